Background: an optimization exercise with open tools, aiming at small area. Do not read the settings as production practice.
Where RTL was checked, it was by simulation tests only, not by an equivalence proof against the original.
Runs are listed by start time; runs that overlapped did not see each other's results, and the first one shown may already differ from the original design.
Not every run is shown, and edits may drop behaviour that the tests do not exercise.
Function not checked in run 2: the RTL went through the layout flow alone.
The clock port is modelled as an ideal driver, which makes a skipped or thinned clock tree look cheaper than it is; a real chip needs a root buffer or a tree.

[constraint.sdc]
create_clock -name core_clock -period 14.0 [get_ports {clk_100MHz}]
set_input_delay 2.8000 -clock core_clock [delete_from_list [all_inputs] [get_ports {clk_100MHz}]]
set_output_delay 2.8000 -clock core_clock [all_outputs]
set_load 0.01 [all_outputs]
[design.v]
`timescale 1ns / 1ps
module vga_controller(
    input clk_100MHz,    
    input reset,         
    output video_on,     
    output hsync,        
    output vsync,        
    output p_tick,       
    output [9:0] x,      
    output [9:0] y       
    );
    parameter HD = 640;              
    parameter HF = 48;               
    parameter HB = 16;               
    parameter HR = 96;               
    parameter HMAX = HD+HF+HB+HR-1;  
    parameter VD = 480;              
    parameter VF = 10;               
    parameter VB = 33;               
    parameter VR = 2;                
    parameter VMAX = VD+VF+VB+VR-1;  
	reg  [1:0] r_25MHz;
	wire w_25MHz;
	always @(posedge clk_100MHz or posedge reset)
		if(reset)
		  r_25MHz <= 0;
		else
		  r_25MHz <= r_25MHz + 1;
	assign w_25MHz = (r_25MHz == 0) ? 1 : 0;  
    reg [9:0] h_count_reg, h_count_next;
    reg [9:0] v_count_reg, v_count_next;
    reg v_sync_reg, h_sync_reg;
    wire v_sync_next, h_sync_next;
    always @(posedge clk_100MHz or posedge reset)
        if(reset) begin
            v_count_reg <= 0;
            h_count_reg <= 0;
            v_sync_reg  <= 1'b0;
            h_sync_reg  <= 1'b0;
        end
        else begin
            v_count_reg <= v_count_next;
            h_count_reg <= h_count_next;
            v_sync_reg  <= v_sync_next;
            h_sync_reg  <= h_sync_next;
        end
    wire w_tick_edge = (r_25MHz == 2'd3);
    always @(posedge clk_100MHz or posedge reset)       
        if(reset)
            h_count_next <= 0;
        else if(w_tick_edge)
            if(h_count_next == HMAX)                 
                h_count_next <= 0;
            else
                h_count_next <= h_count_next + 1;         
    always @(posedge clk_100MHz or posedge reset)
        if(reset)
            v_count_next <= 0;
        else if(w_tick_edge)
            if(h_count_next == HMAX)                 
                if((v_count_next == VMAX))           
                    v_count_next <= 0;
                else
                    v_count_next <= v_count_next + 1;
    assign h_sync_next = (h_count_reg >= (HD+HB) && h_count_reg <= (HD+HB+HR-1));
    assign v_sync_next = (v_count_reg >= (VD+VB) && v_count_reg <= (VD+VB+VR-1));
    assign video_on = (h_count_reg < HD) && (v_count_reg < VD);  
    assign hsync  = h_sync_reg;
    assign vsync  = v_sync_reg;
    assign x      = h_count_reg;
    assign y      = v_count_reg;
    assign p_tick = w_25MHz;
endmodule
`timescale 1ns / 1ps
module simple_nuclear_display(
    input clk_100MHz,       
    input reset,
    input [11:0] sw,        
    output hsync, 
    output vsync,
    output [11:0] rgb       
);
    wire video_on;          
    wire p_tick;            
    wire [9:0] x, y;        
    reg [11:0] rgb_reg;     
    localparam BLACK       = 12'h000;
    localparam WHITE       = 12'hFFF;
    localparam YELLOW      = 12'hFF0;
    localparam GREEN       = 12'h0F0;
    localparam DARK_GREEN  = 12'h080;
    localparam RED         = 12'hF00;
    localparam DISPLAY_X = 120;        
    localparam DISPLAY_Y = 110;        
    localparam DISPLAY_WIDTH = 400;    
    localparam DISPLAY_HEIGHT = 260;   
    vga_controller vga_c(
        .clk_100MHz(clk_100MHz), 
        .reset(reset), 
        .video_on(video_on), 
        .hsync(hsync), 
        .vsync(vsync), 
        .p_tick(p_tick), 
        .x(x), 
        .y(y)
    );
    always @(posedge clk_100MHz or posedge reset)
    begin
        if (reset)
            rgb_reg <= BLACK;
        else if (p_tick) begin
            rgb_reg <= BLACK;
            if (video_on) begin
                if (x >= DISPLAY_X && x < DISPLAY_X + DISPLAY_WIDTH && 
                    y >= DISPLAY_Y && y < DISPLAY_Y + DISPLAY_HEIGHT) begin
                    if (x < DISPLAY_X + 3 || x >= DISPLAY_X + DISPLAY_WIDTH - 3 ||
                        y < DISPLAY_Y + 3 || y >= DISPLAY_Y + DISPLAY_HEIGHT - 3) begin
                        rgb_reg <= GREEN;
                    end
                    else if (y >= DISPLAY_Y + 60 && y < DISPLAY_Y + 63) begin
                        rgb_reg <= GREEN;
                    end
                    else if (y >= DISPLAY_Y + 210 && y < DISPLAY_Y + 213) begin
                        rgb_reg <= GREEN;
                    end
                    else if (x >= DISPLAY_X + DISPLAY_WIDTH/2 - 1 && 
                             x < DISPLAY_X + DISPLAY_WIDTH/2 + 2 &&
                             y >= DISPLAY_Y + 63 && y < DISPLAY_Y + 210) begin
                        rgb_reg <= GREEN;
                    end
                    else if ((x-DISPLAY_X-340)*(x-DISPLAY_X-340) + (y-DISPLAY_Y-30)*(y-DISPLAY_Y-30) <= 225 &&
                             (x-DISPLAY_X-340)*(x-DISPLAY_X-340) + (y-DISPLAY_Y-30)*(y-DISPLAY_Y-30) >= 100) begin
                        rgb_reg <= BLACK;
                    end
                    else if (x >= DISPLAY_X + 50 && x < DISPLAY_X + 150 &&
                             y >= DISPLAY_Y + 100 && y < DISPLAY_Y + 150) begin
                        rgb_reg <= BLACK;
                    end
                    else if (x >= DISPLAY_X + 250 && x < DISPLAY_X + 350 &&
                             y >= DISPLAY_Y + 100 && y < DISPLAY_Y + 150) begin
                        rgb_reg <= BLACK;
                    end
                    else if (y >= DISPLAY_Y + 225 && y < DISPLAY_Y + 240) begin
                        if (x >= DISPLAY_X + 50 && x < DISPLAY_X + 80) begin
                            rgb_reg <= RED;
                        end
                        else if ((x >= DISPLAY_X + 90 && x < DISPLAY_X + 120) ||
                                 (x >= DISPLAY_X + 130 && x < DISPLAY_X + 160) ||
                                 (x >= DISPLAY_X + 170 && x < DISPLAY_X + 200) ||
                                 (x >= DISPLAY_X + 210 && x < DISPLAY_X + 240) ||
                                 (x >= DISPLAY_X + 250 && x < DISPLAY_X + 280) ||
                                 (x >= DISPLAY_X + 290 && x < DISPLAY_X + 320) ||
                                 (x >= DISPLAY_X + 330 && x < DISPLAY_X + 360)) begin
                            rgb_reg <= DARK_GREEN;
                        end
                        else begin
                            rgb_reg <= YELLOW;
                        end
                    end
                    else if (y >= DISPLAY_Y + 20 && y < DISPLAY_Y + 40 &&
                             x >= DISPLAY_X + 50 && x < DISPLAY_X + 250) begin
                        rgb_reg <= BLACK;
                    end
                    else if (y >= DISPLAY_Y + 15 && y < DISPLAY_Y + 45 &&
                             x >= DISPLAY_X + 360 && x < DISPLAY_X + 390) begin
                        rgb_reg <= BLACK;
                    end
                    else begin
                        rgb_reg <= YELLOW;
                    end
                end
                else if (x >= DISPLAY_X + DISPLAY_WIDTH + 10 &&
                         x < DISPLAY_X + DISPLAY_WIDTH + 20 &&
                         y >= DISPLAY_Y + 200 &&
                         y < DISPLAY_Y + 210) begin
                    rgb_reg <= GREEN;
                end
            end
        end
    end
    assign rgb = (video_on) ? rgb_reg : 12'b0;
endmodule
`timescale 1ns / 1ps
module nuclear_top(
    input clk_100MHz,
    input reset,
    input [11:0] sw,
    output hsync,
    output vsync,
    output [11:0] rgb
);
    simple_nuclear_display display(
        .clk_100MHz(clk_100MHz),
        .reset(reset),
        .sw(sw),
        .hsync(hsync),
        .vsync(vsync),
        .rgb(rgb)
    );
endmodule
[run.sh]
#!/bin/bash
# synth_recipe.tcl (not shown) runs the flow's synth.tcl, then flattens the netlist and writes it again
# the make line also repeats each setting of config.mk as NAME=value (left out here)
make -C /OpenROAD-flow-scripts/flow DESIGN_CONFIG=/design/flow/config.mk WORK_HOME=/design/flow/orfs CLKGATE_MAP_FILE= SYNTH_SCRIPT=/design/flow/synth_recipe.tcl finish
[config.mk]
export PLATFORM = sky130hd
export DESIGN_NAME = nuclear_top
export DESIGN_NICKNAME = nuclear_top
export VERILOG_FILES = /design/flow/design.v
export SDC_FILE = /design/flow/constraint.sdc
export NUM_CORES = 4
export LEC_CHECK = 0
export CAP_MARGIN = 20
export CORE_MARGIN = 2
export CORE_UTILIZATION = 40
export SLEW_MARGIN = 20
==> results.txt, run 1 <==
Met2 Routed Length=39750 microns; largest net degree at the start of global routing=48; mean routed wirelength per cell=18.95 microns; Hold Crit Start=display.vga_c.h_count_next[1]$_DFFE_PP0N_; clk_skew=3.670 ps; Pre-antenna DRT Iters=5; Die Ht=280.8 microns; row cnt=101; Critical path origin=display.vga_c.h_count_reg[3]$_DFF_PP0_; vias in the first global route=22970; area delta synth->final=4.859%; Max stage delay on crit path=910 ps; post_cts resized=0; max-slew violations=0; total track usage=0.2180; post-layout net count=4338; maximum net fanout on the critical path=19; starting density of the core=0.4035; post-CTS setup buffer count=0; hpwl dp=70610 microns; Critical Path RT=14130 ps; register area share after synthesis=0.03838; diode count=0; maxcap violations=0; layout cells sized above 1=0.02744; Tmin final=13060 ps; Final Hold Fails=0; final setup violation count=0; crit end category=flop; worst-margin pin slew=1083 ps; vias after detailed routing=20950; M1 WL=33910 microns; initial antenna violation count=1; first-pass GRT wire length=130400 microns; area share of the largest cell type after synthesis=0.5180; core area=0.07595 sq mm; number of synthesized flops with an enable pin=0; HP Class=flop to flop; clock sinks=47; Syn. warnings=2; PortBufs=11; Most common cell on crit path=fa_1; routed length on met3=5026 microns; FFs w/ async S/R, synth=1.000; clock latency on the worst-skew pair=290 ps; cells after synthesis=3279; Syn Std Cell Area=0.03065 sq mm; CTS H-Tree Depth=2; top routing layer in use=met4; path type of the worst setup path=flop to flop; die area=0.07884 sq mm; Worst-path clk slew=60 ps; CP max-delay cell=ha_1; run status=complete, no violations; CTS root buffer=clkbuf_16; GPL Wtd Cong=0.9713; CP arrival=13180 ps; Layout fillers=7466; CTS Hold Bufs=0; CTS tree=yes; Initial DRC Count=1415; fmax=76.59 MHz; Tcrit/Tclk final=0.9326; RSZ-0062 raised after global routing=no; Setup crit start kind=flop; relative slew slack=0.2746; Num CTS Buffers=5; drt via density=4.901; Primary FF master, synth=dfrtp_1; Die Wd=280.8 microns; syn_area_per_cell=9.346 sq um; Antenna Violating Nets Remaining=0; # DRC=0; Fin Setup TNS=0 ps; hold_ws=424.8 ps; Reg-to-Reg Start=display.vga_c.h_count_reg[3]$_DFF_PP0_; Synth area leaders=fa_1 52%, inv_1 13%, ha_1 12%, dfrtp_1 3.8%, nand2_1 3.4%; Yosys cell types=85; number of synthesized register bits=47; Clock Tree Buf Depth=2; grt total ovfl=0; top cell type by total area after synthesis=fa_1; IO Pins=28; final wirelength=80980 microns
synthesized netlist by cell type, drive strengths merged (7+ instances only):
cell type  count
nand2        275
nand3         31
or2            8
nand2b        24
nor2b          9
a31oi          9
and2          84
ha           288
dfrtp         47
nor3          19
a21oi         53
xor2          28
inv         1056
a21o          15
nor2         144
a211oi        15
o211ai         7
nand4         10
buf           18
and3          15
fa           793
nor4           8
xnor2         87
o21ai         56
clkbuf        79
worst paths after layout:
| kind | endpoint | slack [ps] | cells after the start |
|---|---|---|---|
| min in group asynchronous | display.vga_c.v_count_reg[5]$_DFF_PP0_ | 2960 | 2 |
| worst min register to register | display.vga_c.h_count_reg[1]$_DFF_PP0_ | 420 | 0 |
| max in group asynchronous | display.vga_c.r_25MHz[1]$_DFF_PP0_ | 10550 | 2 |
| worst min-delay path | display.vga_c.h_count_reg[1]$_DFF_PP0_ | 420 | 0 |
| worst max register to register | display.rgb_reg[7]$_DFFE_PP0N_ | 940 | 35 |
| worst max-delay path | display.rgb_reg[7]$_DFFE_PP0N_ | 940 | 35 |
per-stage QoR:
stage	worst slack, ps	instances	instance area, sq um	utilization
global placement	1184	4266	31980	0.4210
global route	416.3	4274	32130	0.4231
floorplan	2900	3282	30660	-
detailed placement	1117	4266	31980	0.4210
finish	943.0	4274	32130	0.4231
CTS	1106	4274	32130	0.4231
final cells by class:
cell class,instances,area (sq um),area share
Multi-Input combinational cell,2077,25120,0.7816
Clock buffer,8,156.4,0.004867
Inverter,1061,3985,0.1240
Timing Repair Buffer,51,410.4,0.01277
Sequential cell,47,1176,0.03660
Tap cell,1030,1289,0.04010
cells in the final DEF, fill, tap and decap left out, drive strengths merged, types with 19 or more instances in the layout:
cell / n
nand3: 31
inv: 1055
buf: 40
o21ai: 56
ha: 288
and2: 84
dfrtp: 47
nor2: 144
xor2: 28
fa: 793
nand2b: 24
nor3: 19
xnor2: 87
a21oi: 53
nand2: 275
routing by layer:
metal,GRT usage,vias up
met5,0,-
met4,0.05238,0
met3,0.02785,99
met2,0.3731,624
met1,0.2940,10810
li1,-,9417
critical path: cells and delay by family, from the launching register on:
| family | cells | cell delay (ps) |
|---|---|---|
| DFF | 1 | 690 |
| buffers and inverters | 8 | 750 |
| and+or+nand+nor | 4 | 1390 |
| xor gates and xnor gates | 1 | 270 |
| adders and majority gates | 13 | 6780 |
| AOI/OAI and AO/OA | 9 | 3000 |
cell families (layout without fill, tap and decap cells):
family	after synthesis	after routing	synth area share
buffers and inverters	1158	1120	0.1435
and+or+nand+nor	650	650	0.09823
AOI/OAI and AO/OA	221	221	0.04863
xor gates and xnor gates	116	116	0.03385
DFF	47	47	0.03838
adders and majority gates	1081	1081	0.6356
other	1	4	0.0001224
muxes	5	5	0.001715
Power of run 1 is not shown: the default activity estimate is doubtful for this run.
==> run 2: changes to the inputs <==
==> design.v (replaced) <==
`timescale 1ns / 1ps
module vga_controller(
    input clk_100MHz,
    input reset,
    output [1:0] phase,
    output [9:0] x,
    output [9:0] y
    );
    reg [1:0] r;
    reg [9:0] dx, dy;
    always @(posedge clk_100MHz or posedge reset)
        if (reset) begin
            r  <= 2'd0;
            dx <= 10'd798;
            dy <= 10'd524;
        end else begin
            r <= r + 2'd1;
            if (r == 2'd0) begin
                if (dx == 10'd799) begin
                    dx <= 10'd0;
                    dy <= (dy == 10'd524) ? 10'd0 : dy + 10'd1;
                end else
                    dx <= dx + 10'd1;
            end
        end
    assign phase = r;
    assign x = dx;
    assign y = dy;
endmodule
`timescale 1ns / 1ps
module simple_nuclear_display(
    input clk_100MHz,
    input reset,
    input [11:0] sw,
    output hsync,
    output vsync,
    output [11:0] rgb
);
    wire [1:0] r;
    wire [9:0] x, y;
    vga_controller vga_c(.clk_100MHz(clk_100MHz), .reset(reset),
                         .phase(r), .x(x), .y(y));
    wire r1 = (r == 2'd1);
    assign hsync = r1 ? (x >= 656 && x <= 751) : (x >= 655 && x <= 750);
    assign vsync = (r1 || x != 799) ? (y >= 513 && y <= 514)
                                    : (y >= 512 && y <= 513);
    wire panel  = x >= 120 && x < 520 && y >= 110 && y < 370;
    wire border = x < 123 || x >= 517 || y < 113 || y >= 367;
    wire hdiv   = (y >= 170 && y < 173) || (y >= 320 && y < 323);
    wire vdiv   = x >= 319 && x < 322 && y >= 173 && y < 320;
    reg [31:0] ring_row;
    always @* begin
        case (y[4:0])
            5'd0: ring_row = 32'h003ffff8;
            5'd1: ring_row = 32'h007ffffc;
            5'd2: ring_row = 32'h00fffffe;
            5'd3: ring_row = 32'h01fe00ff;
            5'd4: ring_row = 32'h01fc007f;
            5'd5: ring_row = 32'h83f0001f;
            5'd6: ring_row = 32'h83f0001f;
            5'd7: ring_row = 32'hc7e0000f;
            5'd8: ring_row = 32'hc7c00007;
            5'd9: ring_row = 32'hc7c00007;
            5'd10: ring_row = 32'hc7c00007;
            5'd11: ring_row = 32'hc7c00007;
            5'd12: ring_row = 32'hefc00007;
            5'd13: ring_row = 32'hc7c00007;
            5'd14: ring_row = 32'hc7c00007;
            5'd15: ring_row = 32'hc7c00007;
            5'd16: ring_row = 32'hc7c00007;
            5'd17: ring_row = 32'hc7e0000f;
            5'd18: ring_row = 32'h83f0001f;
            5'd19: ring_row = 32'h83f0001f;
            5'd20: ring_row = 32'h01fc007f;
            5'd21: ring_row = 32'h01fe00ff;
            5'd22: ring_row = 32'h00fffffe;
            5'd23: ring_row = 32'h007ffffc;
            5'd24: ring_row = 32'h003ffff8;
            5'd25: ring_row = 32'h000fffe0;
            5'd26: ring_row = 32'h0003ff80;
            5'd27: ring_row = 32'h00001000;
            5'd28: ring_row = 32'h00000000;
            5'd29: ring_row = 32'h00001000;
            5'd30: ring_row = 32'h0003ff80;
            5'd31: ring_row = 32'h000fffe0;
            default: ring_row = 32'h0;
        endcase
    end
    wire ring   = x >= 445 && x <= 475 && y >= 125 && y <= 155 && ring_row[x[4:0]];
    wire boxes  = y >= 210 && y < 260 &&
                  ((x >= 170 && x < 270) || (x >= 370 && x < 470));
    wire lamps  = y >= 335 && y < 350;
    wire red    = x >= 170 && x < 200;
    wire dgreen = (x >= 210 && x < 240) || (x >= 250 && x < 280) ||
                  (x >= 290 && x < 320) || (x >= 330 && x < 360) ||
                  (x >= 370 && x < 400) || (x >= 410 && x < 440) ||
                  (x >= 450 && x < 480);
    wire title  = y >= 130 && y < 150 && x >= 170 && x < 370;
    wire label  = y >= 125 && y < 155 && x >= 480 && x < 510;
    wire status = x >= 530 && x < 540 && y >= 310 && y < 320;
    reg [2:0] c;  
    always @* begin
        if (panel) begin
            if (border || hdiv || vdiv)  c = 3'b011;
            else if (ring || boxes)      c = 3'b000;
            else if (lamps)              c = red ? 3'b100 : dgreen ? 3'b010 : 3'b111;
            else if (title || label)     c = 3'b000;
            else                         c = 3'b111;
        end else if (status)             c = 3'b011;
        else                             c = 3'b000;
    end
    assign rgb = {{4{c[2]}}, c[1], {3{c[0]}}, 4'b0000};
endmodule
`timescale 1ns / 1ps
module nuclear_top(
    input clk_100MHz,
    input reset,
    input [11:0] sw,
    output hsync,
    output vsync,
    output [11:0] rgb
);
    simple_nuclear_display display(
        .clk_100MHz(clk_100MHz),
        .reset(reset),
        .sw(sw),
        .hsync(hsync),
        .vsync(vsync),
        .rgb(rgb)
    );
endmodule
--- a/config.mk
+++ b/config.mk
@@ -7,2 +7,3 @@
 export LEC_CHECK = 0
+export ABC_AREA = 1
 export CAP_MARGIN = 20
==> results.txt, run 2 <==
Critical Path RT=11200 ps (-2930 ps); biggest regs=display.vga_c.dx (10), display.vga_c.dy (10), display.vga_c.r (2); synth cell count leaders=103 x nand2_1, 55 x inv_1, 52 x nand3_1, 48 x nor2_1, 23 x a21oi_1; Primary FF master, synth=dfrtp_1; fmax=168.1 MHz (+120%); Pre-antenna DRT Iters=5 (unchanged); Hold Crit Start=display.vga_c.r[0]$_DFF_PP0_; FFs w/ async S/R, synth=1.000 (unchanged); final wirelength=7867 microns (-90%); crit end category=primary output; worst-margin pin slew=836.1 ps (-246.7 ps); clock latency on the worst-skew pair=260 ps (-30 ps); first-pass GRT wire length=13450 microns (-90%); layout cells sized above 1=0.08072 (+0.05328); Critical path origin=display.vga_c.dx[1]$_DFFE_PP1N_; clk_skew=3.471 ps (-0.1985 ps); largest net degree at the start of global routing=23 (-52%); Fin Setup TNS=0 ps (unchanged); Synth area leaders=nand2_1 14%, dfrtp_1 12%, nand3_1 9.4%, dfstp_2 8.5%, inv_1 7.4%; drt via density=5.627 (+15%); post-layout net count=473 (-89%); CTS H-Tree Depth=1 (-1); post_cts resized=0 (unchanged); RSZ-0062 raised after global routing=no; Num CTS Buffers=3 (-2); Clock Tree Buf Depth=2 (unchanged); grt total ovfl=0 (unchanged); top cell type by total area after synthesis=nand2_1; Yosys cell types=48 (-44%); hold_ws=449.3 ps (+24.45 ps); Syn. warnings=2 (unchanged); max-slew violations=0 (unchanged); commonest non-fill, non-tap cell in the layout=nand2_1; HP Class=flop to flop; Setup crit start kind=flop; relative slew slack=0.4420 (+0.1674); hpwl dp=6328 microns (-91%); die area=0.007623 sq mm (-90%); clock sinks=22 (-53%); final setup violation count=0 (unchanged); Syn Std Cell Area=0.002776 sq mm (-91%); syn_area_per_cell=6.143 sq um (-34%); core area=0.006756 sq mm (-91%); row cnt=30 (-70%); mean routed wirelength per cell=14.96 microns (-21%); PortBufs=11 (unchanged); leading cell types in the layout, fill and taps excluded=103 x nand2_1, 55 x inv_1, 52 x nand3_1, 48 x nor2_1, 23 x a21oi_1; IO Pins=28 (unchanged); Tmin final=5949 ps (-7108 ps); initial antenna violation count=0 (-1); CP arrival=3150 ps (-10030 ps); total track usage=0.2192 (+0.001212); vias after detailed routing=2960 (-86%); Worst-path clk slew=80 ps (+20 ps); area delta synth->final=4.191%; maximum net fanout on the critical path=14 (-5); starting density of the core=0.4109 (+0.007424); most common cell in the netlist=nand2_1; Die Ht=87.31 microns (-69%); post-CTS setup buffer count=0 (unchanged); diode count=0 (unchanged); number of synthesized register bits=22 (-53%); CTS tree=yes; Initial DRC Count=321 (-77%); cells after synthesis=452 (-86%); Antenna Violating Nets Remaining=0 (unchanged); register area share after synthesis=0.2023 (+0.1640); CTS root buffer=clkbuf_8; Die Wd=87.31 microns (-69%); number of synthesized flops with an enable pin=0 (unchanged); Reg-to-Reg Start=display.vga_c.dx[1]$_DFFE_PP1N_; path type of the worst setup path=flop to primary output; CTS Hold Bufs=0 (unchanged); # DRC=0 (unchanged); maxcap violations=0 (unchanged); area share of the largest cell type after synthesis=0.1393 (-0.3788); vias in the first global route=2698 (-88%); run status=complete, no violations; Tcrit/Tclk final=0.4249 (-0.5077); GPL Wtd Cong=1.057 (+8.8%); Final Hold Fails=0 (unchanged)
## run 2: cell types whose count changed in the layout (fill, tap and decap cells not counted), sizes merged, moves of 34 or more
cell | before | now
buf | 40 | 0
nand2 | 275 | 106
and2 | 84 | 0
xnor2 | 87 | 0
nor2 | 144 | 55
ha | 288 | 12
fa | 793 | 0
inv | 1055 | 60
dfrtp | 47 | 13
## run 2: cell type report
type	instances	area, sq um
Clock inverter	1	30.03
Fill cell	737	3864
Timing Repair Buffer	11	110.1
Inverter	62	232.7
Sequential cell	22	561.8
Clock buffer	3	41.29
Tap cell	80	100.1
Multi-Input combinational cell	347	1817
## run 2: worst max-delay path, stage by stage, from the launching register on
cell	delay, ps
dfstp_2	700
inv_1	300
nand2_1	290
nand2_1	70
nand2_1	110
nand2_1	80
a2111oi_0	370
nand4_1	230
nand2_1	170
clkdlybuf4s50_1	550
## run 2: cells by family after synthesis
| family | after synthesis | synth area share |
|---|---|---|
| AOI/OAI and AO/OA | 74 | 0.1600 |
| adders and majority gates | 12 | 0.05408 |
| xor gates and xnor gates | 5 | 0.01577 |
| and+or+nand+nor | 252 | 0.4191 |
| buffers and inverters | 86 | 0.1474 |
| DFF | 22 | 0.2023 |
| other | 1 | 0.001351 |
## run 2: per-stage QoR
step	instances	area, sq um	util	worst slack [ps]
after floorplan	455	2788	-	9139
after global placement	522	2821	0.4176	8420
after detailed placement	522	2821	0.4176	8388
after CTS	526	2893	0.4281	8075
after global routing	526	2893	0.4281	7783
final	526	2893	0.4281	8051
## run 2: worst paths after layout
kind | endpoint | slack, ps | cells after the start
min | display.vga_c.r[0]$_DFF_PP0_ | 450 | 1
max reg2reg | display.vga_c.dy[6]$_DFFE_PP0P_ | 11600 | 9
max | rgb[6] | 8050 | 9
min in group asynchronous | display.vga_c.r[0]$_DFF_PP0_ | 3000 | 2
min reg2reg | display.vga_c.r[0]$_DFF_PP0_ | 450 | 1
max in group asynchronous | display.vga_c.dy[8]$_DFFE_PP0P_ | 10490 | 2
## run 2: layer usage
layer	up-vias	track usage	part of all wire
li1	1485	-	-
met1	1329	0.3297	0.48
met2	136	0.3464	0.44
met3	10	0.009479	0.062
met4	0	0.04615	0.0097
met5	-	0	0
Power of run 2 is not shown: the default activity estimate is doubtful for this run.
==> run 3: changes to the inputs <==
==> design.v (replaced) <==
`timescale 1ns / 1ps
module vga_controller(
    input [1:0] qs,
    input [4:0] XHs,
    input [5:0] XLs,
    input [6:0] YHs,
    input [2:0] YLs,
    output [1:0] qns,
    output [4:0] XHns,
    output [5:0] XLns,
    output [6:0] YHns,
    output [2:0] YLns,
    output hsync,
    output vsync,
    output [2:0] c);
    wire new_n101;
    wire new_n103;
    wire new_n104;
    wire new_n105;
    wire new_n106;
    wire new_n108;
    wire new_n110;
    wire new_n111;
    wire new_n112;
    wire new_n113;
    wire new_n114;
    wire new_n115;
    wire new_n116;
    wire new_n117;
    wire new_n118;
    wire new_n119;
    wire new_n120;
    wire new_n121;
    wire new_n122;
    wire new_n123;
    wire new_n125;
    wire new_n126;
    wire new_n127;
    wire new_n128;
    wire new_n129;
    wire new_n130;
    wire new_n131;
    wire new_n133;
    wire new_n134;
    wire new_n135;
    wire new_n136;
    wire new_n137;
    wire new_n139;
    wire new_n140;
    wire new_n141;
    wire new_n143;
    wire new_n144;
    wire new_n145;
    wire new_n147;
    wire new_n149;
    wire new_n150;
    wire new_n151;
    wire new_n152;
    wire new_n153;
    wire new_n155;
    wire new_n157;
    wire new_n158;
    wire new_n159;
    wire new_n162;
    wire new_n163;
    wire new_n164;
    wire new_n165;
    wire new_n166;
    wire new_n167;
    wire new_n168;
    wire new_n169;
    wire new_n170;
    wire new_n171;
    wire new_n172;
    wire new_n173;
    wire new_n175;
    wire new_n176;
    wire new_n177;
    wire new_n178;
    wire new_n179;
    wire new_n180;
    wire new_n181;
    wire new_n183;
    wire new_n184;
    wire new_n185;
    wire new_n186;
    wire new_n187;
    wire new_n188;
    wire new_n189;
    wire new_n190;
    wire new_n191;
    wire new_n192;
    wire new_n193;
    wire new_n194;
    wire new_n195;
    wire new_n196;
    wire new_n197;
    wire new_n198;
    wire new_n199;
    wire new_n200;
    wire new_n201;
    wire new_n202;
    wire new_n203;
    wire new_n204;
    wire new_n205;
    wire new_n206;
    wire new_n207;
    wire new_n208;
    wire new_n209;
    wire new_n210;
    wire new_n211;
    wire new_n212;
    wire new_n213;
    wire new_n214;
    wire new_n215;
    wire new_n216;
    wire new_n217;
    wire new_n218;
    wire new_n219;
    wire new_n220;
    wire new_n221;
    wire new_n222;
    wire new_n223;
    wire new_n224;
    wire new_n225;
    wire new_n226;
    wire new_n227;
    wire new_n228;
    wire new_n229;
    wire new_n230;
    wire new_n231;
    wire new_n232;
    wire new_n233;
    wire new_n234;
    wire new_n235;
    wire new_n236;
    wire new_n237;
    wire new_n238;
    wire new_n239;
    wire new_n240;
    wire new_n241;
    wire new_n242;
    wire new_n243;
    wire new_n244;
    wire new_n245;
    wire new_n246;
    wire new_n247;
    wire new_n248;
    wire new_n249;
    wire new_n250;
    wire new_n251;
    wire new_n252;
    wire new_n253;
    wire new_n254;
    wire new_n255;
    wire new_n256;
    wire new_n257;
    wire new_n258;
    wire new_n259;
    wire new_n260;
    wire new_n261;
    wire new_n262;
    wire new_n263;
    wire new_n264;
    wire new_n265;
    wire new_n266;
    wire new_n267;
    wire new_n268;
    wire new_n269;
    wire new_n270;
    wire new_n271;
    wire new_n272;
    wire new_n273;
    wire new_n274;
    wire new_n275;
    wire new_n276;
    wire new_n277;
    wire new_n278;
    wire new_n279;
    wire new_n280;
    wire new_n281;
    wire new_n282;
    wire new_n283;
    wire new_n284;
    wire new_n285;
    wire new_n286;
    wire new_n287;
    wire new_n288;
    wire new_n289;
    wire new_n290;
    wire new_n291;
    wire new_n292;
    wire new_n293;
    wire new_n294;
    wire new_n295;
    wire new_n296;
    wire new_n297;
    wire new_n298;
    wire new_n299;
    wire new_n300;
    wire new_n301;
    wire new_n302;
    wire new_n303;
    wire new_n304;
    wire new_n305;
    wire new_n306;
    wire new_n307;
    wire new_n308;
    wire new_n311;
    wire new_n312;
    wire new_n313;
    wire new_n314;
    wire new_n315;
    wire new_n316;
    wire new_n317;
    wire new_n318;
    wire new_n319;
    wire new_n320;
    wire new_n321;
    wire new_n322;
    wire new_n323;
    wire new_n324;
    wire new_n54;
    wire new_n55;
    wire new_n56;
    wire new_n57;
    wire new_n58;
    wire new_n59;
    wire new_n60;
    wire new_n61;
    wire new_n62;
    wire new_n63;
    wire new_n64;
    wire new_n65;
    wire new_n66;
    wire new_n68;
    wire new_n69;
    wire new_n70;
    wire new_n72;
    wire new_n73;
    wire new_n74;
    wire new_n75;
    wire new_n76;
    wire new_n77;
    wire new_n78;
    wire new_n79;
    wire new_n80;
    wire new_n81;
    wire new_n83;
    wire new_n84;
    wire new_n85;
    wire new_n86;
    wire new_n87;
    wire new_n88;
    wire new_n90;
    wire new_n91;
    wire new_n92;
    wire new_n95;
    wire new_n96;
    wire new_n98;
    wire new_n99;
    assign qns[0] = ( ~ qs[1] );
    assign qns[1] = ( qs[0] );
    assign new_n54 = ( ~ XLs[0] );
    assign new_n55 = ( ~ XLs[1] & ~ new_n54 );
    assign new_n56 = ( ~ qs[0] & ~ qs[1] );
    assign new_n57 = ( ~ new_n55 ) | ( ~ new_n56 );
    assign new_n58 = ( ~ XLs[2] & ~ new_n57 );
    assign new_n59 = ( ~ XLs[3] );
    assign new_n60 = ( ~ new_n58 ) | ( ~ new_n59 );
    assign new_n61 = ( ~ new_n60 );
    assign new_n62 = ( ~ XLs[4] & ~ XLs[5] );
    assign new_n63 = ( ~ new_n61 ) | ( ~ new_n62 );
    assign new_n64 = ( ~ XHs[0] & ~ new_n63 );
    assign new_n65 = ( ~ new_n64 );
    assign new_n66 = ( ~ new_n63 ) | ( ~ XHs[0] );
    assign XHns[0] = ( ~ new_n65 ) | ( ~ new_n66 );
    assign new_n68 = ( ~ new_n65 ) | ( ~ XHs[1] );
    assign new_n69 = ( ~ XHs[1] );
    assign new_n70 = ( ~ new_n64 ) | ( ~ new_n69 );
    assign XHns[1] = ( ~ new_n68 ) | ( ~ new_n70 );
    assign new_n72 = ( ~ XLs[1] );
    assign new_n73 = ( ~ XLs[0] & ~ new_n72 );
    assign new_n74 = ( ~ XLs[2] & ~ XLs[3] );
    assign new_n75 = ( ~ new_n74 );
    assign new_n76 = ( ~ XHs[3] & ~ XHs[4] );
    assign new_n77 = ( ~ new_n76 );
    assign new_n78 = ( ~ new_n73 & ~ new_n75 & ~ new_n77 );
    assign new_n79 = ( ~ XHs[0] & ~ XHs[1] & ~ XHs[2] );
    assign new_n80 = ( ~ new_n61 ) | ( ~ new_n62 ) | ( ~ new_n79 );
    assign new_n81 = ( ~ new_n70 ) | ( ~ XHs[2] );
    assign XHns[2] = ( ~ new_n78 & ~ new_n80 ) | ( ~ new_n81 );
    assign new_n83 = ( ~ XHs[2] );
    assign new_n84 = ( ~ XHs[3] );
    assign new_n85 = ( ~ new_n64 ) | ( ~ new_n69 ) | ( ~ new_n83 ) | ( ~ new_n84 );
    assign new_n86 = ( ~ new_n80 ) | ( ~ XHs[3] );
    assign new_n87 = ( ~ new_n78 ) | ( ~ new_n62 );
    assign new_n88 = ( ~ new_n87 );
    assign XHns[3] = ( ~ new_n85 & ~ new_n88 ) | ( ~ new_n86 & ~ new_n88 );
    assign new_n90 = ( ~ new_n85 ) | ( ~ XHs[4] );
    assign new_n91 = ( ~ new_n77 & ~ new_n80 );
    assign new_n92 = ( ~ new_n91 );
    assign XHns[4] = ( ~ new_n90 ) | ( ~ new_n92 );
    assign XLns[0] = ( XLs[0] & ~ new_n56 ) | ( ~ XLs[0] & new_n56 );
    assign new_n95 = ( ~ new_n56 ) | ( ~ XLs[0] );
    assign new_n96 = ( ~ new_n95 ) | ( ~ XLs[1] );
    assign XLns[1] = ( ~ new_n96 ) | ( ~ new_n57 );
    assign new_n98 = ( ~ new_n58 );
    assign new_n99 = ( ~ new_n57 ) | ( ~ XLs[2] );
    assign XLns[2] = ( ~ new_n98 ) | ( ~ new_n99 );
    assign new_n101 = ( ~ new_n98 ) | ( ~ XLs[3] );
    assign XLns[3] = ( ~ new_n62 & ~ new_n60 ) | ( ~ new_n101 );
    assign new_n103 = ( ~ XLs[5] );
    assign new_n104 = ( ~ XLs[4] );
    assign new_n105 = ( ~ new_n61 ) | ( ~ new_n104 );
    assign new_n106 = ( ~ new_n60 ) | ( ~ XLs[4] );
    assign XLns[4] = ( ~ new_n103 & ~ new_n105 ) | ( ~ new_n106 );
    assign new_n108 = ( XLs[5] & ~ new_n105 ) | ( ~ XLs[5] & new_n105 );
    assign XLns[5] = ( ~ new_n108 );
    assign new_n110 = ( ~ YHs[0] );
    assign new_n111 = ( ~ YLs[1] & ~ YLs[2] );
    assign new_n112 = ( ~ new_n111 );
    assign new_n113 = ( ~ YLs[0] );
    assign new_n114 = ( ~ new_n91 ) | ( ~ new_n113 );
    assign new_n115 = ( ~ new_n112 & ~ new_n114 );
    assign new_n116 = ( ~ YHs[2] );
    assign new_n117 = ( ~ YHs[4] );
    assign new_n118 = ( ~ new_n116 ) | ( ~ new_n117 );
    assign new_n119 = ( ~ YHs[5] & ~ YHs[6] );
    assign new_n120 = ( ~ new_n119 );
    assign new_n121 = ( ~ YHs[3] & ~ new_n118 & ~ new_n120 );
    assign new_n122 = ( ~ new_n121 );
    assign new_n123 = ( ~ YHs[1] & ~ new_n122 ) | ( ~ new_n110 ) | ( ~ new_n115 );
    assign YHns[0] = ( ~ new_n110 & ~ new_n115 ) | ( ~ new_n123 );
    assign new_n125 = ( ~ YHs[1] );
    assign new_n126 = ( ~ new_n115 ) | ( ~ new_n110 );
    assign new_n127 = ( ~ new_n126 );
    assign new_n128 = ( ~ new_n76 ) | ( ~ new_n83 );
    assign new_n129 = ( ~ YLs[0] & ~ new_n128 & ~ new_n70 );
    assign new_n130 = ( ~ YHs[0] & ~ YHs[1] );
    assign new_n131 = ( ~ new_n129 ) | ( ~ new_n111 ) | ( ~ new_n130 );
    assign YHns[1] = ( ~ new_n121 & ~ new_n131 ) | ( ~ new_n125 & ~ new_n127 );
    assign new_n133 = ( ~ new_n131 ) | ( ~ YHs[2] );
    assign new_n134 = ( ~ YHs[1] & ~ YHs[2] );
    assign new_n135 = ( ~ new_n134 );
    assign new_n136 = ( ~ new_n135 & ~ new_n126 );
    assign new_n137 = ( ~ new_n136 );
    assign YHns[2] = ( ~ new_n133 & ~ new_n121 ) | ( ~ new_n137 & ~ new_n121 );
    assign new_n139 = ( ~ new_n137 ) | ( ~ YHs[3] );
    assign new_n140 = ( ~ YHs[3] );
    assign new_n141 = ( ~ new_n136 ) | ( ~ new_n140 );
    assign YHns[3] = ( ~ new_n139 ) | ( ~ new_n141 );
    assign new_n143 = ( ~ YHs[3] & ~ YHs[4] );
    assign new_n144 = ( ~ new_n127 ) | ( ~ new_n125 ) | ( ~ new_n116 ) | ( ~ new_n143 );
    assign new_n145 = ( ~ new_n141 ) | ( ~ YHs[4] );
    assign YHns[4] = ( ~ new_n119 & ~ new_n144 ) | ( ~ new_n145 );
    assign new_n147 = ( YHs[5] & ~ new_n144 ) | ( ~ YHs[5] & new_n144 );
    assign YHns[5] = ( ~ new_n147 );
    assign new_n149 = ( ~ YHs[6] );
    assign new_n150 = ( ~ YHs[5] );
    assign new_n151 = ( ~ new_n143 ) | ( ~ new_n150 );
    assign new_n152 = ( ~ new_n151 & ~ new_n137 );
    assign new_n153 = ( new_n149 & ~ new_n152 ) | ( ~ new_n149 & new_n152 );
    assign YHns[6] = ( ~ new_n153 );
    assign new_n155 = ( ~ new_n92 ) | ( ~ YLs[0] );
    assign YLns[0] = ( ~ new_n111 & ~ new_n114 ) | ( ~ new_n155 );
    assign new_n157 = ( ~ YLs[0] & ~ YLs[1] );
    assign new_n158 = ( ~ new_n157 ) | ( ~ YLs[2] );
    assign new_n159 = ( ~ new_n114 ) | ( ~ YLs[1] );
    assign YLns[1] = ( ~ new_n92 & ~ new_n158 ) | ( ~ new_n159 );
    assign YLns[2] = ( new_n92 & YLs[2] ) | ( new_n158 & YLs[2] ) | ( new_n92 & new_n115 ) | ( new_n158 & new_n115 );
    assign new_n162 = ( ~ XHs[0] ) | ( ~ XHs[1] );
    assign new_n163 = ( ~ XHs[2] & ~ new_n103 & ~ new_n162 );
    assign new_n164 = ( ~ new_n55 );
    assign new_n165 = ( ~ XLs[2] & ~ new_n164 );
    assign new_n166 = ( ~ new_n165 );
    assign new_n167 = ( ~ qs[0] & ~ new_n166 ) | ( ~ qns[0] & ~ new_n166 );
    assign new_n168 = ( ~ new_n167 );
    assign new_n169 = ( ~ new_n62 ) | ( ~ new_n69 );
    assign new_n170 = ( ~ new_n168 & ~ new_n169 ) | ( ~ XLs[3] & ~ new_n169 );
    assign new_n171 = ( ~ XLs[3] ) | ( ~ XLs[4] );
    assign new_n172 = ( ~ new_n79 ) | ( ~ new_n84 );
    assign new_n173 = ( ~ new_n162 & ~ new_n171 & ~ new_n167 ) | ( ~ new_n172 );
    assign hsync = ( ~ new_n128 & ~ new_n163 & ~ new_n170 & ~ new_n173 );
    assign new_n175 = ( ~ new_n88 ) | ( ~ new_n167 ) | ( ~ new_n113 ) | ( ~ new_n79 );
    assign new_n176 = ( ~ YLs[2] & ~ new_n125 );
    assign new_n177 = ( ~ YHs[0] ) | ( ~ YHs[1] );
    assign new_n178 = ( ~ new_n177 ) | ( ~ new_n116 );
    assign new_n179 = ( ~ YHs[0] ) | ( ~ YHs[1] ) | ( ~ YHs[2] );
    assign new_n180 = ( ~ new_n178 ) | ( ~ new_n179 );
    assign new_n181 = ( ~ YLs[1] & ~ new_n175 ) | ( ~ new_n121 ) | ( ~ new_n176 ) | ( ~ new_n180 );
    assign vsync = ( ~ YLs[1] & ~ new_n181 ) | ( ~ new_n175 & ~ new_n181 );
    assign new_n183 = ( ~ YHs[0] & ~ YLs[1] );
    assign new_n184 = ( ~ new_n183 ) | ( ~ new_n116 );
    assign new_n185 = ( ~ YHs[0] ) | ( ~ YHs[2] ) | ( ~ YLs[1] );
    assign new_n186 = ( ~ new_n184 ) | ( ~ new_n176 ) | ( ~ new_n185 );
    assign new_n187 = ( ~ YLs[2] );
    assign new_n188 = ( ~ YHs[0] & ~ new_n187 );
    assign new_n189 = ( ~ new_n188 ) | ( ~ YHs[1] ) | ( ~ new_n157 );
    assign new_n190 = ( ~ new_n186 ) | ( ~ new_n189 );
    assign new_n191 = ( ~ new_n190 );
    assign new_n192 = ( ~ XLs[2] );
    assign new_n193 = ( ~ new_n54 & ~ new_n180 );
    assign new_n194 = ( ~ new_n157 ) | ( ~ YHs[0] ) | ( ~ YLs[2] );
    assign new_n195 = ( ~ new_n194 );
    assign new_n196 = ( ~ new_n193 ) | ( ~ new_n195 );
    assign new_n197 = ( ~ new_n191 ) | ( ~ new_n192 ) | ( ~ new_n196 );
    assign new_n198 = ( ~ new_n116 ) | ( ~ YLs[0] );
    assign new_n199 = ( ~ new_n113 ) | ( ~ YHs[2] );
    assign new_n200 = ( ~ new_n198 ) | ( ~ new_n199 );
    assign new_n201 = ( ~ new_n200 & ~ YLs[2] ) | ( ~ new_n54 & ~ YLs[2] );
    assign new_n202 = ( ~ new_n201 ) | ( ~ new_n72 );
    assign new_n203 = ( ~ new_n197 ) | ( ~ new_n202 );
    assign new_n204 = ( ~ new_n203 );
    assign new_n205 = ( ~ YHs[0] ) | ( ~ YLs[1] );
    assign new_n206 = ( ~ new_n205 );
    assign new_n207 = ( ~ new_n206 ) | ( ~ new_n199 );
    assign new_n208 = ( ~ new_n198 ) | ( ~ new_n183 );
    assign new_n209 = ( ~ new_n207 ) | ( ~ new_n208 ) | ( ~ new_n176 );
    assign new_n210 = ( ~ new_n209 ) | ( ~ new_n189 );
    assign new_n211 = ( ~ new_n200 );
    assign new_n212 = ( ~ new_n210 ) | ( ~ XLs[0] ) | ( ~ new_n211 );
    assign new_n213 = ( ~ new_n189 );
    assign new_n214 = ( ~ new_n176 & ~ new_n213 ) | ( ~ new_n180 & ~ new_n213 );
    assign new_n215 = ( ~ new_n212 ) | ( ~ XLs[2] ) | ( ~ new_n214 );
    assign new_n216 = ( ~ new_n204 ) | ( ~ new_n215 );
    assign new_n217 = ( ~ new_n180 );
    assign new_n218 = ( ~ new_n187 & ~ new_n157 ) | ( ~ new_n217 );
    assign new_n219 = ( ~ new_n218 & ~ XLs[1] ) | ( ~ new_n192 & ~ XLs[1] );
    assign new_n220 = ( ~ new_n192 & ~ new_n210 ) | ( ~ new_n219 );
    assign new_n221 = ( ~ new_n216 ) | ( ~ new_n220 );
    assign new_n222 = ( ~ new_n221 ) | ( ~ XLs[3] );
    assign new_n223 = ( ~ new_n212 ) | ( ~ new_n214 );
    assign new_n224 = ( ~ new_n166 ) | ( ~ XLs[3] );
    assign new_n225 = ( ~ new_n223 ) | ( ~ new_n224 );
    assign new_n226 = ( ~ new_n187 & ~ new_n157 ) | ( ~ new_n189 ) | ( ~ new_n217 );
    assign new_n227 = ( ~ new_n226 );
    assign new_n228 = ( ~ new_n192 & ~ new_n55 );
    assign new_n229 = ( ~ new_n227 ) | ( ~ new_n228 );
    assign new_n230 = ( ~ new_n225 ) | ( ~ new_n73 ) | ( ~ new_n229 );
    assign new_n231 = ( ~ new_n171 );
    assign new_n232 = ( ~ new_n230 ) | ( ~ new_n231 );
    assign new_n233 = ( ~ XLs[0] & ~ new_n176 );
    assign new_n234 = ( ~ new_n188 & ~ new_n233 );
    assign new_n235 = ( ~ new_n234 ) | ( ~ new_n72 );
    assign new_n236 = ( ~ new_n235 ) | ( ~ XLs[2] );
    assign new_n237 = ( ~ new_n226 & ~ new_n236 ) | ( ~ new_n62 );
    assign new_n238 = ( ~ new_n195 & ~ new_n104 ) | ( ~ new_n180 & ~ new_n104 );
    assign new_n239 = ( ~ new_n214 & ~ XLs[3] ) | ( ~ new_n238 & ~ XLs[3] );
    assign new_n240 = ( ~ new_n210 ) | ( ~ XLs[0] ) | ( ~ new_n104 );
    assign new_n241 = ( ~ new_n237 ) | ( ~ new_n239 ) | ( ~ new_n240 );
    assign new_n242 = ( ~ new_n222 ) | ( ~ new_n232 ) | ( ~ new_n241 );
    assign new_n243 = ( ~ new_n225 ) | ( ~ new_n229 );
    assign new_n244 = ( ~ new_n73 & ~ new_n201 ) | ( ~ new_n228 );
    assign new_n245 = ( ~ new_n210 ) | ( ~ new_n164 );
    assign new_n246 = ( ~ XLs[2] & ~ new_n73 );
    assign new_n247 = ( ~ new_n245 ) | ( ~ new_n246 );
    assign new_n248 = ( ~ new_n191 ) | ( ~ XLs[2] ) | ( ~ new_n196 );
    assign new_n249 = ( ~ new_n244 ) | ( ~ new_n247 ) | ( ~ new_n248 );
    assign new_n250 = ( ~ new_n249 ) | ( ~ XLs[4] );
    assign new_n251 = ( ~ new_n243 & ~ new_n250 );
    assign new_n252 = ( ~ new_n234 ) | ( ~ new_n164 );
    assign new_n253 = ( ~ new_n252 ) | ( ~ new_n59 ) | ( ~ new_n246 );
    assign new_n254 = ( ~ new_n226 & ~ new_n253 ) | ( ~ XLs[5] );
    assign new_n255 = ( ~ XHs[4] );
    assign new_n256 = ( ~ YHs[4] & ~ YHs[5] & ~ new_n140 );
    assign new_n257 = ( ~ new_n254 ) | ( ~ new_n255 ) | ( ~ new_n79 ) | ( ~ new_n256 );
    assign new_n258 = ( ~ new_n251 & ~ new_n257 );
    assign new_n259 = ( ~ new_n242 ) | ( ~ new_n258 );
    assign new_n260 = ( ~ XLs[1] ) | ( ~ XLs[2] );
    assign new_n261 = ( ~ new_n260 );
    assign new_n262 = ( ~ new_n231 ) | ( ~ new_n261 );
    assign new_n263 = ( ~ new_n262 ) | ( ~ new_n103 );
    assign new_n264 = ( ~ new_n263 );
    assign new_n265 = ( ~ new_n83 ) | ( ~ XHs[0] );
    assign new_n266 = ( ~ new_n264 ) | ( ~ new_n265 );
    assign new_n267 = ( XHs[0] ) | ( new_n83 );
    assign new_n268 = ( ~ new_n266 ) | ( ~ XHs[1] ) | ( ~ new_n267 );
    assign new_n269 = ( ~ new_n268 ) | ( ~ new_n83 );
    assign new_n270 = ( ~ new_n83 & ~ new_n162 );
    assign new_n271 = ( ~ new_n179 ) | ( ~ XHs[3] ) | ( ~ YHs[3] );
    assign new_n272 = ( ~ new_n263 & ~ new_n271 ) | ( ~ new_n270 & ~ new_n271 );
    assign new_n273 = ( ~ new_n269 ) | ( ~ new_n272 );
    assign new_n274 = ( ~ new_n273 ) | ( ~ new_n117 );
    assign new_n275 = ( ~ new_n274 ) | ( ~ new_n178 );
    assign new_n276 = ( ~ new_n275 ) | ( ~ new_n150 );
    assign new_n277 = ( ~ XLs[1] & ~ XLs[2] ) | ( ~ XLs[3] );
    assign new_n278 = ( ~ new_n277 ) | ( ~ new_n62 );
    assign new_n279 = ( ~ new_n278 ) | ( ~ new_n267 );
    assign new_n280 = ( ~ new_n279 ) | ( ~ new_n69 ) | ( ~ new_n265 );
    assign new_n281 = ( ~ new_n268 ) | ( ~ new_n280 ) | ( ~ XHs[3] );
    assign new_n282 = ( ~ new_n281 ) | ( ~ YHs[5] );
    assign new_n283 = ( ~ new_n179 );
    assign new_n284 = ( ~ new_n130 );
    assign new_n285 = ( ~ new_n284 ) | ( ~ YHs[2] ) | ( ~ new_n140 );
    assign new_n286 = ( ~ new_n140 & ~ new_n283 ) | ( ~ new_n285 );
    assign new_n287 = ( ~ new_n282 ) | ( ~ YHs[4] ) | ( ~ new_n286 );
    assign new_n288 = ( ~ new_n278 ) | ( ~ new_n135 ) | ( ~ new_n256 );
    assign new_n289 = ( ~ new_n288 ) | ( ~ new_n270 );
    assign new_n290 = ( ~ new_n172 ) | ( ~ XHs[4] );
    assign new_n291 = ( ~ new_n140 & ~ new_n117 ) | ( ~ new_n119 );
    assign new_n292 = ( ~ new_n290 ) | ( ~ new_n291 );
    assign new_n293 = ( ~ new_n289 & ~ new_n292 ) | ( ~ new_n76 & ~ new_n292 );
    assign new_n294 = ( ~ new_n287 ) | ( ~ new_n293 );
    assign new_n295 = ( ~ new_n276 & ~ new_n294 ) | ( ~ YHs[6] & ~ new_n294 );
    assign new_n296 = ( ~ new_n125 & ~ new_n116 ) | ( ~ new_n149 ) | ( ~ new_n143 );
    assign new_n297 = ( ~ new_n264 ) | ( ~ new_n178 );
    assign new_n298 = ( ~ new_n296 & ~ new_n297 );
    assign new_n299 = ( ~ new_n298 ) | ( ~ XHs[3] ) | ( ~ new_n270 );
    assign new_n300 = ( ~ new_n259 ) | ( ~ new_n295 ) | ( ~ new_n299 );
    assign new_n301 = ( ~ new_n117 ) | ( ~ new_n149 ) | ( ~ YHs[3] );
    assign new_n302 = ( ~ new_n75 ) | ( ~ new_n284 ) | ( ~ XHs[1] ) | ( ~ XHs[2] );
    assign new_n303 = ( ~ new_n178 & ~ new_n301 & ~ new_n302 );
    assign new_n304 = ( ~ XHs[4] & ~ new_n104 );
    assign new_n305 = ( ~ new_n303 ) | ( ~ YHs[5] ) | ( ~ new_n264 ) | ( ~ new_n304 );
    assign new_n306 = ( ~ new_n270 );
    assign new_n307 = ( ~ new_n298 ) | ( ~ new_n255 ) | ( ~ new_n306 );
    assign new_n308 = ( ~ new_n307 );
    assign c[0] = ( ~ new_n300 & ~ new_n308 ) | ( ~ new_n305 & ~ new_n308 );
    assign c[1] = ( ~ new_n300 ) | ( ~ new_n305 );
    assign new_n311 = ( ~ new_n59 ) | ( ~ new_n104 );
    assign new_n312 = ( ~ new_n311 & ~ new_n261 ) | ( ~ new_n163 );
    assign new_n313 = ( ~ new_n75 & ~ new_n164 & ~ new_n169 & ~ new_n267 ) | ( ~ new_n312 );
    assign new_n314 = ( ~ new_n150 & ~ new_n143 );
    assign new_n315 = ( ~ new_n118 & ~ new_n284 ) | ( ~ new_n314 );
    assign new_n316 = ( ~ new_n151 & ~ new_n283 ) | ( ~ new_n315 );
    assign new_n317 = ( ~ new_n118 ) | ( ~ YHs[1] ) | ( ~ new_n140 ) | ( ~ YHs[6] );
    assign new_n318 = ( ~ new_n135 & ~ new_n301 ) | ( ~ new_n317 );
    assign new_n319 = ( ~ new_n318 ) | ( ~ new_n110 ) | ( ~ new_n112 );
    assign new_n320 = ( ~ new_n311 & ~ new_n228 ) | ( ~ XHs[4] ) | ( ~ XLs[5] );
    assign new_n321 = ( ~ new_n307 ) | ( ~ new_n87 ) | ( ~ new_n319 ) | ( ~ new_n320 );
    assign new_n322 = ( ~ new_n119 & ~ new_n313 & ~ new_n321 ) | ( ~ new_n119 & ~ new_n316 & ~ new_n321 ) | ( ~ new_n210 & ~ new_n313 & ~ new_n321 ) | ( ~ new_n210 & ~ new_n316 & ~ new_n321 );
    assign new_n323 = ( new_n259 & new_n295 );
    assign new_n324 = ( ~ new_n322 ) | ( ~ new_n323 );
    assign c[2] = ( ~ new_n324 );
endmodule
`timescale 1ns / 1ps
module simple_nuclear_display(
    input clk_100MHz,
    input reset,
    input [11:0] sw,
    output hsync,
    output vsync,
    output [11:0] rgb
);
    reg  [1:0] qs;
    wire [1:0] qns;
    reg  [4:0] XHs;
    wire [4:0] XHns;
    reg  [5:0] XLs;
    wire [5:0] XLns;
    reg  [6:0] YHs;
    wire [6:0] YHns;
    reg  [2:0] YLs;
    wire [2:0] YLns;
    wire [2:0] c;
    vga_controller logic_i(.qs(qs), .qns(qns), .XHs(XHs), .XHns(XHns), .XLs(XLs), .XLns(XLns), .YHs(YHs), .YHns(YHns), .YLs(YLs), .YLns(YLns),
                           .hsync(hsync), .vsync(vsync), .c(c));
    always @(posedge clk_100MHz or posedge reset)
        if (reset) begin
            qs <= 2'd0;
            XHs <= 5'd0;
            XLs <= 6'd0;
            YHs <= 7'd0;
            YLs <= 3'd0;
        end else begin
            qs <= qns;
            XHs <= XHns;
            XLs <= XLns;
            YHs <= YHns;
            YLs <= YLns;
        end
    assign rgb = {{4{c[2]}}, c[1], {3{c[0]}}, 4'b0000};
endmodule
`timescale 1ns / 1ps
module nuclear_top(
    input clk_100MHz,
    input reset,
    input [11:0] sw,
    output hsync,
    output vsync,
    output [11:0] rgb
);
    simple_nuclear_display display(
        .clk_100MHz(clk_100MHz),
        .reset(reset),
        .sw(sw),
        .hsync(hsync),
        .vsync(vsync),
        .rgb(rgb)
    );
endmodule
==> results.txt, run 3 <==
path type of the worst setup path=flop to primary output; Die Wd=73.77 microns (-16%); Synth area leaders=dfrtp_1 30%, nand2_1 12%, inv_1 8.1%, nand3_1 7.7%, nor2_1 7.3%; starting density of the core=0.4122 (+0.001259); Pre-antenna DRT Iters=4 (-1); mean routed wirelength per cell=13.42 microns (-10%); Syn Std Cell Area=0.001947 sq mm (-30%); post-layout net count=326 (-31%); Yosys cell types=32 (-33%); CTS root buffer=clkbuf_8; Die Ht=73.77 microns (-16%); area delta synth->final=8.933%; most common cell in the netlist=nand2_1; Tmin final=5812 ps (-136.7 ps); fmax=172.1 MHz (+2.4%); Worst-path clk slew=90 ps (about the same); CP arrival=3010 ps (-140 ps); Layout fillers=513 (-30%); register area share after synthesis=0.2956 (+0.09329); number of synthesized register bits=23 (+4.5%); Antenna Violating Nets Remaining=0 (unchanged); clk_skew=5.550 ps (+2.079 ps); Num CTS Buffers=3 (unchanged); CP max-delay cell=dfrtp_1; syn_area_per_cell=6.622 sq um (+7.8%); relative slew slack=0.3905 (-0.05147); Fin Setup TNS=0 ps (unchanged); largest family of logic cells by synthesized area=simple AND/OR/NAND/NOR gates; core area=0.004723 sq mm (-30%); cells after synthesis=294 (-35%); FFs w/ async S/R, synth=1.000 (unchanged); CTS H-Tree Depth=1 (unchanged); Setup crit start kind=flop; Adder-Cell Fraction of Synth Area=0.06427 (+0.01019); Primary FF master, synth=dfrtp_1; clock sinks=23 (+4.5%); simple-gate portion of the synthesized area=0.3734 (-0.04571); Initial DRC Count=112 (-65%); Max stage delay on crit path=570 ps (-130 ps); hpwl dp=3958 microns (-37%); Met2 Routed Length=2290 microns (-34%); total track usage=0.1980 (-0.02120); max-slew violations=0 (unchanged); row cnt=25 (-17%); Tcrit/Tclk final=0.4151 (-0.009765); Register Area=575.6 sq um (+2.4%); post_cts resized=0 (unchanged); Critical Path RT=11200 ps (about the same); RSZ-0062 raised after global routing=no; vias in the first global route=1772 (-34%); post-synthesis compound-gate area fraction=0.1260 (-0.03402); # DRC=0 (unchanged); PortBufs=11 (unchanged); first-pass GRT wire length=8307 microns (-38%); final wirelength=4939 microns (-37%); vias after detailed routing=1894 (-36%); Clock Tree Buf Depth=2 (unchanged); initial antenna violation count=0 (unchanged); HP Class=flop to flop; grt total ovfl=0 (unchanged); M1 WL=2343 microns (-38%); drt via density=5.147 (-8.5%); Final Hold Fails=0 (unchanged); largest net degree at the start of global routing=24 (+4.3%); biggest regs=display.XLs (6), display.YHs (6), display.XHs (5); GPL Wtd Cong=0.9128 (-14%); Syn. warnings=1 (-1); post-CTS setup buffer count=0 (unchanged); area share of the largest cell type after synthesis=0.2956 (+0.1564); run status=complete, no violations; critical path, cell by cell=nand2_1, ha_1, nor2_1, nor2_1, o21ai_0, nand2_1, nand2_1, nand3_1, nand3_1, nand2_1, nand2_1, nor2_1, clkdlybuf4s50_1; worst-margin pin slew=913.2 ps (+77.12 ps); die area=0.005441 sq mm (-29%); top routing layer in use=met4; routed length on met3=255 microns (-48%); CTS Hold Bufs=0 (unchanged); maxcap violations=0 (unchanged); worst setup margin=8188 ps (+136.7 ps); Most common cell on crit path=nand2_1; Synth Area in XOR/XNOR=0.004499 (-0.01127); leading cell types in the layout, fill and taps excluded=64 x nand2_1, 42 x inv_1, 38 x nor2_1, 30 x nand3_1, 23 x dfrtp_1; worst slack, placed=8484 ps (+96.59 ps); synth cell count leaders=64 x nand2_1, 42 x inv_1, 38 x nor2_1, 30 x nand3_1, 23 x dfrtp_1; commonest non-fill, non-tap cell in the layout=nand2_1; maximum net fanout on the critical path=10 (-4); final setup violation count=0 (unchanged); IO Pins=28 (unchanged); post-synthesis mux area share=0 (unchanged); diode count=0 (unchanged); clock latency on the worst-skew pair=270 ps (about the same); crit end category=primary output; Multi-input gate area=0.001121 sq mm (-38%); top cell type by total area after synthesis=dfrtp_1; CTS tree=yes; reg-to-reg setup timing slack=11400 ps (-200 ps); number of synthesized flops with an enable pin=0 (unchanged); layout cells sized above 1=0.07309 (-0.007628)
run 3: changes by cell type in the layout (fill, tap and decap cells not counted), moves of 4 or more:
cell | before | now
nand2_1 | 103 | 64
nor2_1 | 48 | 38
dfstp_2 | 9 | 0
nand4_1 | 11 | 5
a21oi_1 | 23 | 9
dfrtp_1 | 13 | 23
o21ai_1 | 4 | 0
nor3_1 | 17 | 7
inv_1 | 55 | 42
nand3_1 | 52 | 30
xor2_1 | 5 | 1
run 3: stage by stage:
| step | instances | instance area [sq um] | hold WS (ps) | util |
|---|---|---|---|---|
| 2_1_floorplan | 297 | 1958 | 396.2 | - |
| 3_3_place_gp | 364 | 2074 | 417.9 | 0.4392 |
| 3_5_place_dp | 364 | 2074 | 423.4 | 0.4392 |
| 4_1_cts | 368 | 2121 | 444.5 | 0.4490 |
| 5_1_grt | 368 | 2121 | 460.4 | 0.4490 |
| 6_report | 368 | 2121 | 440.1 | 0.4490 |
run 3: cell families after synthesis:
logic type                 Yosys count
other                                1
and+or+nand+nor                    157
AOI/OAI and AO/OA                   42
DFF                                 23
buffers and inverters               60
adders and majority gates           10
xor gates and xnor gates             1
run 3: layout make-up:
type	instances	area share
clock inverters	1	0.002360
flip-flops and latches	23	0.2714
clock buffers	3	0.01947
repair buffers	11	0.05192
multi-input cells	214	0.5286
well taps	67	0.03953
inverters	49	0.08673
run 3: final timing paths:
| kind | startpoint | to | cells after the start |
|---|---|---|---|
| min in group asynchronous | reset | display.YLs[1]$_DFF_PP0_ | 2 |
| max in group asynchronous | reset | display.YHs[5]$_DFF_PP0_ | 2 |
| max reg2reg | display.XLs[0]$_DFF_PP0_ | display.YHs[6]$_DFF_PP0_ | 17 |
| max | flop | rgb[10] | 13 |
| min | display.qs[0]$_DFF_PP0_ | display.qs[1]$_DFF_PP0_ | 0 |
| min reg2reg | display.qs[0]$_DFF_PP0_ | display.qs[1]$_DFF_PP0_ | 0 |
run 3: critical path: cells and delay by family, from the launching register on:
| family | cells | cell delay, ps |
|---|---|---|
| AND/OR/NAND/NOR | 10 | 1080 |
| AO/OA/AOI/OAI | 1 | 160 |
| flip-flops | 1 | 570 |
| buffers and inverters | 1 | 570 |
| adder cells (fa/ha/maj) | 1 | 370 |
run 3: layer usage:
metal	global-route usage	vias up
met1	0.2784	870
met2	0.3234	61
li1	-	956
met4	0.03030	0
met5	0	-
met3	0.03429	7
Power of run 3 is not shown: the default activity estimate is doubtful for this run.
==> run 4: changes to the inputs <==
==> flow/run.sh (new file) <==
#!/bin/bash
# Layout flow: the standard ORFS flow (standard.sh) unchanged, plus
#  - port buffers of the smallest buffer cell (buf_1) instead of the default,
#  - after floorplan, every logic cell set to the smallest drive of its kind
#    (the design has ~8 ns of slack; later repair steps size up where needed),
#  - clock tree without dummy loads, from small clock buffers.
set -euo pipefail
here=$(pwd)
cat >> config.mk <<EOC
export BUFFER_PORTS_ARGS = -buffer_cell sky130_fd_sc_hd__buf_1
export POST_FLOORPLAN_TCL = $here/flow/downsize.tcl
export CTS_ARGS = ${FLOW_CTS_ARGS:--sink_clustering_enable -repair_clock_nets -dont_use_dummy_load}
EOC
bash standard.sh finish > "$here/flow_make.log" 2>&1
==> flow/downsize.tcl (new file) <==
# Set every non-sequential cell to the smallest-area drive strength of the same
# cell family (same name but the _N suffix), keeping its pins.
set dont_use_pats $::env(DONT_USE_CELLS)
proc is_dont_use {name} {
  foreach p $::dont_use_pats { if {[string match $p $name]} { return 1 } }
  return 0
}
set n 0
foreach inst [[ord::get_db_block] getInsts] {
  set m [$inst getMaster]
  set name [$m getName]
  if {![regexp {^(sky130_fd_sc_hd__[a-z0-9]+)_([0-9]+)$} $name -> base drive]} { continue }
  if {[regexp {df|dl|sdf|edf|conb|tap|fill|decap|clkbuf|clkinv|clkdly|dlygate|buf} $base]} { continue }
  set best $name
  set best_area [expr {[$m getWidth] * [$m getHeight]}]
  foreach d {0 1 2 4 6 8 12 16} {
    set cand ${base}_$d
    set cm [[ord::get_db] findMaster $cand]
    if {$cm == "NULL" || [is_dont_use $cand]} { continue }
    set a [expr {[$cm getWidth] * [$cm getHeight]}]
    if {$a < $best_area} { set best $cand; set best_area $a }
  }
  if {$best ne $name} {
    replace_cell [$inst getName] $best
    incr n
  }
}
puts "downsize: $n cells set to a smaller drive"
==> standard.sh (new file) <==
#!/bin/bash
# synth_recipe.tcl (not shown) runs the flow's synth.tcl, then flattens the netlist and writes it again
# the make line also repeats each setting of config.mk as NAME=value (left out here)
make -C /OpenROAD-flow-scripts/flow DESIGN_CONFIG=/design/flow/config.mk WORK_HOME=/design/flow/orfs CLKGATE_MAP_FILE= SYNTH_SCRIPT=/design/flow/synth_recipe.tcl "${@:-finish}"
--- a/config.mk
+++ b/config.mk
@@ -12 +12,4 @@
 export SLEW_MARGIN = 20
+export BUFFER_PORTS_ARGS = -buffer_cell sky130_fd_sc_hd__buf_1
+export POST_FLOORPLAN_TCL = /design/flow/flow/downsize.tcl
+export CTS_ARGS = -sink_clustering_enable -repair_clock_nets -dont_use_dummy_load
removed: run.sh
==> results.txt, run 4 <==
syn_area_per_cell=6.622 sq um (unchanged); Die Ht=73.77 microns (unchanged); register area share after synthesis=0.2956 (unchanged); run status=stopped before the end; simple-gate portion of the synthesized area=0.3734 (unchanged); post-synthesis mux area share=0 (unchanged); area share of the largest cell type after synthesis=0.2956 (unchanged); stop err=Error: floorplan.tcl, 161 can't read "::dont_use_pats": no such variable; Syn. warnings=1 (unchanged); starting density of the core=0.4122 (unchanged); cells after synthesis=294 (unchanged); FFs w/ async S/R, synth=1.000 (unchanged); post-synthesis compound-gate area fraction=0.1260 (unchanged); Synth Area in XOR/XNOR=0.004499 (unchanged); largest family of logic cells by synthesized area=simple AND/OR/NAND/NOR gates; Adder-Cell Fraction of Synth Area=0.06427 (unchanged); number of synthesized flops with an enable pin=0 (unchanged); Die Wd=73.77 microns (unchanged); Yosys cell types=32 (unchanged); most common cell in the netlist=nand2_1; synth cell count leaders=64 x nand2_1, 42 x inv_1, 38 x nor2_1, 30 x nand3_1, 23 x dfrtp_1; row cnt=25 (unchanged); Synth area leaders=dfrtp_1 30%, nand2_1 12%, inv_1 8.1%, nand3_1 7.7%, nor2_1 7.3%; Syn Std Cell Area=0.001947 sq mm (unchanged); number of synthesized register bits=23 (unchanged); Primary FF master, synth=dfrtp_1; Exit stage=2_1_floorplan; top cell type by total area after synthesis=dfrtp_1
==> run 4: cell counts after synthesis <==
No cell type changed its count.
==> run 4: logic make-up after synthesis <==
family | count (synthesis)
other cells | 1
flops | 23
simple gates | 157
buf+inv | 60
compound gates | 42
xor+xnor | 1
fa+ha+maj | 10
==> run 5: changes to the inputs <==
--- a/flow/downsize.tcl
+++ b/flow/downsize.tcl
@@ -2,3 +2,3 @@
 # cell family (same name but the _N suffix), keeping its pins.
-set dont_use_pats $::env(DONT_USE_CELLS)
+set ::dont_use_pats $::env(DONT_USE_CELLS)
 proc is_dont_use {name} {
==> results.txt, run 5 <==
run status=complete, no violations; IO Pins=28; Num CTS Buffers=3; biggest regs=display.XLs (6), display.YHs (6), display.XHs (5); Synth area leaders=dfrtp_1 30%, nand2_1 12%, inv_1 8.1%, nand3_1 7.7%, nor2_1 7.3%; mean routed wirelength per cell=12.87 microns; most common cell in the netlist=nand2_1; worst-margin pin slew=883.4 ps; CP arrival=2630 ps; vias after detailed routing=1856; Most common cell on crit path=nand2_1; Syn. warnings=1 (unchanged); register area share after synthesis=0.2956 (unchanged); number of synthesized flops with an enable pin=0 (unchanged); HP Class=flop to flop; crit end category=primary output; post-layout net count=326; fmax=184.2 MHz; Syn Std Cell Area=0.001947 sq mm (unchanged); Primary FF master, synth=dfrtp_1; CTS H-Tree Depth=1; synth cell count leaders=64 x nand2_1, 42 x inv_1, 38 x nor2_1, 30 x nand3_1, 23 x dfrtp_1; cells after synthesis=294 (unchanged); maximum net fanout on the critical path=7; CP max-delay cell=dfrtp_1; Worst-path clk slew=80 ps; Max stage delay on crit path=490 ps; Worst path depth=13; commonest non-fill, non-tap cell in the layout=nand2_1; vias in the first global route=1781; clk_skew=8.113 ps; diode count=0; area share of the largest cell type after synthesis=0.2956 (unchanged); RSZ-0062 raised after global routing=no; maxcap violations=0; Initial DRC Count=90; CTS root buffer=clkbuf_8; Clock Tree Buf Depth=2; critical path buffer and inverter count=2; top cell type by total area after synthesis=dfrtp_1; Yosys cell types=32 (unchanged); CTS tree=yes; path type of the worst setup path=flop to primary output; leading cell types in the layout, fill and taps excluded=67 x nand2_1, 44 x nor2_1, 42 x inv_1, 32 x nand3_1, 23 x dfrtp_1; grt total ovfl=0; post-CTS setup buffer count=0; # DRC=0; clock latency on the worst-skew pair=270 ps; hold path cells=0; critical path, cell by cell=inv_1, ha_1, nor2_1, nor2_1, o21ai_0, nand2_1, nand2_1, nand3_1, nand3_1, nand2_1, nand2_1, nor2_1, buf_1; Die Ht=73.77 microns (unchanged); syn_area_per_cell=6.622 sq um (unchanged); die area=0.005441 sq mm; area delta synth->final=1.478%; row cnt=25 (unchanged); Tcrit/Tclk final=0.3878; Antenna Violating Nets Remaining=0; relative slew slack=0.4104; core area=0.004723 sq mm; total track usage=0.1943; Critical Path RT=11200 ps; Tmin final=5429 ps; PortBufs=11; Crit path max-delay family=simple AND/OR/NAND/NOR gates; max-slew violations=0; final setup violation count=0; number of synthesized register bits=23 (unchanged); final non-filler cell total=367; clock sinks=23; largest net degree at the start of global routing=24; Pre-antenna DRT Iters=4; first-pass GRT wire length=8231 microns; final wirelength=4724 microns; FFs w/ async S/R, synth=1.000 (unchanged); Setup crit start kind=flop; initial antenna violation count=0; hpwl dp=3823 microns; Fin Setup TNS=0 ps; drt via density=5.057; Final Hold Fails=0; post_cts resized=0; Inst Count DP=364; starting density of the core=0.4122 (unchanged); Die Wd=73.77 microns (unchanged); cells on worst reg2reg path=17; layout cells sized above 1=0.03333; CTS Hold Bufs=0; GPL Wtd Cong=0.8959
-- run 5: path summary, 6_finish.rpt --
| check | start | endpoint | slack, ps |
|---|---|---|---|
| worst max-delay path | display.YHs[2]$_DFF_PP0_ | rgb[11] | 8570 |
| worst min-delay path | display.qs[0]$_DFF_PP0_ | display.qs[1]$_DFF_PP0_ | 440 |
| worst max register to register | display.XLs[0]$_DFF_PP0_ | display.YHs[6]$_DFF_PP0_ | 10890 |
| worst min register to register | display.qs[0]$_DFF_PP0_ | display.qs[1]$_DFF_PP0_ | 440 |
| max in group asynchronous | reset | display.XHs[4]$_DFF_PP0_ | 10770 |
| min in group asynchronous | reset | display.YLs[2]$_DFF_PP0_ | 2680 |
-- run 5: cells by family (layout without fill, tap and decap cells) --
| group | Yosys count | in the layout | share of synthesized area |
|---|---|---|---|
| AND/OR/NAND/NOR | 157 | 157 | 0.3734 |
| buffers and inverters | 60 | 63 | 0.1343 |
| AO/OA/AOI/OAI | 42 | 42 | 0.1260 |
| flip-flops | 23 | 23 | 0.2956 |
| adder cells (fa/ha/maj) | 10 | 10 | 0.06427 |
| other | 1 | 4 | 0.001926 |
| XOR/XNOR | 1 | 1 | 0.004500 |
-- run 5: layout make-up --
cell class,instances,area [sq um]
tap,67,83.83
clock buffer,3,41.29
inverter,49,183.9
fill,527,2748
sequential,23,575.6
timing repair buffer,11,41.29
multi-input combinational,214,1050
-- run 5: through the flow --
| stage | setup WS [ps] | util | area (sq um) | hold WS, ps |
|---|---|---|---|---|
| 2_1_floorplan | 9205 | - | 1958 | 396.2 |
| 3_3_place_gp | 8955 | 0.4095 | 1934 | 413.2 |
| 3_5_place_dp | 8922 | 0.4095 | 1934 | 424.6 |
| 4_1_cts | 8615 | 0.4183 | 1976 | 441.0 |
| 5_1_grt | 8273 | 0.4183 | 1976 | 468.1 |
| 6_report | 8571 | 0.4183 | 1976 | 440.6 |
-- run 5: layer usage --
layer / vias to the layer above / track usage / wire, microns
met5: - / 0 / 0
met4: 0 / 0.04444 / 25
met3: 5 / 0.03841 / 219
met2: 44 / 0.3065 / 2088
met1: 847 / 0.2733 / 2390
li1: 960 / - / -
Power of run 5 is not shown: the default activity estimate is doubtful for this run.
==> run 6: changes to the inputs <==
==> flow/run.sh (replaced) <==
#!/bin/bash
# Layout flow: the standard ORFS flow (standard.sh), with these changes:
#  - synthesis is the standard flow's script (synth_recipe.tcl) with only ABC's mapping script
#    replaced by flow/map.abc (area-oriented mapping, no buffering or upsizing);
#    the registers, their cells and names are the standard synthesis's: the standard
#    synthesis runs first, and flow/fixnames.py gives any register whose name yosys
#    numbered (rather than naming it after its net) the standard synthesis's name;
#  - port buffers of the smallest buffer cell (buf_1) instead of the default;
#  - after floorplan, every logic cell set to the smallest drive of its kind
#    (the design has ~8 ns of slack; later repair steps size up where needed);
#  - clock tree without dummy loads.
# Every tool's output is in orfs/logs/ (the standard synthesis's in std_logs/);
# make's own output in flow_*.log.
set -euo pipefail
here=$(pwd)
res=$here/orfs/results/$FLOW_PLATFORM/nuclear_top/base
# 1. the standard synthesis, for its register names
bash standard.sh synth > "$here/flow_std_synth.log" 2>&1
cp "$res/1_2_yosys.v" "$here/std_1_2_yosys.v"
cp -r "$here/orfs/logs" "$here/std_logs"
rm -rf "$here/orfs"
# 2. this flow's synthesis, names fixed to the standard ones
sed "s|@ABC_SCRIPT@|$here/flow/map.abc|" flow/synth_tmpl.tcl > "$here/flow_synth.tcl"
cat >> config.mk <<EOC
export BUFFER_PORTS_ARGS = -buffer_cell sky130_fd_sc_hd__buf_1
export POST_FLOORPLAN_TCL = $here/flow/downsize.tcl
export CTS_ARGS = -sink_clustering_enable -repair_clock_nets -dont_use_dummy_load
EOC
bash standard.sh "SYNTH_SCRIPT=$here/flow_synth.tcl" "$res/1_2_yosys.v" > "$here/flow_synth.log" 2>&1
python3 flow/fixnames.py "$here/std_1_2_yosys.v" "$res/1_2_yosys.v" > "$here/fixnames.log" 2>&1
# 3. the rest of the standard flow
bash standard.sh "SYNTH_SCRIPT=$here/flow_synth.tcl" finish > "$here/flow_make.log" 2>&1
==> flow/fixnames.py (new file) <==
# fixnames.py STANDARD.v MINE.v : give each register of MINE.v the instance name the
# standard synthesis (STANDARD.v) gave the register driving the same net. Yosys names a
# register after its net, except one it re-creates (an enable it adds, say), which gets a
# number that depends on the rest of the netlist; this keeps those names the standard ones.
import re, sys
std, mine = sys.argv[1], sys.argv[2]
inst_re = re.compile(r'^(\s*)(sky130_fd_sc_hd__\w+)\s+(\S+)\s*\((.*?)\);', re.S | re.M)
def flops(text):
    out = {}
    for m in inst_re.finditer(text):
        cell, name, body = m.group(2), m.group(3), m.group(4)
        if re.match(r'sky130_fd_sc_hd__(df|sdf|edf)', cell):
            q = re.search(r'\.Q\((.*?)\)', body, re.S)
            out[q.group(1).strip()] = (name, cell)
    return out
s_text, m_text = open(std).read(), open(mine).read()
sf, mf = flops(s_text), flops(m_text)
assert set(sf) == set(mf), "register sets differ"
names = set(m.group(3) for m in inst_re.finditer(m_text))
ren = {}
for q, (mname, mcell) in mf.items():
    sname, scell = sf[q]
    assert mcell == scell, f"cell type differs for {q}: {mcell} vs {scell}"
    if mname != sname:
        ren[mname] = sname
# names taken by other cells in mine that we need: move those cells aside
taken = {v for v in ren.values() if v in names and v not in ren}
k = 0
for t in taken:
    while f"_fix{k}_" in names: k += 1
    ren[t] = f"_fix{k}_"; k += 1
def sub(m):
    n = m.group(3)
    return m.group(0) if n not in ren else m.group(0).replace(n, ren[n], 1)
m_text = inst_re.sub(lambda m: m.group(1) + m.group(2) + ' ' + ren.get(m.group(3), m.group(3)) + ' (' + m.group(4) + ');', m_text)
open(mine, 'w').write(m_text)
print("fixnames: renamed", ren)
==> flow/map.abc (new file) <==
strash
&get -n
&dch -f
&nf -R 1000
&put
topo
==> flow/synth_tmpl.tcl (new file) <==
# The standard flow's synthesis script (synth_recipe.tcl) with ABC's mapping script replaced:
# the logic is mapped for area (amap) with no buffering or gate upsizing.
proc synth {args} { yosys synth -nofsm -noshare {*}$args }
proc abc {args} {
  set i [lsearch -exact $args -script]
  if {$i >= 0} { lset args [expr {$i + 1}] @ABC_SCRIPT@ }
  yosys abc {*}$args
}
source $::env(SCRIPTS_DIR)/synth.tcl
# left out here: clear keep_hierarchy, flatten, clean up, hide names made inside functions, write 1_2_yosys.v
==> results.txt, run 6 <==
Final Hold Fails=0 (unchanged); grt total ovfl=0 (unchanged); post-CTS setup buffer count=0 (unchanged); RSZ-0062 raised after global routing=no; Yosys cell types=39 (+22%); run status=complete, no violations; Initial DRC Count=164 (+82%); Post-DP Area=0.001814 sq mm (-6.2%); total track usage=0.1873 (-0.006988); Tcrit/Tclk final=0.4680 (+0.08018); worst-margin pin slew=925.3 ps (+41.91 ps); clk_skew=9.554 ps (+1.441 ps); clock latency on the worst-skew pair=270 ps (about the same); reg-to-reg critical path endpoint=display.YHs[6]$_DFF_PP0_; Num CTS Buffers=3 (unchanged); final setup violation count=0 (unchanged); number of synthesized register bits=23 (unchanged); final core occ=0.4321 (+0.01383); Critical Path RT=11200 ps (about the same); syn_area_per_cell=7.507 sq um (+13%); drt via density=5.776 (+14%); CP arrival=3750 ps (+1120 ps); PortBufs=11 (unchanged); diode count=0 (unchanged); path type of the worst setup path=flop to primary output; biggest regs=display.XLs (6), display.YHs (6), display.XHs (5); hold path cells=0 (unchanged); post-layout net count=269 (-17%); leading cell types in the layout, fill and taps excluded=31 x nand2_1, 28 x nor2_1, 23 x dfrtp_1, 21 x o21ai_0, 18 x a21oi_1; number of synthesized flops with an enable pin=0 (unchanged); Synth area leaders=dfrtp_1 33%, ha_1 7.1%, nand2_1 6.6%, nor2_1 6.0%, o21ai_0 6.0%; Worst-path clk slew=80 ps (about the same); CTS tree=yes; post_cts resized=0 (unchanged); maximum net fanout on the critical path=9 (+2); Die Ht=70.41 microns (-4.5%); crit end category=primary output; max-slew violations=0 (unchanged); Reg-to-Reg Start=display.XLs[0]$_DFF_PP0_; mean routed wirelength per cell=14.52 microns (+13%); largest net degree at the start of global routing=24 (unchanged); hpwl dp=3254 microns (-15%); HP Class=flop to flop; fmax=152.6 MHz (-17%); die area=0.004958 sq mm (-8.9%); initial antenna violation count=0 (unchanged); starting density of the core=0.4108 (-0.001346); Tmin final=6552 ps (+1123 ps); fin area=0.001856 sq mm (-6.1%); area share of the largest cell type after synthesis=0.3262 (+0.03061); first-pass GRT wire length=7541 microns (-8.4%); core area=0.004294 sq mm (-9.1%); vias after detailed routing=1704 (-8.2%); CTS root buffer=clkbuf_8; Antenna Violating Nets Remaining=0 (unchanged); register area share after synthesis=0.3262 (+0.03061); synth cell count leaders=31 x nand2_1, 28 x nor2_1, 23 x dfrtp_1, 21 x o21ai_0, 18 x a21oi_1; Pre-antenna DRT Iters=4 (unchanged); Syn. warnings=1 (unchanged); cells after synthesis=235 (-20%); FFs w/ async S/R, synth=1.000 (unchanged); CTS H-Tree Depth=1 (unchanged); most common cell in the netlist=nand2_1; vias in the first global route=1564 (-12%); Hold Crit Start=display.qs[0]$_DFF_PP0_; cells on worst reg2reg path=14 (-3); Clock Tree Buf Depth=2 (unchanged); GPL Wtd Cong=0.8709 (-2.8%); area delta synth->final=5.177%; relative slew slack=0.3672 (-0.04324); Fin Setup TNS=0 ps (unchanged); top cell type by total area after synthesis=dfrtp_1; Hold EP=display.qs[1]$_DFF_PP0_; row cnt=24 (-4.0%); final wirelength=4284 microns (-9.3%); clock sinks=23 (unchanged); IO Pins=28 (unchanged); Syn Std Cell Area=0.001764 sq mm (-9.4%); Die Wd=70.41 microns (-4.5%); Primary FF master, synth=dfrtp_1; commonest non-fill, non-tap cell in the layout=nand2_1; CTS Hold Bufs=0 (unchanged); maxcap violations=0 (unchanged); Setup crit start kind=flop; # DRC=0 (unchanged); reg-to-reg setup timing slack=10630 ps (-260 ps); layout cells sized above 1=0.01235 (-0.02099)
-- run 6: cell types whose count changed in the layout (fill, tap and decap cells not counted), sizes merged, moves of 3 or more --
cell    delta
a21o       +3
clkinv    +17
and3       +4
nand2     -36
nor3       +5
nor2      -16
nand3     -22
inv       -49
a21oi      +9
nand2b     +6
-- run 6: metal layers --
metal / vias to the layer above / wire [microns] / GRT usage
met5: - / 0 / 0
li1: 856 / - / -
met4: 0 / 54 / 0.05128
met3: 5 / 220 / 0.02886
met2: 49 / 1964 / 0.2914
met1: 794 / 2045 / 0.2694
-- run 6: area by class of cell --
cell class / count / area (sq um)
timing repair buffer: 11 / 41.29
sequential: 23 / 575.6
inverter: 17 / 63.81
clock buffer: 3 / 41.29
fill: 456 / 2439
multi-input combinational: 189 / 1069
tap: 52 / 65.06
-- run 6: worst max-delay path by stage --
stage | from | end | slack [ps] | cells past startpoint
floorplan | display.YHs[2]$_DFF_PP0_ | rgb[10] | 8060 | 14
global placement | display.YHs[2]$_DFF_PP0_ | rgb[9] | 7770 | 14
detailed placement | display.YHs[2]$_DFF_PP0_ | rgb[8] | 7790 | 14
CTS | display.YHs[2]$_DFF_PP0_ | rgb[8] | 7470 | 14
global route | display.YHs[2]$_DFF_PP0_ | rgb[10] | 7010 | 14
finish | display.YHs[2]$_DFF_PP0_ | rgb[8] | 7450 | 14
-- run 6: worst max-delay path, stage by stage, from the launching register on --
cell	delay, ps
dfrtp_1	540
clkinv_1	220
ha_1	220
nor3_1	120
o21ai_0	280
a31oi_1	320
mux2i_1	100
o21ai_0	70
o311ai_0	140
nand2_1	100
nand3_1	80
nand4_1	120
nand3_1	110
a2111oi_0	830
buf_1	220
-- run 6: cell families (layout without fill, tap and decap cells) --
family,after synthesis,after routing,synth area share
other,1,4,0.002126
muxes,1,1,0.005674
AOI/OAI and AO/OA,66,66,0.2277
DFF,23,23,0.3262
buffers and inverters,26,31,0.07446
xor gates and xnor gates,2,2,0.009931
adders and majority gates,10,10,0.07092
and+or+nand+nor,106,106,0.2830
-- run 6: stage by stage --
stage	std cells	hold WS, ps	setup slack, ps
6_report	295	443.1	7448
5_1_grt	295	463.5	7011
4_1_cts	295	441.6	7470
3_5_place_dp	292	425.7	7793
3_3_place_gp	292	424.6	7770
2_1_floorplan	238	396.5	8063
Power of run 6 is not shown: the default activity estimate is doubtful for this run.
==> run 7: changes to the inputs <==
==> design.v (replaced) <==
`timescale 1ns / 1ps
module vga_controller(
    input [1:0] qs,
    input [4:0] XHs,
    input [5:0] XLs,
    input [6:0] YHs,
    input [2:0] YLs,
    output [1:0] qns,
    output [4:0] XHns,
    output [5:0] XLns,
    output [6:0] YHns,
    output [2:0] YLns,
    output hsync,
    output vsync,
    output [2:0] c);
    wire new_n101;
    wire new_n102;
    wire new_n104;
    wire new_n105;
    wire new_n106;
    wire new_n108;
    wire new_n110;
    wire new_n111;
    wire new_n112;
    wire new_n113;
    wire new_n114;
    wire new_n115;
    wire new_n116;
    wire new_n117;
    wire new_n118;
    wire new_n119;
    wire new_n120;
    wire new_n121;
    wire new_n122;
    wire new_n123;
    wire new_n124;
    wire new_n125;
    wire new_n127;
    wire new_n128;
    wire new_n130;
    wire new_n131;
    wire new_n132;
    wire new_n133;
    wire new_n135;
    wire new_n136;
    wire new_n137;
    wire new_n139;
    wire new_n140;
    wire new_n141;
    wire new_n143;
    wire new_n144;
    wire new_n145;
    wire new_n147;
    wire new_n149;
    wire new_n151;
    wire new_n152;
    wire new_n153;
    wire new_n154;
    wire new_n155;
    wire new_n156;
    wire new_n158;
    wire new_n160;
    wire new_n161;
    wire new_n162;
    wire new_n163;
    wire new_n164;
    wire new_n165;
    wire new_n166;
    wire new_n167;
    wire new_n168;
    wire new_n169;
    wire new_n171;
    wire new_n172;
    wire new_n173;
    wire new_n174;
    wire new_n175;
    wire new_n176;
    wire new_n177;
    wire new_n178;
    wire new_n179;
    wire new_n181;
    wire new_n182;
    wire new_n183;
    wire new_n184;
    wire new_n185;
    wire new_n186;
    wire new_n187;
    wire new_n188;
    wire new_n189;
    wire new_n190;
    wire new_n191;
    wire new_n192;
    wire new_n193;
    wire new_n194;
    wire new_n195;
    wire new_n196;
    wire new_n197;
    wire new_n198;
    wire new_n199;
    wire new_n200;
    wire new_n201;
    wire new_n202;
    wire new_n203;
    wire new_n204;
    wire new_n205;
    wire new_n206;
    wire new_n207;
    wire new_n208;
    wire new_n209;
    wire new_n210;
    wire new_n211;
    wire new_n212;
    wire new_n213;
    wire new_n214;
    wire new_n215;
    wire new_n216;
    wire new_n217;
    wire new_n218;
    wire new_n219;
    wire new_n220;
    wire new_n221;
    wire new_n222;
    wire new_n223;
    wire new_n224;
    wire new_n225;
    wire new_n226;
    wire new_n227;
    wire new_n228;
    wire new_n229;
    wire new_n230;
    wire new_n231;
    wire new_n232;
    wire new_n233;
    wire new_n234;
    wire new_n235;
    wire new_n236;
    wire new_n237;
    wire new_n238;
    wire new_n239;
    wire new_n240;
    wire new_n241;
    wire new_n242;
    wire new_n243;
    wire new_n244;
    wire new_n245;
    wire new_n246;
    wire new_n247;
    wire new_n248;
    wire new_n249;
    wire new_n250;
    wire new_n251;
    wire new_n252;
    wire new_n253;
    wire new_n254;
    wire new_n255;
    wire new_n256;
    wire new_n257;
    wire new_n258;
    wire new_n259;
    wire new_n260;
    wire new_n261;
    wire new_n262;
    wire new_n263;
    wire new_n264;
    wire new_n265;
    wire new_n266;
    wire new_n267;
    wire new_n268;
    wire new_n269;
    wire new_n270;
    wire new_n271;
    wire new_n272;
    wire new_n273;
    wire new_n274;
    wire new_n275;
    wire new_n276;
    wire new_n277;
    wire new_n278;
    wire new_n279;
    wire new_n280;
    wire new_n281;
    wire new_n282;
    wire new_n283;
    wire new_n284;
    wire new_n285;
    wire new_n286;
    wire new_n287;
    wire new_n288;
    wire new_n289;
    wire new_n290;
    wire new_n291;
    wire new_n292;
    wire new_n293;
    wire new_n295;
    wire new_n296;
    wire new_n298;
    wire new_n299;
    wire new_n300;
    wire new_n301;
    wire new_n302;
    wire new_n303;
    wire new_n304;
    wire new_n305;
    wire new_n306;
    wire new_n307;
    wire new_n308;
    wire new_n309;
    wire new_n310;
    wire new_n311;
    wire new_n312;
    wire new_n313;
    wire new_n314;
    wire new_n315;
    wire new_n316;
    wire new_n317;
    wire new_n318;
    wire new_n319;
    wire new_n54;
    wire new_n55;
    wire new_n56;
    wire new_n57;
    wire new_n58;
    wire new_n59;
    wire new_n60;
    wire new_n61;
    wire new_n62;
    wire new_n63;
    wire new_n64;
    wire new_n65;
    wire new_n66;
    wire new_n67;
    wire new_n68;
    wire new_n69;
    wire new_n71;
    wire new_n72;
    wire new_n73;
    wire new_n75;
    wire new_n76;
    wire new_n77;
    wire new_n78;
    wire new_n79;
    wire new_n80;
    wire new_n82;
    wire new_n83;
    wire new_n84;
    wire new_n86;
    wire new_n87;
    wire new_n88;
    wire new_n89;
    wire new_n91;
    wire new_n92;
    wire new_n93;
    wire new_n95;
    wire new_n97;
    wire new_n98;
    wire new_n99;
    assign qns[0] = ( ~ qs[1] );
    assign qns[1] = ( qs[0] );
    assign new_n54 = ( ~ XLs[4] );
    assign new_n55 = ( ~ XLs[5] );
    assign new_n56 = ( ~ new_n54 ) | ( ~ new_n55 );
    assign new_n57 = ( ~ XLs[2] );
    assign new_n58 = ( ~ XLs[3] );
    assign new_n59 = ( ~ new_n57 ) | ( ~ new_n58 );
    assign new_n60 = ( ~ qs[0] & ~ qs[1] );
    assign new_n61 = ( ~ XLs[0] & ~ XLs[1] );
    assign new_n62 = ( ~ new_n60 ) | ( ~ new_n61 );
    assign new_n63 = ( ~ new_n59 & ~ new_n62 );
    assign new_n64 = ( ~ new_n63 );
    assign new_n65 = ( ~ new_n56 & ~ new_n64 );
    assign new_n66 = ( ~ new_n65 );
    assign new_n67 = ( ~ new_n66 ) | ( ~ XHs[0] );
    assign new_n68 = ( ~ XHs[0] );
    assign new_n69 = ( ~ new_n65 ) | ( ~ new_n68 );
    assign XHns[0] = ( ~ new_n67 ) | ( ~ new_n69 );
    assign new_n71 = ( ~ new_n69 ) | ( ~ XHs[1] );
    assign new_n72 = ( ~ XHs[0] & ~ XHs[1] );
    assign new_n73 = ( ~ new_n65 ) | ( ~ new_n72 );
    assign XHns[1] = ( ~ new_n71 ) | ( ~ new_n73 );
    assign new_n75 = ( ~ XHs[3] & ~ XHs[4] );
    assign new_n76 = ( ~ XHs[2] );
    assign new_n77 = ( ~ new_n72 ) | ( ~ new_n76 );
    assign new_n78 = ( ~ new_n77 );
    assign new_n79 = ( ~ new_n65 ) | ( ~ new_n78 );
    assign new_n80 = ( ~ new_n73 ) | ( ~ XHs[2] );
    assign XHns[2] = ( ~ new_n75 & ~ new_n79 ) | ( ~ new_n80 );
    assign new_n82 = ( ~ XHs[3] );
    assign new_n83 = ( ~ new_n78 ) | ( ~ new_n82 ) | ( ~ XHs[4] );
    assign new_n84 = ( ~ new_n79 );
    assign XHns[3] = ( ~ new_n82 & ~ new_n84 ) | ( ~ new_n83 & ~ new_n66 );
    assign new_n86 = ( ~ new_n83 & ~ new_n66 ) | ( ~ XHs[4] );
    assign new_n87 = ( ~ new_n75 );
    assign new_n88 = ( ~ new_n87 & ~ new_n79 );
    assign new_n89 = ( ~ new_n88 );
    assign XHns[4] = ( ~ new_n86 ) | ( ~ new_n89 );
    assign new_n91 = ( ~ qs[0] & ~ qs[1] ) | ( ~ XLs[0] );
    assign new_n92 = ( ~ XLs[0] );
    assign new_n93 = ( ~ new_n60 ) | ( ~ new_n92 );
    assign XLns[0] = ( ~ new_n91 ) | ( ~ new_n93 );
    assign new_n95 = ( ~ new_n93 ) | ( ~ XLs[1] );
    assign XLns[1] = ( ~ new_n95 ) | ( ~ new_n62 );
    assign new_n97 = ( ~ XLs[1] );
    assign new_n98 = ( ~ new_n97 ) | ( ~ new_n57 );
    assign new_n99 = ( ~ new_n62 ) | ( ~ XLs[2] );
    assign XLns[2] = ( ~ new_n98 & ~ new_n93 ) | ( ~ new_n99 );
    assign new_n101 = ( ~ new_n98 & ~ new_n93 );
    assign new_n102 = ( ~ new_n63 ) | ( ~ new_n56 );
    assign XLns[3] = ( ~ new_n58 & ~ new_n101 ) | ( ~ new_n102 );
    assign new_n104 = ( ~ XLs[3] & ~ XLs[4] );
    assign new_n105 = ( ~ new_n101 ) | ( ~ new_n104 );
    assign new_n106 = ( ~ new_n64 ) | ( ~ XLs[4] );
    assign XLns[4] = ( ~ new_n55 & ~ new_n105 ) | ( ~ new_n106 );
    assign new_n108 = ( ~ new_n105 ) | ( ~ XLs[5] );
    assign XLns[5] = ( ~ new_n66 ) | ( ~ new_n108 );
    assign new_n110 = ( ~ YHs[5] & ~ YHs[6] );
    assign new_n111 = ( ~ new_n110 );
    assign new_n112 = ( ~ YHs[2] & ~ YHs[3] );
    assign new_n113 = ( ~ YHs[4] );
    assign new_n114 = ( ~ new_n112 ) | ( ~ new_n113 );
    assign new_n115 = ( ~ new_n111 & ~ new_n114 );
    assign new_n116 = ( ~ YHs[0] & ~ YHs[1] );
    assign new_n117 = ( ~ YLs[1] & ~ YLs[2] );
    assign new_n118 = ( ~ new_n117 );
    assign new_n119 = ( ~ YLs[0] );
    assign new_n120 = ( ~ new_n88 ) | ( ~ new_n119 );
    assign new_n121 = ( ~ new_n118 & ~ new_n120 );
    assign new_n122 = ( ~ new_n121 );
    assign new_n123 = ( ~ new_n122 ) | ( ~ YHs[0] );
    assign new_n124 = ( ~ YHs[0] );
    assign new_n125 = ( ~ new_n121 ) | ( ~ new_n124 );
    assign YHns[0] = ( ~ new_n115 & ~ new_n123 ) | ( ~ new_n115 & ~ new_n125 ) | ( ~ new_n116 & ~ new_n123 ) | ( ~ new_n116 & ~ new_n125 );
    assign new_n127 = ( ~ new_n121 ) | ( ~ new_n116 );
    assign new_n128 = ( ~ new_n125 ) | ( ~ YHs[1] );
    assign YHns[1] = ( ~ new_n115 & ~ new_n127 ) | ( ~ new_n128 );
    assign new_n130 = ( ~ YHs[1] & ~ YHs[2] );
    assign new_n131 = ( ~ new_n130 ) | ( ~ new_n124 );
    assign new_n132 = ( ~ new_n131 & ~ new_n122 );
    assign new_n133 = ( ~ YHs[2] & ~ new_n132 ) | ( ~ new_n127 & ~ new_n132 );
    assign YHns[2] = ( ~ new_n115 & ~ new_n133 );
    assign new_n135 = ( ~ new_n131 & ~ new_n122 ) | ( ~ YHs[3] );
    assign new_n136 = ( ~ new_n127 );
    assign new_n137 = ( ~ new_n136 ) | ( ~ new_n112 );
    assign YHns[3] = ( ~ new_n135 ) | ( ~ new_n137 );
    assign new_n139 = ( ~ new_n114 );
    assign new_n140 = ( ~ new_n136 ) | ( ~ new_n139 );
    assign new_n141 = ( ~ new_n137 ) | ( ~ YHs[4] );
    assign YHns[4] = ( ~ new_n110 & ~ new_n140 ) | ( ~ new_n141 );
    assign new_n143 = ( ~ new_n140 ) | ( ~ YHs[5] );
    assign new_n144 = ( ~ YHs[5] );
    assign new_n145 = ( ~ new_n121 ) | ( ~ new_n144 ) | ( ~ new_n139 ) | ( ~ new_n116 );
    assign YHns[5] = ( ~ new_n143 ) | ( ~ new_n145 );
    assign new_n147 = ( ~ new_n145 ) | ( ~ YHs[6] );
    assign YHns[6] = ( ~ new_n111 & ~ new_n140 ) | ( ~ new_n147 );
    assign new_n149 = ( ~ new_n89 ) | ( ~ YLs[0] );
    assign YLns[0] = ( ~ new_n117 & ~ new_n120 ) | ( ~ new_n149 );
    assign new_n151 = ( ~ new_n120 ) | ( ~ YLs[1] );
    assign new_n152 = ( ~ YLs[2] );
    assign new_n153 = ( ~ YLs[0] & ~ YLs[1] );
    assign new_n154 = ( ~ new_n153 );
    assign new_n155 = ( ~ new_n152 & ~ new_n154 );
    assign new_n156 = ( ~ new_n88 ) | ( ~ new_n155 );
    assign YLns[1] = ( ~ new_n151 ) | ( ~ new_n156 );
    assign new_n158 = ( ~ new_n156 ) | ( ~ YLs[2] );
    assign YLns[2] = ( ~ new_n122 ) | ( ~ new_n158 );
    assign new_n160 = ( ~ XHs[1] );
    assign new_n161 = ( ~ qns[0] ) | ( ~ qs[0] );
    assign new_n162 = ( ~ new_n161 ) | ( ~ new_n61 );
    assign new_n163 = ( ~ XLs[2] & ~ new_n162 ) | ( ~ XLs[3] );
    assign new_n164 = ( ~ new_n98 & ~ new_n56 ) | ( ~ XLs[3] & ~ new_n56 );
    assign new_n165 = ( ~ XHs[0] ) | ( ~ XHs[1] ) | ( ~ XLs[4] );
    assign new_n166 = ( ~ new_n76 ) | ( ~ XHs[0] );
    assign new_n167 = ( ~ new_n160 & ~ new_n55 & ~ new_n166 );
    assign new_n168 = ( ~ XHs[2] & ~ new_n72 & ~ new_n87 & ~ new_n167 );
    assign new_n169 = ( ~ new_n163 & ~ new_n165 ) | ( ~ new_n168 );
    assign hsync = ( ~ new_n160 & ~ new_n169 ) | ( ~ new_n163 & ~ new_n169 ) | ( ~ new_n164 & ~ new_n169 );
    assign new_n171 = ( ~ new_n57 ) | ( ~ XLs[0] ) | ( ~ XLs[1] );
    assign new_n172 = ( ~ new_n171 ) | ( ~ new_n57 ) | ( ~ new_n104 );
    assign new_n173 = ( ~ XLs[5] & ~ new_n172 );
    assign new_n174 = ( ~ new_n173 ) | ( ~ new_n75 );
    assign new_n175 = ( ~ YLs[0] & ~ new_n77 & ~ new_n162 & ~ new_n174 );
    assign new_n176 = ( ~ new_n175 );
    assign new_n177 = ( ~ new_n152 ) | ( ~ YHs[1] );
    assign new_n178 = ( ~ YHs[0] & ~ new_n177 & ~ new_n111 & ~ new_n114 );
    assign new_n179 = ( ~ YLs[1] & ~ new_n176 ) | ( ~ new_n178 );
    assign vsync = ( ~ YLs[1] & ~ new_n179 ) | ( ~ new_n176 & ~ new_n179 );
    assign new_n181 = ( new_n57 & new_n98 ) | ( new_n61 & new_n98 );
    assign new_n182 = ( ~ YHs[0] ) | ( ~ YLs[2] );
    assign new_n183 = ( ~ new_n182 ) | ( ~ YHs[1] );
    assign new_n184 = ( ~ new_n92 ) | ( ~ YHs[0] ) | ( ~ YLs[2] );
    assign new_n185 = ( ~ new_n181 ) | ( ~ new_n183 ) | ( ~ new_n184 );
    assign new_n186 = ( ~ YHs[0] ) | ( ~ YHs[1] );
    assign new_n187 = ( ~ YHs[2] );
    assign new_n188 = ( ~ new_n186 ) | ( ~ new_n187 );
    assign new_n189 = ( ~ YHs[0] ) | ( ~ YHs[1] ) | ( ~ YHs[2] );
    assign new_n190 = ( ~ new_n188 ) | ( ~ new_n189 );
    assign new_n191 = ( ~ new_n124 ) | ( ~ YLs[2] );
    assign new_n192 = ( ~ new_n190 ) | ( ~ new_n191 );
    assign new_n193 = ( ~ new_n152 & ~ new_n153 );
    assign new_n194 = ( ~ new_n193 );
    assign new_n195 = ( ~ new_n192 ) | ( ~ new_n194 );
    assign new_n196 = ( ~ XLs[2] & ~ new_n54 );
    assign new_n197 = ( ~ XLs[4] & ~ new_n57 );
    assign new_n198 = ( ~ new_n171 & ~ new_n197 ) | ( ~ new_n196 & ~ new_n197 );
    assign new_n199 = ( ~ new_n195 ) | ( ~ new_n198 );
    assign new_n200 = ( ~ new_n185 ) | ( ~ new_n199 );
    assign new_n201 = ( ~ YLs[0] ) | ( ~ YLs[1] );
    assign new_n202 = ( ~ new_n201 );
    assign new_n203 = ( ~ new_n153 & ~ new_n202 );
    assign new_n204 = ( ~ new_n92 & ~ new_n203 );
    assign new_n205 = ( ~ YHs[0] & ~ YLs[1] );
    assign new_n206 = ( ~ YHs[0] ) | ( ~ YLs[1] );
    assign new_n207 = ( ~ new_n206 ) | ( ~ YHs[1] ) | ( ~ new_n152 );
    assign new_n208 = ( ~ new_n205 & ~ new_n207 );
    assign new_n209 = ( ~ new_n204 & ~ new_n181 ) | ( ~ new_n208 );
    assign new_n210 = ( ~ new_n200 ) | ( ~ new_n209 );
    assign new_n211 = ( ~ new_n183 & ~ new_n193 );
    assign new_n212 = ( ~ new_n188 ) | ( ~ new_n189 ) | ( ~ new_n152 );
    assign new_n213 = ( ~ new_n211 ) | ( ~ new_n212 );
    assign new_n214 = ( ~ new_n213 ) | ( ~ new_n54 );
    assign new_n215 = ( ~ new_n211 ) | ( ~ new_n212 ) | ( ~ XLs[4] );
    assign new_n216 = ( ~ new_n214 ) | ( ~ new_n215 );
    assign new_n217 = ( ~ XLs[1] ) | ( ~ XLs[2] );
    assign new_n218 = ( ~ new_n92 & ~ new_n217 );
    assign new_n219 = ( ~ new_n216 ) | ( ~ new_n218 );
    assign new_n220 = ( ~ new_n61 ) | ( ~ XLs[4] );
    assign new_n221 = ( ~ new_n54 ) | ( ~ XLs[1] );
    assign new_n222 = ( ~ new_n220 ) | ( ~ new_n221 );
    assign new_n223 = ( ~ new_n222 ) | ( ~ new_n203 );
    assign new_n224 = ( ~ new_n223 & ~ new_n198 ) | ( ~ new_n208 & ~ new_n198 );
    assign new_n225 = ( ~ new_n203 & ~ new_n222 );
    assign new_n226 = ( ~ new_n225 ) | ( ~ new_n152 );
    assign new_n227 = ( ~ new_n213 );
    assign new_n228 = ( ~ new_n226 ) | ( ~ new_n227 );
    assign new_n229 = ( ~ new_n224 ) | ( ~ new_n228 );
    assign new_n230 = ( ~ new_n210 ) | ( ~ new_n219 ) | ( ~ new_n229 );
    assign new_n231 = ( ~ new_n230 ) | ( ~ XLs[3] );
    assign new_n232 = ( ~ new_n92 ) | ( ~ new_n97 );
    assign new_n233 = ( ~ new_n177 ) | ( ~ XLs[0] );
    assign new_n234 = ( new_n232 & new_n191 & new_n233 ) | ( new_n172 );
    assign new_n235 = ( ~ YHs[3] );
    assign new_n236 = ( ~ new_n130 & ~ new_n235 ) | ( ~ new_n124 & ~ new_n235 );
    assign new_n237 = ( ~ XHs[4] );
    assign new_n238 = ( ~ new_n236 ) | ( ~ new_n237 );
    assign new_n239 = ( ~ new_n238 );
    assign new_n240 = ( ~ YHs[4] & ~ YHs[5] );
    assign new_n241 = ( ~ new_n239 ) | ( ~ new_n78 ) | ( ~ new_n240 );
    assign new_n242 = ( ~ new_n234 & ~ new_n241 ) | ( ~ XLs[5] & ~ new_n241 );
    assign new_n243 = ( ~ new_n195 & ~ new_n227 );
    assign new_n244 = ( ~ new_n233 ) | ( ~ new_n97 ) | ( ~ new_n191 );
    assign new_n245 = ( ~ new_n244 & ~ XLs[5] ) | ( ~ new_n197 & ~ XLs[5] );
    assign new_n246 = ( ~ new_n243 ) | ( ~ new_n245 );
    assign new_n247 = ( ~ new_n213 ) | ( ~ new_n194 ) | ( ~ new_n192 );
    assign new_n248 = ( ~ new_n155 ) | ( ~ XLs[1] ) | ( ~ new_n196 );
    assign new_n249 = ( ~ new_n247 ) | ( ~ new_n248 );
    assign new_n250 = ( ~ XLs[4] & ~ new_n208 ) | ( ~ new_n92 );
    assign new_n251 = ( ~ new_n246 ) | ( ~ new_n249 ) | ( ~ new_n250 );
    assign new_n252 = ( ~ new_n215 ) | ( ~ new_n58 );
    assign new_n253 = ( ~ new_n252 );
    assign new_n254 = ( ~ new_n251 ) | ( ~ new_n253 );
    assign new_n255 = ( ~ new_n231 ) | ( ~ new_n242 ) | ( ~ new_n254 );
    assign new_n256 = ( ~ XLs[1] ) | ( ~ XLs[2] ) | ( ~ XLs[3] ) | ( ~ XLs[4] );
    assign new_n257 = ( ~ new_n256 ) | ( ~ new_n55 ) | ( ~ new_n166 );
    assign new_n258 = ( ~ new_n257 ) | ( ~ XHs[1] );
    assign new_n259 = ( ~ new_n258 ) | ( ~ new_n76 );
    assign new_n260 = ( ~ new_n256 ) | ( ~ new_n55 );
    assign new_n261 = ( ~ XHs[1] ) | ( ~ XHs[2] );
    assign new_n262 = ( ~ new_n68 & ~ new_n261 );
    assign new_n263 = ( ~ new_n188 ) | ( ~ new_n189 ) | ( ~ XHs[3] );
    assign new_n264 = ( ~ new_n260 & ~ new_n263 ) | ( ~ new_n262 & ~ new_n263 );
    assign new_n265 = ( ~ new_n259 ) | ( ~ new_n264 );
    assign new_n266 = ( new_n87 ) | ( new_n164 );
    assign new_n267 = ( ~ new_n265 ) | ( ~ new_n266 );
    assign new_n268 = ( ~ new_n240 );
    assign new_n269 = ( ~ new_n235 & ~ new_n130 & ~ new_n268 );
    assign new_n270 = ( ~ new_n267 ) | ( ~ new_n269 );
    assign new_n271 = ( ~ new_n112 ) | ( ~ new_n144 ) | ( ~ new_n186 );
    assign new_n272 = ( ~ XHs[3] & ~ new_n262 ) | ( ~ new_n237 );
    assign new_n273 = ( ~ YHs[6] & ~ new_n272 ) | ( ~ YHs[6] & ~ new_n83 ) | ( ~ new_n268 & ~ new_n272 ) | ( ~ new_n271 & ~ new_n272 ) | ( ~ new_n268 & ~ new_n83 ) | ( ~ new_n271 & ~ new_n83 );
    assign new_n274 = ( ~ new_n270 ) | ( ~ new_n273 );
    assign new_n275 = ( new_n116 ) | ( ~ YHs[2] ) | ( ~ YHs[4] );
    assign new_n276 = ( ~ YHs[3] ) | ( ~ YHs[4] );
    assign new_n277 = ( ~ new_n68 ) | ( ~ XHs[2] );
    assign new_n278 = ( ~ XHs[1] & ~ new_n277 ) | ( ~ XHs[3] );
    assign new_n279 = ( ~ new_n275 & ~ new_n278 ) | ( ~ new_n276 & ~ new_n278 );
    assign new_n280 = ( ~ new_n257 ) | ( ~ XHs[1] ) | ( ~ new_n277 );
    assign new_n281 = ( ~ new_n164 ) | ( ~ new_n160 ) | ( ~ new_n166 );
    assign new_n282 = ( ~ new_n279 ) | ( ~ new_n280 ) | ( ~ new_n281 );
    assign new_n283 = ( ~ new_n276 & ~ new_n189 );
    assign new_n284 = ( ~ new_n282 & ~ new_n283 ) | ( ~ new_n111 & ~ new_n283 );
    assign new_n285 = ( ~ new_n274 & ~ new_n284 );
    assign new_n286 = ( ~ new_n255 ) | ( ~ new_n285 );
    assign new_n287 = ( ~ YHs[4] & ~ YHs[6] & ~ new_n260 );
    assign new_n288 = ( ~ new_n59 ) | ( ~ XLs[4] ) | ( ~ YHs[5] );
    assign new_n289 = ( ~ new_n188 & ~ new_n261 & ~ new_n288 );
    assign new_n290 = ( ~ new_n287 ) | ( ~ new_n289 ) | ( ~ new_n239 );
    assign new_n291 = ( ~ YHs[1] & ~ YHs[3] & ~ new_n263 ) | ( ~ YHs[2] & ~ YHs[3] & ~ new_n263 );
    assign new_n292 = ( ~ new_n291 ) | ( ~ new_n287 );
    assign new_n293 = ( ~ new_n292 );
    assign c[0] = ( ~ new_n286 & ~ new_n293 ) | ( ~ new_n290 & ~ new_n293 );
    assign new_n295 = ( ~ new_n262 );
    assign new_n296 = ( ~ new_n295 & ~ new_n292 );
    assign c[1] = ( ~ new_n286 & ~ new_n296 ) | ( ~ new_n290 & ~ new_n296 );
    assign new_n298 = ( ~ new_n286 );
    assign new_n299 = ( ~ YHs[4] & ~ new_n236 ) | ( ~ YHs[5] );
    assign new_n300 = ( ~ new_n189 ) | ( ~ new_n235 ) | ( ~ new_n240 );
    assign new_n301 = ( ~ new_n173 ) | ( ~ XHs[2] ) | ( ~ new_n61 ) | ( ~ new_n72 );
    assign new_n302 = ( ~ new_n104 ) | ( ~ new_n217 );
    assign new_n303 = ( ~ new_n167 ) | ( ~ new_n302 );
    assign new_n304 = ( new_n301 & new_n303 ) | ( new_n299 & new_n300 );
    assign new_n305 = ( ~ new_n304 );
    assign new_n306 = ( ~ new_n293 ) | ( ~ new_n295 );
    assign new_n307 = ( ~ new_n232 ) | ( ~ XLs[2] );
    assign new_n308 = ( ~ new_n307 ) | ( ~ new_n104 );
    assign new_n309 = ( ~ new_n308 ) | ( ~ XHs[4] ) | ( ~ XLs[5] );
    assign new_n310 = ( ~ YLs[2] & ~ new_n111 );
    assign new_n311 = ( ~ YHs[4] & ~ YHs[6] );
    assign new_n312 = ( ~ new_n311 ) | ( ~ new_n130 );
    assign new_n313 = ( ~ new_n235 ) | ( ~ YHs[1] ) | ( ~ YHs[6] );
    assign new_n314 = ( ~ new_n114 ) | ( ~ new_n124 ) | ( ~ new_n118 );
    assign new_n315 = ( ~ new_n312 & ~ new_n314 ) | ( ~ new_n313 & ~ new_n314 );
    assign new_n316 = ( ~ new_n201 & ~ new_n315 ) | ( ~ new_n310 & ~ new_n315 );
    assign new_n317 = ( ~ new_n306 ) | ( ~ new_n174 ) | ( ~ new_n309 ) | ( ~ new_n316 );
    assign new_n318 = ( ~ new_n305 & ~ new_n317 );
    assign new_n319 = ( ~ new_n298 ) | ( ~ new_n318 );
    assign c[2] = ( ~ new_n319 );
endmodule
`timescale 1ns / 1ps
module simple_nuclear_display(
    input clk_100MHz,
    input reset,
    input [11:0] sw,
    output hsync,
    output vsync,
    output [11:0] rgb
);
    reg  [1:0] qs;
    wire [1:0] qns;
    reg  [4:0] XHs;
    wire [4:0] XHns;
    reg  [5:0] XLs;
    wire [5:0] XLns;
    reg  [6:0] YHs;
    wire [6:0] YHns;
    reg  [2:0] YLs;
    wire [2:0] YLns;
    wire [2:0] c;
    vga_controller logic_i(.qs(qs), .qns(qns), .XHs(XHs), .XHns(XHns), .XLs(XLs), .XLns(XLns), .YHs(YHs), .YHns(YHns), .YLs(YLs), .YLns(YLns), .hsync(hsync), .vsync(vsync), .c(c));
    always @(posedge clk_100MHz or posedge reset)
        if (reset) begin
            qs <= 2'd0;
            XHs <= 5'd0;
            XLs <= 6'd1;
            YHs <= 7'd0;
            YLs <= 3'd0;
        end else begin
            qs <= qns;
            XHs <= XHns;
            XLs <= XLns;
            YHs <= YHns;
            YLs <= YLns;
        end
    assign rgb = {{4{c[2]}}, c[1], {3{c[0]}}, 4'b0000};
endmodule
`timescale 1ns / 1ps
module nuclear_top(
    input clk_100MHz,
    input reset,
    input [11:0] sw,
    output hsync,
    output vsync,
    output [11:0] rgb
);
    simple_nuclear_display display(
        .clk_100MHz(clk_100MHz),
        .reset(reset),
        .sw(sw),
        .hsync(hsync),
        .vsync(vsync),
        .rgb(rgb)
    );
endmodule
==> results.txt, run 7 <==
run status=complete, no violations; maxcap violations=0 (unchanged); synth cell count leaders=36 x nand2_1, 28 x o21ai_0, 23 x nor2_1, 22 x dfrtp_1, 19 x clkinv_1; CTS tree=yes; final wirelength=4104 microns (-4.2%); vias in the first global route=1551 (-0.83%); Yosys cell types=37 (-5.1%); Synth area leaders=dfrtp_1 32%, o21ai_0 8.1%, nand2_1 7.8%, ha_1 6.5%, nor2_1 5.0%; commonest non-fill, non-tap cell in the layout=nand2_1; max-slew violations=0 (unchanged); number of synthesized register bits=23 (unchanged); Tmin final=6212 ps (-339.7 ps); FFs w/ async S/R, synth=1.000 (unchanged); first-pass GRT wire length=7314 microns (-3.0%); Final Hold Fails=0 (unchanged); CTS root buffer=clkbuf_8; vias after detailed routing=1686 (-1.1%); cells after synthesis=233 (-0.85%); mean routed wirelength per cell=14.10 microns (-2.9%); worst slack, placed=8120 ps (+326.6 ps); hpwl dp=3136 microns (-3.6%); CTS Hold Bufs=0 (unchanged); most common cell in the netlist=nand2_1; worst setup margin=7788 ps (+339.7 ps); biggest regs=display.YHs (7), display.XLs (6), display.XHs (5); Tcrit/Tclk final=0.4437 (-0.02426); RSZ-0062 raised after global routing=no; starting density of the core=0.4253 (+0.01445); largest net degree at the start of global routing=24 (unchanged); clock latency on the worst-skew pair=260 ps (about the same); CP arrival=3410 ps (-340 ps); max reg flops=7; core area=0.004086 sq mm (-4.8%); row cnt=23 (-4.2%); CTS H-Tree Depth=1 (unchanged); syn_area_per_cell=7.459 sq um (-0.64%); post-CTS setup buffer count=0 (unchanged); IO Pins=28 (unchanged); path type of the worst setup path=flop to primary output; fin area=0.001827 sq mm (-1.6%); Fin Setup TNS=0 ps (unchanged); area delta synth->final=5.111% (about the same); Syn. warnings=1 (unchanged); diode count=0 (unchanged); final setup violation count=0 (unchanged); worst-margin pin slew=829.3 ps (-95.98 ps); relative slew slack=0.4437 (+0.07652); crit end category=primary output; HP Class=flop to flop; Die Wd=69.92 microns (-0.70%); Die Ht=69.92 microns (-0.70%); drt via density=5.794 (+0.30%); leading cell types in the layout, fill and taps excluded=36 x nand2_1, 28 x o21ai_0, 23 x nor2_1, 22 x dfrtp_1, 19 x clkinv_1; largest reg by FF count=display.YHs; Pre-antenna DRT Iters=4 (unchanged); number of synthesized flops with an enable pin=0 (unchanged); Post-DP Area=0.001785 sq mm (-1.6%); clk_skew=7.831 ps (-1.723 ps); area share of the largest cell type after synthesis=0.3168 (-0.009466); initial antenna violation count=0 (unchanged); final core occ=0.4470 (+0.01492); PortBufs=11 (unchanged); Setup crit start kind=flop; Num CTS Buffers=3 (unchanged); die area=0.004888 sq mm (-1.4%); Initial DRC Count=198 (+21%); # DRC=0 (unchanged); Antenna Violating Nets Remaining=0 (unchanged); register area share after synthesis=0.3319 (+0.005652); clock sinks=23 (unchanged); post_cts resized=0 (unchanged); Worst-path clk slew=80 ps (about the same); Clock Tree Buf Depth=2 (unchanged); fmax=161.0 MHz (+5.5%); post-layout net count=266 (-1.1%); GPL Wtd Cong=0.8580 (-1.5%); Primary FF master, synth=dfrtp_1; maximum net fanout on the critical path=13 (+4); layout cells sized above 1=0.01660 (+0.004252); top cell type by total area after synthesis=dfrtp_1; total track usage=0.1807 (-0.006586); grt total ovfl=0 (unchanged); Critical Path RT=11200 ps (about the same); Syn Std Cell Area=0.001738 sq mm (-1.5%)
[run 7: metrics by stage]
stage | hold slack [ps] | std cells
after floorplan | 375.1 | 236
final | 409.9 | 291
after global routing | 460.2 | 291
after detailed placement | 407.3 | 288
after CTS | 417.0 | 291
after global placement | 390.7 | 288
[run 7: cell type report]
cell class	instances	area (sq um)
flip-flops and latches	23	576.8
clock buffers	3	41.29
inverters	19	71.32
repair buffers	11	41.29
fillers	444	2260
well taps	50	62.56
multi-input cells	185	1033
[run 7: layer usage]
metal	part of all wire	track usage
met4	0.0063	0.04487
met2	0.46	0.2857
met3	0.039	0.02165
met5	0	0
met1	0.49	0.2629
[run 7: worst paths after layout]
kind                                                from                       end  slack (ps)  cells after the start
worst max-delay path            display.YHs[1]$_DFF_PP0_                    rgb[8]        7790                     11
worst min-delay path             display.qs[0]$_DFF_PP0_   display.qs[1]$_DFF_PP0_         410                      0
worst max register to register  display.XLs[1]$_DFF_PP0_  display.YHs[6]$_DFF_PP0_       10730                     10
worst min register to register   display.qs[0]$_DFF_PP0_   display.qs[1]$_DFF_PP0_         410                      0
max in group asynchronous                          reset  display.XLs[5]$_DFF_PP0_       11040                      2
min in group asynchronous                          reset  display.XHs[3]$_DFF_PP0_        2570                      2
[run 7: kinds of logic after synthesis]
group,synth area share
AO/OA/AOI/OAI,0.2189
XOR/XNOR,0.02016
adder cells (fa/ha/maj),0.06480
buffers and inverters,0.07991
flip-flops,0.3319
other,0.002158
AND/OR/NAND/NOR,0.2822
[run 7: critical path, stage by stage (launching register included)]
cell	delay [ps]
dfrtp_1	580
nand2_1	140
ha_1	340
nor2b_1	140
nor3_1	390
ha_1	310
o41ai_1	290
o21ai_0	150
nand4_1	110
nand3_1	100
nor3_1	400
buf_1	200
Power of run 7 is not shown: the default activity estimate is doubtful for this run.
==> run 8: changes to the inputs <==
--- a/flow/run.sh
+++ b/flow/run.sh
@@ -26,3 +26,3 @@
 export POST_FLOORPLAN_TCL = $here/flow/downsize.tcl
-export CTS_ARGS = -sink_clustering_enable -repair_clock_nets -dont_use_dummy_load
+export CTS_ARGS = -repair_clock_nets -dont_use_dummy_load -root_buf sky130_fd_sc_hd__clkbuf_8 -buf_list {sky130_fd_sc_hd__clkbuf_8}
 EOC
--- a/config.mk
+++ b/config.mk
@@ -14,2 +14,2 @@
 export POST_FLOORPLAN_TCL = /design/flow/flow/downsize.tcl
-export CTS_ARGS = -sink_clustering_enable -repair_clock_nets -dont_use_dummy_load
+export CTS_ARGS = -repair_clock_nets -dont_use_dummy_load -root_buf sky130_fd_sc_hd__clkbuf_8 -buf_list {sky130_fd_sc_hd__clkbuf_8}
==> results.txt, run 8 <==
Clock Tree Buf Depth=2 (unchanged); Hold EP=display.qs[1]$_DFF_PP0_; layout cells sized above 1=0.01660 (unchanged); Die Ht=69.92 microns (unchanged); drt via density=5.794 (unchanged); PortBufs=11 (unchanged); syn_area_per_cell=7.459 sq um (unchanged); reg-to-reg setup timing slack=10730 ps (about the same); largest reg by FF count=display.YHs; cells after synthesis=233 (unchanged); fmax=161.0 MHz (unchanged); relative slew slack=0.4437 (unchanged); maximum net fanout on the critical path=13 (unchanged); most common cell in the netlist=nand2_1; Inst Count DP=288 (unchanged); clock latency on the worst-skew pair=260 ps (about the same); total track usage=0.1807 (unchanged); clock sinks=23 (unchanged); Final Hold Fails=0 (unchanged); Yosys cell types=37 (unchanged); CTS root buffer=clkbuf_8; Syn. warnings=1 (unchanged); initial antenna violation count=0 (unchanged); # DRC=0 (unchanged); post-CTS setup buffer count=0 (unchanged); CP arrival=3410 ps (about the same); Synth area leaders=dfrtp_1 32%, o21ai_0 8.1%, nand2_1 7.8%, ha_1 6.5%, nor2_1 5.0%; worst-margin pin slew=829.3 ps (unchanged); Critical Path RT=11200 ps (about the same); GPL Wtd Cong=0.8580 (unchanged); area share of the largest cell type after synthesis=0.3168 (unchanged); biggest regs=display.YHs (7), display.XLs (6), display.XHs (5); Register Area=576.8 sq um (unchanged); cells on worst reg2reg path=10 (unchanged); run status=complete, no violations; core area=0.004086 sq mm (unchanged); CTS tree=yes; Antenna Violating Nets Remaining=0 (unchanged); hpwl dp=3136 microns (unchanged); maxcap violations=0 (unchanged); number of synthesized register bits=23 (unchanged); Layout fillers=444 (unchanged); top cell type by total area after synthesis=dfrtp_1; starting density of the core=0.4253 (unchanged); Primary FF master, synth=dfrtp_1; final setup violation count=0 (unchanged); Reg-to-Reg Start=display.XLs[1]$_DFF_PP0_; vias after detailed routing=1686 (unchanged); HP Class=flop to flop; synth cell count leaders=36 x nand2_1, 28 x o21ai_0, 23 x nor2_1, 22 x dfrtp_1, 19 x clkinv_1; mean routed wirelength per cell=14.10 microns (unchanged); path type of the worst setup path=flop to primary output; crit end category=primary output; leading cell types in the layout, fill and taps excluded=36 x nand2_1, 28 x o21ai_0, 23 x nor2_1, 22 x dfrtp_1, 19 x clkinv_1; Max stage delay on crit path=580 ps (about the same); Num CTS Buffers=3 (unchanged); grt total ovfl=0 (unchanged); clk_skew=7.831 ps (unchanged); vias in the first global route=1551 (unchanged); max-slew violations=0 (unchanged); diode count=0 (unchanged); reg-to-reg critical path endpoint=display.YHs[6]$_DFF_PP0_; row cnt=23 (unchanged); post_cts resized=0 (unchanged); final non-filler cell total=291 (unchanged); final wirelength=4104 microns (unchanged); RSZ-0062 raised after global routing=no; post-layout net count=266 (unchanged); IO Pins=28 (unchanged); hold path cells=0 (unchanged); Syn Std Cell Area=0.001738 sq mm (unchanged); Hold Crit Start=display.qs[0]$_DFF_PP0_; max reg flops=7 (unchanged); register area share after synthesis=0.3319 (unchanged); area delta synth->final=5.111% (unchanged); number of synthesized flops with an enable pin=0 (unchanged); CTS H-Tree Depth=1 (unchanged); Pre-antenna DRT Iters=4 (unchanged); CP max-delay cell=dfrtp_1; Multi-input gate area=0.001033 sq mm (unchanged); Tmin final=6212 ps (unchanged); Tcrit/Tclk final=0.4437 (unchanged); Fin Setup TNS=0 ps (unchanged); die area=0.004888 sq mm (unchanged); Initial DRC Count=198 (unchanged); critical path, cell by cell=nand2_1, ha_1, nor2b_1, nor3_1, ha_1, o41ai_1, o21ai_0, nand4_1, nand3_1, nor3_1, buf_1; commonest non-fill, non-tap cell in the layout=nand2_1; Worst-path clk slew=80 ps (about the same); CTS Hold Bufs=0 (unchanged); FFs w/ async S/R, synth=1.000 (unchanged); Die Wd=69.92 microns (unchanged); first-pass GRT wire length=7314 microns (unchanged); Setup crit start kind=flop; largest net degree at the start of global routing=24 (unchanged)
## run 8: cell counts in the layout (fill, tap and decap cells not counted)
No cell type changed its count.
## run 8: worst max-delay path by stage
stage / to / cells past startpoint / start
after CTS: rgb[9] / 11 / display.YHs[1]$_DFF_PP0_
after detailed placement: rgb[9] / 11 / display.YHs[1]$_DFF_PP0_
after floorplan: rgb[10] / 11 / display.YHs[2]$_DFF_PP0_
after global routing: rgb[10] / 11 / display.YHs[1]$_DFF_PP0_
after global placement: rgb[8] / 11 / display.YHs[1]$_DFF_PP0_
final: rgb[8] / 11 / display.YHs[1]$_DFF_PP0_
## run 8: area by class of cell
| type | instances | share of cell area |
|---|---|---|
| Multi-Input combinational cell | 185 | 0.5658 |
| Clock buffer | 3 | 0.02260 |
| Inverter | 19 | 0.03904 |
| Tap cell | 50 | 0.03425 |
| Timing Repair Buffer | 11 | 0.02260 |
| Sequential cell | 23 | 0.3158 |
## run 8: routing by layer
metal,global-route usage,vias up,wire length (microns)
met3,0.02165,2,159
met4,0.04487,0,26
met5,0,-,0
met2,0.2857,42,1897
li1,-,851,-
met1,0.2629,791,2020
## run 8: logic make-up after synthesis
kind of cell | Yosys count | share of synthesized area
AND/OR/NAND/NOR | 106 | 0.2822
AO/OA/AOI/OAI | 62 | 0.2189
buffers and inverters | 28 | 0.07991
flip-flops | 23 | 0.3319
adder cells (fa/ha/maj) | 9 | 0.06480
XOR/XNOR | 4 | 0.02016
other | 1 | 0.002158
## run 8: critical path: cells and delay by family, from the launching register on
| family | cells | cell delay (ps) |
|---|---|---|
| AND/OR/NAND/NOR | 6 | 1280 |
| adder cells (fa/ha/maj) | 2 | 650 |
| flip-flops | 1 | 580 |
| AO/OA/AOI/OAI | 2 | 440 |
| buffers and inverters | 1 | 200 |
## run 8: through the flow
step                hold slack [ps]  instance area [sq um]  setup slack [ps]    util
floorplan                     375.1                   1749              8432       -
global placement              390.7                   1785              8156  0.4369
detailed placement            407.3                   1785              8120  0.4369
CTS                           417.0                   1827              7816  0.4470
global route                  460.2                   1827              7467  0.4470
finish                        409.9                   1827              7788  0.4470
Power of run 8 is not shown: the default activity estimate is doubtful for this run.
==> run 9: changes to the inputs <==
--- a/flow/run.sh
+++ b/flow/run.sh
@@ -26,3 +26,3 @@
 export POST_FLOORPLAN_TCL = $here/flow/downsize.tcl
-export CTS_ARGS = -repair_clock_nets -dont_use_dummy_load -root_buf sky130_fd_sc_hd__clkbuf_8 -buf_list {sky130_fd_sc_hd__clkbuf_8}
+export CTS_ARGS = -sink_clustering_enable -sink_clustering_size 50 -sink_clustering_max_diameter 1000 -repair_clock_nets -dont_use_dummy_load -root_buf sky130_fd_sc_hd__clkbuf_8 -buf_list {sky130_fd_sc_hd__clkbuf_8}
 EOC
--- a/config.mk
+++ b/config.mk
@@ -14,2 +14,2 @@
 export POST_FLOORPLAN_TCL = /design/flow/flow/downsize.tcl
-export CTS_ARGS = -repair_clock_nets -dont_use_dummy_load -root_buf sky130_fd_sc_hd__clkbuf_8 -buf_list {sky130_fd_sc_hd__clkbuf_8}
+export CTS_ARGS = -sink_clustering_enable -sink_clustering_size 50 -sink_clustering_max_diameter 1000 -repair_clock_nets -dont_use_dummy_load -root_buf sky130_fd_sc_hd__clkbuf_8 -buf_list {sky130_fd_sc_hd__clkbuf_8}
==> results.txt, run 9 <==
run status=complete, no violations; Tmin final=6212 ps (unchanged); Fin Setup TNS=0 ps (unchanged); number of synthesized register bits=23 (unchanged); max reg flops=7 (unchanged); CTS H-Tree Depth=1 (unchanged); final non-filler cell total=291 (unchanged); post-layout net count=266 (unchanged); largest net degree at the start of global routing=24 (unchanged); CP arrival=3410 ps (about the same); CTS Hold Bufs=0 (unchanged); critical path, cell by cell=nand2_1, ha_1, nor2b_1, nor3_1, ha_1, o41ai_1, o21ai_0, nand4_1, nand3_1, nor3_1, buf_1; Clock Tree Buf Depth=2 (unchanged); Tcrit/Tclk final=0.4437 (unchanged); Setup crit start kind=flop; starting density of the core=0.4253 (unchanged); IO Pins=28 (unchanged); Antenna Violating Nets Remaining=0 (unchanged); FFs w/ async S/R, synth=1.000 (unchanged); Hold Crit Start=display.qs[0]$_DFF_PP0_; CTS tree=yes; maximum net fanout on the critical path=13 (unchanged); number of synthesized flops with an enable pin=0 (unchanged); HP Class=flop to flop; Reg-to-Reg Start=display.XLs[1]$_DFF_PP0_; clk_skew=7.831 ps (unchanged); leading cell types in the layout, fill and taps excluded=36 x nand2_1, 28 x o21ai_0, 23 x nor2_1, 22 x dfrtp_1, 19 x clkinv_1; relative slew slack=0.4437 (unchanged); Inst Count DP=288 (unchanged); Num CTS Buffers=3 (unchanged); Pre-antenna DRT Iters=4 (unchanged); area share of the largest cell type after synthesis=0.3168 (unchanged); vias after detailed routing=1686 (unchanged); Critical path origin=display.YHs[1]$_DFF_PP0_; GPL Wtd Cong=0.8580 (unchanged); path type of the worst setup path=flop to primary output; top cell type by total area after synthesis=dfrtp_1; area delta synth->final=5.111% (unchanged); biggest regs=display.YHs (7), display.XLs (6), display.XHs (5); Syn Std Cell Area=0.001738 sq mm (unchanged); Primary FF master, synth=dfrtp_1; Final Hold Fails=0 (unchanged); first-pass GRT wire length=7314 microns (unchanged); fmax=161.0 MHz (unchanged); die area=0.004888 sq mm (unchanged); post-CTS setup buffer count=0 (unchanged); syn_area_per_cell=7.459 sq um (unchanged); synth cell count leaders=36 x nand2_1, 28 x o21ai_0, 23 x nor2_1, 22 x dfrtp_1, 19 x clkinv_1; mean routed wirelength per cell=14.10 microns (unchanged); RSZ-0062 raised after global routing=no; clock sinks=23 (unchanged); cells after synthesis=233 (unchanged); largest reg by FF count=display.YHs; Syn. warnings=1 (unchanged); grt total ovfl=0 (unchanged); worst-margin pin slew=829.3 ps (unchanged); Max stage delay on crit path=580 ps (about the same); vias in the first global route=1551 (unchanged); Die Wd=69.92 microns (unchanged); max-slew violations=0 (unchanged); Yosys cell types=37 (unchanged); Synth area leaders=dfrtp_1 32%, o21ai_0 8.1%, nand2_1 7.8%, ha_1 6.5%, nor2_1 5.0%; commonest non-fill, non-tap cell in the layout=nand2_1; initial antenna violation count=0 (unchanged); register area share after synthesis=0.3319 (unchanged); drt via density=5.794 (unchanged); Critical Path RT=11200 ps (about the same); Worst-path clk slew=80 ps (about the same); row cnt=23 (unchanged); Die Ht=69.92 microns (unchanged); CP max-delay cell=dfrtp_1; maxcap violations=0 (unchanged); core area=0.004086 sq mm (unchanged); hpwl dp=3136 microns (unchanged); Initial DRC Count=198 (unchanged); most common cell in the netlist=nand2_1; # DRC=0 (unchanged); final wirelength=4104 microns (unchanged); clock latency on the worst-skew pair=260 ps (about the same); PortBufs=11 (unchanged); crit end category=primary output; CTS root buffer=clkbuf_8; final setup violation count=0 (unchanged); post_cts resized=0 (unchanged); total track usage=0.1807 (unchanged); layout cells sized above 1=0.01660 (unchanged); diode count=0 (unchanged)
## run 9: cell type report
cell class,count,area [sq um]
fillers,444,2260
multi-input cells,185,1033
flip-flops and latches,23,576.8
inverters,19,71.32
well taps,50,62.56
clock buffers,3,41.29
repair buffers,11,41.29
## run 9: metal layers
layer  global-route usage  up-vias  share of wire
li1                     -      851              -
met1               0.2629      791           0.49
met2               0.2857       42           0.46
met3              0.02165        2          0.039
met4              0.04487        0         0.0063
met5                    0        -              0
## run 9: per-stage QoR
step | setup slack (ps) | utilization | hold WS [ps] | area (sq um)
final | 7788 | 0.4470 | 409.9 | 1827
after global routing | 7467 | 0.4470 | 460.2 | 1827
after CTS | 7816 | 0.4470 | 417.0 | 1827
after detailed placement | 8120 | 0.4369 | 407.3 | 1785
after global placement | 8156 | 0.4369 | 390.7 | 1785
after floorplan | 8432 | - | 375.1 | 1749
## run 9: logic make-up after synthesis
family / count (synthesis) / share of synthesized area
AO/OA/AOI/OAI: 62 / 0.2189
XOR/XNOR: 4 / 0.02016
adder cells (fa/ha/maj): 9 / 0.06480
buffers and inverters: 28 / 0.07991
flip-flops: 23 / 0.3319
other: 1 / 0.002158
AND/OR/NAND/NOR: 106 / 0.2822
## run 9: final timing paths
kind	slack (ps)	end	cells after the start
max in group asynchronous	11040	display.XLs[5]$_DFF_PP0_	2
min	410	display.qs[1]$_DFF_PP0_	0
max reg2reg	10730	display.YHs[6]$_DFF_PP0_	10
min reg2reg	410	display.qs[1]$_DFF_PP0_	0
max	7790	rgb[8]	11
min in group asynchronous	2570	display.XHs[3]$_DFF_PP0_	2
## run 9: critical path, delay by kind of cell, from the launching register on
kind	cells	cell delay (ps)
compound gates	2	440
fa+ha+maj	2	650
buf+inv	1	200
flops	1	580
simple gates	6	1280
Power of run 9 is not shown: the default activity estimate is doubtful for this run.
==> run 10: changes to the inputs <==
--- a/flow/run.sh
+++ b/flow/run.sh
@@ -26,3 +26,4 @@
 export POST_FLOORPLAN_TCL = $here/flow/downsize.tcl
-export CTS_ARGS = -sink_clustering_enable -sink_clustering_size 50 -sink_clustering_max_diameter 1000 -repair_clock_nets -dont_use_dummy_load -root_buf sky130_fd_sc_hd__clkbuf_8 -buf_list {sky130_fd_sc_hd__clkbuf_8}
+export CTS_ARGS = -sink_clustering_enable -repair_clock_nets -dont_use_dummy_load
+export POST_CTS_TCL = $here/flow/onebuf.tcl
 EOC
==> flow/onebuf.tcl (new file) <==
# After CTS: hang every register on the clock tree's root buffer and remove the
# leaf buffers under it. The design has ~22 registers close together, which one
# clkbuf_16 drives with a clock-pin slew under the limit; the clock port
# still drives only the root buffer, made a clkbuf_16.
set block [ord::get_db_block]
set clk_net [[$block findBTerm clk_100MHz] getNet]
set root ""
foreach it [$clk_net getITerms] {
  set inst [$it getInst]
  if {[string match "sky130_fd_sc_hd__clkbuf_*" [[$inst getMaster] getName]]} { set root $inst }
}
if {$root eq ""} { error "onebuf: no root clock buffer" }
set root_out [[$root findITerm X] getNet]
set moved 0
set removed 0
foreach it [$root_out getITerms] {
  set inst [$it getInst]
  if {$inst == $root} { continue }
  if {![string match "sky130_fd_sc_hd__clkbuf_*" [[$inst getMaster] getName]]} { continue }
  set leaf_out [[$inst findITerm X] getNet]
  foreach lit [$leaf_out getITerms] {
    if {[$lit getInst] == $inst} { continue }
    $lit disconnect
    $lit connect $root_out
    incr moved
  }
  odb::dbInst_destroy $inst
  odb::dbNet_destroy $leaf_out
  incr removed
}
replace_cell [$root getName] sky130_fd_sc_hd__clkbuf_16
puts "onebuf: removed $removed leaf buffers, moved $moved clock pins to [$root_out getName]"
detailed_placement
check_placement -verbose
estimate_parasitics -placement
report_clock_min_period
--- a/config.mk
+++ b/config.mk
@@ -14,2 +14,3 @@
 export POST_FLOORPLAN_TCL = /design/flow/flow/downsize.tcl
-export CTS_ARGS = -sink_clustering_enable -sink_clustering_size 50 -sink_clustering_max_diameter 1000 -repair_clock_nets -dont_use_dummy_load -root_buf sky130_fd_sc_hd__clkbuf_8 -buf_list {sky130_fd_sc_hd__clkbuf_8}
+export CTS_ARGS = -sink_clustering_enable -repair_clock_nets -dont_use_dummy_load
+export POST_CTS_TCL = /design/flow/flow/onebuf.tcl
==> results.txt, run 10 <==
clock latency on the worst-skew pair=160 ps (-100 ps); area share of the largest cell type after synthesis=0.3168 (unchanged); row cnt=23 (unchanged); RSZ-0062 raised after global routing=no; leading cell types in the layout, fill and taps excluded=36 x nand2_1, 28 x o21ai_0, 23 x nor2_1, 22 x dfrtp_1, 19 x clkinv_1; grt total ovfl=0 (unchanged); run status=complete, no violations; Setup crit start kind=flop; vias in the first global route=1542 (-0.58%); Antenna Violating Nets Remaining=0 (unchanged); number of synthesized flops with an enable pin=0 (unchanged); most common cell in the netlist=nand2_1; initial antenna violation count=0 (unchanged); Initial DRC Count=245 (+24%); Critical Path RT=11200 ps (about the same); Die Wd=69.92 microns (unchanged); syn_area_per_cell=7.459 sq um (unchanged); synth cell count leaders=36 x nand2_1, 28 x o21ai_0, 23 x nor2_1, 22 x dfrtp_1, 19 x clkinv_1; CP arrival=3300 ps (-110 ps); starting density of the core=0.4253 (unchanged); post-layout net count=264 (-0.75%); vias after detailed routing=1698 (+0.71%); clock sinks=23 (unchanged); CP max-delay cell=dfrtp_1; Final Hold Fails=0 (unchanged); core area=0.004086 sq mm (unchanged); IO Pins=28 (unchanged); Tcrit/Tclk final=0.4358 (-0.007949); PortBufs=11 (unchanged); layout cells sized above 1=0.008368 (-0.008229); Die Ht=69.92 microns (unchanged); GPL Wtd Cong=0.8580 (unchanged); Syn. warnings=1 (unchanged); fmax=163.9 MHz (+1.8%); relative slew slack=0.4388 (-0.004913); crit end category=primary output; final wirelength=4177 microns (+1.8%); mean routed wirelength per cell=14.45 microns (+2.5%); HP Class=flop to flop; Max stage delay on crit path=580 ps (about the same); max reg flops=7 (unchanged); Primary FF master, synth=dfrtp_1; path type of the worst setup path=flop to primary output; area delta synth->final=4.176%; biggest regs=display.YHs (7), display.XLs (6), display.XHs (5); Pre-antenna DRT Iters=5 (+1); FFs w/ async S/R, synth=1.000 (unchanged); clk_skew=8.067 ps (+0.2355 ps); worst-margin pin slew=836.7 ps (+7.325 ps); largest net degree at the start of global routing=24 (unchanged); top cell type by total area after synthesis=dfrtp_1; diode count=0 (unchanged); total track usage=0.1986 (+0.01786); hold_ws=420.6 ps (+10.69 ps); Syn Std Cell Area=0.001738 sq mm (unchanged); first-pass GRT wire length=7272 microns (-0.57%); die area=0.004888 sq mm (unchanged); final setup violation count=0 (unchanged); maximum net fanout on the critical path=13 (unchanged); Synth area leaders=dfrtp_1 32%, o21ai_0 8.1%, nand2_1 7.8%, ha_1 6.5%, nor2_1 5.0%; Layout fillers=443 (-0.23%); commonest non-fill, non-tap cell in the layout=nand2_1; maxcap violations=0 (unchanged); Tmin final=6101 ps (-111.3 ps); number of synthesized register bits=23 (unchanged); drt via density=5.875 (+1.4%); cells after synthesis=233 (unchanged); hpwl dp=3136 microns (unchanged); max-slew violations=0 (unchanged); # DRC=0 (unchanged); Fin Setup TNS=0 ps (unchanged); Yosys cell types=37 (unchanged); Worst-path clk slew=100 ps (+20 ps); critical path, cell by cell=nand2_1, ha_1, nor2b_1, nor3_1, ha_1, o41ai_1, o21ai_0, nand4_1, nand3_1, nor3_1, buf_1; register area share after synthesis=0.3319 (unchanged); largest reg by FF count=display.YHs
run 10: changes by cell type in the layout (fill, tap and decap cells not counted):
cell | previous run | this run
clkbuf_16 | 0 | 1
clkbuf_8 | 3 | 0
run 10: final timing paths:
check / slack [ps] / start / cells past startpoint / end
max in group asynchronous: 10940 / reset / 2 / display.YHs[2]$_DFF_PP0_
worst min register to register: 420 / display.qs[0]$_DFF_PP0_ / 0 / display.qs[1]$_DFF_PP0_
worst max-delay path: 7900 / display.YHs[1]$_DFF_PP0_ / 11 / rgb[8]
worst min-delay path: 420 / display.qs[0]$_DFF_PP0_ / 0 / display.qs[1]$_DFF_PP0_
min in group asynchronous: 2660 / reset / 2 / display.XHs[0]$_DFF_PP0_
worst max register to register: 10680 / display.XLs[1]$_DFF_PP0_ / 10 / display.YHs[6]$_DFF_PP0_
run 10: logic make-up after synthesis:
kind of cell | after synthesis | share of synthesized area
compound gates | 62 | 0.2189
xor+xnor | 4 | 0.02016
fa+ha+maj | 9 | 0.06480
buf+inv | 28 | 0.07991
flops | 23 | 0.3319
other cells | 1 | 0.002158
simple gates | 106 | 0.2822
run 10: stage by stage:
| stage | std cells | utilization | area [sq um] | setup slack [ps] |
|---|---|---|---|---|
| floorplan | 236 | - | 1749 | 8432 |
| global placement | 288 | 0.4369 | 1785 | 8156 |
| detailed placement | 288 | 0.4369 | 1785 | 8120 |
| global route | 289 | 0.4431 | 1810 | 7564 |
| finish | 289 | 0.4431 | 1810 | 7899 |
run 10: cell type report:
class / instances / area, sq um / area share
well taps: 50 / 62.56 / 0.03455
inverters: 19 / 71.32 / 0.03939
clock buffers: 1 / 25.02 / 0.01382
repair buffers: 11 / 41.29 / 0.02281
multi-input cells: 185 / 1033 / 0.5708
flip-flops and latches: 23 / 576.8 / 0.3186
run 10: critical path: cells and delay by family, from the launching register on:
family	cells	cell delay [ps]
adder cells (fa/ha/maj)	2	650
flip-flops	1	580
AO/OA/AOI/OAI	2	440
buffers and inverters	1	200
AND/OR/NAND/NOR	6	1280
run 10: routing by layer:
metal  vias up  wire [microns]  track usage
met4         0              42      0.02564
met1       793            1969       0.2900
met3         4             226      0.01732
met2        56            1938       0.3291
met5         -               0            0
li1        845               -            -
Power of run 10 is not shown: the default activity estimate is doubtful for this run.
==> run 11: changes to the inputs <==
==> design.v (replaced) <==
`timescale 1ns / 1ps
module vga_controller(
    input [1:0] qs,
    input [4:0] XHs,
    input [5:0] XLs,
    input [5:0] YHs,
    input [3:0] YLs,
    output [1:0] qns,
    output [4:0] XHns,
    output [5:0] XLns,
    output [5:0] YHns,
    output [3:0] YLns,
    output hsync,
    output vsync,
    output [2:0] c);
    wire new_n102;
    wire new_n103;
    wire new_n105;
    wire new_n106;
    wire new_n108;
    wire new_n109;
    wire new_n110;
    wire new_n113;
    wire new_n114;
    wire new_n116;
    wire new_n118;
    wire new_n121;
    wire new_n122;
    wire new_n123;
    wire new_n124;
    wire new_n125;
    wire new_n126;
    wire new_n127;
    wire new_n128;
    wire new_n129;
    wire new_n130;
    wire new_n132;
    wire new_n133;
    wire new_n134;
    wire new_n135;
    wire new_n136;
    wire new_n137;
    wire new_n138;
    wire new_n139;
    wire new_n140;
    wire new_n141;
    wire new_n142;
    wire new_n143;
    wire new_n145;
    wire new_n146;
    wire new_n147;
    wire new_n148;
    wire new_n149;
    wire new_n150;
    wire new_n151;
    wire new_n152;
    wire new_n153;
    wire new_n154;
    wire new_n155;
    wire new_n156;
    wire new_n157;
    wire new_n158;
    wire new_n159;
    wire new_n160;
    wire new_n161;
    wire new_n162;
    wire new_n163;
    wire new_n164;
    wire new_n165;
    wire new_n166;
    wire new_n167;
    wire new_n168;
    wire new_n169;
    wire new_n170;
    wire new_n171;
    wire new_n172;
    wire new_n173;
    wire new_n174;
    wire new_n175;
    wire new_n176;
    wire new_n177;
    wire new_n178;
    wire new_n179;
    wire new_n180;
    wire new_n181;
    wire new_n182;
    wire new_n183;
    wire new_n184;
    wire new_n185;
    wire new_n186;
    wire new_n187;
    wire new_n188;
    wire new_n189;
    wire new_n190;
    wire new_n191;
    wire new_n192;
    wire new_n193;
    wire new_n194;
    wire new_n195;
    wire new_n196;
    wire new_n197;
    wire new_n198;
    wire new_n199;
    wire new_n200;
    wire new_n201;
    wire new_n202;
    wire new_n203;
    wire new_n204;
    wire new_n205;
    wire new_n206;
    wire new_n207;
    wire new_n208;
    wire new_n209;
    wire new_n210;
    wire new_n211;
    wire new_n212;
    wire new_n213;
    wire new_n214;
    wire new_n215;
    wire new_n216;
    wire new_n217;
    wire new_n218;
    wire new_n219;
    wire new_n220;
    wire new_n223;
    wire new_n224;
    wire new_n225;
    wire new_n226;
    wire new_n227;
    wire new_n228;
    wire new_n229;
    wire new_n230;
    wire new_n231;
    wire new_n232;
    wire new_n233;
    wire new_n234;
    wire new_n235;
    wire new_n236;
    wire new_n237;
    wire new_n238;
    wire new_n239;
    wire new_n240;
    wire new_n54;
    wire new_n55;
    wire new_n56;
    wire new_n57;
    wire new_n58;
    wire new_n60;
    wire new_n62;
    wire new_n63;
    wire new_n64;
    wire new_n65;
    wire new_n66;
    wire new_n68;
    wire new_n69;
    wire new_n70;
    wire new_n73;
    wire new_n75;
    wire new_n78;
    wire new_n79;
    wire new_n80;
    wire new_n81;
    wire new_n83;
    wire new_n84;
    wire new_n85;
    wire new_n88;
    wire new_n89;
    wire new_n90;
    wire new_n91;
    wire new_n92;
    wire new_n93;
    wire new_n94;
    wire new_n95;
    wire new_n96;
    wire new_n97;
    wire new_n98;
    wire new_n99;
    assign qns[0] = ( ~ qs[1] );
    assign qns[1] = ( qs[0] );
    assign new_n54 = ( XLs[0] ) | ( XLs[1] );
    assign new_n55 = ( ~ qs[0] & ~ qs[1] & ~ new_n54 );
    assign new_n56 = ( ~ XLs[2] & ~ XLs[3] );
    assign new_n57 = ( ~ new_n55 ) | ( ~ new_n56 );
    assign new_n58 = ( ~ XLs[4] & ~ XLs[5] & ~ new_n57 );
    assign XHns[0] = ( XHs[0] & ~ new_n58 ) | ( ~ XHs[0] & new_n58 );
    assign new_n60 = ( XHs[0] ) | ( ~ new_n58 );
    assign XHns[1] = ( ~ XHs[1] & ~ new_n60 ) | ( XHs[1] & new_n60 );
    assign new_n62 = ( ~ XHs[3] & ~ XHs[4] );
    assign new_n63 = ( ~ XHs[0] & ~ XHs[1] );
    assign new_n64 = ( ~ new_n58 ) | ( ~ new_n63 );
    assign new_n65 = ( XHs[2] ) | ( new_n64 );
    assign new_n66 = ( ~ XHs[2] ) | ( ~ new_n64 );
    assign XHns[2] = ( ~ new_n62 & ~ new_n65 ) | ( ~ new_n66 );
    assign new_n68 = ( ~ XHs[3] & ~ new_n65 );
    assign new_n69 = ( ~ XHs[4] ) | ( ~ new_n68 );
    assign new_n70 = ( ~ XHs[3] ) | ( ~ new_n65 );
    assign XHns[3] = ( ~ new_n69 ) | ( ~ new_n70 );
    assign XHns[4] = ( XHs[4] & ~ new_n68 ) | ( ~ XHs[4] & new_n68 );
    assign new_n73 = ( ~ qs[0] & ~ qs[1] );
    assign XLns[0] = ( XLs[0] & ~ new_n73 ) | ( ~ XLs[0] & new_n73 );
    assign new_n75 = ( ~ qs[0] & ~ qs[1] & ~ XLs[0] );
    assign XLns[1] = ( XLs[1] & ~ new_n75 ) | ( ~ XLs[1] & new_n75 );
    assign XLns[2] = ( XLs[2] & ~ new_n55 ) | ( ~ XLs[2] & new_n55 );
    assign new_n78 = ( ~ XLs[2] & ~ new_n54 );
    assign new_n79 = ( ~ new_n73 ) | ( ~ new_n78 );
    assign new_n80 = ( ~ XLs[3] ) | ( ~ new_n79 );
    assign new_n81 = ( ~ XLs[3] & ~ XLs[4] & ~ XLs[5] );
    assign XLns[3] = ( ~ new_n57 & ~ new_n81 ) | ( ~ new_n80 & ~ new_n81 );
    assign new_n83 = ( ~ XLs[4] & ~ new_n57 );
    assign new_n84 = ( ~ XLs[5] ) | ( ~ new_n83 );
    assign new_n85 = ( ~ XLs[4] ) | ( ~ new_n57 );
    assign XLns[4] = ( ~ new_n84 ) | ( ~ new_n85 );
    assign XLns[5] = ( XLs[5] & ~ new_n83 ) | ( ~ XLs[5] & new_n83 );
    assign new_n88 = ( ~ YHs[0] );
    assign new_n89 = ( XHs[3] ) | ( XHs[4] ) | ( new_n65 );
    assign new_n90 = ( ~ YLs[0] & ~ new_n89 );
    assign new_n91 = ( ~ YLs[1] & ~ YLs[2] & ~ YLs[3] );
    assign new_n92 = ( ~ new_n88 ) | ( ~ new_n90 ) | ( ~ new_n91 );
    assign new_n93 = ( ~ YHs[4] & ~ YHs[5] );
    assign new_n94 = ( ~ YHs[2] & ~ YHs[3] );
    assign new_n95 = ( ~ new_n93 ) | ( ~ new_n94 );
    assign new_n96 = ( ~ YHs[1] & ~ new_n95 );
    assign new_n97 = ( ~ YLs[1] & ~ YLs[2] );
    assign new_n98 = ( ~ new_n90 ) | ( ~ new_n97 );
    assign new_n99 = ( ~ YLs[3] & ~ new_n98 ) | ( ~ YHs[0] );
    assign YHns[0] = ( ~ new_n92 & ~ new_n96 ) | ( ~ new_n99 );
    assign YHns[1] = ( ~ YHs[1] & ~ new_n92 ) | ( YHs[1] & new_n92 );
    assign new_n102 = ( ~ YHs[1] & ~ new_n92 );
    assign new_n103 = ( ~ YHs[2] & ~ new_n102 ) | ( YHs[2] & new_n102 );
    assign YHns[2] = ( ~ new_n93 & ~ new_n103 ) | ( ~ new_n94 & ~ new_n103 );
    assign new_n105 = ( ~ new_n94 ) | ( ~ new_n102 );
    assign new_n106 = ( ~ YHs[1] & ~ YHs[2] & ~ new_n92 ) | ( ~ YHs[3] );
    assign YHns[3] = ( ~ new_n93 & ~ new_n105 ) | ( ~ new_n106 );
    assign new_n108 = ( ~ YHs[4] & ~ new_n105 );
    assign new_n109 = ( ~ YHs[5] ) | ( ~ new_n108 );
    assign new_n110 = ( ~ YHs[4] ) | ( ~ new_n105 );
    assign YHns[4] = ( ~ new_n109 ) | ( ~ new_n110 );
    assign YHns[5] = ( YHs[5] & ~ new_n108 ) | ( ~ YHs[5] & new_n108 );
    assign new_n113 = ( YLs[0] ) | ( new_n89 );
    assign new_n114 = ( ~ YLs[0] ) | ( ~ new_n89 );
    assign YLns[0] = ( ~ new_n113 & ~ new_n91 ) | ( ~ new_n114 );
    assign new_n116 = ( ~ YLs[1] );
    assign YLns[1] = ( ~ new_n116 & ~ new_n90 ) | ( new_n116 & new_n90 );
    assign new_n118 = ( ~ YLs[1] & ~ new_n113 ) | ( ~ YLs[2] );
    assign YLns[2] = ( ~ new_n98 ) | ( ~ new_n118 );
    assign YLns[3] = ( ~ YLs[3] & ~ new_n98 ) | ( YLs[3] & new_n98 );
    assign new_n121 = ( ~ XLs[4] & ~ XLs[5] );
    assign new_n122 = ( ~ qs[0] );
    assign new_n123 = ( ~ new_n122 & ~ qs[1] ) | ( ~ new_n78 );
    assign new_n124 = ( ~ XLs[3] & ~ XLs[5] ) | ( ~ new_n123 & ~ XLs[5] );
    assign new_n125 = ( ~ XHs[0] ) | ( ~ XHs[1] );
    assign new_n126 = ( ~ new_n121 & ~ new_n124 & ~ new_n125 );
    assign new_n127 = ( ~ XLs[1] & ~ XLs[2] ) | ( ~ XLs[3] );
    assign new_n128 = ( ~ new_n121 ) | ( ~ new_n127 );
    assign new_n129 = ( XHs[0] & new_n128 ) | ( XHs[1] );
    assign new_n130 = ( ~ XHs[0] & ~ new_n129 ) | ( ~ XLs[3] & ~ new_n129 ) | ( ~ new_n123 & ~ new_n129 );
    assign hsync = ( ~ XHs[2] & ~ new_n126 & ~ new_n130 & new_n62 );
    assign new_n132 = ( XHs[0] ) | ( XHs[1] ) | ( XHs[2] );
    assign new_n133 = ( ~ new_n81 ) | ( ~ new_n62 );
    assign new_n134 = ( ~ YLs[0] & ~ new_n132 & ~ new_n123 & ~ new_n133 );
    assign new_n135 = ( ~ YLs[2] );
    assign new_n136 = ( ~ YLs[0] & ~ YLs[1] ) | ( ~ YLs[2] );
    assign new_n137 = ( ~ YLs[0] );
    assign new_n138 = ( ~ new_n116 & ~ YLs[3] ) | ( ~ XLs[0] & ~ new_n137 );
    assign new_n139 = ( ~ new_n137 & ~ new_n116 & ~ new_n135 );
    assign new_n140 = ( new_n88 & YLs[2] & new_n138 ) | ( new_n139 & YLs[3] );
    assign new_n141 = ( new_n88 & YLs[3] & new_n136 ) | ( new_n140 );
    assign new_n142 = ( ~ YHs[1] & ~ new_n97 & ~ new_n95 );
    assign new_n143 = ( ~ new_n135 & ~ new_n134 ) | ( ~ new_n141 ) | ( ~ new_n142 );
    assign vsync = ( ~ YLs[1] & ~ new_n143 ) | ( ~ new_n134 & ~ new_n143 );
    assign new_n145 = ( YLs[3] & ~ new_n97 );
    assign new_n146 = ( YHs[0] ) | ( YHs[1] ) | ( new_n145 );
    assign new_n147 = ( ~ XLs[1] & ~ XLs[5] ) | ( ~ XLs[2] & ~ XLs[5] ) | ( ~ XLs[3] & ~ XLs[5] ) | ( ~ XLs[4] & ~ XLs[5] );
    assign new_n148 = ( ~ XHs[3] ) | ( ~ YHs[3] ) | ( ~ new_n147 );
    assign new_n149 = ( ~ YHs[0] & ~ YHs[2] ) | ( ~ YHs[1] & ~ YHs[2] ) | ( ~ new_n145 & ~ YHs[2] );
    assign new_n150 = ( ~ YHs[2] & ~ new_n148 & ~ new_n149 ) | ( ~ new_n146 & ~ new_n148 & ~ new_n149 );
    assign new_n151 = ( ~ XHs[0] ) | ( ~ XHs[1] ) | ( ~ XHs[2] );
    assign new_n152 = ( new_n150 & ~ new_n151 );
    assign new_n153 = ( ~ XLs[0] & ~ new_n138 ) | ( ~ YLs[2] );
    assign new_n154 = ( ~ new_n116 ) | ( ~ YLs[3] );
    assign new_n155 = ( ~ YLs[0] & ~ YLs[2] ) | ( ~ YLs[1] & ~ YLs[2] );
    assign new_n156 = ( ~ YHs[0] ) | ( ~ new_n91 );
    assign new_n157 = ( ~ YHs[0] & ~ new_n139 & ~ new_n155 ) | ( ~ new_n156 );
    assign new_n158 = ( ~ new_n153 & ~ new_n157 ) | ( ~ new_n154 & ~ new_n157 );
    assign new_n159 = ( ~ new_n135 & ~ new_n158 ) | ( ~ YLs[3] & ~ new_n158 );
    assign new_n160 = ( ~ YLs[0] & ~ XLs[0] ) | ( ~ new_n97 & ~ XLs[0] );
    assign new_n161 = ( ~ new_n141 & ~ new_n159 & ~ new_n160 );
    assign new_n162 = ( ~ XLs[1] & ~ new_n161 );
    assign new_n163 = ( ~ YHs[0] & ~ YLs[3] );
    assign new_n164 = ( ~ YLs[1] & ~ new_n157 ) | ( ~ new_n163 & ~ new_n157 );
    assign new_n165 = ( ~ YLs[2] & ~ YLs[3] ) | ( YHs[0] );
    assign new_n166 = ( ~ YLs[3] & ~ new_n165 ) | ( ~ new_n139 & ~ new_n165 );
    assign new_n167 = ( ~ XLs[3] & ~ new_n166 );
    assign new_n168 = ( ~ XLs[0] & ~ new_n164 ) | ( ~ new_n167 ) | ( ~ XLs[2] );
    assign new_n169 = ( ~ YLs[0] ) | ( ~ new_n97 );
    assign new_n170 = ( ~ new_n157 & ~ new_n166 ) | ( ~ new_n157 & ~ new_n169 ) | ( ~ new_n160 & ~ new_n166 ) | ( ~ new_n160 & ~ new_n169 );
    assign new_n171 = ( ~ XLs[1] ) | ( ~ XLs[2] ) | ( ~ new_n170 );
    assign new_n172 = ( XLs[1] ) | ( ~ XLs[2] ) | ( ~ new_n164 );
    assign new_n173 = ( ~ XLs[3] ) | ( ~ new_n171 ) | ( ~ new_n172 );
    assign new_n174 = ( ~ new_n162 & ~ new_n168 ) | ( ~ new_n173 );
    assign new_n175 = ( ~ XLs[2] & ~ new_n159 ) | ( ~ new_n54 & ~ new_n159 );
    assign new_n176 = ( ~ new_n127 & ~ new_n175 & ~ XLs[4] ) | ( ~ new_n127 & ~ XLs[1] & ~ XLs[4] ) | ( ~ new_n141 & ~ new_n175 & ~ XLs[4] ) | ( ~ new_n141 & ~ XLs[1] & ~ XLs[4] );
    assign new_n177 = ( ~ new_n54 & ~ new_n141 & new_n164 );
    assign new_n178 = ( ~ new_n161 & ~ new_n177 ) | ( ~ XLs[5] );
    assign new_n179 = ( ~ XLs[3] & ~ new_n170 ) | ( ~ new_n54 & ~ new_n170 );
    assign new_n180 = ( ~ XLs[0] & ~ XLs[2] ) | ( ~ XLs[1] & ~ XLs[2] );
    assign new_n181 = ( XLs[0] & XLs[1] & new_n166 ) | ( new_n141 );
    assign new_n182 = ( ~ new_n164 & ~ new_n181 & ~ new_n78 ) | ( ~ new_n164 & ~ XLs[2] & ~ new_n78 ) | ( ~ new_n180 & ~ new_n181 & ~ new_n78 ) | ( ~ new_n180 & ~ XLs[2] & ~ new_n78 );
    assign new_n183 = ( ~ new_n180 );
    assign new_n184 = ( ~ XLs[3] & ~ new_n166 ) | ( ~ XLs[4] );
    assign new_n185 = ( ~ XLs[3] & ~ new_n184 ) | ( ~ new_n175 & ~ new_n184 ) | ( ~ new_n183 & ~ new_n184 );
    assign new_n186 = ( ~ new_n179 & ~ new_n182 ) | ( ~ new_n185 );
    assign new_n187 = ( ~ new_n178 ) | ( ~ new_n186 );
    assign new_n188 = ( ~ new_n174 & ~ new_n187 ) | ( ~ new_n176 & ~ new_n187 );
    assign new_n189 = ( ~ YHs[0] & ~ new_n145 ) | ( ~ YHs[1] );
    assign new_n190 = ( ~ YHs[3] ) | ( ~ YHs[4] ) | ( ~ new_n189 );
    assign new_n191 = ( ~ YLs[0] & ~ new_n146 ) | ( ~ YLs[3] & ~ new_n146 );
    assign new_n192 = ( ~ XLs[3] & ~ XLs[4] );
    assign new_n193 = ( ~ new_n192 ) | ( ~ new_n180 );
    assign new_n194 = ( XLs[5] & new_n193 ) | ( new_n132 ) | ( XHs[4] );
    assign new_n195 = ( ~ new_n163 & YHs[1] ) | ( ~ new_n136 & YHs[1] );
    assign new_n196 = ( ~ YHs[2] & ~ new_n195 ) | ( ~ YHs[3] );
    assign new_n197 = ( XHs[0] ) | ( ~ new_n147 );
    assign new_n198 = ( ~ XHs[1] & ~ XHs[2] ) | ( ~ new_n197 & ~ XHs[2] );
    assign new_n199 = ( ~ XHs[2] & ~ new_n198 & ~ YHs[3] ) | ( ~ new_n129 & ~ new_n198 & ~ YHs[3] );
    assign new_n200 = ( ~ YHs[0] & ~ YHs[1] ) | ( ~ new_n145 & ~ YHs[1] );
    assign new_n201 = ( ~ YHs[2] & ~ YHs[3] ) | ( ~ YHs[0] );
    assign new_n202 = ( ~ new_n200 ) | ( ~ new_n201 );
    assign new_n203 = ( ~ YHs[2] ) | ( ~ new_n202 );
    assign new_n204 = ( ~ new_n202 & ~ YHs[2] ) | ( ~ new_n132 & ~ new_n128 ) | ( ~ XHs[3] );
    assign new_n205 = ( ~ YHs[3] & ~ new_n204 ) | ( ~ new_n198 & ~ new_n204 );
    assign new_n206 = ( ~ new_n147 & ~ new_n151 ) | ( ~ new_n203 ) | ( ~ new_n205 );
    assign new_n207 = ( ~ new_n199 & ~ new_n206 ) | ( ~ YHs[4] );
    assign new_n208 = ( ~ YHs[3] ) | ( ~ YHs[4] );
    assign new_n209 = ( ~ new_n128 ) | ( ~ new_n146 );
    assign new_n210 = ( ~ new_n190 & ~ new_n209 );
    assign new_n211 = ( ~ new_n151 & ~ new_n210 ) | ( ~ new_n62 );
    assign new_n212 = ( ~ XHs[3] & ~ new_n132 ) | ( ~ XHs[4] );
    assign new_n213 = ( ~ new_n149 & ~ new_n208 ) | ( ~ new_n211 ) | ( ~ new_n212 );
    assign new_n214 = ( ~ new_n196 & ~ new_n213 & ~ YHs[5] ) | ( ~ new_n207 & ~ new_n213 & ~ YHs[5] );
    assign new_n215 = ( ~ new_n188 & ~ new_n190 & ~ new_n191 & ~ new_n194 ) | ( ~ new_n214 );
    assign new_n216 = ( ~ XLs[4] ) | ( ~ YHs[2] );
    assign new_n217 = ( ~ XHs[1] ) | ( ~ XHs[2] ) | ( ~ new_n93 );
    assign new_n218 = ( ~ XHs[4] & ~ new_n56 & ~ new_n216 & ~ new_n217 );
    assign new_n219 = ( ~ new_n195 & ~ new_n200 );
    assign new_n220 = ( ~ YHs[3] ) | ( ~ new_n147 ) | ( ~ new_n218 ) | ( ~ new_n219 );
    assign c[1] = ( ~ new_n152 & ~ new_n215 ) | ( ~ new_n220 );
    assign c[0] = ( ~ new_n150 & c[1] );
    assign new_n223 = ( ~ XLs[2] ) | ( ~ new_n54 );
    assign new_n224 = ( ~ XHs[4] ) | ( ~ XLs[5] );
    assign new_n225 = ( ~ new_n192 & ~ new_n224 ) | ( ~ new_n223 & ~ new_n224 );
    assign new_n226 = ( ~ YHs[0] ) | ( ~ YLs[3] );
    assign new_n227 = ( ~ YHs[1] ) | ( ~ YHs[2] ) | ( ~ YHs[3] );
    assign new_n228 = ( ~ YHs[1] & ~ new_n226 ) | ( ~ new_n227 );
    assign new_n229 = ( ~ YHs[0] & ~ YHs[3] ) | ( ~ YHs[2] & ~ YHs[3] ) | ( ~ YLs[3] & ~ YHs[3] );
    assign new_n230 = ( XHs[2] & new_n78 & new_n81 & new_n63 );
    assign new_n231 = ( ~ XLs[1] ) | ( ~ XLs[2] );
    assign new_n232 = ( XHs[2] ) | ( ~ XLs[5] ) | ( ~ XHs[0] ) | ( ~ XHs[1] );
    assign new_n233 = ( ~ new_n192 & ~ new_n232 ) | ( ~ new_n231 & ~ new_n232 );
    assign new_n234 = ( ~ new_n230 & ~ new_n233 ) | ( ~ new_n228 & ~ new_n229 );
    assign new_n235 = ( YHs[1] & ~ YHs[4] ) | ( ~ YHs[1] & YHs[4] );
    assign new_n236 = ( ~ new_n145 & ~ new_n201 & ~ new_n235 );
    assign new_n237 = ( ~ YLs[3] & ~ new_n139 ) | ( ~ new_n236 );
    assign new_n238 = ( ~ YHs[2] & ~ YHs[4] );
    assign new_n239 = ( ~ new_n163 ) | ( ~ new_n238 );
    assign new_n240 = ( ~ new_n133 & ~ new_n183 ) | ( ~ new_n234 ) | ( ~ new_n237 ) | ( ~ new_n239 );
    assign c[2] = ( ~ new_n150 & ~ new_n215 & ~ new_n225 & ~ new_n240 ) | ( ~ new_n151 & ~ new_n215 & ~ new_n225 & ~ new_n240 );
endmodule
`timescale 1ns / 1ps
module simple_nuclear_display(
    input clk_100MHz,
    input reset,
    input [11:0] sw,
    output hsync,
    output vsync,
    output [11:0] rgb
);
    reg  [1:0] qs;
    wire [1:0] qns;
    reg  [4:0] XHs;
    wire [4:0] XHns;
    reg  [5:0] XLs;
    wire [5:0] XLns;
    reg  [5:0] YHs;
    wire [5:0] YHns;
    reg  [3:0] YLs;
    wire [3:0] YLns;
    wire [2:0] c;
    vga_controller logic_i(.qs(qs), .qns(qns), .XHs(XHs), .XHns(XHns), .XLs(XLs), .XLns(XLns), .YHs(YHs), .YHns(YHns), .YLs(YLs), .YLns(YLns), .hsync(hsync), .vsync(vsync), .c(c));
    always @(posedge clk_100MHz or posedge reset)
        if (reset) begin
            qs <= 2'd0;
            XHs <= 5'd0;
            XLs <= 6'd1;
            YHs <= 6'd0;
            YLs <= 4'd0;
        end else begin
            qs <= qns;
            XHs <= XHns;
            XLs <= XLns;
            YHs <= YHns;
            YLs <= YLns;
        end
    assign rgb = {{4{c[2]}}, c[1], {3{c[0]}}, 4'b0000};
endmodule
`timescale 1ns / 1ps
module nuclear_top(
    input clk_100MHz,
    input reset,
    input [11:0] sw,
    output hsync,
    output vsync,
    output [11:0] rgb
);
    simple_nuclear_display display(
        .clk_100MHz(clk_100MHz),
        .reset(reset),
        .sw(sw),
        .hsync(hsync),
        .vsync(vsync),
        .rgb(rgb)
    );
endmodule
==> results.txt, run 11 <==
Fin Setup TNS=0 ps (unchanged); Critical path origin=display.YLs[1]$_DFF_PP0_; vias after detailed routing=1676 (-1.3%); Hold Crit Start=display.qs[0]$_DFF_PP0_; area delta synth->final=4.319%; relative slew slack=0.3452 (-0.09362); die area=0.004812 sq mm (-1.6%); HP Class=flop to flop; Tmin final=6364 ps (+262.8 ps); FFs w/ async S/R, synth=1.000 (unchanged); number of synthesized register bits=23 (unchanged); Inst Count DP=278 (-3.5%); final non-filler cell total=279 (-3.5%); layout cells sized above 1=0.008734 (+0.0003654); maxcap violations=0 (unchanged); crit end category=primary output; Critical Path RT=11200 ps (about the same); register area share after synthesis=0.3375 (+0.005588); starting density of the core=0.4212 (-0.004076); GPL Wtd Cong=0.8683 (+1.2%); PortBufs=11 (unchanged); Primary FF master, synth=dfrtp_1; CP max-delay cell=o311ai_0; routed length on met3=219 microns (-3.1%); synth cell count leaders=28 x nand2_1, 25 x nor2_1, 22 x dfrtp_1, 21 x a21oi_1; first-pass GRT wire length=6796 microns (-6.5%); Pre-antenna DRT Iters=4 (-1); Crit path max-delay family=compound AO/OA/AOI/OAI gates; Antenna Violating Nets Remaining=0 (unchanged); grt total ovfl=0 (unchanged); maximum net fanout on the critical path=7 (-6); largest net degree at the start of global routing=24 (unchanged); Syn Std Cell Area=0.001709 sq mm (-1.7%); # DRC=0 (unchanged); Die Wd=69.37 microns (-0.79%); Synth area leaders=dfrtp_1 32%, a21oi_1 6.1%, nand2_1 6.1%, ha_1 5.9%, nor2_1 5.5%; Die Ht=69.37 microns (-0.79%); biggest regs=display.XLs (6), display.YHs (6), display.XHs (5); CP arrival=3560 ps (+260 ps); leading cell types in the layout, fill and taps excluded=28 x nand2_1, 25 x nor2_1, 22 x dfrtp_1, 21 x a21oi_1; clock sinks=23 (unchanged); M1 WL=1986 microns (+0.86%); Syn. warnings=1 (unchanged); total track usage=0.1869 (-0.01168); Met2 Routed Length=1804 microns (-6.9%); most common cell in the netlist=nand2_1; worst-margin pin slew=969.9 ps (+133.3 ps); vias in the first global route=1400 (-9.2%); path type of the worst setup path=flop to primary output; core area=0.004058 sq mm (-0.70%); Reg-to-Reg Start=display.XLs[1]$_DFF_PP0_; number of synthesized flops with an enable pin=0 (unchanged); hpwl dp=2963 microns (-5.5%); Setup crit start kind=flop; cells after synthesis=223 (-4.3%); clk_skew=1.424 ps (-6.643 ps); Yosys cell types=38 (+2.7%); commonest non-fill, non-tap cell in the layout=nand2_1; Tcrit/Tclk final=0.4546 (+0.01877); Final Hold Fails=0 (unchanged); area share of the largest cell type after synthesis=0.3221 (+0.005334); top cell type by total area after synthesis=dfrtp_1; syn_area_per_cell=7.664 sq um (+2.8%); critical path buffer and inverter count=2 (+1); Max stage delay on crit path=810 ps (+230 ps); mean routed wirelength per cell=14.55 microns (+0.66%); post-layout net count=253 (-4.2%); initial antenna violation count=0 (unchanged); final setup violation count=0 (unchanged); drt via density=6.007 (+2.2%); final wirelength=4059 microns (-2.8%); diode count=0 (unchanged); RSZ-0062 raised after global routing=no; Worst-path clk slew=100 ps (about the same); top routing layer in use=met4; clock latency on the worst-skew pair=160 ps (about the same); fmax=157.1 MHz (-4.1%); Initial DRC Count=160 (-35%); max-slew violations=0 (unchanged); IO Pins=28 (unchanged); critical path, cell by cell=clkinv_1, nor2_1, a21oi_1, o311ai_0, nor3_1, o211ai_1, nand2_1, a221oi_1, o31ai_1, a2111oi_1, buf_1; run status=complete, no violations; row cnt=23 (unchanged)
run 11: final cells by class:
type,count,area [sq um]
Fill cell,430,2275
Multi-Input combinational cell,177,1013
Sequential cell,23,576.8
Inverter,17,63.81
Tap cell,50,62.56
Timing Repair Buffer,11,41.29
Clock buffer,1,25.02
run 11: final timing paths:
check / endpoint / slack (ps) / cells past startpoint
max: rgb[10] / 7640 / 11
min reg2reg: display.qs[1]$_DFF_PP0_ / 440 / 0
min: display.qs[1]$_DFF_PP0_ / 440 / 0
max reg2reg: display.YHs[5]$_DFF_PP0_ / 10690 / 13
min in group asynchronous: display.YLs[1]$_DFF_PP0_ / 2660 / 2
max in group asynchronous: display.XLs[2]$_DFF_PP0_ / 10940 / 2
run 11: logic make-up (layout without fill, tap and decap cells):
logic type,after synthesis,after routing,share of synthesized area
buffers and inverters,26,29,0.07686
adders and majority gates,8,8,0.05857
AOI/OAI and AO/OA,73,73,0.2687
other,1,4,0.002194
and+or+nand+nor,87,87,0.2306
xor gates and xnor gates,5,5,0.02562
DFF,23,23,0.3375
run 11: worst reg2reg max path, cell delays in order, from the launching register on:
cell and delay [ps]:
dfrtp_1 510, or2_0 380, nor3_1 280, nand2_1 160
nor3_1 370, nand3_1 230, or2_0 310, nor2_1 180
nand2_1 120, clkinv_1 70, ha_1 170, nand2_1 90
nor2_1 100, ha_1 230
run 11: through the flow:
| stage | cell area (sq um) | setup WS (ps) | utilization | hold slack [ps] |
|---|---|---|---|---|
| final | 1783 | 7636 | 0.4394 | 440.3 |
| after global placement | 1757 | 7733 | 0.4329 | 420.4 |
| after floorplan | 1720 | 7968 | - | 402.6 |
| after global routing | 1783 | 7191 | 0.4394 | 460.7 |
| after detailed placement | 1757 | 7690 | 0.4329 | 412.3 |
run 11: routing by layer:
layer | track usage | up-vias
li1 | - | 832
met2 | 0.2821 | 47
met3 | 0.01744 | 6
met1 | 0.2952 | 791
met4 | 0.02397 | 0
met5 | 0 | -
Power of run 11 is not shown: the default activity estimate is doubtful for this run.
==> run 12: changes to the inputs <==
==> design.v (replaced) <==
`timescale 1ns / 1ps
module vga_controller(
    input [1:0] qs,
    input [4:0] XHs,
    input [5:0] XLs,
    input [6:0] YHs,
    input [2:0] YLs,
    output [1:0] qns,
    output [4:0] XHns,
    output [5:0] XLns,
    output [6:0] YHns,
    output [2:0] YLns,
    output hsync,
    output vsync,
    output [2:0] c);
    wire new_n100;
    wire new_n101;
    wire new_n103;
    wire new_n104;
    wire new_n105;
    wire new_n108;
    wire new_n109;
    wire new_n110;
    wire new_n113;
    wire new_n115;
    wire new_n116;
    wire new_n118;
    wire new_n119;
    wire new_n120;
    wire new_n123;
    wire new_n124;
    wire new_n125;
    wire new_n126;
    wire new_n127;
    wire new_n128;
    wire new_n129;
    wire new_n130;
    wire new_n131;
    wire new_n132;
    wire new_n133;
    wire new_n134;
    wire new_n136;
    wire new_n137;
    wire new_n138;
    wire new_n139;
    wire new_n140;
    wire new_n141;
    wire new_n142;
    wire new_n143;
    wire new_n144;
    wire new_n145;
    wire new_n146;
    wire new_n147;
    wire new_n148;
    wire new_n149;
    wire new_n150;
    wire new_n151;
    wire new_n152;
    wire new_n154;
    wire new_n155;
    wire new_n156;
    wire new_n157;
    wire new_n158;
    wire new_n159;
    wire new_n160;
    wire new_n161;
    wire new_n162;
    wire new_n163;
    wire new_n164;
    wire new_n165;
    wire new_n166;
    wire new_n167;
    wire new_n168;
    wire new_n169;
    wire new_n170;
    wire new_n171;
    wire new_n172;
    wire new_n173;
    wire new_n174;
    wire new_n175;
    wire new_n176;
    wire new_n177;
    wire new_n178;
    wire new_n179;
    wire new_n180;
    wire new_n181;
    wire new_n182;
    wire new_n183;
    wire new_n184;
    wire new_n185;
    wire new_n186;
    wire new_n187;
    wire new_n188;
    wire new_n189;
    wire new_n190;
    wire new_n191;
    wire new_n192;
    wire new_n193;
    wire new_n194;
    wire new_n195;
    wire new_n196;
    wire new_n197;
    wire new_n198;
    wire new_n199;
    wire new_n200;
    wire new_n201;
    wire new_n202;
    wire new_n203;
    wire new_n204;
    wire new_n205;
    wire new_n206;
    wire new_n207;
    wire new_n208;
    wire new_n209;
    wire new_n210;
    wire new_n211;
    wire new_n212;
    wire new_n213;
    wire new_n214;
    wire new_n215;
    wire new_n216;
    wire new_n217;
    wire new_n218;
    wire new_n219;
    wire new_n220;
    wire new_n221;
    wire new_n222;
    wire new_n223;
    wire new_n224;
    wire new_n225;
    wire new_n226;
    wire new_n229;
    wire new_n230;
    wire new_n231;
    wire new_n232;
    wire new_n233;
    wire new_n234;
    wire new_n235;
    wire new_n236;
    wire new_n237;
    wire new_n238;
    wire new_n239;
    wire new_n240;
    wire new_n241;
    wire new_n54;
    wire new_n55;
    wire new_n56;
    wire new_n57;
    wire new_n59;
    wire new_n61;
    wire new_n62;
    wire new_n63;
    wire new_n64;
    wire new_n65;
    wire new_n67;
    wire new_n69;
    wire new_n70;
    wire new_n71;
    wire new_n72;
    wire new_n74;
    wire new_n76;
    wire new_n77;
    wire new_n79;
    wire new_n81;
    wire new_n82;
    wire new_n83;
    wire new_n84;
    wire new_n86;
    wire new_n87;
    wire new_n88;
    wire new_n91;
    wire new_n92;
    wire new_n93;
    wire new_n94;
    wire new_n95;
    wire new_n96;
    wire new_n98;
    wire new_n99;
    assign qns[0] = ( ~ qs[1] );
    assign qns[1] = ( qs[0] );
    assign new_n54 = ( ~ XLs[3] & ~ XLs[4] & ~ XLs[5] );
    assign new_n55 = ( ~ XLs[0] & ~ XLs[1] & ~ XLs[2] );
    assign new_n56 = ( ~ new_n54 ) | ( ~ new_n55 );
    assign new_n57 = ( ~ qs[0] & ~ qs[1] & ~ new_n56 );
    assign XHns[0] = ( XHs[0] & ~ new_n57 ) | ( ~ XHs[0] & new_n57 );
    assign new_n59 = ( XHs[0] ) | ( ~ new_n57 );
    assign XHns[1] = ( ~ XHs[1] & ~ new_n59 ) | ( XHs[1] & new_n59 );
    assign new_n61 = ( ~ XHs[0] & ~ XHs[1] );
    assign new_n62 = ( ~ new_n57 ) | ( ~ new_n61 );
    assign new_n63 = ( ~ XHs[2] ) | ( ~ new_n62 );
    assign new_n64 = ( ~ XHs[2] & ~ new_n62 );
    assign new_n65 = ( ~ XHs[3] & ~ XHs[4] ) | ( ~ new_n64 );
    assign XHns[2] = ( ~ new_n63 ) | ( ~ new_n65 );
    assign new_n67 = ( ~ XHs[2] & ~ new_n62 ) | ( ~ XHs[3] );
    assign XHns[3] = ( ~ XHs[3] & ~ new_n65 ) | ( ~ new_n67 );
    assign new_n69 = ( ~ XHs[4] );
    assign new_n70 = ( ~ XHs[3] & ~ XHs[4] );
    assign new_n71 = ( ~ new_n70 ) | ( ~ new_n64 );
    assign new_n72 = ( ~ XHs[3] & ~ new_n65 );
    assign XHns[4] = ( ~ new_n69 & ~ new_n72 ) | ( ~ new_n71 & ~ new_n72 );
    assign new_n74 = ( ~ qs[0] & ~ qs[1] );
    assign XLns[0] = ( XLs[0] & ~ new_n74 ) | ( ~ XLs[0] & new_n74 );
    assign new_n76 = ( ~ XLs[1] );
    assign new_n77 = ( ~ qs[0] & ~ qs[1] & ~ XLs[0] );
    assign XLns[1] = ( ~ new_n76 & ~ new_n77 ) | ( new_n76 & new_n77 );
    assign new_n79 = ( ~ qs[0] & ~ qs[1] & ~ XLs[0] & ~ XLs[1] );
    assign XLns[2] = ( XLs[2] & ~ new_n79 ) | ( ~ XLs[2] & new_n79 );
    assign new_n81 = ( ~ new_n74 ) | ( ~ new_n55 );
    assign new_n82 = ( ~ XLs[3] ) | ( ~ new_n81 );
    assign new_n83 = ( ~ XLs[2] & ~ XLs[3] );
    assign new_n84 = ( ~ new_n79 ) | ( ~ new_n83 );
    assign XLns[3] = ( ~ new_n82 & ~ new_n54 ) | ( ~ new_n84 & ~ new_n54 );
    assign new_n86 = ( ~ XLs[4] ) | ( ~ new_n84 );
    assign new_n87 = ( ~ XLs[4] & ~ new_n84 );
    assign new_n88 = ( ~ XLs[5] ) | ( ~ new_n87 );
    assign XLns[4] = ( ~ new_n86 ) | ( ~ new_n88 );
    assign XLns[5] = ( XLs[5] & ~ new_n87 ) | ( ~ XLs[5] & new_n87 );
    assign new_n91 = ( ~ YHs[0] );
    assign new_n92 = ( ~ YLs[0] & ~ YLs[1] & ~ YLs[2] & ~ new_n71 );
    assign new_n93 = ( YHs[2] ) | ( YHs[3] ) | ( YHs[4] );
    assign new_n94 = ( YHs[5] ) | ( YHs[6] ) | ( new_n93 );
    assign new_n95 = ( new_n91 & new_n92 );
    assign new_n96 = ( ~ YHs[1] & ~ new_n94 ) | ( ~ new_n95 );
    assign YHns[0] = ( ~ new_n91 & ~ new_n92 ) | ( ~ new_n96 );
    assign new_n98 = ( ~ YHs[0] & ~ YHs[1] );
    assign new_n99 = ( ~ new_n92 ) | ( ~ new_n98 );
    assign new_n100 = ( ~ YHs[5] & ~ YHs[6] & ~ new_n93 );
    assign new_n101 = ( new_n95 ) | ( ~ YHs[1] );
    assign YHns[1] = ( ~ new_n99 & ~ new_n100 ) | ( ~ new_n101 );
    assign new_n103 = ( ~ YHs[1] & ~ YHs[2] );
    assign new_n104 = ( ~ new_n95 ) | ( ~ new_n103 );
    assign new_n105 = ( ~ YHs[2] ) | ( ~ new_n99 );
    assign YHns[2] = ( ~ new_n104 & ~ new_n100 ) | ( ~ new_n105 & ~ new_n100 );
    assign YHns[3] = ( ~ YHs[3] & ~ new_n104 ) | ( YHs[3] & new_n104 );
    assign new_n108 = ( ~ YHs[5] & ~ YHs[6] );
    assign new_n109 = ( new_n93 ) | ( new_n99 );
    assign new_n110 = ( ~ YHs[3] & ~ new_n104 ) | ( ~ YHs[4] );
    assign YHns[4] = ( ~ new_n108 & ~ new_n109 ) | ( ~ new_n110 );
    assign YHns[5] = ( ~ YHs[5] & ~ new_n109 ) | ( YHs[5] & new_n109 );
    assign new_n113 = ( ~ YHs[5] & ~ new_n109 ) | ( ~ YHs[6] );
    assign YHns[6] = ( ~ new_n99 & ~ new_n94 ) | ( ~ new_n113 );
    assign new_n115 = ( ~ YLs[1] & ~ YLs[2] );
    assign new_n116 = ( ~ YLs[0] & ~ new_n71 & ~ new_n115 );
    assign YLns[0] = ( YLs[0] & new_n71 ) | ( new_n116 );
    assign new_n118 = ( ~ YLs[0] & ~ YLs[1] );
    assign new_n119 = ( ~ YLs[2] ) | ( ~ new_n118 );
    assign new_n120 = ( ~ YLs[0] & ~ new_n71 ) | ( ~ YLs[1] );
    assign YLns[1] = ( ~ new_n71 & ~ new_n119 ) | ( ~ new_n120 );
    assign YLns[2] = ( YLs[2] & new_n119 ) | ( new_n92 & new_n119 ) | ( YLs[2] & new_n71 ) | ( new_n92 & new_n71 );
    assign new_n123 = ( ~ qs[0] );
    assign new_n124 = ( ~ new_n123 & ~ qs[1] ) | ( ~ new_n55 );
    assign new_n125 = ( ~ XLs[3] ) | ( ~ new_n124 );
    assign new_n126 = ( ~ XLs[4] & ~ XLs[5] );
    assign new_n127 = ( ~ XLs[1] & ~ XLs[2] ) | ( ~ XLs[3] );
    assign new_n128 = ( ~ new_n126 ) | ( ~ new_n127 );
    assign new_n129 = ( ~ XHs[1] & ~ new_n128 );
    assign new_n130 = ( ~ XHs[0] ) | ( ~ XHs[1] ) | ( ~ XLs[4] );
    assign new_n131 = ( ~ new_n125 & ~ new_n130 );
    assign new_n132 = ( ~ XHs[0] ) | ( ~ XHs[1] ) | ( ~ XLs[5] );
    assign new_n133 = ( ~ XHs[2] & ~ new_n61 );
    assign new_n134 = ( ~ new_n70 ) | ( ~ new_n132 ) | ( ~ new_n133 );
    assign hsync = ( ~ new_n125 & ~ new_n131 & ~ new_n134 ) | ( ~ new_n129 & ~ new_n131 & ~ new_n134 );
    assign new_n136 = ( XHs[0] ) | ( XHs[1] ) | ( XHs[2] );
    assign new_n137 = ( ~ new_n54 ) | ( ~ new_n70 );
    assign new_n138 = ( ~ new_n136 & ~ new_n124 & ~ new_n137 );
    assign new_n139 = ( YLs[0] & ~ YLs[1] ) | ( ~ YLs[0] & YLs[1] );
    assign new_n140 = ( ~ YHs[0] ) | ( ~ YLs[2] );
    assign new_n141 = ( YHs[1] & ~ YLs[2] );
    assign new_n142 = ( ~ YLs[2] & ~ new_n141 ) | ( ~ new_n118 & ~ new_n141 );
    assign new_n143 = ( YHs[1] & ~ YHs[0] );
    assign new_n144 = ( new_n103 ) | ( new_n143 );
    assign new_n145 = ( ~ YLs[0] & ~ YLs[1] & ~ new_n144 ) | ( ~ YLs[2] );
    assign new_n146 = ( ~ YHs[0] ) | ( ~ YHs[1] ) | ( ~ YHs[2] );
    assign new_n147 = ( YHs[0] & YHs[1] ) | ( YHs[2] );
    assign new_n148 = ( ~ new_n146 ) | ( ~ new_n147 );
    assign new_n149 = ( new_n145 & ~ new_n148 );
    assign new_n150 = ( ~ new_n142 & ~ new_n149 );
    assign new_n151 = ( ~ XLs[1] & ~ new_n139 ) | ( ~ new_n140 ) | ( ~ new_n150 );
    assign new_n152 = ( ~ new_n115 & ~ new_n138 ) | ( ~ new_n143 & ~ new_n138 );
    assign vsync = ( ~ new_n138 & ~ new_n152 & ~ new_n94 ) | ( ~ new_n151 & ~ new_n152 & ~ new_n94 );
    assign new_n154 = ( YHs[0] & ~ YLs[1] ) | ( ~ YHs[0] & YLs[1] );
    assign new_n155 = ( ~ new_n76 & ~ YLs[2] );
    assign new_n156 = ( ~ XLs[0] & ~ new_n154 & ~ new_n155 ) | ( ~ XLs[1] & ~ new_n141 );
    assign new_n157 = ( ~ XLs[0] & ~ new_n140 );
    assign new_n158 = ( ~ new_n141 & ~ new_n157 ) | ( ~ new_n149 );
    assign new_n159 = ( ~ XLs[1] ) | ( ~ XLs[2] );
    assign new_n160 = ( ~ YLs[2] & ~ new_n154 ) | ( ~ YLs[2] & ~ new_n141 ) | ( ~ new_n118 & ~ new_n154 ) | ( ~ new_n143 & ~ new_n154 ) | ( ~ new_n118 & ~ new_n141 ) | ( ~ new_n143 & ~ new_n141 );
    assign new_n161 = ( ~ XLs[2] & ~ new_n158 ) | ( ~ new_n159 ) | ( ~ new_n160 );
    assign new_n162 = ( ~ new_n76 & ~ new_n161 ) | ( ~ new_n158 & ~ new_n161 );
    assign new_n163 = ( XLs[0] & XLs[1] ) | ( new_n160 );
    assign new_n164 = ( ~ XLs[2] & ~ XLs[3] ) | ( ~ new_n163 & ~ XLs[3] );
    assign new_n165 = ( new_n139 ) | ( new_n163 );
    assign new_n166 = ( ~ XLs[2] ) | ( ~ XLs[3] );
    assign new_n167 = ( ~ new_n76 & ~ new_n166 ) | ( ~ new_n141 & ~ new_n166 ) | ( ~ new_n154 & ~ new_n166 );
    assign new_n168 = ( ~ new_n146 ) | ( ~ new_n147 ) | ( ~ new_n145 );
    assign new_n169 = ( ~ XLs[0] & ~ YLs[2] );
    assign new_n170 = ( ~ new_n168 & ~ new_n169 ) | ( ~ new_n165 & ~ new_n169 );
    assign new_n171 = ( ~ XLs[1] & ~ XLs[3] );
    assign new_n172 = ( ~ new_n127 & ~ new_n171 ) | ( ~ new_n168 & ~ new_n171 );
    assign new_n173 = ( ~ new_n170 & ~ new_n172 );
    assign new_n174 = ( new_n151 & new_n165 & new_n167 ) | ( new_n173 );
    assign new_n175 = ( ~ XLs[4] & ~ new_n162 & ~ new_n164 & ~ new_n174 );
    assign new_n176 = ( new_n55 & new_n139 ) | ( new_n158 );
    assign new_n177 = ( XLs[0] & XLs[1] ) | ( XLs[2] );
    assign new_n178 = ( ~ XLs[0] & ~ XLs[1] ) | ( ~ XLs[2] );
    assign new_n179 = ( ~ new_n160 ) | ( ~ new_n177 ) | ( ~ new_n178 );
    assign new_n180 = ( ~ new_n158 ) | ( ~ new_n179 );
    assign new_n181 = ( ~ XLs[3] & ~ new_n150 ) | ( ~ XLs[4] );
    assign new_n182 = ( ~ XLs[0] & ~ XLs[1] ) | ( ~ XLs[3] );
    assign new_n183 = ( ~ new_n169 & ~ new_n165 ) | ( ~ XLs[2] ) | ( ~ new_n168 );
    assign new_n184 = ( ~ new_n150 ) | ( ~ new_n139 );
    assign new_n185 = ( ~ XLs[0] & ~ XLs[2] ) | ( ~ XLs[1] & ~ XLs[2] );
    assign new_n186 = ( ~ new_n160 ) | ( ~ new_n184 ) | ( ~ new_n185 );
    assign new_n187 = ( ~ new_n150 & ~ new_n183 ) | ( ~ new_n150 & ~ new_n186 ) | ( ~ new_n140 & ~ new_n183 ) | ( ~ new_n182 & ~ new_n183 ) | ( ~ new_n140 & ~ new_n186 ) | ( ~ new_n182 & ~ new_n186 );
    assign new_n188 = ( ~ XLs[3] & ~ new_n181 & ~ new_n187 ) | ( ~ new_n176 & ~ new_n181 & ~ new_n187 ) | ( ~ new_n180 & ~ new_n181 & ~ new_n187 );
    assign new_n189 = ( ~ XLs[5] & ~ new_n175 & ~ new_n188 ) | ( ~ new_n149 & ~ new_n175 & ~ new_n188 ) | ( ~ new_n156 & ~ new_n175 & ~ new_n188 );
    assign new_n190 = ( ~ YHs[0] & ~ YHs[1] & ~ YHs[2] ) | ( ~ YHs[3] );
    assign new_n191 = ( ~ XHs[4] & ~ new_n190 );
    assign new_n192 = ( ~ XLs[2] & ~ XLs[3] & ~ XLs[4] ) | ( ~ XLs[5] );
    assign new_n193 = ( ~ YHs[4] & ~ YHs[5] & ~ new_n136 );
    assign new_n194 = ( ~ new_n191 ) | ( ~ new_n192 ) | ( ~ new_n193 );
    assign new_n195 = ( ~ XHs[0] ) | ( ~ XHs[1] ) | ( ~ XHs[2] );
    assign new_n196 = ( ~ YHs[3] & ~ YHs[5] & ~ new_n147 );
    assign new_n197 = ( ~ YHs[4] & ~ YHs[5] ) | ( ~ YHs[6] );
    assign new_n198 = ( ~ XHs[3] & ~ new_n136 ) | ( ~ XHs[4] );
    assign new_n199 = ( ~ new_n196 & ~ new_n197 ) | ( ~ new_n198 );
    assign new_n200 = ( ~ YHs[4] & ~ new_n103 );
    assign new_n201 = ( ~ XLs[1] & ~ XLs[5] ) | ( ~ XLs[2] & ~ XLs[5] ) | ( ~ XLs[3] & ~ XLs[5] ) | ( ~ XLs[4] & ~ XLs[5] );
    assign new_n202 = ( XHs[0] ) | ( ~ new_n201 );
    assign new_n203 = ( XHs[2] ) | ( ~ new_n202 ) | ( ~ XHs[1] );
    assign new_n204 = ( ~ XHs[3] ) | ( ~ new_n201 );
    assign new_n205 = ( ~ XHs[0] ) | ( ~ XHs[1] ) | ( ~ new_n204 );
    assign new_n206 = ( ~ XHs[2] ) | ( ~ new_n205 );
    assign new_n207 = ( ~ new_n203 & ~ new_n148 ) | ( ~ new_n206 & ~ new_n148 );
    assign new_n208 = ( ~ new_n70 & ~ new_n207 ) | ( ~ new_n128 & ~ new_n207 ) | ( ~ new_n200 & ~ new_n207 );
    assign new_n209 = ( ~ YHs[5] & ~ new_n208 & YHs[3] );
    assign new_n210 = ( YHs[0] & YHs[1] & YHs[2] );
    assign new_n211 = ( YHs[2] & ~ new_n98 );
    assign new_n212 = ( ~ XHs[2] ) | ( ~ new_n61 );
    assign new_n213 = ( ~ YHs[3] & ~ new_n211 ) | ( ~ new_n212 ) | ( ~ YHs[4] ) | ( ~ XHs[3] );
    assign new_n214 = ( ~ XHs[1] & ~ new_n128 & ~ new_n133 );
    assign new_n215 = ( ~ new_n213 & ~ new_n214 );
    assign new_n216 = ( ~ new_n203 & ~ new_n108 ) | ( ~ new_n205 & ~ new_n108 ) | ( ~ new_n215 & ~ new_n108 );
    assign new_n217 = ( ~ YHs[3] & ~ new_n216 ) | ( ~ YHs[4] & ~ new_n216 ) | ( ~ new_n210 & ~ new_n216 );
    assign new_n218 = ( ~ new_n70 & ~ new_n199 & ~ new_n209 & ~ new_n217 ) | ( ~ new_n195 & ~ new_n199 & ~ new_n209 & ~ new_n217 );
    assign new_n219 = ( ~ new_n189 & ~ new_n194 ) | ( ~ new_n218 );
    assign new_n220 = ( YHs[6] ) | ( ~ XLs[4] ) | ( ~ XHs[2] ) | ( ~ XHs[1] );
    assign new_n221 = ( YHs[4] ) | ( ~ YHs[5] );
    assign new_n222 = ( ~ new_n83 & ~ new_n147 & ~ new_n220 & ~ new_n221 );
    assign new_n223 = ( ~ new_n191 ) | ( ~ new_n201 ) | ( ~ new_n222 );
    assign new_n224 = ( new_n219 & new_n223 );
    assign new_n225 = ( ~ YHs[3] & ~ YHs[4] & ~ new_n210 );
    assign new_n226 = ( ~ YHs[6] & ~ new_n144 & ~ new_n204 & new_n225 );
    assign c[0] = ( ~ new_n224 & ~ new_n226 );
    assign c[1] = ( ~ XHs[0] & ~ new_n224 ) | ( ~ XHs[1] & ~ new_n224 ) | ( ~ XHs[2] & ~ new_n224 ) | ( ~ new_n226 & ~ new_n224 );
    assign new_n229 = ( YHs[4] ) | ( ~ YHs[5] ) | ( ~ new_n190 ) | ( ~ YHs[3] );
    assign new_n230 = ( ~ YHs[3] & ~ YHs[5] );
    assign new_n231 = ( ~ new_n93 ) | ( ~ new_n143 ) | ( ~ new_n230 );
    assign new_n232 = ( ~ new_n229 & ~ new_n115 ) | ( ~ new_n231 & ~ new_n115 );
    assign new_n233 = ( ~ XLs[3] & ~ XLs[4] );
    assign new_n234 = ( ~ new_n233 & ~ new_n132 & ~ XHs[2] ) | ( ~ new_n159 & ~ new_n132 & ~ XHs[2] );
    assign new_n235 = ( ~ new_n56 & ~ new_n212 );
    assign new_n236 = ( new_n221 ) | ( ~ new_n190 );
    assign new_n237 = ( ~ new_n234 & ~ new_n235 ) | ( ~ YHs[5] & ~ new_n225 ) | ( ~ new_n236 );
    assign new_n238 = ( ~ new_n233 ) | ( ~ new_n178 );
    assign new_n239 = ( ~ YLs[0] & ~ YLs[2] & ~ YHs[6] & ~ YHs[5] ) | ( ~ YLs[1] & ~ YLs[2] & ~ YHs[6] & ~ YHs[5] );
    assign new_n240 = ( ~ XHs[4] & ~ new_n239 ) | ( ~ XLs[5] & ~ new_n239 ) | ( ~ new_n238 & ~ new_n239 );
    assign new_n241 = ( ~ new_n137 & ~ new_n177 ) | ( ~ new_n237 ) | ( ~ new_n240 );
    assign c[2] = ( ~ new_n195 & ~ new_n232 & ~ new_n241 & ~ new_n219 ) | ( ~ new_n226 & ~ new_n232 & ~ new_n241 & ~ new_n219 );
endmodule
`timescale 1ns / 1ps
module simple_nuclear_display(
    input clk_100MHz,
    input reset,
    input [11:0] sw,
    output hsync,
    output vsync,
    output [11:0] rgb
);
    reg  [1:0] qs;
    wire [1:0] qns;
    reg  [4:0] XHs;
    wire [4:0] XHns;
    reg  [5:0] XLs;
    wire [5:0] XLns;
    reg  [6:0] YHs;
    wire [6:0] YHns;
    reg  [2:0] YLs;
    wire [2:0] YLns;
    wire [2:0] c;
    vga_controller logic_i(.qs(qs), .qns(qns), .XHs(XHs), .XHns(XHns), .XLs(XLs), .XLns(XLns), .YHs(YHs), .YHns(YHns), .YLs(YLs), .YLns(YLns), .hsync(hsync), .vsync(vsync), .c(c));
    always @(posedge clk_100MHz or posedge reset)
        if (reset) begin
            qs <= 2'd0;
            XHs <= 5'd0;
            XLs <= 6'd1;
            YHs <= 7'd0;
            YLs <= 3'd0;
        end else begin
            qs <= qns;
            XHs <= XHns;
            XLs <= XLns;
            YHs <= YHns;
            YLs <= YLns;
        end
    assign rgb = {{4{c[2]}}, c[1], {3{c[0]}}, 4'b0000};
endmodule
`timescale 1ns / 1ps
module nuclear_top(
    input clk_100MHz,
    input reset,
    input [11:0] sw,
    output hsync,
    output vsync,
    output [11:0] rgb
);
    simple_nuclear_display display(
        .clk_100MHz(clk_100MHz),
        .reset(reset),
        .sw(sw),
        .hsync(hsync),
        .vsync(vsync),
        .rgb(rgb)
    );
endmodule
--- a/flow/run.sh
+++ b/flow/run.sh
@@ -2,4 +2,5 @@
 # Layout flow: the standard ORFS flow (standard.sh), with these changes:
-#  - synthesis is the standard flow's script (synth_recipe.tcl) with only ABC's mapping script
-#    replaced by flow/map.abc (area-oriented mapping, no buffering or upsizing);
+#  - synthesis is the standard flow's script (synth_recipe.tcl) with ABC's mapping script
+#    replaced by flow/map.abc (area-oriented mapping, no buffering or upsizing)
+#    and no half-adder extraction (ABC maps those gates too);
 #    the registers, their cells and names are the standard synthesis's: the standard
@@ -10,3 +11,4 @@
 #    (the design has ~8 ns of slack; later repair steps size up where needed);
-#  - clock tree without dummy loads.
+#  - clock tree without dummy loads; after CTS, flow/onebuf.tcl hangs all registers
+#    on the root clock buffer (a clkbuf_16) and removes the leaf buffers.
 # Every tool's output is in orfs/logs/ (the standard synthesis's in std_logs/);
--- a/flow/synth_tmpl.tcl
+++ b/flow/synth_tmpl.tcl
@@ -1,4 +1,7 @@
-# The standard flow's synthesis script (synth_recipe.tcl) with ABC's mapping script replaced:
-# the logic is mapped for area (amap) with no buffering or gate upsizing.
+# The standard flow's synthesis script (synth_recipe.tcl) with two changes to the logic mapping:
+# ABC's script is replaced (area-oriented &nf mapping, no buffering or gate
+# upsizing), and half adders are left to ABC (extract_fa does nothing).
+# Registers are inferred and named before either step, as in the standard synthesis.
 proc synth {args} { yosys synth -nofsm -noshare {*}$args }
+proc extract_fa {args} { }
 proc abc {args} {
==> results.txt, run 12 <==
Most common cell on crit path=a21oi_1; Multi-input gate area=0.001016 sq mm (+0.25%); Reg-to-Reg Start=display.XLs[1]$_DFF_PP0_; Initial DRC Count=194 (+21%); die area=0.004702 sq mm (-2.3%); most common cell in the netlist=nand2_1; initial antenna violation count=0 (unchanged); Synth area leaders=dfrtp_1 33%, o21ai_0 9.9%, nand2_1 7.9%, nor2_1 5.2%, buf_4 4.1%; area share of the largest cell type after synthesis=0.3301 (+0.007974); Worst-path clk slew=100 ps (about the same); hpwl dp=3015 microns (+1.8%); Crit path max-delay family=compound AO/OA/AOI/OAI gates; leading cell types in the layout, fill and taps excluded=35 x nand2_1, 33 x o21ai_0, 23 x nor2_1, 22 x dfrtp_1; drt via density=6.014 (+0.12%); final non-filler cell total=279 (unchanged); Yosys cell types=38 (unchanged); Register Area=576.8 sq um (unchanged); worst slack, placed=7915 ps (+225.2 ps); Fin Setup TNS=0 ps (unchanged); first-pass GRT wire length=7169 microns (+5.5%); cells after synthesis=223 (unchanged); commonest non-fill, non-tap cell in the layout=nand2_1; IO Pins=28 (unchanged); max-slew violations=0 (unchanged); Die Ht=68.57 microns (-1.1%); CP arrival=3510 ps (-50 ps); M3 GR Usage=0.01786 (+0.0004153); post-layout net count=245 (-3.2%); Setup crit start kind=flop; max reg flops=7; row cnt=23 (unchanged); largest reg by FF count=display.YHs; grt total ovfl=0 (unchanged); mean routed wirelength per cell=15.12 microns (+3.9%); Critical Path RT=11200 ps (about the same); number of synthesized flops with an enable pin=0 (unchanged); FFs w/ async S/R, synth=1.000 (unchanged); path type of the worst setup path=flop to primary output; Primary FF master, synth=dfrtp_1; critical path buffer and inverter count=1 (-1); CP max-delay cell=dfrtp_1; run status=complete, no violations; diode count=0 (unchanged); area delta synth->final=4.351% (about the same); Max stage delay on crit path=580 ps (-230 ps); critical path, cell by cell=nand2b_1, o21ai_0, or3_1, a21oi_1, a21oi_1, a21oi_1, a41oi_1, o21ai_0, a31oi_1, nor4_1, o2111a_1, buf_1; maximum net fanout on the critical path=12 (+5); RSZ-0062 raised after global routing=no; Antenna Violating Nets Remaining=0 (unchanged); PortBufs=11 (unchanged); vias after detailed routing=1678 (+0.12%); cells on worst reg2reg path=10 (-3); reg-to-reg setup timing slack=10970 ps (+280 ps); GRT busiest layer=met2; # DRC=0 (unchanged); worst setup margin=7694 ps (+57.63 ps); core area=0.004000 sq mm (-1.4%); synth cell count leaders=35 x nand2_1, 33 x o21ai_0, 23 x nor2_1, 22 x dfrtp_1; HP Class=flop to flop; fmax=158.6 MHz (+0.91%); met2 usage=0.3413 (+0.05929); starting density of the core=0.4170 (-0.004261); syn_area_per_cell=7.479 sq um (-2.4%); number of synthesized register bits=23 (unchanged); clock sinks=23 (unchanged); Syn. warnings=1 (unchanged); Hold Crit Start=display.qs[0]$_DFF_PP0_; final wirelength=4219 microns (+3.9%); final setup violation count=0 (unchanged); Tcrit/Tclk final=0.4504 (-0.004116); Final Hold Fails=0 (unchanged); relative slew slack=0.4311 (+0.08598); crit end category=primary output; biggest regs=display.YHs (7), display.XLs (6), display.XHs (5); reg-to-reg critical path endpoint=display.YHs[6]$_DFF_PP0_; Syn Std Cell Area=0.001668 sq mm (-2.4%); Tmin final=6306 ps (-57.63 ps); register area share after synthesis=0.3458 (+0.008355); vias in the first global route=1482 (+5.9%); Hold EP=display.qs[1]$_DFF_PP0_; Pre-antenna DRT Iters=5 (+1); Worst path depth=12 (+1); GPL Wtd Cong=0.8813 (+1.5%); met1 usage=0.3272 (+0.03199); largest net degree at the start of global routing=24 (unchanged); top cell type by total area after synthesis=dfrtp_1; clock latency on the worst-skew pair=160 ps (about the same); maxcap violations=0 (unchanged); hold path cells=0 (unchanged); clk_skew=3.265 ps (+1.841 ps); Die Wd=68.57 microns (-1.1%); layout cells sized above 1=0.008734 (unchanged); worst-margin pin slew=848.0 ps (-121.9 ps); Inst Count DP=278 (unchanged); Layout fillers=431 (+0.23%); total track usage=0.2191 (+0.03216)
[run 12: cell type report]
| type | count | area share |
|---|---|---|
| timing repair buffer | 11 | 0.02372 |
| clock buffer | 1 | 0.01438 |
| inverter | 5 | 0.01078 |
| multi-input combinational | 189 | 0.5837 |
| sequential | 23 | 0.3314 |
| tap | 50 | 0.03595 |
[run 12: worst max path at each step]
| stage | from | to |
|---|---|---|
| final | display.YHs[0]$_DFF_PP0_ | rgb[11] |
| after global routing | display.YHs[0]$_DFF_PP0_ | rgb[7] |
| after detailed placement | display.YHs[0]$_DFF_PP0_ | rgb[8] |
| after global placement | display.YHs[0]$_DFF_PP0_ | rgb[8] |
| after floorplan | display.YHs[0]$_DFF_PP0_ | rgb[5] |
[run 12: metrics by stage]
stage | util | cell area (sq um) | hold WS, ps
after detailed placement | 0.4288 | 1715 | 430.0
final | 0.4351 | 1740 | 448.3
after global placement | 0.4288 | 1715 | 417.9
after global routing | 0.4351 | 1740 | 480.6
after floorplan | - | 1679 | 403.7
[run 12: kinds of logic after synthesis]
group	synth area share
AO/OA/AOI/OAI	0.2746
XOR/XNOR	0.04201
buffers and inverters	0.05176
flip-flops	0.3458
other	0.002248
AND/OR/NAND/NOR	0.2836
[run 12: routing by layer]
| metal | part of all wire | wire, microns |
|---|---|---|
| met1 | 0.47 | 1998 |
| met2 | 0.43 | 1830 |
| met3 | 0.075 | 316 |
| met4 | 0.018 | 74 |
| met5 | 0 | 0 |
[run 12: worst reg2reg max path: cells and delay by family, from the launching register on]
kind / cells / cell delay, ps
AOI/OAI and AO/OA: 2 / 300
DFF: 1 / 550
and+or+nand+nor: 8 / 2050
Power of run 12 is not shown: the default activity estimate is doubtful for this run.
==> run 13: changes to the inputs <==
==> design.v (replaced) <==
`timescale 1ns / 1ps
module vga_controller(
    input [1:0] qs,
    input [4:0] XHs,
    input [1:0] XMs,
    input [3:0] XLs,
    input [6:0] YHs,
    input [2:0] YLs,
    output [1:0] qns,
    output [4:0] XHns,
    output [1:0] XMns,
    output [3:0] XLns,
    output [6:0] YHns,
    output [2:0] YLns,
    output hsync,
    output vsync,
    output [2:0] c);
    wire new_n100;
    wire new_n102;
    wire new_n104;
    wire new_n105;
    wire new_n106;
    wire new_n107;
    wire new_n110;
    wire new_n111;
    wire new_n112;
    wire new_n115;
    wire new_n116;
    wire new_n117;
    wire new_n119;
    wire new_n120;
    wire new_n121;
    wire new_n123;
    wire new_n124;
    wire new_n126;
    wire new_n128;
    wire new_n129;
    wire new_n130;
    wire new_n131;
    wire new_n132;
    wire new_n133;
    wire new_n134;
    wire new_n135;
    wire new_n137;
    wire new_n138;
    wire new_n139;
    wire new_n140;
    wire new_n141;
    wire new_n142;
    wire new_n143;
    wire new_n144;
    wire new_n146;
    wire new_n147;
    wire new_n148;
    wire new_n149;
    wire new_n150;
    wire new_n151;
    wire new_n152;
    wire new_n153;
    wire new_n154;
    wire new_n155;
    wire new_n156;
    wire new_n157;
    wire new_n158;
    wire new_n159;
    wire new_n160;
    wire new_n161;
    wire new_n162;
    wire new_n163;
    wire new_n164;
    wire new_n165;
    wire new_n166;
    wire new_n167;
    wire new_n168;
    wire new_n169;
    wire new_n170;
    wire new_n171;
    wire new_n172;
    wire new_n173;
    wire new_n174;
    wire new_n175;
    wire new_n176;
    wire new_n177;
    wire new_n178;
    wire new_n179;
    wire new_n180;
    wire new_n181;
    wire new_n182;
    wire new_n183;
    wire new_n184;
    wire new_n185;
    wire new_n186;
    wire new_n187;
    wire new_n188;
    wire new_n189;
    wire new_n190;
    wire new_n191;
    wire new_n192;
    wire new_n193;
    wire new_n194;
    wire new_n195;
    wire new_n196;
    wire new_n197;
    wire new_n198;
    wire new_n199;
    wire new_n200;
    wire new_n201;
    wire new_n202;
    wire new_n203;
    wire new_n204;
    wire new_n205;
    wire new_n206;
    wire new_n207;
    wire new_n208;
    wire new_n209;
    wire new_n210;
    wire new_n211;
    wire new_n212;
    wire new_n213;
    wire new_n214;
    wire new_n215;
    wire new_n216;
    wire new_n217;
    wire new_n218;
    wire new_n219;
    wire new_n220;
    wire new_n221;
    wire new_n222;
    wire new_n223;
    wire new_n226;
    wire new_n227;
    wire new_n228;
    wire new_n229;
    wire new_n230;
    wire new_n231;
    wire new_n232;
    wire new_n233;
    wire new_n234;
    wire new_n235;
    wire new_n236;
    wire new_n237;
    wire new_n238;
    wire new_n239;
    wire new_n240;
    wire new_n241;
    wire new_n54;
    wire new_n55;
    wire new_n56;
    wire new_n57;
    wire new_n58;
    wire new_n60;
    wire new_n61;
    wire new_n62;
    wire new_n64;
    wire new_n65;
    wire new_n66;
    wire new_n67;
    wire new_n68;
    wire new_n69;
    wire new_n71;
    wire new_n72;
    wire new_n73;
    wire new_n77;
    wire new_n79;
    wire new_n80;
    wire new_n81;
    wire new_n83;
    wire new_n84;
    wire new_n86;
    wire new_n87;
    wire new_n88;
    wire new_n90;
    wire new_n92;
    wire new_n93;
    wire new_n94;
    wire new_n95;
    wire new_n96;
    wire new_n97;
    wire new_n98;
    wire new_n99;
    assign qns[0] = ( ~ qs[1] );
    assign qns[1] = ( qs[0] );
    assign new_n54 = ( ~ qs[0] & ~ qs[1] );
    assign new_n55 = ( ~ XLs[0] & ~ XLs[1] );
    assign new_n56 = ( ~ XLs[2] & ~ XLs[3] );
    assign new_n57 = ( ~ XMs[0] & ~ XMs[1] );
    assign new_n58 = ( ~ new_n54 ) | ( ~ new_n55 ) | ( ~ new_n56 ) | ( ~ new_n57 );
    assign XHns[0] = ( ~ XHs[0] & ~ new_n58 ) | ( XHs[0] & new_n58 );
    assign new_n60 = ( ~ XHs[0] & ~ XHs[1] );
    assign new_n61 = ( ~ new_n60 );
    assign new_n62 = ( ~ XHs[0] & ~ new_n58 ) | ( ~ XHs[1] );
    assign XHns[1] = ( ~ new_n58 & ~ new_n61 ) | ( ~ new_n62 );
    assign new_n64 = ( ~ XHs[3] & ~ XHs[4] );
    assign new_n65 = ( ~ new_n54 ) | ( ~ new_n55 ) | ( ~ new_n56 );
    assign new_n66 = ( ~ XMs[0] & ~ XMs[1] & ~ new_n65 );
    assign new_n67 = ( ~ XHs[2] & ~ new_n61 );
    assign new_n68 = ( ~ new_n66 ) | ( ~ new_n67 );
    assign new_n69 = ( ~ new_n58 & ~ new_n61 ) | ( ~ XHs[2] );
    assign XHns[2] = ( ~ new_n64 & ~ new_n68 ) | ( ~ new_n69 );
    assign new_n71 = ( ~ XHs[3] ) | ( ~ new_n68 );
    assign new_n72 = ( ~ XHs[3] & ~ new_n68 );
    assign new_n73 = ( ~ XHs[4] ) | ( ~ new_n72 );
    assign XHns[3] = ( ~ new_n71 ) | ( ~ new_n73 );
    assign XHns[4] = ( XHs[4] & ~ new_n72 ) | ( ~ XHs[4] & new_n72 );
    assign XMns[0] = ( ~ XMs[0] & ~ new_n65 ) | ( XMs[0] & new_n65 );
    assign new_n77 = ( ~ XMs[0] & ~ new_n65 ) | ( ~ XMs[1] );
    assign XMns[1] = ( ~ new_n58 ) | ( ~ new_n77 );
    assign new_n79 = ( ~ XLs[0] );
    assign new_n80 = ( ~ new_n79 ) | ( ~ new_n54 );
    assign new_n81 = ( ~ qs[0] & ~ qs[1] ) | ( ~ XLs[0] );
    assign XLns[0] = ( ~ new_n80 ) | ( ~ new_n81 );
    assign new_n83 = ( ~ new_n54 ) | ( ~ new_n55 );
    assign new_n84 = ( ~ XLs[1] ) | ( ~ new_n80 );
    assign XLns[1] = ( ~ new_n56 & ~ new_n83 ) | ( ~ new_n84 );
    assign new_n86 = ( ~ XLs[1] & ~ XLs[2] );
    assign new_n87 = ( ~ XLs[3] ) | ( ~ new_n86 );
    assign new_n88 = ( ~ XLs[2] ) | ( ~ new_n83 );
    assign XLns[2] = ( ~ new_n80 & ~ new_n87 ) | ( ~ new_n88 );
    assign new_n90 = ( ~ XLs[2] & ~ new_n83 ) | ( ~ XLs[3] );
    assign XLns[3] = ( ~ new_n65 ) | ( ~ new_n90 );
    assign new_n92 = ( ~ YLs[0] & ~ YLs[1] );
    assign new_n93 = ( ~ new_n66 ) | ( ~ new_n64 ) | ( ~ new_n67 ) | ( ~ new_n92 );
    assign new_n94 = ( YLs[2] ) | ( new_n93 );
    assign new_n95 = ( ~ YHs[0] ) | ( ~ new_n94 );
    assign new_n96 = ( ~ YHs[1] & ~ YHs[2] );
    assign new_n97 = ( ~ YHs[3] & ~ YHs[4] & ~ YHs[5] & ~ YHs[6] );
    assign new_n98 = ( ~ new_n96 ) | ( ~ new_n97 );
    assign new_n99 = ( ~ YHs[0] & ~ new_n94 );
    assign new_n100 = ( ~ new_n98 ) | ( ~ new_n99 );
    assign YHns[0] = ( ~ new_n95 ) | ( ~ new_n100 );
    assign new_n102 = ( ~ YHs[1] & ~ new_n99 ) | ( YHs[1] & new_n99 );
    assign YHns[1] = ( ~ new_n96 & ~ new_n102 ) | ( ~ new_n97 & ~ new_n102 );
    assign new_n104 = ( ~ new_n96 ) | ( ~ new_n99 );
    assign new_n105 = ( ~ YHs[0] & ~ YHs[1] );
    assign new_n106 = ( ~ new_n105 );
    assign new_n107 = ( ~ new_n94 & ~ new_n106 ) | ( ~ YHs[2] );
    assign YHns[2] = ( ~ new_n97 & ~ new_n104 ) | ( ~ new_n107 );
    assign YHns[3] = ( ~ YHs[3] & ~ new_n104 ) | ( YHs[3] & new_n104 );
    assign new_n110 = ( ~ YHs[3] & ~ new_n104 ) | ( ~ YHs[4] );
    assign new_n111 = ( ~ YHs[3] & ~ YHs[4] & ~ new_n104 );
    assign new_n112 = ( ~ YHs[5] & ~ YHs[6] ) | ( ~ new_n111 );
    assign YHns[4] = ( ~ new_n110 ) | ( ~ new_n112 );
    assign YHns[5] = ( YHs[5] & ~ new_n111 ) | ( ~ YHs[5] & new_n111 );
    assign new_n115 = ( ~ YHs[5] & ~ YHs[6] );
    assign new_n116 = ( ~ YHs[3] & ~ YHs[4] & ~ YHs[5] );
    assign new_n117 = ( ~ new_n96 ) | ( ~ new_n116 ) | ( ~ new_n99 );
    assign YHns[6] = ( new_n117 & YHs[6] ) | ( new_n115 & new_n111 );
    assign new_n119 = ( ~ new_n66 ) | ( ~ new_n64 ) | ( ~ new_n67 );
    assign new_n120 = ( ~ YLs[1] & ~ YLs[2] );
    assign new_n121 = ( ~ YLs[0] & ~ new_n119 & ~ new_n120 );
    assign YLns[0] = ( YLs[0] & new_n119 ) | ( new_n121 );
    assign new_n123 = ( ~ YLs[2] ) | ( ~ new_n92 );
    assign new_n124 = ( ~ YLs[0] & ~ new_n119 ) | ( ~ YLs[1] );
    assign YLns[1] = ( ~ new_n119 & ~ new_n123 ) | ( ~ new_n124 );
    assign new_n126 = ( ~ YLs[2] ) | ( ~ new_n93 );
    assign YLns[2] = ( ~ new_n94 ) | ( ~ new_n126 );
    assign new_n128 = ( ~ qs[0] );
    assign new_n129 = ( ~ new_n128 & ~ qs[1] ) | ( ~ new_n55 );
    assign new_n130 = ( ~ XLs[2] & ~ new_n129 ) | ( ~ XLs[3] );
    assign new_n131 = ( ~ XHs[1] & ~ XMs[0] & ~ XMs[1] );
    assign new_n132 = ( ~ XHs[0] & ~ new_n130 ) | ( ~ XHs[0] & ~ new_n131 ) | ( ~ XHs[1] & ~ new_n130 ) | ( ~ XMs[1] & ~ new_n130 ) | ( ~ XHs[1] & ~ new_n131 ) | ( ~ XMs[1] & ~ new_n131 );
    assign new_n133 = ( XMs[0] ) | ( ~ XMs[1] );
    assign new_n134 = ( ~ XLs[2] & ~ new_n133 & ~ XLs[3] ) | ( ~ new_n129 & ~ new_n133 & ~ XLs[3] );
    assign new_n135 = ( ~ new_n132 & ~ new_n134 ) | ( ~ new_n64 );
    assign hsync = ( ~ XHs[2] & ~ new_n60 & ~ new_n135 );
    assign new_n137 = ( ~ YLs[1] );
    assign new_n138 = ( XHs[0] ) | ( XHs[1] ) | ( XHs[2] );
    assign new_n139 = ( ~ XLs[0] ) | ( ~ XLs[1] );
    assign new_n140 = ( ~ new_n56 ) | ( ~ new_n57 ) | ( ~ new_n64 ) | ( ~ new_n139 );
    assign new_n141 = ( ~ YLs[0] & ~ new_n138 & ~ new_n129 & ~ new_n140 );
    assign new_n142 = ( ~ YHs[0] & ~ YHs[2] ) | ( ~ YHs[1] & ~ YHs[2] );
    assign new_n143 = ( YHs[1] & ~ YLs[2] );
    assign new_n144 = ( ~ new_n137 & ~ new_n141 ) | ( ~ new_n142 ) | ( ~ new_n143 ) | ( ~ new_n97 );
    assign vsync = ( ~ new_n137 & ~ new_n144 ) | ( ~ new_n141 & ~ new_n144 );
    assign new_n146 = ( YHs[0] ) | ( ~ YHs[1] );
    assign new_n147 = ( ~ YHs[0] ) | ( ~ YHs[1] ) | ( ~ YHs[2] );
    assign new_n148 = ( ~ new_n96 & new_n147 );
    assign new_n149 = ( ~ new_n146 ) | ( ~ new_n148 );
    assign new_n150 = ( ~ XMs[0] ) | ( ~ XMs[1] );
    assign new_n151 = ( YHs[3] ) | ( ~ new_n150 ) | ( ~ XHs[3] );
    assign new_n152 = ( ~ YHs[4] & ~ YHs[6] & ~ new_n149 & ~ new_n151 );
    assign new_n153 = ( ~ YHs[4] & ~ YHs[6] );
    assign new_n154 = ( ~ XHs[1] ) | ( ~ XHs[2] );
    assign new_n155 = ( ~ new_n133 & ~ new_n154 );
    assign new_n156 = ( ~ XHs[4] & YHs[3] & YHs[5] & new_n142 );
    assign new_n157 = ( YLs[2] ) | ( ~ YHs[1] );
    assign new_n158 = ( ~ YHs[0] & ~ YLs[1] ) | ( YHs[0] & YLs[1] );
    assign new_n159 = ( ~ new_n157 & ~ new_n158 );
    assign new_n160 = ( ~ YLs[0] & ~ YLs[1] ) | ( YLs[0] & YLs[1] );
    assign new_n161 = ( ~ new_n159 ) | ( ~ new_n160 );
    assign new_n162 = ( ~ new_n123 & ~ new_n146 );
    assign new_n163 = ( YHs[0] & YHs[1] ) | ( YHs[2] );
    assign new_n164 = ( ~ new_n163 ) | ( ~ new_n147 );
    assign new_n165 = ( ~ YLs[0] & ~ YLs[1] & ~ new_n149 ) | ( ~ new_n164 & ~ YLs[2] );
    assign new_n166 = ( ~ new_n162 & ~ new_n165 );
    assign new_n167 = ( ~ new_n79 & ~ new_n161 ) | ( ~ new_n166 );
    assign new_n168 = ( ~ XLs[1] & ~ new_n157 );
    assign new_n169 = ( ~ new_n143 ) | ( ~ new_n164 );
    assign new_n170 = ( ~ new_n162 & ~ new_n159 );
    assign new_n171 = ( ~ new_n160 & ~ new_n169 ) | ( ~ new_n170 );
    assign new_n172 = ( new_n55 ) | ( new_n168 ) | ( new_n171 );
    assign new_n173 = ( ~ new_n123 );
    assign new_n174 = ( ~ new_n157 & ~ new_n164 ) | ( ~ new_n170 );
    assign new_n175 = ( ~ new_n55 & ~ new_n168 );
    assign new_n176 = ( ~ YHs[0] & ~ new_n174 & ~ new_n175 ) | ( ~ new_n173 & ~ new_n174 & ~ new_n175 ) | ( ~ new_n148 & ~ new_n174 & ~ new_n175 );
    assign new_n177 = ( ~ YLs[2] ) | ( ~ new_n176 );
    assign new_n178 = ( new_n139 & new_n172 & new_n177 );
    assign new_n179 = ( XLs[3] ) | ( ~ XLs[2] );
    assign new_n180 = ( new_n179 ) | ( ~ new_n165 );
    assign new_n181 = ( ~ new_n178 & ~ new_n180 ) | ( ~ new_n87 );
    assign new_n182 = ( ~ new_n167 & new_n57 ) | ( ~ new_n181 & new_n57 );
    assign new_n183 = ( ~ new_n87 & ~ new_n148 & ~ new_n123 & YHs[0] );
    assign new_n184 = ( ~ new_n56 & ~ new_n183 ) | ( ~ new_n172 & ~ new_n183 );
    assign new_n185 = ( ~ new_n176 & ~ new_n184 );
    assign new_n186 = ( ~ new_n143 & ~ new_n162 ) | ( ~ new_n164 & ~ new_n162 );
    assign new_n187 = ( ~ new_n87 & ~ new_n186 ) | ( ~ new_n179 & ~ new_n186 );
    assign new_n188 = ( ~ XMs[1] & ~ new_n185 & ~ new_n187 & XMs[0] );
    assign new_n189 = ( ~ XLs[0] & ~ new_n87 & ~ new_n176 ) | ( ~ new_n166 & ~ new_n87 & ~ new_n176 ) | ( ~ new_n161 & ~ new_n87 & ~ new_n176 );
    assign new_n190 = ( XLs[0] & XLs[1] );
    assign new_n191 = ( ~ new_n55 & ~ new_n190 );
    assign new_n192 = ( ~ new_n190 & ~ new_n171 ) | ( ~ new_n190 & ~ new_n191 ) | ( ~ new_n174 & ~ new_n171 ) | ( ~ new_n174 & ~ new_n191 );
    assign new_n193 = ( ~ new_n179 & ~ new_n192 );
    assign new_n194 = ( ~ XLs[2] & ~ XLs[3] & ~ new_n186 );
    assign new_n195 = ( ~ new_n133 & ~ new_n189 & ~ new_n193 & ~ new_n194 );
    assign new_n196 = ( ~ new_n188 & ~ new_n195 );
    assign new_n197 = ( ~ new_n186 & ~ new_n179 & ~ XLs[0] & ~ XLs[1] ) | ( ~ new_n161 & ~ new_n179 & ~ XLs[0] & ~ XLs[1] );
    assign new_n198 = ( XMs[0] & XMs[1] );
    assign new_n199 = ( ~ XLs[2] & ~ new_n166 & ~ XLs[3] ) | ( ~ new_n177 & ~ new_n166 & ~ XLs[3] );
    assign new_n200 = ( ~ new_n168 & ~ new_n192 ) | ( ~ new_n199 );
    assign new_n201 = ( ~ YHs[3] ) | ( ~ YHs[6] );
    assign new_n202 = ( ~ new_n198 & ~ new_n201 & ~ XHs[4] & ~ new_n138 ) | ( ~ new_n200 & ~ new_n201 & ~ XHs[4] & ~ new_n138 );
    assign new_n203 = ( ~ new_n196 & ~ new_n197 ) | ( ~ new_n202 );
    assign new_n204 = ( ~ XHs[0] ) | ( ~ XHs[1] ) | ( ~ XHs[2] );
    assign new_n205 = ( ~ new_n150 & ~ new_n204 ) | ( ~ XHs[3] );
    assign new_n206 = ( ~ YHs[2] & ~ YHs[3] ) | ( ~ new_n106 & ~ YHs[3] );
    assign new_n207 = ( XHs[0] & XHs[1] ) | ( new_n198 & XHs[1] );
    assign new_n208 = ( ~ XHs[2] & ~ new_n207 );
    assign new_n209 = ( ~ XHs[2] & ~ new_n208 ) | ( ~ new_n61 & ~ new_n208 );
    assign new_n210 = ( ~ XHs[2] & ~ new_n60 ) | ( ~ new_n131 );
    assign new_n211 = ( ~ YHs[4] ) | ( ~ new_n210 );
    assign new_n212 = ( new_n142 & new_n209 ) | ( new_n142 & new_n211 ) | ( new_n208 & new_n209 ) | ( new_n201 & new_n209 ) | ( new_n208 & new_n211 ) | ( new_n201 & new_n211 );
    assign new_n213 = ( ~ new_n205 & ~ new_n206 & ~ new_n212 );
    assign new_n214 = ( ~ YHs[4] & ~ YHs[6] ) | ( ~ YHs[3] );
    assign new_n215 = ( ~ new_n214 & ~ new_n147 ) | ( ~ new_n115 & ~ new_n213 );
    assign new_n216 = ( YHs[3] & YHs[4] ) | ( new_n163 & YHs[4] );
    assign new_n217 = ( ~ YHs[5] & ~ new_n216 ) | ( ~ YHs[6] );
    assign new_n218 = ( ~ XHs[3] & ~ new_n138 ) | ( ~ XHs[4] );
    assign new_n219 = ( ~ new_n57 & ~ new_n96 & ~ new_n201 );
    assign new_n220 = ( ~ new_n204 & ~ new_n219 ) | ( ~ new_n64 );
    assign new_n221 = ( new_n215 & new_n217 & new_n218 & new_n220 );
    assign new_n222 = ( ~ new_n182 & ~ new_n203 ) | ( ~ new_n221 );
    assign new_n223 = ( ~ XHs[0] & ~ new_n222 ) | ( ~ XHs[1] & ~ new_n222 ) | ( ~ XHs[2] & ~ new_n222 ) | ( ~ new_n152 & ~ new_n222 );
    assign c[1] = ( new_n106 & new_n153 & new_n155 & new_n156 ) | ( new_n223 );
    assign c[0] = ( ~ new_n152 & c[1] );
    assign new_n226 = ( ~ YLs[0] & ~ YLs[2] & ~ YHs[6] & ~ YHs[5] ) | ( ~ YLs[1] & ~ YLs[2] & ~ YHs[6] & ~ YHs[5] );
    assign new_n227 = ( ~ XHs[4] ) | ( ~ new_n198 );
    assign new_n228 = ( ~ XLs[2] & ~ XLs[3] ) | ( ~ new_n190 & ~ XLs[3] );
    assign new_n229 = ( ~ new_n227 & ~ new_n228 ) | ( ~ new_n140 );
    assign new_n230 = ( ~ YHs[2] & ~ YHs[4] );
    assign new_n231 = ( ~ YHs[1] ) | ( ~ YHs[6] );
    assign new_n232 = ( ~ YHs[3] & ~ new_n230 & ~ new_n231 );
    assign new_n233 = ( ~ YHs[3] & ~ new_n232 ) | ( ~ new_n96 & ~ new_n232 ) | ( ~ new_n153 & ~ new_n232 );
    assign new_n234 = ( ~ new_n55 ) | ( ~ new_n56 ) | ( ~ new_n131 ) | ( ~ new_n209 );
    assign new_n235 = ( ~ XHs[0] ) | ( ~ XHs[1] ) | ( ~ XLs[3] ) | ( ~ new_n198 );
    assign new_n236 = ( ~ YHs[3] & ~ YHs[4] ) | ( ~ YHs[5] );
    assign new_n237 = ( ~ new_n105 & ~ new_n236 ) | ( ~ new_n230 & ~ new_n236 );
    assign new_n238 = ( ~ new_n116 & ~ new_n237 ) | ( ~ new_n147 & ~ new_n237 );
    assign new_n239 = ( ~ new_n234 & ~ new_n238 ) | ( ~ new_n235 & ~ new_n238 );
    assign new_n240 = ( ~ new_n152 & ~ new_n239 ) | ( ~ new_n204 );
    assign new_n241 = ( ~ YHs[0] & ~ new_n120 & ~ new_n233 ) | ( ~ new_n240 );
    assign c[2] = ( ~ new_n222 & ~ new_n226 & ~ new_n229 & ~ new_n241 );
endmodule
`timescale 1ns / 1ps
module simple_nuclear_display(
    input clk_100MHz,
    input reset,
    input [11:0] sw,
    output hsync,
    output vsync,
    output [11:0] rgb
);
    reg  [1:0] qs;
    wire [1:0] qns;
    reg  [4:0] XHs;
    wire [4:0] XHns;
    reg  [1:0] XMs;
    wire [1:0] XMns;
    reg  [3:0] XLs;
    wire [3:0] XLns;
    reg  [6:0] YHs;
    wire [6:0] YHns;
    reg  [2:0] YLs;
    wire [2:0] YLns;
    wire [2:0] c;
    vga_controller logic_i(.qs(qs), .qns(qns), .XHs(XHs), .XHns(XHns), .XMs(XMs), .XMns(XMns), .XLs(XLs), .XLns(XLns), .YHs(YHs), .YHns(YHns), .YLs(YLs), .YLns(YLns), .hsync(hsync), .vsync(vsync), .c(c));
    always @(posedge clk_100MHz or posedge reset)
        if (reset) begin
            qs <= 2'd0;
            XHs <= 5'd0;
            XMs <= 2'd0;
            XLs <= 4'd1;
            YHs <= 7'd0;
            YLs <= 3'd0;
        end else begin
            qs <= qns;
            XHs <= XHns;
            XMs <= XMns;
            XLs <= XLns;
            YHs <= YHns;
            YLs <= YLns;
        end
    assign rgb = {{4{c[2]}}, c[1], {3{c[0]}}, 4'b0000};
endmodule
`timescale 1ns / 1ps
module nuclear_top(
    input clk_100MHz,
    input reset,
    input [11:0] sw,
    output hsync,
    output vsync,
    output [11:0] rgb
);
    simple_nuclear_display display(
        .clk_100MHz(clk_100MHz),
        .reset(reset),
        .sw(sw),
        .hsync(hsync),
        .vsync(vsync),
        .rgb(rgb)
    );
endmodule
==> results.txt, run 13 <==
run status=complete, no violations; RSZ-0062 raised after global routing=no; max reg flops=7 (unchanged); vias after detailed routing=1662 (-0.95%); path type of the worst setup path=flop to primary output; biggest regs=display.YHs (7), display.XHs (5), display.XLs (4); final setup violation count=0 (unchanged); Crit path max-delay family=simple AND/OR/NAND/NOR gates; leading cell types in the layout, fill and taps excluded=38 x o21ai_0, 27 x nand2_1, 25 x nor2_1, 22 x dfrtp_1, 14 x a21oi_1; HP Class=flop to flop; Setup crit start kind=flop; drt via density=6.000 (-0.24%); number of synthesized flops with an enable pin=0 (unchanged); Syn. warnings=1 (unchanged); max-slew violations=0 (unchanged); number of synthesized register bits=23 (unchanged); mean routed wirelength per cell=14.55 microns (-3.8%); CP arrival=3420 ps (-90 ps); commonest non-fill, non-tap cell in the layout=o21ai_0; area share of the largest cell type after synthesis=0.3331 (+0.002998); total track usage=0.2153 (-0.003736); top cell type by total area after synthesis=dfrtp_1; starting density of the core=0.4132 (-0.003754); largest reg by FF count=display.YHs; largest net degree at the start of global routing=24 (unchanged); Die Wd=68.28 microns (-0.42%); # DRC=0 (unchanged); Worst-path clk slew=90 ps (about the same); Critical Path RT=11200 ps (about the same); Syn Std Cell Area=0.001653 sq mm (-0.90%); synth cell count leaders=38 x o21ai_0, 27 x nand2_1, 25 x nor2_1, 22 x dfrtp_1, 14 x a21oi_1; Tmin final=6223 ps (-82.74 ps); CP max-delay cell=dfrtp_1; IO Pins=28 (unchanged); core area=0.004000 sq mm (unchanged); Synth area leaders=dfrtp_1 33%, o21ai_0 12%, nand2_1 6.1%, nor2_1 5.7%, a21oi_1 4.2%; Primary FF master, synth=dfrtp_1; maximum net fanout on the critical path=13 (+1); relative slew slack=0.4466 (+0.01543); Layout fillers=414 (-3.9%); cells after synthesis=221 (-0.90%); final non-filler cell total=277 (-0.72%); area delta synth->final=4.390% (about the same); first-pass GRT wire length=7058 microns (-1.5%); post-layout net count=243 (-0.82%); GPL Wtd Cong=0.9145 (+3.8%); die area=0.004662 sq mm (-0.84%); worst-margin pin slew=825.0 ps (-23.01 ps); Inst Count DP=276 (-0.72%); register area share after synthesis=0.3490 (+0.003142); FFs w/ async S/R, synth=1.000 (unchanged); Yosys cell types=41 (+7.9%); Most common cell on crit path=nor2_1; Antenna Violating Nets Remaining=0 (unchanged); initial antenna violation count=0 (unchanged); clk_skew=5.526 ps (+2.261 ps); clock latency on the worst-skew pair=160 ps (about the same); critical path buffer and inverter count=1 (unchanged); Fin Setup TNS=0 ps (unchanged); Initial DRC Count=152 (-22%); final wirelength=4031 microns (-4.5%); grt total ovfl=0 (unchanged); hpwl dp=2958 microns (-1.9%); Final Hold Fails=0 (unchanged); diode count=0 (unchanged); Max stage delay on crit path=600 ps (+20 ps); Die Ht=68.28 microns (-0.42%); crit end category=primary output; clock sinks=23 (unchanged); Tcrit/Tclk final=0.4445 (-0.005910); fmax=160.7 MHz (+1.3%); most common cell in the netlist=o21ai_0; critical path, cell by cell=nor2_1, nor2_1, nand2_1, a41oi_1, nand2_1, a22oi_1, nor2_1, nor2_1, nand3_1, o21ai_0, a2111oi_0, a21oi_1, nor4b_1, buf_1; maxcap violations=0 (unchanged); PortBufs=11 (unchanged); syn_area_per_cell=7.479 sq um (about the same); Pre-antenna DRT Iters=5 (unchanged); vias in the first global route=1457 (-1.7%); layout cells sized above 1=0.008811 (+0.00007695); row cnt=23 (unchanged)
-- run 13: per-stage QoR --
stage,hold WS (ps),area [sq um],util,worst slack (ps)
final,462.2,1725,0.4313,7777
after global placement,431.4,1700,0.4251,7949
after global routing,482.7,1725,0.4313,7357
after floorplan,409.8,1664,-,8378
after detailed placement,438.1,1700,0.4251,7959
-- run 13: area by class of cell --
class	count	area (sq um)	area share
flip-flops and latches	23	576.8	0.3343
repair buffers	11	41.29	0.02393
inverters	7	26.28	0.01523
multi-input cells	185	993.5	0.5758
clock buffers	1	25.02	0.01450
well taps	50	62.56	0.03626
-- run 13: per-layer routing --
layer / up-vias / GRT usage / share of wire
met4: 0 / 0.04250 / 0.012
li1: 824 / - / -
met2: 63 / 0.3265 / 0.45
met3: 5 / 0.01480 / 0.056
met5: - / 0 / 0
met1: 770 / 0.3344 / 0.48
-- run 13: kinds of logic after synthesis --
family | Yosys count | synth area share
compound gates | 78 | 0.2801
xor+xnor | 5 | 0.02649
buf+inv | 16 | 0.05678
flops | 23 | 0.3490
other cells | 1 | 0.002269
simple gates | 98 | 0.2854
-- run 13: worst paths after layout --
path | start | end | slack, ps | cells past startpoint
setup / recovery | display.YHs[1]$_DFF_PP0_ | rgb[9] | 7780 | 14
hold / removal | display.qs[0]$_DFF_PP0_ | display.qs[1]$_DFF_PP0_ | 460 | 0
setup reg to reg | display.XLs[1]$_DFF_PP0_ | display.YHs[6]$_DFF_PP0_ | 10110 | 10
hold reg to reg | display.qs[0]$_DFF_PP0_ | display.qs[1]$_DFF_PP0_ | 460 | 0
max in group asynchronous | reset | display.XLs[3]$_DFF_PP0_ | 10950 | 2
min in group asynchronous | reset | display.YHs[2]$_DFF_PP0_ | 2670 | 2
-- run 13: worst reg2reg max path, delay by kind of cell (launching register included) --
family,cells,cell delay (ps)
AO/OA/AOI/OAI,2,260
flip-flops,1,470
AND/OR/NAND/NOR,8,3040
Power of run 13 is not shown: the default activity estimate is doubtful for this run.

## afterwards: timing with drivers on the ports
How much do the figures lean on ideal ports? The routed layouts below were timed once more, with nothing changed but the port constraints.
Step 1 sets driving cells, clkbuf_16 on the clock port and buf_2 on the other inputs (assumed; they add their load-dependent delay and slew).
Step 2 also shifts input and output timing later by t, the mid clock arrival at the registers, as if the neighbouring blocks saw the same clock.
a / b / c = ideal ports / drivers / drivers and shift; a / b = the first two.
| run | t, ns | slack for setup (ns) | latest minus earliest clock arrival (ns) | worst data-port slew with drivers (ns) | pins driven straight from the clock port |
|---|---|---|---|---|---|
| run 1 | 0.326 | 0.943 / 0.943 / 0.943 | 0.003 / 0.004 | 0.03 | 1 |
| run 2 | 0.280 | 8.051 / 8.028 / 8.309 | 0.003 / 0.003 | 0.03 | 1 |
| run 3 | 0.294 | 8.188 / 8.162 / 8.456 | 0.005 / 0.006 | 0.03 | 1 |
| run 5 | 0.290 | 8.571 / 8.545 / 8.835 | 0.008 / 0.008 | 0.03 | 1 |
| run 6 | 0.292 | 7.448 / 7.420 / 7.712 | 0.010 / 0.010 | 0.03 | 1 |
| run 7 | 0.286 | 7.788 / 7.760 / 8.046 | 0.008 / 0.008 | 0.03 | 1 |
| run 8 | 0.286 | 7.788 / 7.760 / 8.046 | 0.008 / 0.008 | 0.03 | 1 |
| run 9 | 0.286 | 7.788 / 7.760 / 8.046 | 0.008 / 0.008 | 0.03 | 1 |
| run 10 | 0.192 | 7.899 / 7.867 / 8.059 | 0.009 / 0.008 | 0.03 | 1 |
| run 11 | 0.189 | 7.636 / 7.605 / 7.794 | 0.002 / 0.002 | 0.03 | 1 |
| run 12 | 0.188 | 7.694 / 7.663 / 7.851 | 0.003 / 0.003 | 0.03 | 1 |
| run 13 | 0.184 | 7.777 / 7.746 / 7.930 | 0.005 / 0.005 | 0.03 | 1 |
After both steps setup and hold are still met in every run listed.
